This is an optimization exercise on Yosys and OpenROAD, whose aim is small area, not a production implementation. At most, simulation tests tie the RTL to the original design; equivalence was not proved. The runs stand in the order in which they began. Some may have run side by side, so a run need not build on the results above it, and the first need not be the original design. Some runs may be left out. An edit can pass the tests and still lose a function that they never use. No functional check of the RTL was part of runs 1 and 2. Power and IR drop assume default switching activity.

==> design.v <==
`timescale 1ns/1ps
`timescale 1ns/1ps
module pe (
    input [31:0] x,
    input [31:0] weight,
    input in_valid,
    input flush,
    input out_en,
    input calc_bias,
    input calc_relu,
    output wire [31:0] result_out,
    output reg out_valid_r,
    output reg illegal_uop,
    input clk,
    input rst_n
);
wire signed [31:0] x_signed;
wire signed [31:0] weight_signed;
reg signed [31:0] result_nxt, result_r_signed;
reg out_valid;
assign x_signed = x;
assign weight_signed = weight;
assign result_out = result_r_signed;
always @* begin
    result_nxt = '0;
    out_valid = '0;
    illegal_uop = '0;
    casez ({flush, in_valid, calc_bias, calc_relu, out_en})
        5'b1????: begin
            result_nxt = '0;
            out_valid = '0; 
        end 
        5'b00000: begin
            result_nxt = result_r_signed;
            out_valid = out_valid_r;
        end 
        5'b00001: begin
            result_nxt = result_r_signed;
            out_valid = '1;
        end
        5'b00010: begin
            result_nxt = result_r_signed[32-1] ? '0 : result_r_signed;
            out_valid = '0;
        end
        5'b00011: begin
            result_nxt = result_r_signed[32-1] ? '0 : result_r_signed;
            out_valid = '1;
        end
        5'b001??, 5'b01?1?: begin
            illegal_uop = '1;
        end
        5'b01000: begin
            result_nxt = result_r_signed + x_signed * weight_signed;
        end
        5'b01001: begin
            result_nxt = result_r_signed + x_signed * weight_signed;
            out_valid = '1;
        end
        5'b01100: begin
            result_nxt = result_r_signed + weight_signed;
        end
        5'b01101: begin
            result_nxt = result_r_signed + weight_signed;
            out_valid = '1;
        end
    endcase
end
always @(posedge clk or negedge rst_n) begin
    if (!rst_n) begin
        result_r_signed <= '0;
    end
    else begin
        result_r_signed <= result_nxt;
    end
end
always @(posedge clk or negedge rst_n) begin
    if (!rst_n) begin
        out_valid_r <= '0;
    end
    else begin
        out_valid_r <= out_valid;
    end
end
endmodule
`timescale 1ns/1ps
module cu (
    input [8*32-1:0] kernel_data,
    input [31:0] feature_data,
    input [31:0] valid_pe_num,
    input [8-1:0] in_valid  ,
    input [8-1:0] out_en    ,
    input [8-1:0] calc_bias ,
    input [8-1:0] calc_relu ,
    input               flush     ,
    input [14:0] wb_baseaddr,
    input [31:0]      wb_ch_offset,
    output logic wb_busy,
    input last_uop,
    output logic [31:0] result_out,
    output logic [14:0] wb_addr,
    output logic result_out_valid,
    output logic illegal_uop,
    output logic compute_done,
    input wire clk,
    input wire rst_n
);
    localparam IDLE = 2'b00;
    localparam OUTPUT = 2'b01; 
    reg [31:0] counter;
    reg [1:0] state;
    reg [31:0] local_ch_offset_r;
    reg [31:0] local_valid_pe_num;
    reg local_tlast;
    reg [31:0] kernel_data_sync  [8-1:0];
    reg [31:0] feature_data_sync  ;
    reg [8-1:0] in_valid_sync  ;
    reg [8-1:0] out_en_sync    ;
    reg [8-1:0] calc_bias_sync ;
    reg [8-1:0] calc_relu_sync ;
    reg               flush_sync     ;
    reg               last_uop_sync  ;
    reg [14:0]  wb_baseaddr_sync;
    reg [31:0]       wb_ch_offset_sync;
    reg [31:0] result_r [8-1:0];
    reg [14:0]   wb_addr_r;
    wire [31:0] pe_result [8-1:0];
    wire [8-1:0]  pe_out_valid   ;
    wire [8-1:0]  pe_illegal_uop ;
    assign illegal_uop = |pe_illegal_uop;
    assign wb_busy = state != IDLE;
    assign wb_addr = wb_addr_r;
    always @(posedge clk or negedge rst_n) begin
        if (!rst_n) begin
            for (int i = 0; i < 8; i++) begin
                kernel_data_sync[i] <= '0;
            end
            feature_data_sync <= '0;
            in_valid_sync  <= '0;
            out_en_sync    <= '0;
            calc_bias_sync <= '0;
            calc_relu_sync <= '0;
            flush_sync     <= '0;
            last_uop_sync  <= '0;
            wb_baseaddr_sync <= '0;
            wb_ch_offset_sync <= '0;
        end
        else begin
            for (int i = 0; i < 8; i++) begin
                kernel_data_sync[i] <= kernel_data[i*32 +: 32];
            end
            feature_data_sync <= feature_data;
            in_valid_sync  <= in_valid;
            out_en_sync    <= out_en;
            calc_bias_sync <= calc_bias;
            calc_relu_sync <= calc_relu;
            flush_sync     <= flush;
            last_uop_sync  <= last_uop;
            wb_baseaddr_sync <= wb_baseaddr;
            wb_ch_offset_sync <= wb_ch_offset;
        end 
    end
    genvar i;
    generate
        for (i = 0; i < 8; i = i + 1) begin : pe_array
            pe u_pe (
                .x(feature_data_sync),
                .weight(kernel_data_sync[i]),
                .in_valid(in_valid_sync[i]),
                .flush(flush_sync),
                .out_en(out_en_sync[i]),
                .calc_bias(calc_bias_sync[i]),
                .calc_relu(calc_relu_sync[i]),
                .result_out(pe_result[i]),
                .out_valid_r(pe_out_valid[i]),
                .illegal_uop(pe_illegal_uop[i]),
                .clk(clk),
                .rst_n(rst_n)
            );
        end
    endgenerate
    always_ff @(posedge clk or negedge rst_n) begin
        if (~rst_n) begin
            for (int i = 0; i < 8; i++) begin
                result_r[i] <= '0;
            end
            counter <= 0;
            state <= IDLE;
            result_out <= '0;
            result_out_valid <= '0;
            wb_addr_r <= '0;
            local_ch_offset_r <= '0;
            local_valid_pe_num <= '0;
            local_tlast <= '0;
            compute_done <= '0;
        end
        else begin
            case (state)
                IDLE: begin
                    wb_addr_r <= wb_baseaddr_sync;
                    compute_done <= '0;
                    if (|pe_out_valid) begin
                        for (int i = 0; i < 8; i++) begin
                            result_r[i] <= pe_result[i];
                        end
                        counter <= 0;
                        state <= OUTPUT;
                        local_ch_offset_r <= wb_ch_offset_sync;
                        local_valid_pe_num <= valid_pe_num;
                        local_tlast <= last_uop_sync;
                    end
                end
                OUTPUT: begin
                    if (counter == 0) begin
                        result_out <= result_r[counter];
                        wb_addr_r  <= wb_addr_r;
                        result_out_valid <= 1;
                        counter <= counter + 1;
                        compute_done <= '0;
                    end
                    else if (counter < local_valid_pe_num) begin
                        result_out <= result_r[counter];
                        wb_addr_r  <= wb_addr_r + local_ch_offset_r;
                        result_out_valid <= 1;
                        counter <= counter + 1;
                        compute_done <= '0;
                    end
                    else begin
                        result_out <= '0;
                        result_out_valid <= 0;
                        state <= IDLE;
                        compute_done <= local_tlast;
                    end
                end
            endcase
        end
    end
endmodule
`timescale 1ns/1ps
module decoder (
    input [14:0] feature_baseaddr,
    input [15:0] kernel_baseaddr,
    input [31:0] feature_chin,
    input [31:0] feature_chout,
    input [31:0] feature_width,
    input [31:0] feature_height,
    input [7:0] kernel_sizeh,
    input [7:0] kernel_sizew,
    input has_bias,
    input has_relu,
    input [14:0] wb_baseaddr,
    input [31:0]      wb_ch_offset,
    input inst_valid,
    input tlast,
    output decoder_ready,
    output reg [31:0] valid_pe_num,
    output reg [8-1:0] in_valid  ,
    output reg [8-1:0] out_en    ,
    output reg [8-1:0] calc_bias ,
    output reg [8-1:0] calc_relu ,
    output reg               flush     ,
    output [14:0] cu_wb_baseaddr,
    output [31:0]      cu_wb_ch_offset,
    output reg last_uop,
    input wb_busy,
    output logic [14:0] fram_addr,
    output logic [9:0] kram_addr,
    output logic which_slot,     
    input wire clk,
    input wire rst_n
);
localparam IDLE     = 3'd0;
localparam DECODE   = 3'd1;
localparam MAC      = 3'd2;
localparam BIAS     = 3'd3;
localparam RELU     = 3'd4;
localparam OUTPUT   = 3'd5;
localparam FLUSH    = 3'd6;
reg [2:0] state;
reg [2:0] next_state;
reg [14:0]  feature_baseaddr_r;
reg [15:0]  kernel_baseaddr_r;
reg [31:0]       feature_chin_r;
reg [31:0]       feature_chout_r;
reg [31:0]       feature_width_r;
reg [31:0]       feature_height_r;
reg [7:0]       kernel_sizeh_r;
reg [7:0]       kernel_sizew_r;
reg                     has_bias_r;
reg                     has_relu_r;
reg [14:0]  wb_baseaddr_r;
reg [31:0]       wb_ch_offset_r;
reg [32-1:0] kernel_flat_offset;
reg [32-1:0] feature_flat_offset;
reg tlast_r;
reg [32-1:0] ch_cnt;
reg [32-1:0] col_cnt;
reg [32-1:0] row_cnt;
always @(posedge clk or negedge rst_n) begin
    if (!rst_n) begin
        feature_baseaddr_r  <= '0;
        kernel_baseaddr_r   <= '0;
        feature_chin_r      <= '0;
        feature_chout_r     <= '0;
        feature_width_r     <= '0;
        feature_height_r    <= '0;
        kernel_sizeh_r      <= '0;
        kernel_sizew_r      <= '0;
        has_bias_r          <= '0;
        has_relu_r          <= '0;
        wb_baseaddr_r       <= '0;
        wb_ch_offset_r      <= '0;
        kernel_flat_offset  <= '0;
        feature_flat_offset <= '0;
        tlast_r             <= '0;
    end
    else if (inst_valid & decoder_ready) begin
        feature_baseaddr_r  <= feature_baseaddr;
        kernel_baseaddr_r   <= kernel_baseaddr;
        feature_chin_r      <= feature_chin;
        feature_chout_r     <= feature_chout;
        feature_width_r     <= feature_width;
        feature_height_r    <= feature_height;
        kernel_sizeh_r      <= kernel_sizeh;
        kernel_sizew_r      <= kernel_sizew;
        has_bias_r          <= has_bias;
        has_relu_r          <= has_relu;
        wb_baseaddr_r       <= wb_baseaddr;
        wb_ch_offset_r      <= wb_ch_offset;
        kernel_flat_offset  <= kernel_sizew * kernel_sizeh;
        feature_flat_offset <= feature_width * feature_height;
        tlast_r             <= tlast;
    end
end
always @(posedge clk or negedge rst_n) begin
    if (!rst_n) begin
        ch_cnt    <= '0;
        col_cnt   <= '0;
        row_cnt   <= '0;
    end
    else if (state == FLUSH) begin
        ch_cnt    <= '0;
        col_cnt   <= '0;
        row_cnt   <= '0;
    end
    else if (state == MAC) begin
        if (col_cnt == kernel_sizew_r - 1) begin
            col_cnt <= '0;
            if (row_cnt == kernel_sizeh_r - 1) begin
                row_cnt <= '0;
                if (ch_cnt < feature_chin_r) begin
                    ch_cnt <= ch_cnt + 1;
                end
            end
            else begin
                row_cnt <= row_cnt + 1;
            end
        end
        else begin
            col_cnt <= col_cnt + 1;
        end
    end
end
always @(*) begin
    case(state)
        IDLE: begin
            if(inst_valid & decoder_ready) begin
                next_state = DECODE;
            end
            else begin
                next_state = IDLE;
            end
        end
        DECODE: begin
            next_state = MAC;
        end
        MAC: begin
            if ( ch_cnt == feature_chin_r - 1 
                && row_cnt == kernel_sizeh_r - 1 
                && col_cnt == kernel_sizew_r - 1 ) begin
                if(has_bias) begin
                    next_state = BIAS;
                end else if(has_relu) begin
                    next_state = RELU;
                end else begin
                    next_state = OUTPUT;
                end
            end
            else begin
                next_state = MAC;
            end
        end
        BIAS: begin
            if(has_relu) begin
                next_state = RELU;
            end else begin
                next_state = OUTPUT;
            end
        end
        RELU: begin
            next_state = OUTPUT;
        end
        OUTPUT: begin
            if (wb_busy) begin
                next_state = OUTPUT;
            end
            else begin
                next_state = FLUSH;
            end
        end
        FLUSH: begin
            next_state = IDLE;
        end
        default: begin
            next_state = IDLE;
        end
    endcase
end
always @(posedge clk or negedge rst_n) begin
    if(~rst_n) begin
        state <= IDLE;
    end else begin
        state <= next_state;
    end
end
always @(posedge clk or negedge rst_n) begin
    if (!rst_n) begin
        in_valid      <= '0;
        out_en        <= '0;
        calc_bias     <= '0;
        calc_relu     <= '0;
        flush         <= '0; 
        last_uop      <= '0;  
    end
    else begin
        case (state)
            IDLE: begin
                in_valid      <= '0;
                out_en        <= '0;
                calc_bias     <= '0;
                calc_relu     <= '0;
                flush         <= '0; 
                last_uop      <= '0;  
            end
            DECODE: begin
                in_valid      <= '0;
                out_en        <= '0;
                calc_bias     <= '0;
                calc_relu     <= '0;
                flush         <= '0;
                last_uop      <= '0; 
            end
            MAC: begin
                in_valid      <= '1;
                out_en        <= '0;
                calc_bias     <= '0;
                calc_relu     <= '0;
                flush         <= '0; 
                last_uop      <= '0;
            end
            BIAS: begin
                in_valid      <= '1;
                out_en        <= '0;
                calc_bias     <= '1;
                calc_relu     <= '0;
                flush         <= '0; 
                last_uop      <= '0;
            end
            RELU: begin
                in_valid      <= '0;
                out_en        <= '0;
                calc_bias     <= '0;
                calc_relu     <= '1;
                flush         <= '0; 
                last_uop      <= '0;
            end
            OUTPUT: begin
                if (!wb_busy) begin
                    in_valid      <= '0;
                    out_en        <= '1;
                    calc_bias     <= '0;
                    calc_relu     <= '0;
                    flush         <= '0;
                    last_uop      <= tlast_r; 
                end
                else begin
                    in_valid      <= '0;
                    out_en        <= '0;
                    calc_bias     <= '0;
                    calc_relu     <= '0;
                    flush         <= '0;
                    last_uop      <= tlast_r; 
                end
            end
            FLUSH: begin
                in_valid      <= '0;
                out_en        <= '0;
                calc_bias     <= '0;
                calc_relu     <= '0;
                flush         <= '1; 
                last_uop      <= tlast_r;
            end
        endcase
    end
end
always @(posedge clk or negedge rst_n) begin
    if (!rst_n) begin
        valid_pe_num <= '0;
    end
    else if (feature_chout_r < 8) begin
        valid_pe_num <= feature_chout_r;
    end
    else begin
        valid_pe_num <= 8;
    end
end
assign decoder_ready = (state == IDLE);
assign which_slot = kernel_baseaddr_r[16-1];
wire [31:0] k_offset = ch_cnt * kernel_flat_offset + row_cnt * kernel_sizew_r + col_cnt;
wire [31:0] f_offset = ch_cnt * feature_flat_offset + row_cnt * feature_width_r + col_cnt;
assign fram_addr = feature_baseaddr_r + f_offset;
assign kram_addr = kernel_baseaddr_r[9:0] + k_offset;
assign cu_wb_baseaddr = wb_baseaddr_r;
assign cu_wb_ch_offset = wb_ch_offset_r;
endmodule
`timescale 1ns/1ps
module instgen (
    input [31:0] feature_baseaddr,
    input [31:0] kernel_baseaddr,
    input [31:0] feature_width,
    input [31:0] feature_height,
    input [31:0] feature_chin,
    input [31:0] feature_chout,
    input [7:0] kernel_sizeh,
    input [7:0] kernel_sizew,
    input has_bias,
    input has_relu,
    input [7:0] stride,
    input [31:0] output_baseaddr,
    input [31:0] output_width,
    input [31:0] output_height,
    input csrcmd_valid,
    output instgen_ready,
    output reg [14:0]   stride_feature_baseaddr,
    output reg [15:0]   stride_kernel_baseaddr,
    output reg [31:0]        stride_feature_chin,
    output reg [31:0]        stride_feature_chout,
    output reg [31:0]        stride_feature_width,
    output reg [31:0]        stride_feature_height,
    output reg [7:0]                stride_kernel_sizeh,
    output reg [7:0]                stride_kernel_sizew,
    output reg                      stride_has_bias,
    output reg                      stride_has_relu,
    output reg [14:0]   stride_wb_baseaddr,
    output reg [31:0]        stride_wb_ch_offset,
    output inst_valid,
    output reg tlast,
    input  decoder_ready,
    input wire clk,
    input wire rst_n
);
localparam IDLE     = 3'd0;
localparam INIT     = 3'd1;
localparam EXEC     = 3'd2;
localparam DONE     = 3'd3;
reg [2:0] state;
reg [2:0] next_state;
reg [31:0]       feature_baseaddr_r;
reg [31:0]       kernel_baseaddr_r;
reg [31:0]       feature_chin_r;
reg [31:0]       feature_chout_r;
reg [31:0]       feature_width_r;
reg [31:0]       feature_height_r;
reg [7:0]               kernel_sizeh_r;
reg [7:0]               kernel_sizew_r;
reg                     has_bias_r;
reg                     has_relu_r;
reg [7:0]               stride_r;
reg [31:0]       wb_baseaddr_r;
reg [31:0]       output_width_r;
reg [31:0]       output_height_r;
reg [31:0]       position_x, position_x_nxt;
reg [31:0]       position_y, position_y_nxt;
reg [31:0]       feature_flat_offset;
reg [14:0]  wbaddr_offset;
reg conv_done;
assign instgen_ready = (state == IDLE);
assign inst_valid = (state == EXEC);
always @(posedge clk or negedge rst_n) begin
    if (!rst_n) begin
        feature_baseaddr_r  <= '0;
        kernel_baseaddr_r   <= '0;
        feature_chin_r      <= '0;
        feature_chout_r     <= '0;
        feature_width_r     <= '0;
        feature_height_r    <= '0;
        kernel_sizeh_r      <= '0;
        kernel_sizew_r      <= '0;
        has_bias_r          <= '0;
        has_relu_r          <= '0;
        stride_r            <= '0;
        wb_baseaddr_r       <= '0;
        output_width_r      <= '0;
        output_height_r     <= '0;
        feature_flat_offset <= '0;
    end
    else if (csrcmd_valid && instgen_ready) begin
        feature_baseaddr_r  <= feature_baseaddr;
        kernel_baseaddr_r   <= kernel_baseaddr;
        feature_chin_r      <= feature_chin;
        feature_chout_r     <= feature_chout;
        feature_width_r     <= feature_width;
        feature_height_r    <= feature_height;
        kernel_sizeh_r      <= kernel_sizeh;
        kernel_sizew_r      <= kernel_sizew;
        has_bias_r          <= has_bias;
        has_relu_r          <= has_relu;
        stride_r            <= stride;
        wb_baseaddr_r       <= output_baseaddr;
        output_width_r      <= output_width;
        output_height_r     <= output_height;
        feature_flat_offset <= feature_width * feature_height;
    end
end
always @(posedge clk or negedge rst_n) begin
    if (!rst_n) begin
        position_x <= '0;
        position_y <= '0;
    end
    else begin
        position_x <= position_x_nxt;
        position_y <= position_y_nxt;
    end
end
always @(posedge clk or negedge rst_n) begin
    if (!rst_n) begin
        wbaddr_offset <= '0;
    end
    else if (state != EXEC) begin
        wbaddr_offset <= '0;
    end
    else if(inst_valid && decoder_ready) begin
        wbaddr_offset <= wbaddr_offset + 1;
    end
end
always @* begin
    position_x_nxt = '0;
    position_y_nxt = '0;
    conv_done = '0;
    casez (state)
        IDLE: begin
            position_x_nxt = '0;
            position_y_nxt = '0;
        end
        INIT: begin
            position_x_nxt = kernel_sizew_r - 1;
            position_y_nxt = kernel_sizeh_r - 1;
        end
        EXEC: begin
            if(inst_valid && decoder_ready) begin
                position_x_nxt = position_x + stride_r;
                if (position_x_nxt >= feature_width_r) begin
                    position_x_nxt = kernel_sizew_r - 1;
                    position_y_nxt = position_y + stride_r;
                    if (position_y_nxt >= feature_height_r) begin
                        conv_done = 1;
                    end
                end
                else begin
                    position_y_nxt = position_y;
                end
            end
            else begin
                position_x_nxt = position_x;
                position_y_nxt = position_y;
            end
        end
        default: begin
            position_x_nxt = '0;
            position_y_nxt = '0;
        end
    endcase
end
always_ff @(posedge clk or negedge rst_n) begin
    if (~rst_n) begin
        state <= IDLE;
    end else begin
        state <= next_state;
    end
end
always @* begin
    tlast = '0;
    casez (state)
        IDLE: begin
            if (csrcmd_valid & instgen_ready) begin
                next_state = INIT;
            end else begin
                next_state = IDLE;
            end
        end
        INIT: begin
            next_state = EXEC;
        end
        EXEC: begin
            if (conv_done & decoder_ready) begin
                next_state = DONE;
                tlast = '1;
            end else begin
                next_state = EXEC;
            end
        end
        DONE: begin
            if (decoder_ready) begin
                next_state = IDLE;
            end
            else begin
                next_state = DONE;
            end
        end
        default: 
            next_state = IDLE;
    endcase
end
wire [31:0] f_offset = (position_y - kernel_sizeh_r + 1) * feature_width_r + position_x - kernel_sizew_r + 1; 
always @* begin
    stride_feature_baseaddr = feature_baseaddr_r[2+:15] + f_offset;
    stride_kernel_baseaddr = kernel_baseaddr_r[2+:16];
    stride_feature_chin = feature_chin_r;
    stride_feature_chout = feature_chout_r;
    stride_feature_width = feature_width_r;
    stride_feature_height = feature_height_r;
    stride_kernel_sizeh = kernel_sizeh_r;
    stride_kernel_sizew = kernel_sizew_r;
    stride_has_bias = has_bias_r;
    stride_has_relu = has_relu_r;
    stride_wb_baseaddr = wb_baseaddr_r[2+:15] + wbaddr_offset;
    stride_wb_ch_offset = output_width_r * output_height_r;
end
endmodule
`timescale 1ns/1ps
module npu_core (
    input  wire                  start,
    input  wire [31:0]    kernel_baseaddr,
    input  wire [31:0]    feature_baseaddr,
    input  wire [31:0]    output_baseaddr,
    input  wire [31:0]    feature_width,
    input  wire [31:0]    feature_height,
    input  wire [31:0]    feature_chin,
    input  wire [31:0]    feature_chout,
    input  wire [31:0]    output_width,
    input  wire [31:0]    output_height,
    input  wire [7:0]            kernel_size,
    input  wire [7:0]            stride,
    input  wire                  has_bias,
    input  wire                  has_relu,
    input  wire                  conv_mode,    
    output wire                  busy,
    output wire [14:0] fram_raddr,
    input  wire [31:0]      fram_rdata,
    output wire [14:0] fram_waddr,
    output wire [31:0]      fram_wdata,
    output wire                    fram_we,
    output wire [9:0]     kram_raddr,
    output wire                            kram_slot,
    input  wire [8*32-1:0]  kram_rdata,
    output wire                  compute_done,
    output wire                  exception,
    input  wire                  clk,
    input  wire                  rst_n
);
wire [7:0] kernel_sizeh = conv_mode ? kernel_size : 8'd1;
wire [7:0] kernel_sizew = kernel_size;
wire instgen_ready;
wire [14:0]   stride_feature_baseaddr;
wire [15:0]   stride_kernel_baseaddr;
wire [31:0]        stride_feature_chin;
wire [31:0]        stride_feature_chout;
wire [31:0]        stride_feature_width;
wire [31:0]        stride_feature_height;
wire [7:0]                stride_kernel_sizeh;
wire [7:0]                stride_kernel_sizew;
wire                      stride_has_bias;
wire                      stride_has_relu;
wire inst_valid;
wire tlast;
wire decoder_ready;
wire [14:0]   stride_wb_baseaddr;
wire [31:0]        stride_wb_ch_offset;
wire  [31:0] valid_pe_num;
wire  [8-1:0] in_valid  ;
wire  [8-1:0] out_en    ;
wire  [8-1:0] calc_bias ;
wire  [8-1:0] calc_relu ;
wire                flush     ;
wire  [14:0] cu_wb_baseaddr;
wire  [31:0]      cu_wb_ch_offset;
wire wb_busy;
wire last_uop;
wire [14:0] shared_fram_addr;
wire [9:0] shared_kram_addr;
wire which_slot;
wire [31:0] result_out;
wire [14:0] wb_addr;
wire result_out_valid;
wire illegal_uop;
wire bank_conflict;
instgen u_instgen(
    .feature_baseaddr       (feature_baseaddr),
    .kernel_baseaddr        (kernel_baseaddr),
    .feature_width          (feature_width),
    .feature_height         (feature_height),
    .feature_chin           (feature_chin),
    .feature_chout          (feature_chout),
    .kernel_sizeh           (kernel_sizeh),
    .kernel_sizew           (kernel_sizew),
    .has_bias               (has_bias),
    .has_relu               (has_relu),
    .stride                 (stride),
    .output_baseaddr        (output_baseaddr),
    .output_height          (output_height),
    .output_width           (output_width),
    .csrcmd_valid           (start),
    .instgen_ready          (instgen_ready),
    .stride_feature_baseaddr    (stride_feature_baseaddr),
    .stride_kernel_baseaddr     (stride_kernel_baseaddr),
    .stride_feature_chin        (stride_feature_chin),
    .stride_feature_chout       (stride_feature_chout),
    .stride_feature_width       (stride_feature_width),
    .stride_feature_height      (stride_feature_height),
    .stride_kernel_sizeh        (stride_kernel_sizeh),
    .stride_kernel_sizew        (stride_kernel_sizew),
    .stride_has_bias            (stride_has_bias),
    .stride_has_relu            (stride_has_relu),
    .stride_wb_baseaddr         (stride_wb_baseaddr),
    .stride_wb_ch_offset        (stride_wb_ch_offset),
    .inst_valid                 (inst_valid),
    .tlast                      (tlast),
    .decoder_ready              (decoder_ready),
    .clk                        (clk),
    .rst_n                      (rst_n)
);
decoder u_decoder(
    .feature_baseaddr   (stride_feature_baseaddr),
    .kernel_baseaddr    (stride_kernel_baseaddr),
    .feature_chin       (stride_feature_chin),
    .feature_chout      (stride_feature_chout),
    .feature_width      (stride_feature_width),
    .feature_height     (stride_feature_height),
    .kernel_sizeh       (stride_kernel_sizeh),
    .kernel_sizew       (stride_kernel_sizew),
    .has_bias           (stride_has_bias),
    .has_relu           (stride_has_relu),
    .wb_baseaddr        (stride_wb_baseaddr),
    .wb_ch_offset       (stride_wb_ch_offset),
    .inst_valid         (inst_valid),
    .tlast              (tlast),
    .decoder_ready      (decoder_ready),
    .valid_pe_num       (valid_pe_num),
    .in_valid           (in_valid),
    .out_en             (out_en),
    .calc_bias          (calc_bias),
    .calc_relu          (calc_relu),
    .flush              (flush),
    .cu_wb_baseaddr     (cu_wb_baseaddr),
    .cu_wb_ch_offset    (cu_wb_ch_offset),
    .wb_busy            (wb_busy),
    .last_uop           (last_uop),
    .fram_addr          (shared_fram_addr),
    .kram_addr          (shared_kram_addr),
    .which_slot         (which_slot),
    .clk                (clk),
    .rst_n              (rst_n)
);
cu u_cu(
    .kernel_data    (kram_rdata),
    .feature_data   (fram_rdata),
    .valid_pe_num   (valid_pe_num),
    .in_valid       (in_valid),
    .out_en         (out_en),
    .calc_bias      (calc_bias),
    .calc_relu      (calc_relu),
    .flush          (flush),
    .wb_baseaddr    (cu_wb_baseaddr),
    .wb_ch_offset   (cu_wb_ch_offset),
    .wb_busy        (wb_busy),
    .last_uop       (last_uop),
    .result_out     (result_out),
    .wb_addr        (wb_addr),
    .result_out_valid   (result_out_valid),
    .illegal_uop    (illegal_uop),
    .compute_done   (compute_done),
    .clk    (clk),
    .rst_n  (rst_n)
);
assign bank_conflict = (shared_fram_addr[15-1 -: 2] == wb_addr[15-1 -: 2]) && result_out_valid;
assign fram_raddr = shared_fram_addr;
assign fram_waddr = wb_addr;
assign fram_wdata = result_out;
assign fram_we    = result_out_valid;
assign kram_raddr = shared_kram_addr;
assign kram_slot  = which_slot;
assign exception  = illegal_uop | bank_conflict;
assign busy       = ~instgen_ready;
endmodule
==> run.sh <==
#!/bin/bash
# synth_recipe.tcl (not shown) runs the flow's synth.tcl, then flattens the netlist and writes it again
# the make line also repeats each setting of config.mk as NAME=value (left out here)
make -C /OpenROAD-flow-scripts/flow DESIGN_CONFIG=/design/flow/config.mk WORK_HOME=/design/flow/orfs CLKGATE_MAP_FILE= SYNTH_SCRIPT=/design/flow/synth_recipe.tcl finish
==> config.mk <==
export PLATFORM = sky130hd
export DESIGN_NAME = npu_core
export DESIGN_NICKNAME = npu_core
export VERILOG_FILES = /design/flow/design.v
export SDC_FILE = /design/flow/constraint.sdc
export NUM_CORES = 8
export LEC_CHECK = 0
export CAP_MARGIN = 20
export CORE_MARGIN = 2
export CORE_UTILIZATION = 40
export PLACE_DENSITY = 0.6
export SLEW_MARGIN = 20
==> constraint.sdc <==
create_clock -name core_clock -period 13.0 [get_ports {clk}]
set_input_delay 2.6000 -clock core_clock [delete_from_list [all_inputs] [get_ports {clk}]]
set_output_delay 2.6000 -clock core_clock [all_outputs]
set_load 0.01 [all_outputs]
==> run notes, run 1 <==
- DRT iter0 DRCs: 13200
- Critical path startpoint category: flip-flop
- Storage cell area: between 30000 and 40000 um2
- Syn Area/Cell: a little over 9 um2
- Sequential area share after synthesis: 0.166
- Fmax: 85.5 MHz
- DRC: 0
- Rows: 283
- Post-synth EDFFs: 0
- Share of cells above drive strength 1: 0.0405
- FF-to-FF End: u_decoder.feature_baseaddr_r[14]
- Clk latency of the worst-skew pair: between 1 and 1.5 ns
- Post-layout nets: ~32000
- Top Registers: u_cu.kernel_data_sync: 256 flops, u_cu.pe_array.u_pe.result_r_signed: 256 flops, u_cu.result_r: 256 flops
- Seq cells post-synth: 1587
- Overall routed net length: 762000 um
- Worst Max-Slew Pin Slew: 1.31 ns
- Synth async-reset ratio: 1.00
- CTS buffer count: 210
- Placer's final routability congestion estimate: 0.939
- Die ar.: slightly above 600000 um2
- Area added between synthesis and finish: 9.11%
- Routed Antenna Nets: 0
- Ports: ~680
- Post-CTS Resized: 0
- Final hold vios: 0
- Die width: 777 um
- Slew Limit Fails: 0
- TritonCTS clock tree: built
- CTS Buffer Depth: 4
- Wire length per cell: 22.5 um
- Vias in the first global route: 189000
- Worst Hold Class: reg2reg
- Post-DP HPWL: 576000 um
- Hold path start: u_decoder.wb_baseaddr_r[11]
- Final core occ: 0.438
- Distinct cells, synth: between 70 and 80
- Die H: between 700 and 800 um
- Antenna violations before repair: 76
- Via density: 5.26
- Routed vias: 178000
- Top-area cell type share of the netlist area: 0.338
- Starting density of the core: 0.402
- Clk_skew: 0.112 ns
- Post-CTS Hold Fix Bufs: 0
- Crit path max fanout: 15
- MaxCap Viol Count: 0
- Post-CTS Setup Inserts: 0
- CTS Root Cell: clkbuf_16
- Mapped Area: 239000 um2
- Pin count of the biggest net entering global routing: 229
- Synth area leaders: fa_1 34%, dfrtp_1 17%, ha_1 10%
- IO Port Bufs: 585
- TNS Setup: 0 ns
- GRT overflow: 0
- Fin crit share: 0.900
- Relative max-transition margin: 0.126
- Multi-input gate area: 176000 um2
- Sinks on Clock Net: between 1500 and 2000
- Crit Path Category: reg2out
- Gr usage total: 0.254
- RSZ-0062 raised after global routing: no
- Synth Flop Type: dfrtp_1
- Total core area: about 590000 um2
- Worst path required time: around 10 ns
- Start point of the critical path: u_decoder.ch_cnt[2]
- Clock transition at path regs: 0.06 ns
- CP endpoint kind: output pin
- Min Clock Period, post-route: between 10 and 15 ns
- Cells after Synth: around 26000
- Setup violators final: 0
- Setup crit end: exception
- Hold Crit Depth: 0
- Fill cells: 57900
- First drt pass iteration count: 8
- Synth area leader: fa_1
- Ys Warns: 8
- Reg2reg setup slack: around 3.5 ns
- Critical Path AT: 9.09 ns
- R2r startpoint: u_instgen.kernel_sizeh_r[0]
- R2r worst-path depth: 32
- First-pass GRT wire length: 1170000 um
- Status: no timing/DRC/antenna violations
- H-tree depth: 4
-- layout make-up --
type	count	area share
clock buffer	264	0.0219
timing repair buffer	880	0.0327
sequential	1587	0.153
antenna	62	0.000595
clock inverter	127	0.00702
inverter	5114	0.0736
tap	7837	0.0376
multi-input combinational	18000	0.674
-- cells by family after synthesis --
kind of cell    count (synthesis)  synth area share
mux                           290            0.0135
compound gates               2426            0.0656
simple gates                 7826             0.161
flops                        1587             0.166
fa+ha+maj                    6008             0.442
xor+xnor                     1413            0.0520
buf+inv                      6368             0.100
other cells                     1         0.0000157
-- cells in the final DEF, fill, tap and decap left out, drive strengths merged, types with 36 or more instances in the layout --
cell type / Yosys / layout
fa: 4038 / 4038
o211ai: 42 / 42
mux2i: 36 / 36
a31oi: 49 / 49
nand2b: 119 / 119
or2: 49 / 49
o21ai: 722 / 722
clkdlybuf4s50: 0 / 584
nand3: 170 / 170
o2bb2ai: 38 / 38
dfrtp: 1587 / 1587
inv: 5105 / 5125
nor2: 593 / 593
a211oi: 37 / 37
xnor2: 980 / 980
or3: 48 / 48
mux2: 254 / 254
a21oi: 534 / 534
nor2b: 77 / 77
and2: 2831 / 2831
o221ai: 66 / 66
o21a: 65 / 65
nor3: 152 / 152
a221o: 56 / 56
a221oi: 39 / 39
and3: 59 / 59
a21o: 239 / 239
ha: 1970 / 1970
buf: 59 / 296
o21bai: 93 / 93
clkbuf: 1195 / 264
diode: 0 / 62
a22oi: 164 / 164
xor2: 429 / 429
clkinv: 9 / 61
a21boi: 37 / 37
nor4: 53 / 53
nand2: 3499 / 3499
nand4: 96 / 96
-- synthesized netlist by cell type, types with 38 or more instances --
master and count:
nand2b_1 119, a21o_1 239, mux2_2 254, and3_1 59, inv_1 5105, nand4_1 96, xnor2_1 980, a221o_1 56
fa_1 4038, nor2b_1 77, nand3_1 170, nor4_1 53, and2_1 2831, ha_1 1970, o21a_1 65, o21bai_1 93
a31oi_1 49, xor2_1 429, o221ai_1 66, o2bb2ai_1 38, or2_2 49, o21ai_0 721, nand2_1 3499, a221oi_1 39
or3_1 47, dfrtp_1 1587, buf_1 57, a22oi_1 164, a21oi_1 534, clkbuf_1 1195, nor3_1 152, nor2_1 593
o211ai_1 42
-- worst max-delay path: stages (launching register included) --
cell	delay [ns]
dfrtp_1	0.72
buf_4	0.35
and2_1	0.19
fa_1	0.44
fa_1	0.41
fa_1	0.51
ha_1	0.30
ha_1	0.28
inv_1	0.05
fa_1	0.53
inv_1	0.04
ha_1	0.29
fa_1	0.47
ha_1	0.33
nor2b_1	0.15
o21ai_0	0.20
a21boi_0	0.16
o21ai_0	0.18
nand2b_1	0.11
a21o_1	0.19
a21oi_1	0.25
o21ai_0	0.19
o41ai_1	0.49
xnor3_1	0.24
nand3_1	0.08
o21ai_0	0.18
clkdlybuf4s50_1	0.75
-- worst min path at each step --
| stage | slack [ns] | endpoint |
|---|---|---|
| after floorplan | 0.35 | u_cu.last_uop_sync |
| after global placement | 0.36 | u_cu.wb_ch_offset_sync[9] |
| after detailed placement | 0.36 | u_cu.wb_baseaddr_sync[11] |
| after CTS | 0.37 | u_cu.wb_baseaddr_sync[11] |
| after global routing | 0.38 | u_cu.flush_sync |
| final | 0.37 | u_cu.wb_baseaddr_sync[11] |
-- through the flow --
stage | area (um2) | setup slack, ns | instances | hold slack, ns
global placement | 253000 | 2.37 | 33400 | 0.360
global route | 261000 | 0.906 | 33800 | 0.379
finish | 261000 | 1.31 | 33900 | 0.371
CTS | 260000 | 1.22 | 33800 | 0.372
detailed placement | 253000 | 2.42 | 33400 | 0.358
floorplan | 239000 | 3.52 | 25900 | 0.349
-- per-layer routing --
metal | global-route usage | vias to the layer above | wire [um]
met5 | 0 | - | 122
met4 | 0.0998 | 18 | 35000
met3 | 0.0491 | 1442 | 61400
met2 | 0.407 | 6315 | 346000
met1 | 0.341 | 91800 | 319000
li1 | - | 78400 | -
Power of run 1 is left out: the tool's default activity adds up to more than one toggle a clock period on the data nets, which glitch-free logic cannot reach.
## Run 2: large edit since run 1, in outline
design.v: 903 -> 2925 lines; modules unchanged: 0
  fa: new, 4 lines
  ha: new, 4 lines
  gxor: new, 3 lines
  gxnor: new, 3 lines
  gor: new, 3 lines
  gnand: new, 3 lines
  ga22o: new, 3 lines
  ga22oi: new, 3 lines
  ga21oi: new, 3 lines
  pe_tree: new, 1957 lines, shown in part
  mul_unit: new, 550 lines
  add_rc: new, 20 lines
  sub_rc: new, 23 lines
  inc_rc: new, 14 lines
  dec_rc: new, 15 lines
  npu_core: edited, 164 -> 315 lines
  removed: pe, cu, decoder, instgen
  code outside the modules changed too, not shown
==> module fa as of run 2 <==
module fa (input a, input b, input c, output s, output co);
  assign s = a ^ b ^ c;
  assign co = (a & b) | (a & c) | (b & c);
endmodule
==> module ha as of run 2 <==
module ha (input a, input b, output s, output co);
  assign s = a ^ b;
  assign co = a & b;
endmodule
==> module gxor as of run 2 <==
module gxor (input a, input b, output y);
  assign y = a ^ b;
endmodule
==> module gxnor as of run 2 <==
module gxnor (input a, input b, output y);
  assign y = ~(a ^ b);
endmodule
==> module gor as of run 2 <==
module gor (input a, input b, output y);
  assign y = a | b;
endmodule
==> module gnand as of run 2 <==
module gnand (input a, input b, output y);
  assign y = ~(a & b);
endmodule
==> module ga22o as of run 2 <==
module ga22o (input a1, input a2, input b1, input b2, output y);
  assign y = (a1 & a2) | (b1 & b2);
endmodule
==> module ga22oi as of run 2 <==
module ga22oi (input a1, input a2, input b1, input b2, output y);
  assign y = ~((a1 & a2) | (b1 & b2));
endmodule
==> module ga21oi as of run 2 <==
module ga21oi (input a1, input a2, input b1, output y);
  assign y = ~((a1 & a2) | b1);
endmodule
==> module pe_tree as of run 2, first 126 of 1957 lines <==
module pe_tree (input [31:0] x1, input [31:0] x3, input [31:0] w, input [31:0] accn,
                input [2:0] pcn, output [31:0] yn, output [2:0] pcon);
  wire [15:0] s1, s2, s3;
  genvar j;
  generate for (j = 0; j < 16; j = j + 1) begin : dig
    assign s1[j] = ~w[2*j+1] & w[2*j];
    assign s2[j] = w[2*j+1] & ~w[2*j];
    assign s3[j] = w[2*j+1] & w[2*j];
  end endgenerate
  wire p1;
  wire p2;
  wire q3;
  wire p4;
  wire q5;
  wire p6;
  wire q7;
  wire p8;
  wire q9;
  wire p10;
  wire q11;
  wire p12;
  wire q13;
  wire p14;
  wire q15;
  wire p16;
  wire q17;
  wire p18;
  wire q19;
  wire p20;
  wire q21;
  wire p22;
  wire q23;
  wire p24;
  wire q25;
  wire p26;
  wire q27;
  wire p28;
  wire q29;
  wire p30;
  wire q31;
  wire p32;
  wire q33;
  wire p34;
  wire q35;
  wire p36;
  wire q37;
  wire p38;
  wire q39;
  wire p40;
  wire q41;
  wire p42;
  wire q43;
  wire p44;
  wire q45;
  wire p46;
  wire q47;
  wire p48;
  wire q49;
  wire p50;
  wire q51;
  wire p52;
  wire q53;
  wire p54;
  wire q55;
  wire p56;
  wire q57;
  wire p58;
  wire q59;
  wire p60;
  wire q61;
  wire p62;
  wire q63;
  wire p64;
  wire p65;
  wire q66;
  wire p67;
  wire q68;
  wire p69;
  wire q70;
  wire p71;
  wire q72;
  wire p73;
  wire q74;
  wire p75;
  wire q76;
  wire p77;
  wire q78;
  wire p79;
  wire q80;
  wire p81;
  wire q82;
  wire p83;
  wire q84;
  wire p85;
  wire q86;
  wire p87;
  wire q88;
  wire p89;
  wire q90;
  wire p91;
  wire q92;
  wire p93;
  wire q94;
  wire p95;
  wire q96;
  wire p97;
  wire q98;
  wire p99;
  wire q100;
  wire p101;
  wire q102;
  wire p103;
  wire q104;
  wire p105;
  wire q106;
  wire p107;
  wire q108;
  wire p109;
  wire q110;
  wire p111;
  wire q112;
  wire p113;
  wire q114;
  wire p115;
  wire q116;
  wire p117;
==> module mul_unit as of run 2 <==
module mul_unit (input [10:0] a, input [10:0] b, input [14:0] r, output [14:0] y);
  wire [14:0] rn = ~r;
  wire p1;
  wire p2;
  wire p3;
  wire p4;
  wire p5;
  wire p6;
  wire p7;
  wire p8;
  wire p9;
  wire p10;
  wire p11;
  wire p12;
  wire p13;
  wire p14;
  wire p15;
  wire p16;
  wire p17;
  wire p18;
  wire p19;
  wire p20;
  wire p21;
  wire p22;
  wire p23;
  wire p24;
  wire p25;
  wire p26;
  wire p27;
  wire p28;
  wire p29;
  wire p30;
  wire p31;
  wire p32;
  wire p33;
  wire p34;
  wire p35;
  wire p36;
  wire p37;
  wire p38;
  wire p39;
  wire p40;
  wire p41;
  wire p42;
  wire p43;
  wire p44;
  wire p45;
  wire p46;
  wire p47;
  wire p48;
  wire p49;
  wire p50;
  wire p51;
  wire p52;
  wire p53;
  wire p54;
  wire p55;
  wire p56;
  wire p57;
  wire p58;
  wire p59;
  wire p60;
  wire p61;
  wire p62;
  wire p63;
  wire p64;
  wire p65;
  wire p66;
  wire p67;
  wire p68;
  wire p69;
  wire p70;
  wire p71;
  wire p72;
  wire p73;
  wire p74;
  wire p75;
  wire p76;
  wire p77;
  wire p78;
  wire p79;
  wire p80;
  wire p81;
  wire p82;
  wire p83;
  wire p84;
  wire p85;
  wire p86;
  wire p87;
  wire p88;
  wire p89;
  wire p90;
  wire p91;
  wire p92;
  wire p93;
  wire p94;
  wire p95;
  wire p96;
  wire p97;
  wire p98;
  wire p99;
  wire p100;
  wire s101;
  wire c102;
  wire s103;
  wire c104;
  wire s105;
  wire c106;
  wire s107;
  wire c108;
  wire s109;
  wire c110;
  wire s111;
  wire c112;
  wire s113;
  wire c114;
  wire s115;
  wire c116;
  wire s117;
  wire c118;
  wire s119;
  wire c120;
  wire s121;
  wire c122;
  wire s123;
  wire c124;
  wire s125;
  wire c126;
  wire s127;
  wire c128;
  wire s129;
  wire c130;
  wire s131;
  wire c132;
  wire s133;
  wire c134;
  wire s135;
  wire c136;
  wire s137;
  wire c138;
  wire s139;
  wire c140;
  wire s141;
  wire c142;
  wire s143;
  wire c144;
  wire s145;
  wire c146;
  wire s147;
  wire c148;
  wire s149;
  wire c150;
  wire s151;
  wire c152;
  wire s153;
  wire c154;
  wire s155;
  wire c156;
  wire s157;
  wire c158;
  wire s159;
  wire c160;
  wire s161;
  wire c162;
  wire s163;
  wire c164;
  wire s165;
  wire c166;
  wire s167;
  wire c168;
  wire s169;
  wire c170;
  wire s171;
  wire c172;
  wire t173;
  wire s174;
  wire t175;
  wire s176;
  wire t177;
  wire s178;
  wire s179;
  wire c180;
  wire s181;
  wire c182;
  wire s183;
  wire c184;
  wire s185;
  wire c186;
  wire s187;
  wire c188;
  wire s189;
  wire c190;
  wire s191;
  wire c192;
  wire s193;
  wire c194;
  wire s195;
  wire c196;
  wire s197;
  wire c198;
  wire s199;
  wire c200;
  wire s201;
  wire c202;
  wire s203;
  wire c204;
  wire s205;
  wire c206;
  wire s207;
  wire c208;
  wire s209;
  wire c210;
  wire s211;
  wire c212;
  wire s213;
  wire c214;
  wire s215;
  wire c216;
  wire s217;
  wire c218;
  wire s219;
  wire c220;
  wire t221;
  wire s222;
  wire t223;
  wire s224;
  wire s225;
  wire c226;
  wire s227;
  wire c228;
  wire s229;
  wire c230;
  wire s231;
  wire c232;
  wire s233;
  wire c234;
  wire s235;
  wire c236;
  wire s237;
  wire c238;
  wire s239;
  wire c240;
  wire s241;
  wire c242;
  wire s243;
  wire c244;
  wire s245;
  wire c246;
  wire s247;
  wire c248;
  wire t249;
  wire s250;
  wire s251;
  wire c252;
  wire s253;
  wire c254;
  wire s255;
  wire c256;
  wire s257;
  wire c258;
  wire s259;
  wire c260;
  wire s261;
  wire c262;
  wire s263;
  wire c264;
  wire s265;
  wire c266;
  wire s267;
  wire c268;
  wire s269;
  wire c270;
  wire s271;
  wire c272;
  wire s273;
  wire c274;
  wire s275;
  wire c276;
  wire t277;
  wire s278;
  wire s279;
  wire c280;
  wire s281;
  wire c282;
  wire s283;
  wire c284;
  wire s285;
  wire c286;
  wire s287;
  wire c288;
  wire s289;
  wire c290;
  wire s291;
  wire c292;
  wire s293;
  wire c294;
  wire s295;
  wire c296;
  wire s297;
  wire c298;
  wire s299;
  wire c300;
  wire s301;
  wire c302;
  wire s303;
  wire c304;
  wire s305;
  wire c306;
  wire t307;
  wire s308;
  gnand u1 (.a(a[0]), .b(b[0]), .y(p1));
  gnand u2 (.a(a[0]), .b(b[1]), .y(p2));
  gnand u3 (.a(a[0]), .b(b[2]), .y(p3));
  gnand u4 (.a(a[0]), .b(b[3]), .y(p4));
  gnand u5 (.a(a[0]), .b(b[4]), .y(p5));
  gnand u6 (.a(a[0]), .b(b[5]), .y(p6));
  gnand u7 (.a(a[0]), .b(b[6]), .y(p7));
  gnand u8 (.a(a[0]), .b(b[7]), .y(p8));
  gnand u9 (.a(a[0]), .b(b[8]), .y(p9));
  gnand u10 (.a(a[0]), .b(b[9]), .y(p10));
  gnand u11 (.a(a[0]), .b(b[10]), .y(p11));
  gnand u12 (.a(a[1]), .b(b[0]), .y(p12));
  gnand u13 (.a(a[1]), .b(b[1]), .y(p13));
  gnand u14 (.a(a[1]), .b(b[2]), .y(p14));
  gnand u15 (.a(a[1]), .b(b[3]), .y(p15));
  gnand u16 (.a(a[1]), .b(b[4]), .y(p16));
  gnand u17 (.a(a[1]), .b(b[5]), .y(p17));
  gnand u18 (.a(a[1]), .b(b[6]), .y(p18));
  gnand u19 (.a(a[1]), .b(b[7]), .y(p19));
  gnand u20 (.a(a[1]), .b(b[8]), .y(p20));
  gnand u21 (.a(a[1]), .b(b[9]), .y(p21));
  gnand u22 (.a(a[1]), .b(b[10]), .y(p22));
  gnand u23 (.a(a[2]), .b(b[0]), .y(p23));
  gnand u24 (.a(a[2]), .b(b[1]), .y(p24));
  gnand u25 (.a(a[2]), .b(b[2]), .y(p25));
  gnand u26 (.a(a[2]), .b(b[3]), .y(p26));
  gnand u27 (.a(a[2]), .b(b[4]), .y(p27));
  gnand u28 (.a(a[2]), .b(b[5]), .y(p28));
  gnand u29 (.a(a[2]), .b(b[6]), .y(p29));
  gnand u30 (.a(a[2]), .b(b[7]), .y(p30));
  gnand u31 (.a(a[2]), .b(b[8]), .y(p31));
  gnand u32 (.a(a[2]), .b(b[9]), .y(p32));
  gnand u33 (.a(a[2]), .b(b[10]), .y(p33));
  gnand u34 (.a(a[3]), .b(b[0]), .y(p34));
  gnand u35 (.a(a[3]), .b(b[1]), .y(p35));
  gnand u36 (.a(a[3]), .b(b[2]), .y(p36));
  gnand u37 (.a(a[3]), .b(b[3]), .y(p37));
  gnand u38 (.a(a[3]), .b(b[4]), .y(p38));
  gnand u39 (.a(a[3]), .b(b[5]), .y(p39));
  gnand u40 (.a(a[3]), .b(b[6]), .y(p40));
  gnand u41 (.a(a[3]), .b(b[7]), .y(p41));
  gnand u42 (.a(a[3]), .b(b[8]), .y(p42));
  gnand u43 (.a(a[3]), .b(b[9]), .y(p43));
  gnand u44 (.a(a[3]), .b(b[10]), .y(p44));
  gnand u45 (.a(a[4]), .b(b[0]), .y(p45));
  gnand u46 (.a(a[4]), .b(b[1]), .y(p46));
  gnand u47 (.a(a[4]), .b(b[2]), .y(p47));
  gnand u48 (.a(a[4]), .b(b[3]), .y(p48));
  gnand u49 (.a(a[4]), .b(b[4]), .y(p49));
  gnand u50 (.a(a[4]), .b(b[5]), .y(p50));
  gnand u51 (.a(a[4]), .b(b[6]), .y(p51));
  gnand u52 (.a(a[4]), .b(b[7]), .y(p52));
  gnand u53 (.a(a[4]), .b(b[8]), .y(p53));
  gnand u54 (.a(a[4]), .b(b[9]), .y(p54));
  gnand u55 (.a(a[4]), .b(b[10]), .y(p55));
  gnand u56 (.a(a[5]), .b(b[0]), .y(p56));
  gnand u57 (.a(a[5]), .b(b[1]), .y(p57));
  gnand u58 (.a(a[5]), .b(b[2]), .y(p58));
  gnand u59 (.a(a[5]), .b(b[3]), .y(p59));
  gnand u60 (.a(a[5]), .b(b[4]), .y(p60));
  gnand u61 (.a(a[5]), .b(b[5]), .y(p61));
  gnand u62 (.a(a[5]), .b(b[6]), .y(p62));
  gnand u63 (.a(a[5]), .b(b[7]), .y(p63));
  gnand u64 (.a(a[5]), .b(b[8]), .y(p64));
  gnand u65 (.a(a[5]), .b(b[9]), .y(p65));
  gnand u66 (.a(a[6]), .b(b[0]), .y(p66));
  gnand u67 (.a(a[6]), .b(b[1]), .y(p67));
  gnand u68 (.a(a[6]), .b(b[2]), .y(p68));
  gnand u69 (.a(a[6]), .b(b[3]), .y(p69));
  gnand u70 (.a(a[6]), .b(b[4]), .y(p70));
  gnand u71 (.a(a[6]), .b(b[5]), .y(p71));
  gnand u72 (.a(a[6]), .b(b[6]), .y(p72));
  gnand u73 (.a(a[6]), .b(b[7]), .y(p73));
  gnand u74 (.a(a[6]), .b(b[8]), .y(p74));
  gnand u75 (.a(a[7]), .b(b[0]), .y(p75));
  gnand u76 (.a(a[7]), .b(b[1]), .y(p76));
  gnand u77 (.a(a[7]), .b(b[2]), .y(p77));
  gnand u78 (.a(a[7]), .b(b[3]), .y(p78));
  gnand u79 (.a(a[7]), .b(b[4]), .y(p79));
  gnand u80 (.a(a[7]), .b(b[5]), .y(p80));
  gnand u81 (.a(a[7]), .b(b[6]), .y(p81));
  gnand u82 (.a(a[7]), .b(b[7]), .y(p82));
  gnand u83 (.a(a[8]), .b(b[0]), .y(p83));
  gnand u84 (.a(a[8]), .b(b[1]), .y(p84));
  gnand u85 (.a(a[8]), .b(b[2]), .y(p85));
  gnand u86 (.a(a[8]), .b(b[3]), .y(p86));
  gnand u87 (.a(a[8]), .b(b[4]), .y(p87));
  gnand u88 (.a(a[8]), .b(b[5]), .y(p88));
  gnand u89 (.a(a[8]), .b(b[6]), .y(p89));
  gnand u90 (.a(a[9]), .b(b[0]), .y(p90));
  gnand u91 (.a(a[9]), .b(b[1]), .y(p91));
  gnand u92 (.a(a[9]), .b(b[2]), .y(p92));
  gnand u93 (.a(a[9]), .b(b[3]), .y(p93));
  gnand u94 (.a(a[9]), .b(b[4]), .y(p94));
  gnand u95 (.a(a[9]), .b(b[5]), .y(p95));
  gnand u96 (.a(a[10]), .b(b[0]), .y(p96));
  gnand u97 (.a(a[10]), .b(b[1]), .y(p97));
  gnand u98 (.a(a[10]), .b(b[2]), .y(p98));
  gnand u99 (.a(a[10]), .b(b[3]), .y(p99));
  gnand u100 (.a(a[10]), .b(b[4]), .y(p100));
  gxnor u102x (.a(p9), .b(p19), .y(s101));
  gor u102o (.a(p9), .b(p19), .y(c102));
  fa u104 (.a(p10), .b(p20), .c(p30), .s(s103), .co(c104));
  gxnor u106x (.a(p40), .b(p50), .y(s105));
  gor u106o (.a(p40), .b(p50), .y(c106));
  fa u108 (.a(p11), .b(p21), .c(p31), .s(s107), .co(c108));
  fa u110 (.a(p41), .b(p51), .c(p61), .s(s109), .co(c110));
  gxnor u112x (.a(p70), .b(p78), .y(s111));
  gor u112o (.a(p70), .b(p78), .y(c112));
  fa u114 (.a(p22), .b(p32), .c(p42), .s(s113), .co(c114));
  fa u116 (.a(p52), .b(p62), .c(p71), .s(s115), .co(c116));
  gxnor u118x (.a(p79), .b(p86), .y(s117));
  gor u118o (.a(p79), .b(p86), .y(c118));
  fa u120 (.a(p33), .b(p43), .c(p53), .s(s119), .co(c120));
  fa u122 (.a(p63), .b(p72), .c(p80), .s(s121), .co(c122));
  fa u124 (.a(p44), .b(p54), .c(p64), .s(s123), .co(c124));
  gxnor u126x (.a(p6), .b(p16), .y(s125));
  gor u126o (.a(p6), .b(p16), .y(c126));
  fa u128 (.a(p7), .b(p17), .c(p27), .s(s127), .co(c128));
  gxnor u130x (.a(p37), .b(p47), .y(s129));
  gor u130o (.a(p37), .b(p47), .y(c130));
  fa u132 (.a(p8), .b(p18), .c(p28), .s(s131), .co(c132));
  fa u134 (.a(p38), .b(p48), .c(p58), .s(s133), .co(c134));
  gxnor u136x (.a(p67), .b(p75), .y(s135));
  gor u136o (.a(p67), .b(p75), .y(c136));
  fa u138 (.a(p29), .b(p39), .c(p49), .s(s137), .co(c138));
  fa u140 (.a(p59), .b(p68), .c(p76), .s(s139), .co(c140));
  fa u142 (.a(p83), .b(rn[8]), .c(s101), .s(s141), .co(c142));
  fa u144 (.a(p60), .b(p69), .c(p77), .s(s143), .co(c144));
  fa u146 (.a(p84), .b(p90), .c(rn[9]), .s(s145), .co(c146));
  fa u148 (.a(s103), .b(s105), .c(c102), .s(s147), .co(c148));
  fa u150 (.a(p85), .b(p91), .c(p96), .s(s149), .co(c150));
  fa u152 (.a(rn[10]), .b(s107), .c(s109), .s(s151), .co(c152));
  fa u154 (.a(s111), .b(c104), .c(c106), .s(s153), .co(c154));
  fa u156 (.a(p92), .b(p97), .c(rn[11]), .s(s155), .co(c156));
  fa u158 (.a(s113), .b(s115), .c(s117), .s(s157), .co(c158));
  fa u160 (.a(c108), .b(c110), .c(c112), .s(s159), .co(c160));
  fa u162 (.a(p87), .b(p93), .c(p98), .s(s161), .co(c162));
  fa u164 (.a(rn[12]), .b(s119), .c(s121), .s(s163), .co(c164));
  fa u166 (.a(c114), .b(c116), .c(c118), .s(s165), .co(c166));
  fa u168 (.a(p73), .b(p81), .c(p88), .s(s167), .co(c168));
  fa u170 (.a(p94), .b(p99), .c(rn[13]), .s(s169), .co(c170));
  fa u172 (.a(s123), .b(c120), .c(c122), .s(s171), .co(c172));
  gxor u174a (.a(p55), .b(p65), .y(t173));
  gxor u174b (.a(t173), .b(p74), .y(s174));
  gxor u176a (.a(p82), .b(p89), .y(t175));
  gxor u176b (.a(t175), .b(p95), .y(s176));
  gxor u178a (.a(p100), .b(rn[14]), .y(t177));
  gxor u178b (.a(t177), .b(c124), .y(s178));
  gxnor u180x (.a(p4), .b(p14), .y(s179));
  gor u180o (.a(p4), .b(p14), .y(c180));
  fa u182 (.a(p5), .b(p15), .c(p25), .s(s181), .co(c182));
  gxnor u184x (.a(p35), .b(p45), .y(s183));
  gor u184o (.a(p35), .b(p45), .y(c184));
  fa u186 (.a(p26), .b(p36), .c(p46), .s(s185), .co(c186));
  fa u188 (.a(p56), .b(rn[5]), .c(s125), .s(s187), .co(c188));
  fa u190 (.a(p57), .b(p66), .c(rn[6]), .s(s189), .co(c190));
  fa u192 (.a(s127), .b(s129), .c(c126), .s(s191), .co(c192));
  fa u194 (.a(rn[7]), .b(s131), .c(s133), .s(s193), .co(c194));
  fa u196 (.a(s135), .b(c128), .c(c130), .s(s195), .co(c196));
  fa u198 (.a(s137), .b(s139), .c(s141), .s(s197), .co(c198));
  fa u200 (.a(c132), .b(c134), .c(c136), .s(s199), .co(c200));
  fa u202 (.a(s143), .b(s145), .c(s147), .s(s201), .co(c202));
  fa u204 (.a(c138), .b(c140), .c(c142), .s(s203), .co(c204));
  fa u206 (.a(s149), .b(s151), .c(s153), .s(s205), .co(c206));
  fa u208 (.a(c144), .b(c146), .c(c148), .s(s207), .co(c208));
  fa u210 (.a(s155), .b(s157), .c(s159), .s(s209), .co(c210));
  fa u212 (.a(c150), .b(c152), .c(c154), .s(s211), .co(c212));
  fa u214 (.a(s161), .b(s163), .c(s165), .s(s213), .co(c214));
  fa u216 (.a(c156), .b(c158), .c(c160), .s(s215), .co(c216));
  fa u218 (.a(s167), .b(s169), .c(s171), .s(s217), .co(c218));
  fa u220 (.a(c162), .b(c164), .c(c166), .s(s219), .co(c220));
  gxor u222a (.a(s174), .b(s176), .y(t221));
  gxor u222b (.a(t221), .b(s178), .y(s222));
  gxor u224a (.a(c168), .b(c170), .y(t223));
  gxor u224b (.a(t223), .b(c172), .y(s224));
  gxnor u226x (.a(p3), .b(p13), .y(s225));
  gor u226o (.a(p3), .b(p13), .y(c226));
  fa u228 (.a(p24), .b(p34), .c(rn[3]), .s(s227), .co(c228));
  fa u230 (.a(rn[4]), .b(s181), .c(s183), .s(s229), .co(c230));
  fa u232 (.a(s185), .b(s187), .c(c182), .s(s231), .co(c232));
  fa u234 (.a(s189), .b(s191), .c(c186), .s(s233), .co(c234));
  fa u236 (.a(s193), .b(s195), .c(c190), .s(s235), .co(c236));
  fa u238 (.a(s197), .b(s199), .c(c194), .s(s237), .co(c238));
  fa u240 (.a(s201), .b(s203), .c(c198), .s(s239), .co(c240));
  fa u242 (.a(s205), .b(s207), .c(c202), .s(s241), .co(c242));
  fa u244 (.a(s209), .b(s211), .c(c206), .s(s243), .co(c244));
  fa u246 (.a(s213), .b(s215), .c(c210), .s(s245), .co(c246));
  fa u248 (.a(s217), .b(s219), .c(c214), .s(s247), .co(c248));
  gxor u250a (.a(s222), .b(s224), .y(t249));
  gxor u250b (.a(t249), .b(c218), .y(s250));
  gxnor u252x (.a(p2), .b(p12), .y(s251));
  gor u252o (.a(p2), .b(p12), .y(c252));
  fa u254 (.a(p23), .b(rn[2]), .c(s225), .s(s253), .co(c254));
  fa u256 (.a(s179), .b(s227), .c(c226), .s(s255), .co(c256));
  fa u258 (.a(c180), .b(s229), .c(c228), .s(s257), .co(c258));
  fa u260 (.a(c184), .b(s231), .c(c230), .s(s259), .co(c260));
  fa u262 (.a(c188), .b(s233), .c(c232), .s(s261), .co(c262));
  fa u264 (.a(c192), .b(s235), .c(c234), .s(s263), .co(c264));
  fa u266 (.a(c196), .b(s237), .c(c236), .s(s265), .co(c266));
  fa u268 (.a(c200), .b(s239), .c(c238), .s(s267), .co(c268));
  fa u270 (.a(c204), .b(s241), .c(c240), .s(s269), .co(c270));
  fa u272 (.a(c208), .b(s243), .c(c242), .s(s271), .co(c272));
  fa u274 (.a(c212), .b(s245), .c(c244), .s(s273), .co(c274));
  fa u276 (.a(c216), .b(s247), .c(c246), .s(s275), .co(c276));
  gxor u278a (.a(c220), .b(s250), .y(t277));
  gxor u278b (.a(t277), .b(c248), .y(s278));
  gxnor u280x (.a(p1), .b(rn[0]), .y(s279));
  gor u280o (.a(p1), .b(rn[0]), .y(c280));
  fa u282 (.a(rn[1]), .b(s251), .c(c280), .s(s281), .co(c282));
  fa u284 (.a(s253), .b(c252), .c(c282), .s(s283), .co(c284));
  fa u286 (.a(s255), .b(c254), .c(c284), .s(s285), .co(c286));
  fa u288 (.a(s257), .b(c256), .c(c286), .s(s287), .co(c288));
  fa u290 (.a(s259), .b(c258), .c(c288), .s(s289), .co(c290));
  fa u292 (.a(s261), .b(c260), .c(c290), .s(s291), .co(c292));
  fa u294 (.a(s263), .b(c262), .c(c292), .s(s293), .co(c294));
  fa u296 (.a(s265), .b(c264), .c(c294), .s(s295), .co(c296));
  fa u298 (.a(s267), .b(c266), .c(c296), .s(s297), .co(c298));
  fa u300 (.a(s269), .b(c268), .c(c298), .s(s299), .co(c300));
  fa u302 (.a(s271), .b(c270), .c(c300), .s(s301), .co(c302));
  fa u304 (.a(s273), .b(c272), .c(c302), .s(s303), .co(c304));
  fa u306 (.a(s275), .b(c274), .c(c304), .s(s305), .co(c306));
  gxor u308a (.a(s278), .b(c276), .y(t307));
  gxor u308b (.a(t307), .b(c306), .y(s308));
  assign y[0] = ~s279;
  assign y[1] = ~s281;
  assign y[2] = ~s283;
  assign y[3] = ~s285;
  assign y[4] = ~s287;
  assign y[5] = ~s289;
  assign y[6] = ~s291;
  assign y[7] = ~s293;
  assign y[8] = ~s295;
  assign y[9] = ~s297;
  assign y[10] = ~s299;
  assign y[11] = ~s301;
  assign y[12] = ~s303;
  assign y[13] = ~s305;
  assign y[14] = ~s308;
endmodule
==> module add_rc as of run 2 <==
module add_rc #(parameter W = 15, parameter N = 15) (
    input  [W-1:0] a,
    input  [N-1:0] b,
    input          ci,
    output [W-1:0] s
);
    wire [W:0] c;
    assign c[0] = ci;
    genvar i;
    generate
        for (i = 0; i < W; i = i + 1) begin : bits
            if (i < N) begin : f
                fa u (.a(a[i]), .b(b[i]), .c(c[i]), .s(s[i]), .co(c[i+1]));
            end
            else begin : h
                ha u (.a(a[i]), .b(c[i]), .s(s[i]), .co(c[i+1]));
            end
        end
    endgenerate
endmodule
==> module sub_rc as of run 2 <==
module sub_rc #(parameter W = 10, parameter N = 4) (
    input  [W-1:0] a,
    input  [N-1:0] b,
    output [W-1:0] s,
    output         nb
);
    wire [W:0] c;
    assign c[0] = 1'b1;
    genvar i;
    generate
        for (i = 0; i < W; i = i + 1) begin : bits
            if (i < N) begin : f
                wire bn = ~b[i];
                fa u (.a(a[i]), .b(bn), .c(c[i]), .s(s[i]), .co(c[i+1]));
            end
            else begin : d
                gxnor ux (.a(a[i]), .b(c[i]), .y(s[i]));
                gor   uo (.a(a[i]), .b(c[i]), .y(c[i+1]));
            end
        end
    endgenerate
    assign nb = ~c[W];
endmodule
==> module inc_rc as of run 2 <==
module inc_rc #(parameter W = 10) (
    input  [W-1:0] a,
    output [W-1:0] s
);
    wire [W:0] c;
    assign s[0] = ~a[0];
    assign c[1] = a[0];
    genvar i;
    generate
        for (i = 1; i < W; i = i + 1) begin : bits
            ha u (.a(a[i]), .b(c[i]), .s(s[i]), .co(c[i+1]));
        end
    endgenerate
endmodule
==> module dec_rc as of run 2 <==
module dec_rc #(parameter W = 10) (
    input  [W-1:0] a,
    output [W-1:0] s
);
    wire [W:0] c;    
    assign s[0] = ~a[0];
    assign c[1] = a[0];
    genvar i;
    generate
        for (i = 1; i < W; i = i + 1) begin : bits
            gxnor ux (.a(a[i]), .b(c[i]), .y(s[i]));
            gor   uo (.a(a[i]), .b(c[i]), .y(c[i+1]));
        end
    endgenerate
endmodule
==> module npu_core as of run 2 <==
module npu_core (
    input  wire                  start,
    input  wire [31:0]    kernel_baseaddr,
    input  wire [31:0]    feature_baseaddr,
    input  wire [31:0]    output_baseaddr,
    input  wire [31:0]    feature_width,
    input  wire [31:0]    feature_height,
    input  wire [31:0]    feature_chin,
    input  wire [31:0]    feature_chout,
    input  wire [31:0]    output_width,
    input  wire [31:0]    output_height,
    input  wire [7:0]            kernel_size,
    input  wire [7:0]            stride,
    input  wire                  has_bias,
    input  wire                  has_relu,
    input  wire                  conv_mode,
    output wire                  busy,
    output wire [14:0] fram_raddr,
    input  wire [31:0]      fram_rdata,
    output wire [14:0] fram_waddr,
    output wire [31:0]      fram_wdata,
    output wire                    fram_we,
    output wire [9:0]     kram_raddr,
    output wire                            kram_slot,
    input  wire [8*32-1:0]  kram_rdata,
    output wire                  compute_done,
    output wire                  exception,
    input  wire                  clk,
    input  wire                  rst_n
);
localparam IG_IDLE = 2'd0, IG_INIT = 2'd1, IG_EXEC = 2'd2, IG_DONE = 2'd3;
localparam D_IDLE = 3'd0, D_DECODE = 3'd1, D_MAC = 3'd2, D_BIAS = 3'd3,
           D_RELU = 3'd4, D_OUTPUT = 3'd5, D_FLUSH = 3'd6;
reg [1:0] ig_st;
reg [2:0] d_st;
wire start_acc = start & (ig_st == IG_IDLE);
wire ig_init   = (ig_st == IG_INIT);
wire d_idle    = (d_st == D_IDLE);
wire accept    = d_idle & (ig_st == IG_EXEC);
wire d_mac     = (d_st == D_MAC);
wire d_flush   = (d_st == D_FLUSH);
assign busy = (ig_st != IG_IDLE);
wire [3:0] kh_in = conv_mode ? kernel_size[3:0] : 4'd1;
wire [9:0] fwk_in, ey0_in;
wire       fwk_nb, ey0_nb;
sub_rc #(.W(10), .N(4)) u_fwk (.a(feature_width[9:0]),  .b(kernel_size[3:0]), .s(fwk_in), .nb(fwk_nb));
sub_rc #(.W(10), .N(4)) u_ey0 (.a(feature_height[9:0]), .b(kh_in),            .s(ey0_in), .nb(ey0_nb));
reg [3:0]  c_s, c_kw, c_kh;
reg [9:0]  c_fwk, c_kbase;
reg [10:0] c_chin;
reg        c_bias, c_relu, c_slot;
reg [3:0]  c_cl;                  
reg [14:0] c_choff;               
reg [14:0] c_dcm1;                
reg [14:0] c_sfw;                 
reg        m2, m3;                
wire [14:0] mu_y;
wire        mu_c1 = ig_init;
mul_unit u_mul (
    .a (mu_c1 ? c_choff[10:0] : c_sfw[10:0]),
    .b (mu_c1 ? c_dcm1[10:0] : m2 ? {1'b0, ey} : {7'd0, c_s}),
    .r (m2 ? {5'd0, c_fwk} : 15'd0),
    .y (mu_y)
);
always @(posedge clk) begin
    if (start_acc) begin
        c_s     <= stride[3:0];
        c_kw    <= kernel_size[3:0];
        c_kh    <= kh_in;
        c_fwk   <= fwk_in;
        c_chin  <= feature_chin[10:0];
        c_kbase <= kernel_baseaddr[11:2];
        c_slot  <= kernel_baseaddr[17];
        c_bias  <= has_bias;
        c_relu  <= has_relu;
        c_cl    <= (feature_chout[10:3] != 8'd0) ? 4'd11 : {1'b0, feature_chout[2:0]} + 4'd3;
    end
    if (start_acc)  c_choff <= {4'd0, output_width[10:0]};
    else if (mu_c1) c_choff <= mu_y;
    if (start_acc)  c_dcm1  <= {4'd0, output_height[10:0]};
    else if (m2)    c_dcm1  <= mu_y;
    if (start_acc)  c_sfw   <= {4'd0, feature_width[10:0]};
    else if (m3)    c_sfw   <= mu_y;
end
reg [9:0]  ex, ey;
reg [14:0] f_win, f_row;
wire [9:0]  exs, eys;
wire        wrapx, wrapy;
sub_rc #(.W(10), .N(4)) u_exs (.a(ex), .b(c_s), .s(exs), .nb(wrapx));
sub_rc #(.W(10), .N(4)) u_eys (.a(ey), .b(c_s), .s(eys), .nb(wrapy));
wire conv_done = wrapx & wrapy;
wire [14:0] fwin_s, frow_s;
add_rc #(.W(15), .N(4))  u_fwin (.a(f_win), .b(c_s),   .ci(1'b0), .s(fwin_s));
add_rc #(.W(15), .N(15)) u_frow (.a(f_row), .b(c_sfw), .ci(1'b0), .s(frow_s));
always @(posedge clk) begin
    if (start_acc) begin
        ex    <= fwk_in;
        ey    <= ey0_in;
        f_win <= feature_baseaddr[16:2];
        f_row <= feature_baseaddr[16:2];
    end
    else if (d_flush) begin
        if (wrapx) begin
            ex    <= c_fwk;
            ey    <= eys;
            f_win <= frow_s;
            f_row <= frow_s;
        end
        else begin
            ex    <= exs;
            f_win <= fwin_s;
        end
    end
end
always @(posedge clk or negedge rst_n) begin
    if (!rst_n) begin
        ig_st <= IG_IDLE;
        m2    <= 1'b0;
        m3    <= 1'b0;
    end
    else begin
        m2 <= ig_init;
        m3 <= m2;
        case (ig_st)
            IG_IDLE: if (start) ig_st <= IG_INIT;
            IG_INIT: ig_st <= IG_EXEC;
            IG_EXEC: if (d_idle & conv_done) ig_st <= IG_DONE;
            default: if (d_idle) ig_st <= IG_IDLE;
        endcase
    end
end
reg [3:0]  colr, rowr;
reg [10:0] chr;
reg [14:0] f;
reg [9:0]  kaddr;
reg        slot_d, tlast_d;
wire col_end  = (colr == 4'd1);
wire row_end  = (rowr == 4'd1);
wire last_mac = col_end & row_end & (chr == 11'd1);
reg [3:0] cnt;
wire wb_busy = (cnt != 4'd0);
always @(posedge clk or negedge rst_n) begin
    if (!rst_n) begin
        d_st <= D_IDLE;
    end
    else begin
        case (d_st)
            D_IDLE:   if (ig_st == IG_EXEC) d_st <= D_DECODE;
            D_DECODE: d_st <= D_MAC;
            D_MAC:    if (last_mac) d_st <= c_bias ? D_BIAS : c_relu ? D_RELU : D_OUTPUT;
            D_BIAS:   d_st <= c_relu ? D_RELU : D_OUTPUT;
            D_RELU:   d_st <= D_OUTPUT;
            D_OUTPUT: if (!wb_busy) d_st <= D_FLUSH;
            default:  d_st <= D_IDLE;
        endcase
    end
end
wire [10:0] chr_m1;
dec_rc #(.W(11)) u_chr (.a(chr), .s(chr_m1));
always @(posedge clk) begin
    if (accept) begin
        colr <= c_kw;
        rowr <= c_kh;
        chr  <= c_chin;
    end
    else if (d_mac) begin
        if (col_end) begin
            colr <= c_kw;
            if (row_end) begin
                rowr <= c_kh;
                chr  <= chr_m1;
            end
            else begin
                rowr <= rowr - 4'd1;
            end
        end
        else begin
            colr <= colr - 4'd1;
        end
    end
end
wire [14:0] f_step = !col_end ? 15'd0 : !row_end ? {5'd0, c_fwk} : c_dcm1;
wire [14:0] f_s;
wire [9:0]  kaddr_s;
add_rc #(.W(15), .N(15)) u_f (.a(f), .b(f_step), .ci(1'b1), .s(f_s));
inc_rc #(.W(10)) u_kaddr (.a(kaddr), .s(kaddr_s));
always @(posedge clk or negedge rst_n) begin
    if (!rst_n) begin
        f       <= '0;
        kaddr   <= '0;
        slot_d  <= 1'b0;
        tlast_d <= 1'b0;
    end
    else begin
        if (accept | d_flush) begin
            f     <= f_win;
            kaddr <= c_kbase;
        end
        else if (d_mac) begin
            f     <= f_s;
            kaddr <= kaddr_s;
        end
        if (accept) begin
            slot_d  <= c_slot;
            tlast_d <= conv_done;
        end
    end
end
assign fram_raddr = f;
assign kram_raddr = kaddr;
assign kram_slot  = slot_d;
reg mac_d, mac_dd, bias_d;
always @(posedge clk or negedge rst_n) begin
    if (!rst_n) begin
        mac_d  <= 1'b0;
        mac_dd <= 1'b0;
        bias_d <= 1'b0;
    end
    else begin
        mac_d  <= d_mac;
        mac_dd <= mac_d;
        bias_d <= (d_st == D_BIAS);
    end
end
wire first = mac_d & ~mac_dd;
wire [31:0] x1 = mac_d ? fram_rdata : {31'd0, bias_d};
wire [31:0] x3 = x1 + {x1[30:0], 1'b0};
reg [31:0] accn [0:8-1];    
reg [2:0]  pcn  [0:8-1];    
genvar gi;
generate
    for (gi = 0; gi < 8; gi = gi + 1) begin : pe_array
        wire [31:0] yn;
        wire [2:0]  pcon;
        pe_tree u_tree (
            .x1   (x1),
            .x3   (x3),
            .w    (kram_rdata[gi*32 +: 32]),
            .accn (accn[gi] | {32{first}}),
            .pcn  (pcn[gi] | {3{first}}),
            .yn   (yn),
            .pcon (pcon)
        );
        always @(posedge clk) begin
            accn[gi] <= yn;
            pcn[gi]  <= pcon;
        end
    end
endgenerate
reg [14:0] wbc, wa, choff_w;
reg [3:0]  cl_w;
reg        relu_w, tlast_w, done_r;
reg [31:0] dout_n;
reg [31:0] wbuf [0:5];
wire we = cnt[3] | cnt[2];
wire cnt_end = (cnt == cl_w);
wire [14:0] wbc_s, wa_s;
inc_rc #(.W(15)) u_wbc (.a(wbc), .s(wbc_s));
add_rc #(.W(15), .N(15)) u_wa (.a(wa), .b(choff_w), .ci(1'b0), .s(wa_s));
always @(posedge clk or negedge rst_n) begin
    if (!rst_n) begin
        cnt     <= 4'd0;
        done_r  <= 1'b0;
        cl_w    <= 4'd0;
        tlast_w <= 1'b0;
    end
    else begin
        if (d_flush)
            cnt <= 4'd1;
        else if (wb_busy)
            cnt <= cnt_end ? 4'd0 : cnt + 4'd1;
        done_r <= cnt_end & tlast_w & wb_busy;
        if (d_flush) begin
            cl_w    <= c_cl;
            tlast_w <= tlast_d;
        end
    end
end
always @(posedge clk) begin
    if (start_acc)
        wbc <= output_baseaddr[16:2];
    else if (d_flush)
        wbc <= wbc_s;
    if (d_flush) begin
        wa      <= wbc;
        choff_w <= c_choff;
        relu_w  <= c_relu;
    end
    else if (we) begin
        wa <= wa_s;
    end
    if (cnt == 4'd3)
        dout_n <= accn[0];
    else if (cnt == 4'd4)
        dout_n <= accn[1];
    else
        dout_n <= wbuf[0];
end
integer bi;
always @(posedge clk) begin
    for (bi = 0; bi < 5; bi = bi + 1) begin
        if (cnt == 4'd4)
            wbuf[bi] <= accn[bi + 2];
        else
            wbuf[bi] <= wbuf[bi + 1];
    end
    wbuf[5] <= accn[7];
end
wire relu_zero = relu_w & ~dout_n[31];
assign fram_wdata   = ~dout_n & {32{~relu_zero}};
assign fram_waddr   = wa;
assign fram_we      = we;
assign compute_done = done_r;
assign exception    = we & (f[14:13] == wa[14:13]);
endmodule
--- a/config.mk
+++ b/config.mk
@@ -11,2 +11,3 @@
 export PLACE_DENSITY = 0.6
 export SLEW_MARGIN = 20
+export SYNTH_HIERARCHICAL = 1
==> run notes, run 2 <==
- Cells after Synth: 10300 (-60%)
- Crit path max fanout: 38 (+23)
- Power Dens Cells: between 300 and 400 nW/um2
- Die H: 548 um (-29%)
- Rows: 199 (-30%)
- Leakage: 0.0454 uW
- Crit Path Category: in2reg
- Wire length per cell: 34.6 um (+54%)
- Placer's final routability congestion estimate: 0.974 (+3.7%)
- Routed vias: 98900 (-44%)
- DRC: 0 (unchanged)
- Fin crit share: 0.885 (-0.0144)
- Post-CTS Hold Fix Bufs: 0 (unchanged)
- Multi-input gate area: 99000 um2 (-44%)
- Top Registers: accn: 256 flops, wbuf: 192 flops, dout_n: 32 flops
- Min Clock Period, post-route: 11.51 ns (-0.188 ns)
- Gr usage total: 0.334 (+0.0794)
- Clk_skew: 0.0726 ns (-0.0396 ns)
- Die ar.: 301000 um2 (-50%)
- Via density: 6.68 (+27%)
- Fmax: 86.9 MHz (+1.6%)
- Fin area: 134000 um2 (-49%)
- Sinks on Clock Net: 761 (-52%)
- Post-CTS Resized: 0 (unchanged)
- Place WS: 0.724 ns (-1.69 ns)
- Antenna violations before repair: 70 (-7.9%)
- Worst Max-Slew Pin Slew: 1.12 ns (-0.192 ns)
- GRT overflow: 0 (unchanged)
- Syn Area/Cell: 11.5 um2 (+25%)
- Clock transition at path regs: 0.07 ns (about the same)
- Vias in the first global route: 105000 (-45%)
- Die width: 548 um (-29%)
- P_sw: 20300 uW
- RSZ-0062 raised after global routing: no
- Total core area: 294000 um2 (-50%)
- Clk latency of the worst-skew pair: 0.81 ns (-0.22 ns)
- Worst path required time: 13.64 ns (+3.24 ns)
- MaxCap Viol Count: 0 (unchanged)
- Post-layout nets: 13500 (-58%)
- VDD IR max: 422 uV
- Setup violators final: 0 (unchanged)
- Worst path slowest cell: fa_1
- First drt pass iteration count: 7 (-1)
- Routed Antenna Nets: 0 (unchanged)
- Starting density of the core: 0.403 (+0.000872)
- Relative max-transition margin: 0.249 (+0.123)
- Comb pwr share: 0.808
- Reg power frac: 0.119
- CTS buffer count: 97 (-54%)
- Setup ws final: 1.49 ns (+0.188 ns)
- Ports: 675 (unchanged)
- CP endpoint kind: flip-flop
- CTS Root Cell: clkbuf_16
- CTS Buffer Depth: 3 (-1)
- Overall routed net length: 512000 um (-33%)
- H-tree depth: 3 (-1)
- Number of flip-flops in the largest register: 256
- Fill cells: 27200 (-53%)
- Post-CTS Setup Inserts: 0 (unchanged)
- Final core occ: 0.455 (+0.0162)
- Commonest non-fill, non-tap cells in the layout: 2055 x a22o_1, 2048 x a21oi_2, 1910 x fa_1
- Critical path startpoint category: input pin
- Most common cell after layout, fill and taps aside: a22o_1
- Storage cell area: 17500 um2 (-56%)
- Worst Hold Class: reg2reg
- TritonCTS clock tree: built
- Pin count of the biggest net entering global routing: 108 (-53%)
- Cell internal pwr: 22600 uW
- Area post-placement: 130000 um2 (-49%)
- IO Port Bufs: 484 (-17%)
- Total Power: 42900 uW
- Status: no timing/DRC/antenna violations
- TNS Setup: 0 ns (unchanged)
- Area added between synthesis and finish: 12.9%
- Final hold vios: 0 (unchanged)
- Clk network pwr share: 0.073
- Critical Path AT: 12.15 ns (+3.06 ns)
- Post-DP HPWL: 357000 um (-38%)
- Share of cells above drive strength 1: 0.324 (+0.283)
- First-pass GRT wire length: 740000 um (-37%)
- Sw frac: 0.473
- DRT iter0 DRCs: 11600 (-12%)
- Slowest Stage Delay on Critical Path: 0.60 ns (-0.15 ns)
- Ys Warns: 10 (+2)
- CP most frequent cell: fa_1
- Top reg by flops: accn
- Slew Limit Fails: 0 (unchanged)
- Mapped Area: 119000 um2 (-50%)
==> run 2: power groups by stage <==
stage	clock, uW	sequential [uW]	combinational, uW
after floorplan	0	4630	38300
final	3130	5090	34700
after detailed placement	0	5090	34100
after CTS	3170	5050	34700
after global routing	3260	5120	38900
after global placement	0	5090	33300
==> run 2: layout make-up <==
cell class | instances | area share
clock inverters | 76 | 0.00807
multi-input cells | 9000 | 0.740
clock buffers | 108 | 0.0187
flip-flops and latches | 761 | 0.130
repair buffers | 830 | 0.0632
inverters | 88 | 0.00266
diodes | 21 | 0.000393
well taps | 3919 | 0.0366
==> run 2: worst paths after layout <==
path / start / endpoint / slack (ns) / depth (start not counted)
worst min register to register: accn[7][11] / wbuf[5][11] / 0.33 / 0
worst max register to register: mac_d / accn[0][31] / 3.22 / 25
max in group asynchronous: rst_n / mac_d / 10.47 / 2
worst min-delay path: accn[7][11] / wbuf[5][11] / 0.33 / 0
worst max-delay path: fram_rdata[0] / accn[0][31] / 1.49 / 26
min in group asynchronous: rst_n / mac_dd / 1.95 / 2
==> run 2: metrics by stage <==
step           cells  hold WS (ns)
6_report       14800         0.332
5_1_grt        14800         0.349
4_1_cts        14800         0.334
3_5_place_dp   14600         0.329
3_3_place_gp   14600         0.332
2_1_floorplan  10300         0.323
==> run 2: critical path, delay by kind of cell <==
family                     cells  cell delay (ns)
and+or+nand+nor                1             0.32
muxes                          1             0.42
AOI/OAI and AO/OA              6             1.66
buffers and inverters          2             0.95
adders and majority gates     14             5.76
xor gates and xnor gates       2             0.38
==> run 2: per-layer routing <==
metal  vias up  wire length, um  part of all wire  GRT usage
met5         -              546            0.0011          0
met4        86            32000             0.063      0.182
met2      7227           224000              0.44      0.501
met1     51100           193000              0.38      0.421
li1      39000                -                 -          -
met3      1588            62600              0.12      0.115
==> run 3: too many edits to list; what changed since run 2 <==
design.v: 2925 -> 2909 lines; modules unchanged: 11
  go22a: new, 3 lines
  go22ai: new, 3 lines
  go21ai: new, 3 lines
  pe_tree: edited, 1957 -> 1939 lines, shown in part
  npu_core: edited, 315 -> 317 lines
  removed: ga22o, ga22oi, ga21oi
==> module go22a as of run 3 <==
module go22a (input a1, input a2, input b1, input b2, output y);
  assign y = (a1 | a2) & (b1 | b2);
endmodule
==> module go22ai as of run 3 <==
module go22ai (input a1, input a2, input b1, input b2, output y);
  assign y = ~((a1 | a2) & (b1 | b2));
endmodule
==> module go21ai as of run 3 <==
module go21ai (input a1, input a2, input b1, output y);
  assign y = ~((a1 | a2) & b1);
endmodule
==> module pe_tree, changes in run 3, first 35 of 1388 lines <==
@@ -1,10 +1,10 @@
-module pe_tree (input [31:0] x1, input [31:0] x3, input [31:0] w, input [31:0] accn,
-                input [2:0] pcn, output [31:0] yn, output [2:0] pcon);
-  wire [15:0] s1, s2, s3;
+module pe_tree (input [31:0] x1n, input [31:0] x3n, input [31:0] w, input [31:0] acc,
+                input [2:0] pc, output [31:0] y, output [2:0] pco);
+  wire [15:0] s1n, s2n, s3n;
   genvar j;
   generate for (j = 0; j < 16; j = j + 1) begin : dig
-    assign s1[j] = ~w[2*j+1] & w[2*j];
-    assign s2[j] = w[2*j+1] & ~w[2*j];
-    assign s3[j] = w[2*j+1] & w[2*j];
+    assign s1n[j] = w[2*j+1] | ~w[2*j];
+    assign s2n[j] = ~w[2*j+1] | w[2*j];
+    assign s3n[j] = ~(w[2*j+1] & w[2*j]);
   end endgenerate
   wire p1;
@@ -1084,543 +1084,541 @@
   wire t1075;
   wire s1076;
-  ga22oi u1 (.a1(s1[0]), .a2(x1[0]), .b1(s3[0]), .b2(x3[0]), .y(p1));
-  ga22o u3a (.a1(s1[0]), .a2(x1[1]), .b1(s2[0]), .b2(x1[0]), .y(q3));
-  ga21oi u3b (.a1(s3[0]), .a2(x3[1]), .b1(q3), .y(p2));
-  ga22o u5a (.a1(s1[0]), .a2(x1[2]), .b1(s2[0]), .b2(x1[1]), .y(q5));
-  ga21oi u5b (.a1(s3[0]), .a2(x3[2]), .b1(q5), .y(p4));
-  ga22o u7a (.a1(s1[0]), .a2(x1[3]), .b1(s2[0]), .b2(x1[2]), .y(q7));
-  ga21oi u7b (.a1(s3[0]), .a2(x3[3]), .b1(q7), .y(p6));
-  ga22o u9a (.a1(s1[0]), .a2(x1[4]), .b1(s2[0]), .b2(x1[3]), .y(q9));
-  ga21oi u9b (.a1(s3[0]), .a2(x3[4]), .b1(q9), .y(p8));
-  ga22o u11a (.a1(s1[0]), .a2(x1[5]), .b1(s2[0]), .b2(x1[4]), .y(q11));
-  ga21oi u11b (.a1(s3[0]), .a2(x3[5]), .b1(q11), .y(p10));
-  ga22o u13a (.a1(s1[0]), .a2(x1[6]), .b1(s2[0]), .b2(x1[5]), .y(q13));
-  ga21oi u13b (.a1(s3[0]), .a2(x3[6]), .b1(q13), .y(p12));
-  ga22o u15a (.a1(s1[0]), .a2(x1[7]), .b1(s2[0]), .b2(x1[6]), .y(q15));
-  ga21oi u15b (.a1(s3[0]), .a2(x3[7]), .b1(q15), .y(p14));
==> module npu_core, changes in run 3 <==
@@ -226,23 +226,25 @@
 wire [31:0] x1 = mac_d ? fram_rdata : {31'd0, bias_d};
 wire [31:0] x3 = x1 + {x1[30:0], 1'b0};
-reg [31:0] accn [0:8-1];    
-reg [2:0]  pcn  [0:8-1];    
+wire [31:0] x1n = ~x1;
+wire [31:0] x3n = ~x3;
+reg [31:0] acc [0:8-1];    
+reg [2:0]  pc  [0:8-1];    
 genvar gi;
 generate
     for (gi = 0; gi < 8; gi = gi + 1) begin : pe_array
-        wire [31:0] yn;
-        wire [2:0]  pcon;
+        wire [31:0] y;
+        wire [2:0]  pco;
         pe_tree u_tree (
-            .x1   (x1),
-            .x3   (x3),
-            .w    (kram_rdata[gi*32 +: 32]),
-            .accn (accn[gi] | {32{first}}),
-            .pcn  (pcn[gi] | {3{first}}),
-            .yn   (yn),
-            .pcon (pcon)
+            .x1n (x1n),
+            .x3n (x3n),
+            .w   (kram_rdata[gi*32 +: 32]),
+            .acc (acc[gi] & {32{~first}}),
+            .pc  (pc[gi] & {3{~first}}),
+            .y   (y),
+            .pco (pco)
         );
         always @(posedge clk) begin
-            accn[gi] <= yn;
-            pcn[gi]  <= pcon;
+            acc[gi] <= y;
+            pc[gi]  <= pco;
         end
     end
@@ -251,5 +253,5 @@
 reg [3:0]  cl_w;
 reg        relu_w, tlast_w, done_r;
-reg [31:0] dout_n;
+reg [31:0] dout;
 reg [31:0] wbuf [0:5];
 wire we = cnt[3] | cnt[2];
@@ -291,9 +293,9 @@
     end
     if (cnt == 4'd3)
-        dout_n <= accn[0];
+        dout <= acc[0];
     else if (cnt == 4'd4)
-        dout_n <= accn[1];
+        dout <= acc[1];
     else
-        dout_n <= wbuf[0];
+        dout <= wbuf[0];
 end
 integer bi;
@@ -301,12 +303,12 @@
     for (bi = 0; bi < 5; bi = bi + 1) begin
         if (cnt == 4'd4)
-            wbuf[bi] <= accn[bi + 2];
+            wbuf[bi] <= acc[bi + 2];
         else
             wbuf[bi] <= wbuf[bi + 1];
     end
-    wbuf[5] <= accn[7];
+    wbuf[5] <= acc[7];
 end
-wire relu_zero = relu_w & ~dout_n[31];
-assign fram_wdata   = ~dout_n & {32{~relu_zero}};
+wire relu_zero = relu_w & dout[31];
+assign fram_wdata   = dout & {32{~relu_zero}};
 assign fram_waddr   = wa;
 assign fram_we      = we;
==> run notes, run 3 <==
- Status: no timing/DRC/antenna violations
- CTS Root Cell: clkbuf_16
- Area post-placement: 120000 um2 (-7.7%)
- Top Registers: acc: 256 flops, wbuf: 192 flops, dout: 32 flops
- DRC: 0 (unchanged)
- Fin area: 124000 um2 (-7.7%)
- Number of flip-flops in the largest register: 256 (unchanged)
- Slowest Stage Delay on Critical Path: 0.67 ns (+0.07 ns)
- Crit Path Category: in2reg
- Setup violators final: 0 (unchanged)
- Clk_skew: 0.0821 ns (+0.00953 ns)
- Rows: 191 (-4.0%)
- Sinks on Clock Net: 761 (unchanged)
- R2r worst-path depth: 26 (+4.0%)
- Post-CTS Hold Fix Bufs: 0 (unchanged)
- Mapped Area: 108000 um2 (-8.5%)
- First drt pass iteration count: 9 (+2)
- CTS Buffer Depth: 3 (unchanged)
- Post-layout nets: 13600 (+0.45%)
- Most common cell after layout, fill and taps aside: o21ai_1
- Post-CTS Resized: 0 (unchanged)
- Final core occ: 0.457 (+0.00230)
- Wire length per cell: 33.7 um (-2.5%)
- Relative max-transition margin: 0.229 (-0.0202)
- Fin crit share: 0.864 (-0.0213)
- WP depth: 27 (+3.8%)
- Reg2reg setup slack: 2.99 ns (-0.23 ns)
- TritonCTS clock tree: built
- Die ar.: 275000 um2 (-8.4%)
- Clock transition at path regs: 0.07 ns (about the same)
- Routed vias: 96900 (-2.0%)
- Worst path required time: 13.63 ns (about the same)
- Commonest non-fill, non-tap cells in the layout: 2052 x o21ai_1, 2048 x o22a_1, 1874 x fa_1
- CTS buffer count: 94 (-3.1%)
- Setup crit end: acc[6][31]
- Post-DP HPWL: 327000 um (-8.4%)
- Starting density of the core: 0.401 (-0.00131)
- DRT iter0 DRCs: 12600 (+8.4%)
- Critical path startpoint category: input pin
- Min Clock Period, post-route: 11.23 ns (-0.277 ns)
- Start point of the critical path: fram_rdata[1]
- Top reg by flops: acc
- Fmax: 89.1 MHz (+2.5%)
- Worst Hold Class: reg2reg
- RSZ-0062 raised after global routing: no
- H-tree depth: 3 (unchanged)
- Pin count of the biggest net entering global routing: 134 (+24%)
- Via density: 6.74 (+0.88%)
- Post-CTS Setup Inserts: 0 (unchanged)
- Total core area: 270000 um2 (-8.2%)
- GRT overflow: 0 (unchanged)
- Slew Limit Fails: 0 (unchanged)
- Overall routed net length: 484000 um (-5.4%)
- Gr usage total: 0.344 (+0.0106)
- Place WS: 1.07 ns (+0.341 ns)
- FF-to-FF End: acc[6][31]
- Setup ws final: 1.77 ns (+0.277 ns)
- Ys Warns: 10 (unchanged)
- Die H: 525 um (-4.3%)
- Crit path max fanout: 32 (-16%)
- Vias in the first global route: 102000 (-2.9%)
- Worst Max-Slew Pin Slew: 1.15 ns (+0.0321 ns)
- Share of cells above drive strength 1: 0.0959 (-0.228)
- Worst path slowest cell: clkdlybuf4s50_1
- MaxCap Viol Count: 0 (unchanged)
- Ports: 675 (unchanged)
- Cells after Synth: 10100 (-1.4%)
- CP endpoint kind: flip-flop
- Critical Path AT: 11.86 ns (-0.29 ns)
- Antenna violations before repair: 54 (-23%)
- Final hold vios: 0 (unchanged)
- CP Buf/Inv Count: 5 (+3)
- IO Port Bufs: 484 (unchanged)
- Syn Area/Cell: 10.7 um2 (-7.1%)
- CP top delay family: adder cells
- Routed Antenna Nets: 0 (unchanged)
- Placer's final routability congestion estimate: 0.953 (-2.2%)
- TNS Setup: 0 ns (unchanged)
- R2r startpoint: mac_d
- Clk latency of the worst-skew pair: 0.82 ns (about the same)
- First-pass GRT wire length: 706000 um (-4.6%)
- Die width: 525 um (-4.3%)
- Area added between synthesis and finish: 13.8%
[run 3: per-layer routing]
layer	routed length, um	part of all wire	global-route usage	vias up
met5	418	0.00086	0	-
met4	36200	0.075	0.220	60
met3	60300	0.12	0.118	1941
met2	213000	0.44	0.522	7785
met1	174000	0.36	0.418	48200
li1	-	-	-	39000
[run 3: area by class of cell]
class / instances / area (um2)
inverter: 85 / 330
multi-input combinational: 8860 / 89200
clock buffer: 119 / 2520
clock inverter: 58 / 763
fill: 25000 / 147000
timing repair buffer: 894 / 8740
antenna: 29 / 72.6
sequential: 761 / 17500
tap: 3570 / 4470
[run 3: per-stage QoR]
step / instances / hold slack [ns]
2_1_floorplan: 10100 / 0.323
3_3_place_gp: 14200 / 0.330
3_5_place_dp: 14200 / 0.330
4_1_cts: 14300 / 0.348
5_1_grt: 14400 / 0.355
6_report: 14400 / 0.346
[run 3: worst min-delay path by stage]
stage                from           to  slack, ns  cells past startpoint
3_3_place_gp    acc[7][8]   wbuf[5][8]       0.33                      0
6_report       acc[7][19]  wbuf[5][19]       0.35                      0
4_1_cts         acc[7][6]   wbuf[5][6]       0.35                      0
3_5_place_dp    acc[7][6]   wbuf[5][6]       0.33                      0
5_1_grt        acc[7][10]  wbuf[5][10]       0.36                      0
2_1_floorplan   acc[7][0]   wbuf[5][0]       0.32                      0
Power of run 3 is not shown: the default activity estimate is doubtful for this run.
==> inputs of run 4 (changes only) <==
--- a/config.mk
+++ b/config.mk
@@ -8,6 +8,7 @@
 export CAP_MARGIN = 20
 export CORE_MARGIN = 2
-export CORE_UTILIZATION = 40
-export PLACE_DENSITY = 0.6
+export CORE_UTILIZATION = 55
+export CTS_BUF_LIST = sky130_fd_sc_hd__clkbuf_4 sky130_fd_sc_hd__clkbuf_8
+export PLACE_DENSITY = 0.65
 export SLEW_MARGIN = 20
 export SYNTH_HIERARCHICAL = 1
==> run notes, run 4 <==
- Status: no timing/DRC/antenna violations
- Gr usage total: 0.461 (+0.116)
- Min Clock Period, post-route: 11.28 ns (+0.0554 ns)
- Slew Limit Fails: 0 (unchanged)
- Commonest non-fill, non-tap cells in the layout: 2052 x o21ai_1, 2048 x o22a_1, 1874 x fa_1
- Starting density of the core: 0.552 (+0.150)
- Via density: 7.25 (+7.5%)
- Cells after Synth: 10100 (unchanged)
- Critical Path AT: 12.13 ns (+0.27 ns)
- Fin crit share: 0.868 (+0.00426)
- Area added between synthesis and finish: 12.9%
- Most common cell after layout, fill and taps aside: o21ai_1
- Relative max-transition margin: 0.125 (-0.104)
- Overall routed net length: 465000 um (-3.9%)
- Worst path required time: 13.85 ns (+0.22 ns)
- GRT overflow: 0 (unchanged)
- Post-DP HPWL: 309000 um (-5.4%)
- Pin count of the biggest net entering global routing: 134 (unchanged)
- Post-CTS Resized: 0 (unchanged)
- Setup violators final: 0 (unchanged)
- Hold Crit Depth: 0 (unchanged)
- R2r worst-path depth: 25 (-3.8%)
- Slowest Stage Delay on Critical Path: 0.86 ns (+0.19 ns)
- First drt pass iteration count: 8 (-1)
- Mapped Area: 108000 um2 (unchanged)
- MaxCap Viol Count: 0 (unchanged)
- Top reg by flops: acc
- RSZ-0062 raised after global routing: no
- Crit path max fanout: 16 (-50%)
- Die ar.: 201000 um2 (-27%)
- Total core area: 197000 um2 (-27%)
- Clk latency of the worst-skew pair: 1.00 ns (+0.18 ns)
- First-pass GRT wire length: 681000 um (-3.4%)
- H-tree depth: 4 (+1)
- Placer's final routability congestion estimate: 0.976 (+2.4%)
- Die H: 448 um (-15%)
- CTS Buffer Depth: 3 (unchanged)
- Ports: 675 (unchanged)
- CP most frequent cell: fa_1
- Worst path slowest cell: clkdlybuf4s50_1
- Routed vias: 98200 (+1.3%)
- Crit Path Category: in2reg
- CTS buffer count: 153 (+63%)
- Rows: 163 (-15%)
- CP endpoint kind: flip-flop
- Ys Warns: 10 (unchanged)
- Final hold vios: 0 (unchanged)
- DRT iter0 DRCs: 13700 (+8.6%)
- Vias in the first global route: 103000 (+0.92%)
- Post-CTS Hold Fix Bufs: 0 (unchanged)
- IO Port Bufs: 484 (unchanged)
- DRC: 0 (unchanged)
- Share of cells above drive strength 1: 0.106 (+0.0105)
- Clock transition at path regs: 0.06 ns (about the same)
- Die width: 448 um (-15%)
- Post-layout nets: 13600 (+0.49%)
- Fmax: 88.6 MHz (-0.49%)
- Critical path startpoint category: input pin
- Clk_skew: 0.0719 ns (-0.0102 ns)
- Antenna violations before repair: 37 (-31%)
- Number of flip-flops in the largest register: 256 (unchanged)
- Top Registers: acc: 256 flops, wbuf: 192 flops, dout: 32 flops
- TritonCTS clock tree: built
- Wire length per cell: 34.4 um (+1.9%)
- Reg2reg setup slack: 3.13 ns (+0.14 ns)
- Routed Antenna Nets: 0 (unchanged)
- Worst Max-Slew Pin Slew: 1.31 ns (+0.159 ns)
- Post-CTS Setup Inserts: 0 (unchanged)
- Final core occ: 0.623 (+0.166)
- Syn Area/Cell: 10.7 um2 (unchanged)
- Worst Hold Class: reg2reg
- Sinks on Clock Net: 761 (unchanged)
- CTS Root Cell: clkbuf_8
- Fill cells: 16400 (-34%)
[run 4: final timing paths]
path	to	start
setup / recovery	acc[0][31]	fram_rdata[2]
hold / removal	wbuf[5][12]	acc[7][12]
setup reg to reg	acc[0][31]	mac_d
hold reg to reg	wbuf[5][12]	acc[7][12]
max in group asynchronous	mac_d	rst_n
min in group asynchronous	slot_d	rst_n
[run 4: metal layers]
| layer | global-route usage | routed length [um] | vias up |
|---|---|---|---|
| met5 | 0.00337 | 286 | - |
| met4 | 0.353 | 41700 | 34 |
| met3 | 0.163 | 61400 | 2238 |
| met2 | 0.675 | 201000 | 8337 |
| met1 | 0.557 | 161000 | 48500 |
| li1 | - | - | 39100 |
[run 4: stage by stage]
step	instance area (um2)	worst slack (ns)	setup TNS (ns)	cells	hold WS, ns
2_1_floorplan	109000	-1.17	-54.47	10100	0.323
4_1_cts	122000	1.87	0	13500	0.345
5_1_grt	123000	1.39	0	13500	0.353
3_5_place_dp	119000	0.861	0	13200	0.329
3_3_place_gp	119000	0.867	0	13200	0.329
6_report	123000	1.72	0	13500	0.343
[run 4: critical path: cells and delay by family]
| family | cells | cell delay, ns |
|---|---|---|
| buf+inv | 4 | 1.56 |
| fa+ha+maj | 13 | 5.59 |
| compound gates | 5 | 1.77 |
| xor+xnor | 3 | 0.52 |
| simple gates | 1 | 0.06 |
[run 4: final cells by class]
| class | count | area (um2) | share of cell area |
|---|---|---|---|
| repair buffers | 901 | 8690 | 0.0709 |
| clock inverters | 65 | 810 | 0.00661 |
| clock buffers | 210 | 2710 | 0.0221 |
| flip-flops and latches | 761 | 17500 | 0.142 |
| diodes | 27 | 67.6 | 0.000551 |
| well taps | 2640 | 3300 | 0.0270 |
| inverters | 85 | 329 | 0.00269 |
| multi-input cells | 8860 | 89200 | 0.728 |
Power of run 4 is not shown: the default activity estimate is doubtful for this run.
==> inputs of run 5 (changes only) <==
==> flow/run.sh (new file) <==
#!/bin/bash
# The standard layout (standard.sh: the standard flow's own ORFS run), with two changes:
# the port buffers are the smallest buffer cell, and after global routing the
# resizer gives back drive strength that timing does not need.
export BUFFER_PORTS_ARGS="-buffer_cell sky130_fd_sc_hd__buf_1"
export RECOVER_POWER=100
bash standard.sh > standard.log 2>&1
==> standard.sh (new file) <==
#!/bin/bash
# synth_recipe.tcl (not shown) runs the flow's synth.tcl, then flattens the netlist and writes it again
# the make line also repeats each setting of config.mk as NAME=value (left out here)
make -C /OpenROAD-flow-scripts/flow DESIGN_CONFIG=/design/flow/config.mk WORK_HOME=/design/flow/orfs CLKGATE_MAP_FILE= SYNTH_SCRIPT=/design/flow/synth_recipe.tcl "${@:-finish}"
--- a/config.mk
+++ b/config.mk
@@ -8,7 +8,8 @@
 export CAP_MARGIN = 20
 export CORE_MARGIN = 2
-export CORE_UTILIZATION = 55
-export CTS_BUF_LIST = sky130_fd_sc_hd__clkbuf_4 sky130_fd_sc_hd__clkbuf_8
-export PLACE_DENSITY = 0.65
+export CORE_UTILIZATION = 40
+export CTS_CLUSTER_DIAMETER = 60
+export CTS_CLUSTER_SIZE = 30
+export PLACE_DENSITY = 0.6
 export SLEW_MARGIN = 20
 export SYNTH_HIERARCHICAL = 1
removed: run.sh
==> run notes, run 5 <==
- R2r startpoint: mac_d
- Mapped Area: 108000 um2 (unchanged)
- CTS Root Cell: clkbuf_16
- Number of flip-flops in the largest register: 256 (unchanged)
- Top reg by flops: acc
- Post-CTS Setup Inserts: 0 (unchanged)
- Total core area: 270000 um2 (+37%)
- CP most frequent cell: fa_1
- Wire length per cell: 33.6 um (-2.1%)
- Clk_skew: 0.0700 ns (-0.00188 ns)
- Die width: 525 um (+17%)
- Worst path required time: 13.75 ns (-0.10 ns)
- Area added between synthesis and finish: 10.7%
- Worst Hold Class: reg2reg
- Crit path max fanout: 43 (+27)
- Top Registers: acc: 256 flops, wbuf: 192 flops, dout: 32 flops
- Ys Warns: 10 (unchanged)
- Post-DP HPWL: 324000 um (+4.7%)
- Gr usage total: 0.344 (-0.117)
- Clk latency of the worst-skew pair: 0.82 ns (-0.18 ns)
- Slew Limit Fails: 875 (+875)
- CTS Buffer Depth: 3 (unchanged)
- Post-CTS Hold Fix Bufs: 0 (unchanged)
- Start point of the critical path: mac_d
- Layout check fault list: capacitance limit, slew limit
- CP endpoint kind: flip-flop
- Share of cells above drive strength 1: 0.0767 (-0.0297)
- Slowest Stage Delay on Critical Path: 1.36 ns (+0.50 ns)
- Crit Path Category: reg2reg
- Syn Area/Cell: 10.7 um2 (unchanged)
- Routed Antenna Nets: 0 (unchanged)
- Fmax: 84.3 MHz (-4.8%)
- Multi-input gate area: 88900 um2 (-0.33%)
- Cells after Synth: 10100 (unchanged)
- Storage cell area: 17500 um2 (about the same)
- Sinks on Clock Net: 761 (unchanged)
- Post-CTS Resized: 0 (unchanged)
- Via density: 6.80 (-6.2%)
- Overall routed net length: 483000 um (+3.7%)
- Setup crit end: acc[3][23]
- Worst Max-Slew Pin Slew: 7.25 ns (+5.94 ns)
- H-tree depth: 3 (-1)
- CP top delay family: adder cells
- Busiest grt layer: met2
- Place WS: 1.36 ns (+0.496 ns)
- DRT iter0 DRCs: 13600 (-0.81%)
- DRC: 0 (unchanged)
- Vias in the first global route: 102000 (-0.82%)
- CTS buffer count: 89 (-42%)
- Relative max-transition margin: -3.83 (-3.96)
- First drt pass iteration count: 9 (+1)
- Post-layout nets: 13500 (-0.69%)
- Min Clock Period, post-route: 11.86 ns (+0.575 ns)
- Fin crit share: 0.912 (+0.0442)
- Status: complete, but fails checks
- Final hold vios: 0 (unchanged)
- Critical Path AT: 12.61 ns (+0.48 ns)
- Die H: 525 um (+17%)
- Clock transition at path regs: 0.09 ns (+0.03 ns)
- Critical path startpoint category: flip-flop
- Placer's final routability congestion estimate: 0.950 (-2.6%)
- CP Buf/Inv Count: 5 (+1)
- GRT overflow: 0 (unchanged)
- WP depth: 24 (-7.7%)
- Setup violators final: 0 (unchanged)
- Starting density of the core: 0.401 (-0.150)
- R2r worst-path depth: 24 (-4.0%)
- Routed vias: 97600 (-0.62%)
- Worst path slowest cell: dfrtp_1
- Met3 Use GR: 0.115 (-0.0482)
- Fill cells: 25400 (+55%)
- Commonest non-fill, non-tap cells in the layout: 2048 x o22a_1, 2023 x o21ai_1, 1975 x fa_1
- Die ar.: 275000 um2 (+37%)
- TritonCTS clock tree: built
- Met1 Resource Use GR: 0.422 (-0.135)
- Antenna violations before repair: 83 (+120%)
- MaxCap Viol Count: 20 (+20)
- RSZ-0062 raised after global routing: no
- Pin count of the biggest net entering global routing: 101 (-25%)
- Most common cell after layout, fill and taps aside: o22a_1
- IO Port Bufs: 484 (unchanged)
- Reg2reg setup slack: 1.14 ns (-1.99 ns)
- Cell breakdown of the critical path: buf_4 -> inv_1 -> nor2_1 -> ha_1 -> inv_1 -> a211oi_1 -> a211oi_1 -> or3_1 -> nand3_4 -> buf_12 -> clkbuf_1 -> o21ai_0 -> fa_1 -> fa_1 -> fa_1 -> fa_1 -> ha_1 -> fa_1 -> fa_1 -> fa_1 -> fa_1 -> fa_2 -> fa_2 -> fa_2
- Rows: 191 (+17%)
- Ports: 675 (unchanged)
- First-pass GRT wire length: 706000 um (+3.6%)
- FF-to-FF End: acc[3][23]
- Setup ws final: 1.14 ns (-0.575 ns)
- Routing usage on met2: 0.518 (-0.157)
==> run 5: metrics by stage <==
stage,std cells,hold slack (ns),instance area [um2],TNS [ns],util
after global routing,14300,0.357,120000,0,0.444
after floorplan,10100,0.323,109000,-54.47,-
final,14300,0.344,120000,0,0.444
after CTS,14300,0.346,120000,0,0.445
after detailed placement,14100,0.331,117000,0,0.432
after global placement,14100,0.329,117000,0,0.432
==> run 5: cell type report <==
class	count	area share
antenna	32	0.000667
clock buffer	93	0.0190
clock inverter	75	0.0101
inverter	85	0.00272
multi-input combinational	8860	0.740
sequential	761	0.145
tap	3570	0.0372
timing repair buffer	871	0.0447
==> run 5: worst reg2reg max path, stage by stage (launching register included) <==
cell and delay (ns):
dfrtp_1 1.36, buf_4 0.76, inv_1 0.35, nor2_1 0.19, ha_1 0.31, inv_1 0.08, a211oi_1 0.79, a211oi_1 0.37
or3_1 0.51, nand3_4 0.27, buf_12 0.42, clkbuf_1 0.98, o21ai_0 0.34, fa_1 0.52, fa_1 0.58, fa_1 0.45
fa_1 0.48, ha_1 0.23, fa_1 0.40, fa_1 0.43, fa_1 0.40, fa_1 0.42, fa_2 0.37, fa_2 0.35
fa_2 0.52
==> run 5: worst min-delay path by stage <==
stage / start / end / slack [ns] / depth (start not counted)
2_1_floorplan: acc[7][0] / wbuf[5][0] / 0.32 / 0
3_3_place_gp: acc[7][8] / wbuf[5][8] / 0.33 / 0
3_5_place_dp: acc[7][1] / wbuf[5][1] / 0.33 / 0
4_1_cts: acc[7][1] / wbuf[5][1] / 0.35 / 0
5_1_grt: acc[7][0] / wbuf[5][0] / 0.36 / 0
6_report: acc[7][1] / wbuf[5][1] / 0.34 / 0
==> run 5: metal layers <==
metal	wire, um	up-vias
li1	-	38900
met1	174000	48700
met2	211000	7926
met3	60800	1955
met4	36300	84
met5	555	-
Power of run 5 is not shown: the default activity estimate is doubtful for this run.
==> inputs of run 6 (changes only) <==
==> flow/run.sh (replaced) <==
#!/bin/bash
# The standard layout (standard.sh: the standard flow's own ORFS run), with two changes:
# the port buffers are the smallest buffer cell, and the floorplan step drops
# synthesis buffers instead of upsizing cells on unplaced timing.
export BUFFER_PORTS_ARGS="-buffer_cell sky130_fd_sc_hd__buf_1"
export REMOVE_ABC_BUFFERS=1
bash standard.sh > standard.log 2>&1
--- a/config.mk
+++ b/config.mk
@@ -9,6 +9,6 @@
 export CORE_MARGIN = 2
 export CORE_UTILIZATION = 40
-export CTS_CLUSTER_DIAMETER = 60
-export CTS_CLUSTER_SIZE = 30
+export CTS_CLUSTER_DIAMETER = 80
+export CTS_CLUSTER_SIZE = 35
 export PLACE_DENSITY = 0.6
 export SLEW_MARGIN = 20
==> run notes, run 6 <==
- First-pass GRT wire length: 717000 um (+1.6%)
- Commonest non-fill, non-tap cells in the layout: 2069 x fa_1, 2054 x o21ai_1, 2048 x o22a_1
- Starting density of the core: 0.401 (unchanged)
- Most common cell after layout, fill and taps aside: fa_1
- Top Registers: acc: 256 flops, wbuf: 192 flops, dout: 32 flops
- Status: no timing/DRC/antenna violations
- CTS Root Cell: clkbuf_16
- GRT overflow: 0 (unchanged)
- Setup ws final: 1.78 ns (+0.635 ns)
- Vias in the first global route: 103000 (+0.77%)
- CP most frequent cell: fa_1
- Placer's final routability congestion estimate: 0.966 (+1.7%)
- Slowest Stage Delay on Critical Path: 0.59 ns (-0.77 ns)
- Storage cell area: 17500 um2 (about the same)
- Clock transition at path regs: 0.09 ns (about the same)
- Post-CTS Hold Fix Bufs: 0 (unchanged)
- Setup violators final: 0 (unchanged)
- Multi-input gate area: 88600 um2 (-0.28%)
- Worst path slowest cell: o22ai_1
- Syn Area/Cell: 10.7 um2 (unchanged)
- First drt pass iteration count: 9 (unchanged)
- Routed Antenna Nets: 0 (unchanged)
- TritonCTS clock tree: built
- Die H: 525 um (unchanged)
- Cells after Synth: 10100 (unchanged)
- DRT iter0 DRCs: 13100 (-3.3%)
- CP top delay family: adder cells
- Place WS: 1.12 ns (-0.236 ns)
- CTS Buffer Depth: 3 (unchanged)
- Post-CTS Resized: 0 (unchanged)
- Post-route insts no fill: 14300 (-0.16%)
- Number of flip-flops in the largest register: 256 (unchanged)
- Total core area: 270000 um2 (unchanged)
- Fin crit share: 0.863 (-0.0489)
- Rows: 191 (unchanged)
- Area added between synthesis and finish: 10.0%
- Crit path max fanout: 40 (-7.0%)
- Hold path start: acc[7][17]
- DRC: 0 (unchanged)
- RSZ-0062 raised after global routing: no
- H-tree depth: 3 (unchanged)
- R2r startpoint: mac_d
- Fmax: 89.1 MHz (+5.7%)
- Worst Hold Class: reg2reg
- Mapped Area: 108000 um2 (unchanged)
- Ys Warns: 10 (unchanged)
- Relative max-transition margin: 0.151 (+3.98)
- Crit Path Category: in2reg
- Fill cells: 25400 (-0.33%)
- CTS buffer count: 70 (-21%)
- Overall routed net length: 495000 um (+2.6%)
- Tightest hold margin: 0.341 ns (-0.00339 ns)
- Routed vias: 98000 (+0.47%)
- Final hold vios: 0 (unchanged)
- MaxCap Viol Count: 0 (-100%)
- Via density: 6.84 (+0.63%)
- Top reg by flops: acc
- Die width: 525 um (unchanged)
- Pin count of the biggest net entering global routing: 128 (+27%)
- Gr usage total: 0.351 (+0.00776)
- Clk latency of the worst-skew pair: 0.76 ns (-0.06 ns)
- Clk_skew: 0.0467 ns (-0.0233 ns)
- Worst path required time: 13.62 ns (-0.13 ns)
- Post-CTS Setup Inserts: 0 (unchanged)
- Sinks on Clock Net: 761 (unchanged)
- Worst Max-Slew Pin Slew: 1.27 ns (-5.98 ns)
- Placed Cells: 14200 (+0.19%)
- Antenna violations before repair: 89 (+7.2%)
- Ports: 675 (unchanged)
- Share of cells above drive strength 1: 0.0750 (-0.00168)
- Slew Limit Fails: 0 (-100%)
- Post-layout nets: 13500 (+0.052%)
- Post-DP HPWL: 329000 um (+1.6%)
- CP endpoint kind: flip-flop
- Critical Path AT: 11.84 ns (-0.77 ns)
- IO Port Bufs: 484 (unchanged)
- Start point of the critical path: fram_rdata[2]
- CP Buf/Inv Count: 2 (-3)
- Min Clock Period, post-route: 11.22 ns (-0.635 ns)
- Wire length per cell: 34.6 um (+2.7%)
- Critical path startpoint category: input pin
- Die ar.: 275000 um2 (unchanged)
[run 6: stage by stage]
stage | TNS, ns | utilization | instance area, um2
after floorplan | -2793.10 | - | 106000
after global placement | 0 | 0.431 | 117000
after detailed placement | 0 | 0.431 | 117000
after CTS | 0 | 0.442 | 119000
after global routing | 0 | 0.442 | 119000
final | 0 | 0.442 | 119000
[run 6: cell type report]
cell class              instances  share of cell area
multi-input cells            8860               0.742
flip-flops and latches        761               0.146
repair buffers                897              0.0481
well taps                    3570              0.0374
clock buffers                  72              0.0148
clock inverters                57             0.00787
inverters                      85             0.00276
diodes                         22            0.000461
[run 6: final timing paths]
kind	slack [ns]	endpoint	cells past startpoint
max reg2reg	2.83	acc[5][31]	23
max	1.78	acc[5][31]	26
min reg2reg	0.34	wbuf[5][17]	0
min in group asynchronous	1.95	slot_d	2
max in group asynchronous	10.52	mac_d	2
min	0.34	wbuf[5][17]	0
[run 6: layer usage]
layer / vias up / track usage / part of all wire
li1: 38900 / - / -
met1: 49000 / 0.427 / 0.36
met2: 8079 / 0.521 / 0.43
met3: 1981 / 0.150 / 0.14
met4: 114 / 0.199 / 0.068
met5: - / 0.00225 / 0.0016
Power of run 6 is not shown: the default activity estimate is doubtful for this run.
==> inputs of run 7 (changes only) <==
==> flow/run.sh (replaced) <==
#!/bin/bash
# The standard layout (standard.sh: the standard flow's own ORFS run, standard synthesis
# included), with three changes made through ORFS's own variables:
# * the port buffers are the smallest buffer cell (every port still gets one);
# * the floorplan step drops synthesis buffers instead of upsizing cells on
#   unplaced timing;
# * after global routing the resizer gives back drive strength that timing
#   does not need.
# Each tool's output is in orfs/logs/; make's own output goes to standard.log.
export BUFFER_PORTS_ARGS="-buffer_cell sky130_fd_sc_hd__buf_1"
export REMOVE_ABC_BUFFERS=1
export RECOVER_POWER=100
bash standard.sh > standard.log 2>&1
==> run notes, run 7 <==
- Status: complete, but fails checks
- Layout check fault list: capacitance limit, slew limit
- CTS Root Cell: clkbuf_16
- Worst Max-Slew Pin Slew: 8.16 ns (+6.89 ns)
- Post-CTS Setup Inserts: 0 (unchanged)
- Critical path startpoint category: input pin
- Die width: 525 um (unchanged)
- Top reg by flops: acc
- Top Registers: acc: 256 flops, wbuf: 192 flops, dout: 32 flops
- Overall routed net length: 495000 um (about the same)
- Routed Antenna Nets: 0 (unchanged)
- Hold Crit Depth: 0 (unchanged)
- DRT iter0 DRCs: 13800 (+5.2%)
- Slew Limit Fails: 762 (+762)
- Syn Area/Cell: 10.7 um2 (unchanged)
- Clk latency of the worst-skew pair: 0.76 ns (about the same)
- Cells after Synth: 10100 (unchanged)
- Antenna violations before repair: 90 (+1.1%)
- Ys Warns: 10 (unchanged)
- R2r worst-path depth: 7 (-70%)
- Final hold vios: 0 (unchanged)
- Sinks on Clock Net: 761 (unchanged)
- Crit Path Category: in2reg
- Worst path required time: 13.59 ns (-0.03 ns)
- Ports: 675 (unchanged)
- Mapped Area: 108000 um2 (unchanged)
- Vias in the first global route: 103000 (unchanged)
- Fmax: 83.3 MHz (-6.5%)
- Die H: 525 um (unchanged)
- FF-to-FF End: dout[24]
- Gr usage total: 0.351 (unchanged)
- Via density: 6.85 (about the same)
- Worst hold endpoint: wbuf[5][17]
- Post-route insts no fill: 14300 (+0.021%)
- H-tree depth: 3 (unchanged)
- DRC: 0 (unchanged)
- Critical Path AT: 12.60 ns (+0.76 ns)
- Total core area: 270000 um2 (unchanged)
- Rows: 191 (unchanged)
- Post-DP HPWL: 329000 um (unchanged)
- Relative max-transition margin: -4.44 (-4.59)
- RSZ-0062 raised after global routing: no
- Hold path start: acc[7][17]
- Post-CTS Hold Fix Bufs: 0 (unchanged)
- Routed vias: 98100 (+0.093%)
- Most common cell after layout, fill and taps aside: fa_1
- TritonCTS clock tree: built
- Placer's final routability congestion estimate: 0.966 (unchanged)
- Min Clock Period, post-route: 12.00 ns (+0.778 ns)
- R2r startpoint: cnt[0]
- First drt pass iteration count: 7 (-2)
- Reg2reg setup slack: 1.39 ns (-1.44 ns)
- Starting density of the core: 0.401 (unchanged)
- Clk_skew: 0.0451 ns (-0.00168 ns)
- CTS buffer count: 70 (unchanged)
- Number of flip-flops in the largest register: 256 (unchanged)
- Wire length per cell: 34.6 um (about the same)
- MaxCap Viol Count: 18 (+18)
- Placed Cells: 14200 (unchanged)
- First-pass GRT wire length: 717000 um (unchanged)
- Setup violators final: 0 (unchanged)
- Die ar.: 275000 um2 (unchanged)
- Pin count of the biggest net entering global routing: 128 (unchanged)
- IO Port Bufs: 484 (unchanged)
- GRT overflow: 0 (unchanged)
- Post-layout nets: 13500 (unchanged)
- Clock transition at path regs: 0.09 ns (about the same)
- Crit path max fanout: 33 (-18%)
- Share of cells above drive strength 1: 0.0666 (-0.00839)
- Worst Hold Class: reg2reg
- Area added between synthesis and finish: 9.95% (about the same)
- Setup ws final: 0.997 ns (-0.778 ns)
- Fin crit share: 0.923 (+0.0599)
- CTS Buffer Depth: 3 (unchanged)
- Commonest non-fill, non-tap cells in the layout: 2069 x fa_1, 2048 x o22a_1, 2014 x o21ai_1
- CP endpoint kind: flip-flop
- Place WS: 1.12 ns (unchanged)
- Post-CTS Resized: 0 (unchanged)
[run 7: worst max-delay path by stage]
| stage | startpoint | endpoint | slack, ns | depth (start not counted) |
|---|---|---|---|---|
| final | fram_rdata[0] | pc[5][2] | 1.0 | 18 |
| after global routing | fram_rdata[0] | acc[4][23] | 0.79 | 18 |
| after CTS | fram_rdata[2] | acc[5][31] | 1.91 | 27 |
| after detailed placement | fram_rdata[2] | acc[3][31] | 1.12 | 26 |
| after global placement | fram_rdata[2] | acc[5][31] | 1.21 | 27 |
| after floorplan | fram_rdata[0] | acc[0][31] | -12.05 | 15 |
[run 7: routing by layer]
layer / GRT usage / wire (um) / vias up
met3: 0.150 / 70800 / 1950
li1: - / - / 38900
met4: 0.199 / 33800 / 114
met2: 0.521 / 212000 / 8124
met1: 0.427 / 178000 / 49000
met5: 0.00225 / 849 / -
[run 7: layout make-up]
type / count / area [um2]
Fill cell: 25400 / 151000
Multi-Input combinational cell: 8860 / 88600
Sequential cell: 761 / 17500
Timing Repair Buffer: 897 / 5680
Tap cell: 3570 / 4470
Clock buffer: 72 / 1770
Clock inverter: 57 / 940
Inverter: 85 / 325
Antenna cell: 25 / 62.6
[run 7: metrics by stage]
stage / hold slack, ns / util / setup TNS (ns) / instance area (um2)
2_1_floorplan: 0.323 / - / -2793.10 / 106000
5_1_grt: 0.342 / 0.441 / 0 / 119000
3_3_place_gp: 0.330 / 0.431 / 0 / 117000
3_5_place_dp: 0.330 / 0.431 / 0 / 117000
6_report: 0.339 / 0.441 / 0 / 119000
4_1_cts: 0.338 / 0.442 / 0 / 119000
[run 7: worst max-delay path: stages]
cell,delay (ns)
buf_1,0.13
mux2i_1,1.65
a21o_1,1.79
buf_12,0.35
clkbuf_1,0.54
o21ai_0,0.33
fa_1,0.61
fa_1,0.46
fa_1,0.55
fa_1,0.48
ha_1,0.22
fa_1,0.38
fa_1,0.41
fa_1,0.39
fa_1,0.41
fa_1,0.39
fa_1,0.39
fa_1,0.43
Power of run 7 is not shown: the default activity estimate is doubtful for this run.
==> inputs of run 8 (changes only) <==
--- a/design.v
+++ b/design.v
@@ -20,4 +20,7 @@
   assign y = ~(a & b);
 endmodule
+module ga22o (input a1, input a2, input b1, input b2, output y);
+  assign y = (a1 & a2) | (b1 & b2);
+endmodule
 module go22a (input a1, input a2, input b1, input b2, output y);
   assign y = (a1 | a2) & (b1 | b2);
@@ -30,5 +33,5 @@
 endmodule
 module pe_tree (input [31:0] x1n, input [31:0] x3n, input [31:0] w, input [31:0] acc,
-                input [2:0] pc, output [31:0] y, output [2:0] pco);
+                input [1:0] pc, output [31:0] y, output [1:0] pco);
   wire [15:0] s1n, s2n, s3n;
   genvar j;
@@ -598,12 +601,12 @@
   wire s559;
   wire c560;
-  wire t561;
-  wire s562;
-  wire t563;
-  wire s564;
-  wire t565;
-  wire s566;
-  wire t567;
-  wire s568;
+  wire s561;
+  wire c562;
+  wire s563;
+  wire c564;
+  wire s565;
+  wire c566;
+  wire s567;
+  wire c568;
   wire s569;
   wire c570;
@@ -702,12 +705,12 @@
   wire s663;
   wire c664;
-  wire t665;
-  wire s666;
-  wire t667;
-  wire s668;
-  wire t669;
-  wire s670;
-  wire t671;
-  wire s672;
+  wire s665;
+  wire c666;
+  wire s667;
+  wire c668;
+  wire s669;
+  wire c670;
+  wire s671;
+  wire c672;
   wire s673;
   wire c674;
@@ -828,10 +831,10 @@
   wire s789;
   wire c790;
-  wire t791;
-  wire s792;
-  wire t793;
-  wire s794;
-  wire t795;
-  wire s796;
+  wire s791;
+  wire c792;
+  wire s793;
+  wire c794;
+  wire s795;
+  wire c796;
   wire s797;
   wire c798;
@@ -930,8 +933,8 @@
   wire s891;
   wire c892;
-  wire t893;
-  wire s894;
-  wire t895;
-  wire s896;
+  wire s893;
+  wire c894;
+  wire s895;
+  wire c896;
   wire s897;
   wire c898;
@@ -988,6 +991,6 @@
   wire s949;
   wire c950;
-  wire t951;
-  wire s952;
+  wire s951;
+  wire c952;
   wire s953;
   wire c954;
@@ -1016,38 +1019,38 @@
   wire s977;
   wire c978;
-  wire s979;
-  wire c980;
-  wire s981;
-  wire c982;
-  wire s983;
-  wire c984;
-  wire s985;
-  wire c986;
-  wire s987;
-  wire c988;
-  wire s989;
-  wire c990;
-  wire s991;
-  wire c992;
-  wire s993;
-  wire c994;
-  wire s995;
-  wire c996;
-  wire s997;
-  wire c998;
-  wire s999;
-  wire c1000;
-  wire s1001;
-  wire c1002;
-  wire s1003;
-  wire c1004;
-  wire s1005;
-  wire c1006;
-  wire s1007;
-  wire c1008;
+  wire t979;
+  wire s980;
+  wire t981;
+  wire s982;
+  wire t983;
+  wire s984;
+  wire t985;
+  wire s986;
+  wire t987;
+  wire s988;
+  wire t989;
+  wire s990;
+  wire t991;
+  wire s992;
+  wire t993;
+  wire s994;
+  wire t995;
+  wire s996;
+  wire t997;
+  wire s998;
+  wire t999;
+  wire s1000;
+  wire t1001;
+  wire s1002;
+  wire t1003;
+  wire s1004;
+  wire t1005;
+  wire s1006;
+  wire t1007;
+  wire s1008;
   wire s1009;
   wire c1010;
-  wire t1011;
-  wire s1012;
+  wire s1011;
+  wire c1012;
   wire s1013;
   wire c1014;
@@ -1108,10 +1111,6 @@
   wire s1069;
   wire c1070;
-  wire s1071;
-  wire c1072;
-  wire s1073;
-  wire c1074;
-  wire t1075;
-  wire s1076;
+  wire t1071;
+  wire s1072;
   go22ai u1 (.a1(s3n[0]), .a2(x3n[0]), .b1(s1n[0]), .b2(x1n[0]), .y(p1));
   go22a u3a (.a1(s1n[0]), .a2(x1n[1]), .b1(s2n[0]), .b2(x1n[0]), .y(q3));
@@ -1642,329 +1641,326 @@
   go22a u528a (.a1(s1n[15]), .a2(x1n[1]), .b1(s2n[15]), .b2(x1n[0]), .y(q528));
   go21ai u528b (.a1(s3n[15]), .a2(x3n[1]), .b1(q528), .y(p527));
-  fa u530 (.a(p48), .b(p107), .c(p162), .s(s529), .co(c530));
-  fa u532 (.a(p50), .b(p109), .c(p164), .s(s531), .co(c532));
-  fa u534 (.a(p52), .b(p111), .c(p166), .s(s533), .co(c534));
-  ha u536 (.a(p217), .b(p264), .s(s535), .co(c536));
-  fa u538 (.a(p54), .b(p113), .c(p168), .s(s537), .co(c538));
-  fa u540 (.a(p219), .b(p266), .c(p309), .s(s539), .co(c540));
-  fa u542 (.a(p56), .b(p115), .c(p170), .s(s541), .co(c542));
-  fa u544 (.a(p221), .b(p268), .c(p311), .s(s543), .co(c544));
-  ha u546 (.a(p350), .b(p385), .s(s545), .co(c546));
-  fa u548 (.a(p58), .b(p117), .c(p172), .s(s547), .co(c548));
-  fa u550 (.a(p223), .b(p270), .c(p313), .s(s549), .co(c550));
-  fa u552 (.a(p352), .b(p387), .c(p418), .s(s551), .co(c552));
-  fa u554 (.a(p60), .b(p119), .c(p174), .s(s553), .co(c554));
-  fa u556 (.a(p225), .b(p272), .c(p315), .s(s555), .co(c556));
-  fa u558 (.a(p354), .b(p389), .c(p420), .s(s557), .co(c558));
-  ha u560 (.a(p447), .b(p470), .s(s559), .co(c560));
-  gxor u562a (.a(p62), .b(p121), .y(t561));
-  gxor u562b (.a(t561), .b(p176), .y(s562));
-  gxor u564a (.a(p227), .b(p274), .y(t563));
-  gxor u564b (.a(t563), .b(p317), .y(s564));
-  gxor u566a (.a(p356), .b(p391), .y(t565));
-  gxor u566b (.a(t565), .b(p422), .y(s566));
-  gxor u568a (.a(p449), .b(p472), .y(t567));
-  gxor u568b (.a(t567), .b(p491), .y(s568));
-  fa u570 (.a(p32), .b(p91), .c(p146), .s(s569), .co(c570));
-  fa u572 (.a(p34), .b(p93), .c(p148), .s(s571), .co(c572));
-  fa u574 (.a(p36), .b(p95), .c(p150), .s(s573), .co(c574));
-  ha u576 (.a(p201), .b(p248), .s(s575), .co(c576));
-  fa u578 (.a(p38), .b(p97), .c(p152), .s(s577), .co(c578));
-  fa u580 (.a(p203), .b(p250), .c(p293), .s(s579), .co(c580));
-  fa u582 (.a(p40), .b(p99), .c(p154), .s(s581), .co(c582));
-  fa u584 (.a(p205), .b(p252), .c(p295), .s(s583), .co(c584));
-  ha u586 (.a(p334), .b(p369), .s(s585), .co(c586));
-  fa u588 (.a(p42), .b(p101), .c(p156), .s(s587), .co(c588));
-  fa u590 (.a(p207), .b(p254), .c(p297), .s(s589), .co(c590));
-  fa u592 (.a(p336), .b(p371), .c(p402), .s(s591), .co(c592));
-  fa u594 (.a(p44), .b(p103), .c(p158), .s(s593), .co(c594));
-  fa u596 (.a(p209), .b(p256), .c(p299), .s(s595), .co(c596));
-  fa u598 (.a(p338), .b(p373), .c(p404), .s(s597), .co(c598));
-  ha u600 (.a(p431), .b(p454), .s(s599), .co(c600));
-  fa u602 (.a(p46), .b(p105), .c(p160), .s(s601), .co(c602));
-  fa u604 (.a(p211), .b(p258), .c(p301), .s(s603), .co(c604));
-  fa u606 (.a(p340), .b(p375), .c(p406), .s(s605), .co(c606));
-  fa u608 (.a(p433), .b(p456), .c(p475), .s(s607), .co(c608));
-  fa u610 (.a(p213), .b(p260), .c(p303), .s(s609), .co(c610));
-  fa u612 (.a(p342), .b(p377), .c(p408), .s(s611), .co(c612));
-  fa u614 (.a(p435), .b(p458), .c(p477), .s(s613), .co(c614));
-  fa u616 (.a(p493), .b(acc[24]), .c(pc[2]), .s(s615), .co(c616));
-  fa u618 (.a(p215), .b(p262), .c(p305), .s(s617), .co(c618));
-  fa u620 (.a(p344), .b(p379), .c(p410), .s(s619), .co(c620));
-  fa u622 (.a(p437), .b(p460), .c(p479), .s(s621), .co(c622));
-  fa u624 (.a(p494), .b(acc[25]), .c(s531), .s(s623), .co(c624));
-  fa u626 (.a(p307), .b(p346), .c(p381), .s(s625), .co(c626));
-  fa u628 (.a(p412), .b(p439), .c(p462), .s(s627), .co(c628));
-  fa u630 (.a(p481), .b(p496), .c(p508), .s(s629), .co(c630));
-  fa u632 (.a(acc[26]), .b(s533), .c(s535), .s(s631), .co(c632));
-  fa u634 (.a(p348), .b(p383), .c(p414), .s(s633), .co(c634));
-  fa u636 (.a(p441), .b(p464), .c(p483), .s(s635), .co(c636));
-  fa u638 (.a(p498), .b(p509), .c(acc[27]), .s(s637), .co(c638));
-  fa u640 (.a(s537), .b(s539), .c(c534), .s(s639), .co(c640));
-  fa u642 (.a(p416), .b(p443), .c(p466), .s(s641), .co(c642));
-  fa u644 (.a(p485), .b(p500), .c(p511), .s(s643), .co(c644));
-  fa u646 (.a(p519), .b(acc[28]), .c(s541), .s(s645), .co(c646));
-  fa u648 (.a(s543), .b(s545), .c(c538), .s(s647), .co(c648));
-  fa u650 (.a(p445), .b(p468), .c(p487), .s(s649), .co(c650));
-  fa u652 (.a(p502), .b(p513), .c(p520), .s(s651), .co(c652));
-  fa u654 (.a(acc[29]), .b(s547), .c(s549), .s(s653), .co(c654));
-  fa u656 (.a(s551), .b(c542), .c(c544), .s(s655), .co(c656));
-  fa u658 (.a(p489), .b(p504), .c(p515), .s(s657), .co(c658));
-  fa u660 (.a(p522), .b(p526), .c(acc[30]), .s(s659), .co(c660));
-  fa u662 (.a(s553), .b(s555), .c(s557), .s(s661), .co(c662));
-  fa u664 (.a(s559), .b(c548), .c(c550), .s(s663), .co(c664));
-  gxor u666a (.a(p506), .b(p517), .y(t665));
-  gxor u666b (.a(t665), .b(p524), .y(s666));
-  gxor u668a (.a(p527), .b(acc[31]), .y(t667));
-  gxor u668b (.a(t667), .b(s562), .y(s668));
-  gxor u670a (.a(s564), .b(s566), .y(t669));
-  gxor u670b (.a(t669), .b(s568), .y(s670));
-  gxor u672a (.a(c554), .b(c556), .y(t671));
-  gxor u672b (.a(t671), .b(c558), .y(s672));
-  ha u674 (.a(p16), .b(p75), .s(s673), .co(c674));
-  ha u676 (.a(p18), .b(p77), .s(s675), .co(c676));
-  fa u678 (.a(p20), .b(p79), .c(p134), .s(s677), .co(c678));
-  fa u680 (.a(p22), .b(p81), .c(p136), .s(s679), .co(c680));
-  fa u682 (.a(p24), .b(p83), .c(p138), .s(s681), .co(c682));
-  ha u684 (.a(p189), .b(p236), .s(s683), .co(c684));
-  fa u686 (.a(p26), .b(p85), .c(p140), .s(s685), .co(c686));
-  fa u688 (.a(p191), .b(p238), .c(p281), .s(s687), .co(c688));
-  fa u690 (.a(p28), .b(p87), .c(p142), .s(s689), .co(c690));
-  fa u692 (.a(p193), .b(p240), .c(p283), .s(s691), .co(c692));
-  ha u694 (.a(p322), .b(p358), .s(s693), .co(c694));
-  fa u696 (.a(p30), .b(p89), .c(p144), .s(s695), .co(c696));
-  fa u698 (.a(p195), .b(p242), .c(p285), .s(s697), .co(c698));
-  fa u700 (.a(p324), .b(p359), .c(acc[15]), .s(s699), .co(c700));
-  fa u702 (.a(p197), .b(p244), .c(p287), .s(s701), .co(c702));
-  fa u704 (.a(p326), .b(p361), .c(p393), .s(s703), .co(c704));
-  fa u706 (.a(acc[16]), .b(pc[1]), .c(s569), .s(s705), .co(c706));
-  fa u708 (.a(p199), .b(p246), .c(p289), .s(s707), .co(c708));
-  fa u710 (.a(p328), .b(p363), .c(p394), .s(s709), .co(c710));
-  fa u712 (.a(acc[17]), .b(s571), .c(c570), .s(s711), .co(c712));
-  fa u714 (.a(p291), .b(p330), .c(p365), .s(s713), .co(c714));
-  fa u716 (.a(p396), .b(p424), .c(acc[18]), .s(s715), .co(c716));
-  fa u718 (.a(s573), .b(s575), .c(c572), .s(s717), .co(c718));
-  fa u720 (.a(p332), .b(p367), .c(p398), .s(s719), .co(c720));
-  fa u722 (.a(p425), .b(acc[19]), .c(s577), .s(s721), .co(c722));
-  fa u724 (.a(s579), .b(c574), .c(c576), .s(s723), .co(c724));
-  fa u726 (.a(p400), .b(p427), .c(p451), .s(s725), .co(c726));
-  fa u728 (.a(acc[20]), .b(s581), .c(s583), .s(s727), .co(c728));
-  fa u730 (.a(s585), .b(c578), .c(c580), .s(s729), .co(c730));
-  fa u732 (.a(p429), .b(p452), .c(acc[21]), .s(s731), .co(c732));
-  fa u734 (.a(s587), .b(s589), .c(s591), .s(s733), .co(c734));
-  fa u736 (.a(c582), .b(c584), .c(c586), .s(s735), .co(c736));
-  fa u738 (.a(p474), .b(acc[22]), .c(s593), .s(s737), .co(c738));
-  fa u740 (.a(s595), .b(s597), .c(s599), .s(s739), .co(c740));
-  fa u742 (.a(c588), .b(c590), .c(c592), .s(s741), .co(c742));
-  fa u744 (.a(acc[23]), .b(s601), .c(s603), .s(s743), .co(c744));
-  fa u746 (.a(s605), .b(s607), .c(c594), .s(s745), .co(c746));
-  fa u748 (.a(c596), .b(c598), .c(c600), .s(s747), .co(c748));
-  fa u750 (.a(s529), .b(s609), .c(s611), .s(s749), .co(c750));
-  fa u752 (.a(s613), .b(s615), .c(c602), .s(s751), .co(c752));
-  fa u754 (.a(c604), .b(c606), .c(c608), .s(s753), .co(c754));
-  fa u756 (.a(c530), .b(s617), .c(s619), .s(s755), .co(c756));
-  fa u758 (.a(s621), .b(s623), .c(c610), .s(s757), .co(c758));
-  fa u760 (.a(c612), .b(c614), .c(c616), .s(s759), .co(c760));
-  fa u762 (.a(c532), .b(s625), .c(s627), .s(s761), .co(c762));
-  fa u764 (.a(s629), .b(s631), .c(c618), .s(s763), .co(c764));
-  fa u766 (.a(c620), .b(c622), .c(c624), .s(s765), .co(c766));
-  fa u768 (.a(c536), .b(s633), .c(s635), .s(s767), .co(c768));
-  fa u770 (.a(s637), .b(s639), .c(c626), .s(s769), .co(c770));
-  fa u772 (.a(c628), .b(c630), .c(c632), .s(s771), .co(c772));
-  fa u774 (.a(c540), .b(s641), .c(s643), .s(s773), .co(c774));
-  fa u776 (.a(s645), .b(s647), .c(c634), .s(s775), .co(c776));
-  fa u778 (.a(c636), .b(c638), .c(c640), .s(s777), .co(c778));
-  fa u780 (.a(c546), .b(s649), .c(s651), .s(s779), .co(c780));
-  fa u782 (.a(s653), .b(s655), .c(c642), .s(s781), .co(c782));
-  fa u784 (.a(c644), .b(c646), .c(c648), .s(s783), .co(c784));
-  fa u786 (.a(c552), .b(s657), .c(s659), .s(s785), .co(c786));
-  fa u788 (.a(s661), .b(s663), .c(c650), .s(s787), .co(c788));
-  fa u790 (.a(c652), .b(c654), .c(c656), .s(s789), .co(c790));
-  gxor u792a (.a(c560), .b(s666), .y(t791));
-  gxor u792b (.a(t791), .b(s668), .y(s792));
-  gxor u794a (.a(s670), .b(s672), .y(t793));
-  gxor u794b (.a(t793), .b(c658), .y(s794));
-  gxor u796a (.a(c660), .b(c662), .y(t795));
-  gxor u796b (.a(t795), .b(c664), .y(s796));
-  ha u798 (.a(p12), .b(p71), .s(s797), .co(c798));
-  fa u800 (.a(p14), .b(p73), .c(p128), .s(s799), .co(c800));
-  fa u802 (.a(p130), .b(p181), .c(p229), .s(s801), .co(c802));
-  ha u804 (.a(acc[8]), .b(pc[0]), .s(s803), .co(c804));
-  fa u806 (.a(p132), .b(p183), .c(p230), .s(s805), .co(c806));
-  fa u808 (.a(acc[9]), .b(s675), .c(c674), .s(s807), .co(c808));
-  fa u810 (.a(p185), .b(p232), .c(p276), .s(s809), .co(c810));
-  fa u812 (.a(acc[10]), .b(s677), .c(c676), .s(s811), .co(c812));
-  fa u814 (.a(p187), .b(p234), .c(p277), .s(s813), .co(c814));
-  fa u816 (.a(acc[11]), .b(s679), .c(c678), .s(s815), .co(c816));
-  fa u818 (.a(p279), .b(p319), .c(acc[12]), .s(s817), .co(c818));
-  fa u820 (.a(s681), .b(s683), .c(c680), .s(s819), .co(c820));
-  fa u822 (.a(p320), .b(acc[13]), .c(s685), .s(s821), .co(c822));
-  fa u824 (.a(s687), .b(c682), .c(c684), .s(s823), .co(c824));
-  fa u826 (.a(acc[14]), .b(s689), .c(s691), .s(s825), .co(c826));
-  fa u828 (.a(s693), .b(c686), .c(c688), .s(s827), .co(c828));
-  fa u830 (.a(s695), .b(s697), .c(s699), .s(s829), .co(c830));
-  fa u832 (.a(c690), .b(c692), .c(c694), .s(s831), .co(c832));
-  fa u834 (.a(s701), .b(s703), .c(s705), .s(s833), .co(c834));
-  fa u836 (.a(c696), .b(c698), .c(c700), .s(s835), .co(c836));
-  fa u838 (.a(s707), .b(s709), .c(s711), .s(s837), .co(c838));
-  fa u840 (.a(c702), .b(c704), .c(c706), .s(s839), .co(c840));
-  fa u842 (.a(s713), .b(s715), .c(s717), .s(s841), .co(c842));
-  fa u844 (.a(c708), .b(c710), .c(c712), .s(s843), .co(c844));
-  fa u846 (.a(s719), .b(s721), .c(s723), .s(s845), .co(c846));
-  fa u848 (.a(c714), .b(c716), .c(c718), .s(s847), .co(c848));
-  fa u850 (.a(s725), .b(s727), .c(s729), .s(s849), .co(c850));
-  fa u852 (.a(c720), .b(c722), .c(c724), .s(s851), .co(c852));
-  fa u854 (.a(s731), .b(s733), .c(s735), .s(s853), .co(c854));
-  fa u856 (.a(c726), .b(c728), .c(c730), .s(s855), .co(c856));
-  fa u858 (.a(s737), .b(s739), .c(s741), .s(s857), .co(c858));
-  fa u860 (.a(c732), .b(c734), .c(c736), .s(s859), .co(c860));
-  fa u862 (.a(s743), .b(s745), .c(s747), .s(s861), .co(c862));
-  fa u864 (.a(c738), .b(c740), .c(c742), .s(s863), .co(c864));
-  fa u866 (.a(s749), .b(s751), .c(s753), .s(s865), .co(c866));
-  fa u868 (.a(c744), .b(c746), .c(c748), .s(s867), .co(c868));
-  fa u870 (.a(s755), .b(s757), .c(s759), .s(s869), .co(c870));
-  fa u872 (.a(c750), .b(c752), .c(c754), .s(s871), .co(c872));
-  fa u874 (.a(s761), .b(s763), .c(s765), .s(s873), .co(c874));
-  fa u876 (.a(c756), .b(c758), .c(c760), .s(s875), .co(c876));
-  fa u878 (.a(s767), .b(s769), .c(s771), .s(s877), .co(c878));
-  fa u880 (.a(c762), .b(c764), .c(c766), .s(s879), .co(c880));
-  fa u882 (.a(s773), .b(s775), .c(s777), .s(s881), .co(c882));
-  fa u884 (.a(c768), .b(c770), .c(c772), .s(s883), .co(c884));
-  fa u886 (.a(s779), .b(s781), .c(s783), .s(s885), .co(c886));
-  fa u888 (.a(c774), .b(c776), .c(c778), .s(s887), .co(c888));
-  fa u890 (.a(s785), .b(s787), .c(s789), .s(s889), .co(c890));
-  fa u892 (.a(c780), .b(c782), .c(c784), .s(s891), .co(c892));
-  gxor u894a (.a(s792), .b(s794), .y(t893));
-  gxor u894b (.a(t893), .b(s796), .y(s894));
-  gxor u896a (.a(c786), .b(c788), .y(t895));
-  gxor u896b (.a(t895), .b(c790), .y(s896));
-  ha u898 (.a(p8), .b(p67), .s(s897), .co(c898));
-  fa u900 (.a(p10), .b(p69), .c(p124), .s(s899), .co(c900));
-  fa u902 (.a(p126), .b(p178), .c(acc[6]), .s(s901), .co(c902));
-  fa u904 (.a(p179), .b(acc[7]), .c(s799), .s(s903), .co(c904));
-  fa u906 (.a(s673), .b(s801), .c(s803), .s(s905), .co(c906));
-  fa u908 (.a(s805), .b(s807), .c(c802), .s(s907), .co(c908));
-  fa u910 (.a(s809), .b(s811), .c(c806), .s(s909), .co(c910));
-  fa u912 (.a(s813), .b(s815), .c(c810), .s(s911), .co(c912));
-  fa u914 (.a(s817), .b(s819), .c(c814), .s(s913), .co(c914));
-  fa u916 (.a(s821), .b(s823), .c(c818), .s(s915), .co(c916));
-  fa u918 (.a(s825), .b(s827), .c(c822), .s(s917), .co(c918));
-  fa u920 (.a(s829), .b(s831), .c(c826), .s(s919), .co(c920));
-  fa u922 (.a(s833), .b(s835), .c(c830), .s(s921), .co(c922));
-  fa u924 (.a(s837), .b(s839), .c(c834), .s(s923), .co(c924));
-  fa u926 (.a(s841), .b(s843), .c(c838), .s(s925), .co(c926));
-  fa u928 (.a(s845), .b(s847), .c(c842), .s(s927), .co(c928));
-  fa u930 (.a(s849), .b(s851), .c(c846), .s(s929), .co(c930));
-  fa u932 (.a(s853), .b(s855), .c(c850), .s(s931), .co(c932));
-  fa u934 (.a(s857), .b(s859), .c(c854), .s(s933), .co(c934));
-  fa u936 (.a(s861), .b(s863), .c(c858), .s(s935), .co(c936));
-  fa u938 (.a(s865), .b(s867), .c(c862), .s(s937), .co(c938));
-  fa u940 (.a(s869), .b(s871), .c(c866), .s(s939), .co(c940));
-  fa u942 (.a(s873), .b(s875), .c(c870), .s(s941), .co(c942));
-  fa u944 (.a(s877), .b(s879), .c(c874), .s(s943), .co(c944));
-  fa u946 (.a(s881), .b(s883), .c(c878), .s(s945), .co(c946));
-  fa u948 (.a(s885), .b(s887), .c(c882), .s(s947), .co(c948));
-  fa u950 (.a(s889), .b(s891), .c(c886), .s(s949), .co(c950));
-  gxor u952a (.a(s894), .b(s896), .y(t951));
-  gxor u952b (.a(t951), .b(c890), .y(s952));
-  ha u954 (.a(p4), .b(p64), .s(s953), .co(c954));
-  fa u956 (.a(p6), .b(p65), .c(acc[3]), .s(s955), .co(c956));
-  fa u958 (.a(p123), .b(acc[4]), .c(s897), .s(s957), .co(c958));
-  fa u960 (.a(acc[5]), .b(s899), .c(c898), .s(s959), .co(c960));
-  fa u962 (.a(s797), .b(s901), .c(c900), .s(s961), .co(c962));
-  fa u964 (.a(c798), .b(s903), .c(c902), .s(s963), .co(c964));
-  fa u966 (.a(c800), .b(s905), .c(c904), .s(s965), .co(c966));
-  fa u968 (.a(c804), .b(s907), .c(c906), .s(s967), .co(c968));
-  fa u970 (.a(c808), .b(s909), .c(c908), .s(s969), .co(c970));
-  fa u972 (.a(c812), .b(s911), .c(c910), .s(s971), .co(c972));
-  fa u974 (.a(c816), .b(s913), .c(c912), .s(s973), .co(c974));
-  fa u976 (.a(c820), .b(s915), .c(c914), .s(s975), .co(c976));
-  fa u978 (.a(c824), .b(s917), .c(c916), .s(s977), .co(c978));
-  fa u980 (.a(c828), .b(s919), .c(c918), .s(s979), .co(c980));
-  fa u982 (.a(c832), .b(s921), .c(c920), .s(s981), .co(c982));
-  fa u984 (.a(c836), .b(s923), .c(c922), .s(s983), .co(c984));
-  fa u986 (.a(c840), .b(s925), .c(c924), .s(s985), .co(c986));
-  fa u988 (.a(c844), .b(s927), .c(c926), .s(s987), .co(c988));
-  fa u990 (.a(c848), .b(s929), .c(c928), .s(s989), .co(c990));
-  fa u992 (.a(c852), .b(s931), .c(c930), .s(s991), .co(c992));
-  fa u994 (.a(c856), .b(s933), .c(c932), .s(s993), .co(c994));
-  fa u996 (.a(c860), .b(s935), .c(c934), .s(s995), .co(c996));
-  fa u998 (.a(c864), .b(s937), .c(c936), .s(s997), .co(c998));
-  fa u1000 (.a(c868), .b(s939), .c(c938), .s(s999), .co(c1000));
-  fa u1002 (.a(c872), .b(s941), .c(c940), .s(s1001), .co(c1002));
-  fa u1004 (.a(c876), .b(s943), .c(c942), .s(s1003), .co(c1004));
-  fa u1006 (.a(c880), .b(s945), .c(c944), .s(s1005), .co(c1006));
-  fa u1008 (.a(c884), .b(s947), .c(c946), .s(s1007), .co(c1008));
-  fa u1010 (.a(c888), .b(s949), .c(c948), .s(s1009), .co(c1010));
-  gxor u1012a (.a(c892), .b(s952), .y(t1011));
-  gxor u1012b (.a(t1011), .b(c950), .y(s1012));
-  ha u1014 (.a(p1), .b(acc[0]), .s(s1013), .co(c1014));
-  fa u1016 (.a(p2), .b(acc[1]), .c(c1014), .s(s1015), .co(c1016));
-  fa u1018 (.a(acc[2]), .b(s953), .c(c1016), .s(s1017), .co(c1018));
-  fa u1020 (.a(s955), .b(c954), .c(c1018), .s(s1019), .co(c1020));
-  fa u1022 (.a(s957), .b(c956), .c(c1020), .s(s1021), .co(c1022));
-  fa u1024 (.a(s959), .b(c958), .c(c1022), .s(s1023), .co(c1024));
-  fa u1026 (.a(s961), .b(c960), .c(c1024), .s(s1025), .co(c1026));
-  fa u1028 (.a(s963), .b(c962), .c(c1026), .s(s1027), .co(c1028));
-  ha u1030 (.a(s965), .b(c964), .s(s1029), .co(c1030));
-  fa u1032 (.a(s967), .b(c966), .c(c1030), .s(s1031), .co(c1032));
-  fa u1034 (.a(s969), .b(c968), .c(c1032), .s(s1033), .co(c1034));
-  fa u1036 (.a(s971), .b(c970), .c(c1034), .s(s1035), .co(c1036));
-  fa u1038 (.a(s973), .b(c972), .c(c1036), .s(s1037), .co(c1038));
-  fa u1040 (.a(s975), .b(c974), .c(c1038), .s(s1039), .co(c1040));
-  fa u1042 (.a(s977), .b(c976), .c(c1040), .s(s1041), .co(c1042));
-  fa u1044 (.a(s979), .b(c978), .c(c1042), .s(s1043), .co(c1044));
-  ha u1046 (.a(s981), .b(c980), .s(s1045), .co(c1046));
-  fa u1048 (.a(s983), .b(c982), .c(c1046), .s(s1047), .co(c1048));
-  fa u1050 (.a(s985), .b(c984), .c(c1048), .s(s1049), .co(c1050));
-  fa u1052 (.a(s987), .b(c986), .c(c1050), .s(s1051), .co(c1052));
-  fa u1054 (.a(s989), .b(c988), .c(c1052), .s(s1053), .co(c1054));
-  fa u1056 (.a(s991), .b(c990), .c(c1054), .s(s1055), .co(c1056));
-  fa u1058 (.a(s993), .b(c992), .c(c1056), .s(s1057), .co(c1058));
-  fa u1060 (.a(s995), .b(c994), .c(c1058), .s(s1059), .co(c1060));
-  ha u1062 (.a(s997), .b(c996), .s(s1061), .co(c1062));
-  fa u1064 (.a(s999), .b(c998), .c(c1062), .s(s1063), .co(c1064));
-  fa u1066 (.a(s1001), .b(c1000), .c(c1064), .s(s1065), .co(c1066));
-  fa u1068 (.a(s1003), .b(c1002), .c(c1066), .s(s1067), .co(c1068));
-  fa u1070 (.a(s1005), .b(c1004), .c(c1068), .s(s1069), .co(c1070));
-  fa u1072 (.a(s1007), .b(c1006), .c(c1070), .s(s1071), .co(c1072));
-  fa u1074 (.a(s1009), .b(c1008), .c(c1072), .s(s1073), .co(c1074));
-  gxor u1076a (.a(s1012), .b(c1010), .y(t1075));
-  gxor u1076b (.a(t1075), .b(c1074), .y(s1076));
-  assign y[0] = s1013;
-  assign y[1] = s1015;
-  assign y[2] = s1017;
-  assign y[3] = s1019;
-  assign y[4] = s1021;
-  assign y[5] = s1023;
-  assign y[6] = s1025;
-  assign y[7] = s1027;
-  assign y[8] = s1029;
-  assign y[9] = s1031;
-  assign y[10] = s1033;
-  assign y[11] = s1035;
-  assign y[12] = s1037;
-  assign y[13] = s1039;
-  assign y[14] = s1041;
-  assign y[15] = s1043;
-  assign y[16] = s1045;
-  assign y[17] = s1047;
-  assign y[18] = s1049;
-  assign y[19] = s1051;
-  assign y[20] = s1053;
-  assign y[21] = s1055;
-  assign y[22] = s1057;
-  assign y[23] = s1059;
-  assign y[24] = s1061;
-  assign y[25] = s1063;
-  assign y[26] = s1065;
-  assign y[27] = s1067;
-  assign y[28] = s1069;
-  assign y[29] = s1071;
-  assign y[30] = s1073;
-  assign y[31] = s1076;
-  assign pco[0] = c1028;
-  assign pco[1] = c1044;
-  assign pco[2] = c1060;
+  fa u530 (.a(acc[2]), .b(p4), .c(p64), .s(s529), .co(c530));
+  fa u532 (.a(acc[3]), .b(p6), .c(p65), .s(s531), .co(c532));
+  fa u534 (.a(acc[4]), .b(p8), .c(p67), .s(s533), .co(c534));
+  fa u536 (.a(p123), .b(c532), .c(s533), .s(s535), .co(c536));
+  fa u538 (.a(acc[5]), .b(p10), .c(p69), .s(s537), .co(c538));
+  fa u540 (.a(p124), .b(c534), .c(s537), .s(s539), .co(c540));
+  fa u542 (.a(acc[6]), .b(p12), .c(p71), .s(s541), .co(c542));
+  fa u544 (.a(p126), .b(p178), .c(c538), .s(s543), .co(c544));
+  fa u546 (.a(s541), .b(s543), .c(c540), .s(s545), .co(c546));
+  fa u548 (.a(acc[7]), .b(p14), .c(p73), .s(s547), .co(c548));
+  fa u550 (.a(p128), .b(p179), .c(c542), .s(s549), .co(c550));
+  fa u552 (.a(s547), .b(c544), .c(s549), .s(s551), .co(c552));
+  fa u554 (.a(acc[8]), .b(p16), .c(p75), .s(s553), .co(c554));
+  fa u556 (.a(p130), .b(p181), .c(p229), .s(s555), .co(c556));
+  fa u558 (.a(c548), .b(s553), .c(s555), .s(s557), .co(c558));
+  fa u560 (.a(c550), .b(s557), .c(c552), .s(s559), .co(c560));
+  fa u562 (.a(acc[9]), .b(p18), .c(p77), .s(s561), .co(c562));
+  fa u564 (.a(p132), .b(p183), .c(p230), .s(s563), .co(c564));
+  fa u566 (.a(c554), .b(c556), .c(s561), .s(s565), .co(c566));
+  fa u568 (.a(s563), .b(c558), .c(s565), .s(s567), .co(c568));
+  fa u570 (.a(acc[10]), .b(p20), .c(p79), .s(s569), .co(c570));
+  fa u572 (.a(p134), .b(p185), .c(p232), .s(s571), .co(c572));
+  fa u574 (.a(p276), .b(c562), .c(c564), .s(s573), .co(c574));
+  fa u576 (.a(s569), .b(s571), .c(s573), .s(s575), .co(c576));
+  fa u578 (.a(c566), .b(c568), .c(s575), .s(s577), .co(c578));
+  fa u580 (.a(acc[11]), .b(p22), .c(p81), .s(s579), .co(c580));
+  fa u582 (.a(p136), .b(p187), .c(p234), .s(s581), .co(c582));
+  fa u584 (.a(p277), .b(c570), .c(c572), .s(s583), .co(c584));
+  fa u586 (.a(s579), .b(s581), .c(c574), .s(s585), .co(c586));
+  fa u588 (.a(s583), .b(c576), .c(s585), .s(s587), .co(c588));
+  fa u590 (.a(acc[12]), .b(p24), .c(p83), .s(s589), .co(c590));
+  fa u592 (.a(p138), .b(p189), .c(p236), .s(s591), .co(c592));
+  fa u594 (.a(p279), .b(p319), .c(c580), .s(s593), .co(c594));
+  fa u596 (.a(c582), .b(s589), .c(s591), .s(s595), .co(c596));
+  fa u598 (.a(c584), .b(s593), .c(s595), .s(s597), .co(c598));
+  fa u600 (.a(c586), .b(s597), .c(c588), .s(s599), .co(c600));
+  fa u602 (.a(acc[13]), .b(p26), .c(p85), .s(s601), .co(c602));
+  fa u604 (.a(p140), .b(p191), .c(p238), .s(s603), .co(c604));
+  fa u606 (.a(p281), .b(p320), .c(c590), .s(s605), .co(c606));
+  fa u608 (.a(c592), .b(s601), .c(s603), .s(s607), .co(c608));
+  fa u610 (.a(c594), .b(s605), .c(c596), .s(s609), .co(c610));
+  fa u612 (.a(s607), .b(c598), .c(s609), .s(s611), .co(c612));
+  fa u614 (.a(acc[14]), .b(pc[0]), .c(p28), .s(s613), .co(c614));
+  fa u616 (.a(p87), .b(p142), .c(p193), .s(s615), .co(c616));
+  fa u618 (.a(p240), .b(p283), .c(p322), .s(s617), .co(c618));
+  fa u620 (.a(p358), .b(c602), .c(c604), .s(s619), .co(c620));
+  fa u622 (.a(s613), .b(s615), .c(s617), .s(s621), .co(c622));
+  fa u624 (.a(c606), .b(s619), .c(c608), .s(s623), .co(c624));
+  fa u626 (.a(s621), .b(c610), .c(s623), .s(s625), .co(c626));
+  fa u628 (.a(acc[15]), .b(p30), .c(p89), .s(s627), .co(c628));
+  fa u630 (.a(p144), .b(p195), .c(p242), .s(s629), .co(c630));
+  fa u632 (.a(p285), .b(p324), .c(p359), .s(s631), .co(c632));
+  fa u634 (.a(c614), .b(c616), .c(c618), .s(s633), .co(c634));
+  fa u636 (.a(s627), .b(s629), .c(s631), .s(s635), .co(c636));
+  fa u638 (.a(c620), .b(s633), .c(c622), .s(s637), .co(c638));
+  fa u640 (.a(s635), .b(c624), .c(s637), .s(s639), .co(c640));
+  fa u642 (.a(acc[16]), .b(p32), .c(p91), .s(s641), .co(c642));
+  fa u644 (.a(p146), .b(p197), .c(p244), .s(s643), .co(c644));
+  fa u646 (.a(p287), .b(p326), .c(p361), .s(s645), .co(c646));
+  fa u648 (.a(p393), .b(c628), .c(c630), .s(s647), .co(c648));
+  fa u650 (.a(c632), .b(s641), .c(s643), .s(s649), .co(c650));
+  fa u652 (.a(s645), .b(c634), .c(s647), .s(s651), .co(c652));
+  fa u654 (.a(c636), .b(s649), .c(c638), .s(s653), .co(c654));
+  fa u656 (.a(s651), .b(c640), .c(s653), .s(s655), .co(c656));
+  fa u658 (.a(acc[17]), .b(p34), .c(p93), .s(s657), .co(c658));
+  fa u660 (.a(p148), .b(p199), .c(p246), .s(s659), .co(c660));
+  fa u662 (.a(p289), .b(p328), .c(p363), .s(s661), .co(c662));
+  fa u664 (.a(p394), .b(c642), .c(c644), .s(s663), .co(c664));
+  fa u666 (.a(c646), .b(s657), .c(s659), .s(s665), .co(c666));
+  fa u668 (.a(s661), .b(c648), .c(s663), .s(s667), .co(c668));
+  fa u670 (.a(c650), .b(s665), .c(c652), .s(s669), .co(c670));
+  fa u672 (.a(s667), .b(c654), .c(s669), .s(s671), .co(c672));
+  fa u674 (.a(acc[18]), .b(p36), .c(p95), .s(s673), .co(c674));
+  fa u676 (.a(p150), .b(p201), .c(p248), .s(s675), .co(c676));
+  fa u678 (.a(p291), .b(p330), .c(p365), .s(s677), .co(c678));
+  fa u680 (.a(p396), .b(p424), .c(c658), .s(s679), .co(c680));
+  fa u682 (.a(c660), .b(c662), .c(s673), .s(s681), .co(c682));
+  fa u684 (.a(s675), .b(s677), .c(c664), .s(s683), .co(c684));
+  fa u686 (.a(s679), .b(c666), .c(s681), .s(s685), .co(c686));
+  fa u688 (.a(c668), .b(s683), .c(s685), .s(s687), .co(c688));
+  fa u690 (.a(c670), .b(s687), .c(c672), .s(s689), .co(c690));
+  fa u692 (.a(acc[19]), .b(p38), .c(p97), .s(s691), .co(c692));
+  fa u694 (.a(p152), .b(p203), .c(p250), .s(s693), .co(c694));
+  fa u696 (.a(p293), .b(p332), .c(p367), .s(s695), .co(c696));
+  fa u698 (.a(p398), .b(p425), .c(c674), .s(s697), .co(c698));
+  fa u700 (.a(c676), .b(c678), .c(s691), .s(s699), .co(c700));
+  fa u702 (.a(s693), .b(s695), .c(c680), .s(s701), .co(c702));
+  fa u704 (.a(s697), .b(c682), .c(s699), .s(s703), .co(c704));
+  fa u706 (.a(c684), .b(s701), .c(c686), .s(s705), .co(c706));
+  fa u708 (.a(s703), .b(c688), .c(s705), .s(s707), .co(c708));
+  fa u710 (.a(acc[20]), .b(p40), .c(p99), .s(s709), .co(c710));
+  fa u712 (.a(p154), .b(p205), .c(p252), .s(s711), .co(c712));
+  fa u714 (.a(p295), .b(p334), .c(p369), .s(s713), .co(c714));
+  fa u716 (.a(p400), .b(p427), .c(p451), .s(s715), .co(c716));
+  fa u718 (.a(c692), .b(c694), .c(c696), .s(s717), .co(c718));
+  fa u720 (.a(s709), .b(s711), .c(s713), .s(s719), .co(c720));
+  fa u722 (.a(s715), .b(c698), .c(s717), .s(s721), .co(c722));
+  fa u724 (.a(c700), .b(s719), .c(c702), .s(s723), .co(c724));
+  fa u726 (.a(c704), .b(s721), .c(s723), .s(s725), .co(c726));
+  fa u728 (.a(c706), .b(s725), .c(c708), .s(s727), .co(c728));
+  fa u730 (.a(acc[21]), .b(p42), .c(p101), .s(s729), .co(c730));
+  fa u732 (.a(p156), .b(p207), .c(p254), .s(s731), .co(c732));
+  fa u734 (.a(p297), .b(p336), .c(p371), .s(s733), .co(c734));
+  fa u736 (.a(p402), .b(p429), .c(p452), .s(s735), .co(c736));
+  fa u738 (.a(c710), .b(c712), .c(c714), .s(s737), .co(c738));
+  fa u740 (.a(c716), .b(s729), .c(s731), .s(s739), .co(c740));
+  fa u742 (.a(s733), .b(s735), .c(c718), .s(s741), .co(c742));
+  fa u744 (.a(s737), .b(c720), .c(s739), .s(s743), .co(c744));
+  fa u746 (.a(c722), .b(s741), .c(s743), .s(s745), .co(c746));
+  fa u748 (.a(c724), .b(s745), .c(c726), .s(s747), .co(c748));
+  fa u750 (.a(acc[22]), .b(p44), .c(p103), .s(s749), .co(c750));
+  fa u752 (.a(p158), .b(p209), .c(p256), .s(s751), .co(c752));
+  fa u754 (.a(p299), .b(p338), .c(p373), .s(s753), .co(c754));
+  fa u756 (.a(p404), .b(p431), .c(p454), .s(s755), .co(c756));
+  fa u758 (.a(p474), .b(c730), .c(c732), .s(s757), .co(c758));
+  fa u760 (.a(c734), .b(c736), .c(s749), .s(s759), .co(c760));
+  fa u762 (.a(s751), .b(s753), .c(s755), .s(s761), .co(c762));
+  fa u764 (.a(c738), .b(s757), .c(c740), .s(s763), .co(c764));
+  fa u766 (.a(s759), .b(s761), .c(c742), .s(s765), .co(c766));
+  fa u768 (.a(c744), .b(s763), .c(s765), .s(s767), .co(c768));
+  fa u770 (.a(c746), .b(s767), .c(c748), .s(s769), .co(c770));
+  fa u772 (.a(acc[23]), .b(p46), .c(p105), .s(s771), .co(c772));
+  fa u774 (.a(p160), .b(p211), .c(p258), .s(s773), .co(c774));
+  fa u776 (.a(p301), .b(p340), .c(p375), .s(s775), .co(c776));
+  fa u778 (.a(p406), .b(p433), .c(p456), .s(s777), .co(c778));
+  fa u780 (.a(p475), .b(c750), .c(c752), .s(s779), .co(c780));
+  fa u782 (.a(c754), .b(c756), .c(s771), .s(s781), .co(c782));
+  fa u784 (.a(s773), .b(s775), .c(s777), .s(s783), .co(c784));
+  fa u786 (.a(c758), .b(s779), .c(c760), .s(s785), .co(c786));
+  fa u788 (.a(c762), .b(s781), .c(s783), .s(s787), .co(c788));
+  fa u790 (.a(c764), .b(s785), .c(s787), .s(s789), .co(c790));
+  fa u792 (.a(c766), .b(s789), .c(c768), .s(s791), .co(c792));
+  fa u794 (.a(acc[24]), .b(pc[1]), .c(p48), .s(s793), .co(c794));
+  fa u796 (.a(p107), .b(p162), .c(p213), .s(s795), .co(c796));
+  fa u798 (.a(p260), .b(p303), .c(p342), .s(s797), .co(c798));
+  fa u800 (.a(p377), .b(p408), .c(p435), .s(s799), .co(c800));
+  fa u802 (.a(p458), .b(p477), .c(p493), .s(s801), .co(c802));
+  fa u804 (.a(c772), .b(c774), .c(c776), .s(s803), .co(c804));
+  fa u806 (.a(c778), .b(s793), .c(s795), .s(s805), .co(c806));
+  fa u808 (.a(s797), .b(s799), .c(s801), .s(s807), .co(c808));
+  fa u810 (.a(c780), .b(s803), .c(c782), .s(s809), .co(c810));
+  fa u812 (.a(c784), .b(s805), .c(s807), .s(s811), .co(c812));
+  fa u814 (.a(c786), .b(c788), .c(s809), .s(s813), .co(c814));
+  fa u816 (.a(s811), .b(c790), .c(s813), .s(s815), .co(c816));
+  fa u818 (.a(acc[25]), .b(p50), .c(p109), .s(s817), .co(c818));
+  fa u820 (.a(p164), .b(p215), .c(p262), .s(s819), .co(c820));
+  fa u822 (.a(p305), .b(p344), .c(p379), .s(s821), .co(c822));
+  fa u824 (.a(p410), .b(p437), .c(p460), .s(s823), .co(c824));
+  fa u826 (.a(p479), .b(p494), .c(c794), .s(s825), .co(c826));
+  fa u828 (.a(c796), .b(c798), .c(c800), .s(s827), .co(c828));
+  fa u830 (.a(c802), .b(s817), .c(s819), .s(s829), .co(c830));
+  fa u832 (.a(s821), .b(s823), .c(c804), .s(s831), .co(c832));
+  fa u834 (.a(s825), .b(s827), .c(c806), .s(s833), .co(c834));
+  fa u836 (.a(c808), .b(s829), .c(c810), .s(s835), .co(c836));
+  fa u838 (.a(s831), .b(c812), .c(s833), .s(s837), .co(c838));
+  fa u840 (.a(c814), .b(s835), .c(s837), .s(s839), .co(c840));
+  fa u842 (.a(acc[26]), .b(p52), .c(p111), .s(s841), .co(c842));
+  fa u844 (.a(p166), .b(p217), .c(p264), .s(s843), .co(c844));
+  fa u846 (.a(p307), .b(p346), .c(p381), .s(s845), .co(c846));
+  fa u848 (.a(p412), .b(p439), .c(p462), .s(s847), .co(c848));
+  fa u850 (.a(p481), .b(p496), .c(p508), .s(s849), .co(c850));
+  fa u852 (.a(c818), .b(c820), .c(c822), .s(s851), .co(c852));
+  fa u854 (.a(c824), .b(s841), .c(s843), .s(s853), .co(c854));
+  fa u856 (.a(s845), .b(s847), .c(s849), .s(s855), .co(c856));
+  fa u858 (.a(c826), .b(c828), .c(s851), .s(s857), .co(c858));
+  fa u860 (.a(c830), .b(s853), .c(s855), .s(s859), .co(c860));
+  fa u862 (.a(c832), .b(c834), .c(s857), .s(s861), .co(c862));
+  fa u864 (.a(s859), .b(c836), .c(c838), .s(s863), .co(c864));
+  fa u866 (.a(s861), .b(c840), .c(s863), .s(s865), .co(c866));
+  fa u868 (.a(acc[27]), .b(p54), .c(p113), .s(s867), .co(c868));
+  fa u870 (.a(p168), .b(p219), .c(p266), .s(s869), .co(c870));
+  fa u872 (.a(p309), .b(p348), .c(p383), .s(s871), .co(c872));
+  fa u874 (.a(p414), .b(p441), .c(p464), .s(s873), .co(c874));
+  fa u876 (.a(p483), .b(p498), .c(p509), .s(s875), .co(c876));
+  fa u878 (.a(c842), .b(c844), .c(c846), .s(s877), .co(c878));
+  fa u880 (.a(c848), .b(c850), .c(s867), .s(s879), .co(c880));
+  fa u882 (.a(s869), .b(s871), .c(s873), .s(s881), .co(c882));
+  fa u884 (.a(s875), .b(c852), .c(s877), .s(s883), .co(c884));
+  fa u886 (.a(c854), .b(c856), .c(s879), .s(s885), .co(c886));
+  fa u888 (.a(s881), .b(c858), .c(c860), .s(s887), .co(c888));
+  fa u890 (.a(s883), .b(s885), .c(c862), .s(s889), .co(c890));
+  fa u892 (.a(s887), .b(c864), .c(s889), .s(s891), .co(c892));
+  fa u894 (.a(acc[28]), .b(p56), .c(p115), .s(s893), .co(c894));
+  fa u896 (.a(p170), .b(p221), .c(p268), .s(s895), .co(c896));
+  fa u898 (.a(p311), .b(p350), .c(p385), .s(s897), .co(c898));
+  fa u900 (.a(p416), .b(p443), .c(p466), .s(s899), .co(c900));
+  fa u902 (.a(p485), .b(p500), .c(p511), .s(s901), .co(c902));
+  fa u904 (.a(p519), .b(c868), .c(c870), .s(s903), .co(c904));
+  fa u906 (.a(c872), .b(c874), .c(c876), .s(s905), .co(c906));
+  fa u908 (.a(s893), .b(s895), .c(s897), .s(s907), .co(c908));
+  fa u910 (.a(s899), .b(s901), .c(c878), .s(s909), .co(c910));
+  fa u912 (.a(s903), .b(s905), .c(c880), .s(s911), .co(c912));
+  fa u914 (.a(c882), .b(s907), .c(c884), .s(s913), .co(c914));
+  fa u916 (.a(s909), .b(c886), .c(s911), .s(s915), .co(c916));
+  fa u918 (.a(c888), .b(s913), .c(s915), .s(s917), .co(c918));
+  fa u920 (.a(c890), .b(s917), .c(c892), .s(s919), .co(c920));
+  fa u922 (.a(acc[29]), .b(p58), .c(p117), .s(s921), .co(c922));
+  fa u924 (.a(p172), .b(p223), .c(p270), .s(s923), .co(c924));
+  fa u926 (.a(p313), .b(p352), .c(p387), .s(s925), .co(c926));
+  fa u928 (.a(p418), .b(p445), .c(p468), .s(s927), .co(c928));
+  fa u930 (.a(p487), .b(p502), .c(p513), .s(s929), .co(c930));
+  fa u932 (.a(p520), .b(c894), .c(c896), .s(s931), .co(c932));
+  fa u934 (.a(c898), .b(c900), .c(c902), .s(s933), .co(c934));
+  fa u936 (.a(s921), .b(s923), .c(s925), .s(s935), .co(c936));
+  fa u938 (.a(s927), .b(s929), .c(c904), .s(s937), .co(c938));
+  fa u940 (.a(c906), .b(s931), .c(s933), .s(s939), .co(c940));
+  fa u942 (.a(c908), .b(s935), .c(c910), .s(s941), .co(c942));
+  fa u944 (.a(c912), .b(s937), .c(s939), .s(s943), .co(c944));
+  fa u946 (.a(c914), .b(s941), .c(c916), .s(s945), .co(c946));
+  fa u948 (.a(s943), .b(c918), .c(s945), .s(s947), .co(c948));
+  fa u950 (.a(acc[30]), .b(p60), .c(p119), .s(s949), .co(c950));
+  fa u952 (.a(p174), .b(p225), .c(p272), .s(s951), .co(c952));
+  fa u954 (.a(p315), .b(p354), .c(p389), .s(s953), .co(c954));
+  fa u956 (.a(p420), .b(p447), .c(p470), .s(s955), .co(c956));
+  fa u958 (.a(p489), .b(p504), .c(p515), .s(s957), .co(c958));
+  fa u960 (.a(p522), .b(p526), .c(c922), .s(s959), .co(c960));
+  fa u962 (.a(c924), .b(c926), .c(c928), .s(s961), .co(c962));
+  fa u964 (.a(c930), .b(s949), .c(s951), .s(s963), .co(c964));
+  fa u966 (.a(s953), .b(s955), .c(s957), .s(s965), .co(c966));
+  fa u968 (.a(c932), .b(c934), .c(s959), .s(s967), .co(c968));
+  fa u970 (.a(s961), .b(c936), .c(s963), .s(s969), .co(c970));
+  fa u972 (.a(s965), .b(c938), .c(c940), .s(s971), .co(c972));
+  fa u974 (.a(s967), .b(s969), .c(c942), .s(s973), .co(c974));
+  fa u976 (.a(c944), .b(s971), .c(s973), .s(s975), .co(c976));
+  fa u978 (.a(c946), .b(s975), .c(c948), .s(s977), .co(c978));
+  gxor u980a (.a(acc[31]), .b(p62), .y(t979));
+  gxor u980b (.a(t979), .b(p121), .y(s980));
+  gxor u982a (.a(p176), .b(p227), .y(t981));
+  gxor u982b (.a(t981), .b(p274), .y(s982));
+  gxor u984a (.a(p317), .b(p356), .y(t983));
+  gxor u984b (.a(t983), .b(p391), .y(s984));
+  gxor u986a (.a(p422), .b(p449), .y(t985));
+  gxor u986b (.a(t985), .b(p472), .y(s986));
+  gxor u988a (.a(p491), .b(p506), .y(t987));
+  gxor u988b (.a(t987), .b(p517), .y(s988));
+  gxor u990a (.a(p524), .b(p527), .y(t989));
+  gxor u990b (.a(t989), .b(c950), .y(s990));
+  gxor u992a (.a(c952), .b(c954), .y(t991));
+  gxor u992b (.a(t991), .b(c956), .y(s992));
+  gxor u994a (.a(c958), .b(s980), .y(t993));
+  gxor u994b (.a(t993), .b(s982), .y(s994));
+  gxor u996a (.a(s984), .b(s986), .y(t995));
+  gxor u996b (.a(t995), .b(s988), .y(s996));
+  gxor u998a (.a(c960), .b(c962), .y(t997));
+  gxor u998b (.a(t997), .b(c964), .y(s998));
+  gxor u1000a (.a(c966), .b(s990), .y(t999));
+  gxor u1000b (.a(t999), .b(s992), .y(s1000));
+  gxor u1002a (.a(s994), .b(s996), .y(t1001));
+  gxor u1002b (.a(t1001), .b(c968), .y(s1002));
+  gxor u1004a (.a(c970), .b(s998), .y(t1003));
+  gxor u1004b (.a(t1003), .b(s1000), .y(s1004));
+  gxor u1006a (.a(c972), .b(s1002), .y(t1005));
+  gxor u1006b (.a(t1005), .b(c974), .y(s1006));
+  gxor u1008a (.a(s1004), .b(c976), .y(t1007));
+  gxor u1008b (.a(t1007), .b(s1006), .y(s1008));
+  ha u1010 (.a(acc[0]), .b(p1), .s(s1009), .co(c1010));
+  fa u1012 (.a(acc[1]), .b(p2), .c(c1010), .s(s1011), .co(c1012));
+  ha u1014 (.a(s529), .b(c1012), .s(s1013), .co(c1014));
+  fa u1016 (.a(c530), .b(s531), .c(c1014), .s(s1015), .co(c1016));
+  ha u1018 (.a(s535), .b(c1016), .s(s1017), .co(c1018));
+  fa u1020 (.a(c536), .b(s539), .c(c1018), .s(s1019), .co(c1020));
+  ha u1022 (.a(s545), .b(c1020), .s(s1021), .co(c1022));
+  fa u1024 (.a(c546), .b(s551), .c(c1022), .s(s1023), .co(c1024));
+  ha u1026 (.a(s559), .b(c1024), .s(s1025), .co(c1026));
+  fa u1028 (.a(s567), .b(c560), .c(c1026), .s(s1027), .co(c1028));
+  ha u1030 (.a(s577), .b(c1028), .s(s1029), .co(c1030));
+  fa u1032 (.a(c578), .b(s587), .c(c1030), .s(s1031), .co(c1032));
+  ha u1034 (.a(s599), .b(c1032), .s(s1033), .co(c1034));
+  fa u1036 (.a(s611), .b(c600), .c(c1034), .s(s1035), .co(c1036));
+  ha u1038 (.a(c612), .b(s625), .s(s1037), .co(c1038));
+  fa u1040 (.a(c626), .b(s639), .c(c1038), .s(s1039), .co(c1040));
+  ha u1042 (.a(s655), .b(c1040), .s(s1041), .co(c1042));
+  fa u1044 (.a(c656), .b(s671), .c(c1042), .s(s1043), .co(c1044));
+  ha u1046 (.a(s689), .b(c1044), .s(s1045), .co(c1046));
+  fa u1048 (.a(s707), .b(c690), .c(c1046), .s(s1047), .co(c1048));
+  ha u1050 (.a(s727), .b(c1048), .s(s1049), .co(c1050));
+  fa u1052 (.a(s747), .b(c728), .c(c1050), .s(s1051), .co(c1052));
+  ha u1054 (.a(s769), .b(c1052), .s(s1053), .co(c1054));
+  fa u1056 (.a(s791), .b(c770), .c(c1054), .s(s1055), .co(c1056));
+  ha u1058 (.a(s815), .b(c792), .s(s1057), .co(c1058));
+  fa u1060 (.a(c816), .b(s839), .c(c1058), .s(s1059), .co(c1060));
+  ha u1062 (.a(s865), .b(c1060), .s(s1061), .co(c1062));
+  fa u1064 (.a(c866), .b(s891), .c(c1062), .s(s1063), .co(c1064));
+  ha u1066 (.a(s919), .b(c1064), .s(s1065), .co(c1066));
+  fa u1068 (.a(s947), .b(c920), .c(c1066), .s(s1067), .co(c1068));
+  ha u1070 (.a(s977), .b(c1068), .s(s1069), .co(c1070));
+  gxor u1072a (.a(c978), .b(s1008), .y(t1071));
+  gxor u1072b (.a(t1071), .b(c1070), .y(s1072));
+  assign y[0] = s1009;
+  assign y[1] = s1011;
+  assign y[2] = s1013;
+  assign y[3] = s1015;
+  assign y[4] = s1017;
+  assign y[5] = s1019;
+  assign y[6] = s1021;
+  assign y[7] = s1023;
+  assign y[8] = s1025;
+  assign y[9] = s1027;
+  assign y[10] = s1029;
+  assign y[11] = s1031;
+  assign y[12] = s1033;
+  assign y[13] = s1035;
+  assign y[14] = s1037;
+  assign y[15] = s1039;
+  assign y[16] = s1041;
+  assign y[17] = s1043;
+  assign y[18] = s1045;
+  assign y[19] = s1047;
+  assign y[20] = s1049;
+  assign y[21] = s1051;
+  assign y[22] = s1053;
+  assign y[23] = s1055;
+  assign y[24] = s1057;
+  assign y[25] = s1059;
+  assign y[26] = s1061;
+  assign y[27] = s1063;
+  assign y[28] = s1065;
+  assign y[29] = s1067;
+  assign y[30] = s1069;
+  assign y[31] = s1072;
+  assign pco[0] = c1036;
+  assign pco[1] = c1056;
 endmodule
 module mul_unit (input [10:0] a, input [10:0] b, input [14:0] r, output [14:0] y);
@@ -2821,10 +2817,10 @@
 wire [31:0] x3n = ~x3;
 reg [31:0] acc [0:8-1];    
-reg [2:0]  pc  [0:8-1];    
+reg [1:0]  pc  [0:8-1];    
 genvar gi;
 generate
     for (gi = 0; gi < 8; gi = gi + 1) begin : pe_array
         wire [31:0] y;
-        wire [2:0]  pco;
+        wire [1:0]  pco;
         pe_tree u_tree (
             .x1n (x1n),
@@ -2832,5 +2828,5 @@
             .w   (kram_rdata[gi*32 +: 32]),
             .acc (acc[gi] & {32{~first}}),
-            .pc  (pc[gi] & {3{~first}}),
+            .pc  (pc[gi] & {2{~first}}),
             .y   (y),
             .pco (pco)
@@ -2891,14 +2887,17 @@
         dout <= wbuf[0];
 end
-integer bi;
-always @(posedge clk) begin
-    for (bi = 0; bi < 5; bi = bi + 1) begin
-        if (cnt == 4'd4)
-            wbuf[bi] <= acc[bi + 2];
-        else
-            wbuf[bi] <= wbuf[bi + 1];
+wire wb_ld  = (cnt == 4'd4);
+wire wb_ldn = ~wb_ld;
+genvar bj, bk;
+generate
+    for (bj = 0; bj < 5; bj = bj + 1) begin : wbs
+        for (bk = 0; bk < 32; bk = bk + 1) begin : b
+            wire d;
+            ga22o u_mux (.a1(wb_ld), .a2(acc[bj + 2][bk]), .b1(wb_ldn), .b2(wbuf[bj + 1][bk]), .y(d));
+            always @(posedge clk) wbuf[bj][bk] <= d;
+        end
     end
-    wbuf[5] <= acc[7];
-end
+endgenerate
+always @(posedge clk) wbuf[5] <= acc[7];
 wire relu_zero = relu_w & dout[31];
 assign fram_wdata   = dout & {32{~relu_zero}};
==> flow/run.sh (replaced) <==
#!/bin/bash
# The standard layout (standard.sh: the standard flow's own ORFS run, standard synthesis
# included), with two changes made through ORFS's own variables:
# * the port buffers are the smallest buffer cell (every port still gets one);
# * the floorplan step drops synthesis buffers instead of upsizing cells on
#   unplaced timing.
# Each tool's output is in orfs/logs/; make's own output goes to standard.log.
export BUFFER_PORTS_ARGS="-buffer_cell sky130_fd_sc_hd__buf_1"
export REMOVE_ABC_BUFFERS=1
bash standard.sh > standard.log 2>&1
==> run notes, run 8 <==
- Relative max-transition margin: 0.164 (+4.60)
- Total core area: 268000 um2 (-0.96%)
- Fin area: 118000 um2 (-1.4%)
- FF-to-FF End: acc[2][23]
- Ports: 675 (unchanged)
- DRC: 0 (unchanged)
- Fill cells: 25500 (+0.30%)
- Top Registers: acc: 256 flops, wbuf: 192 flops, dout: 32 flops
- CTS buffer count: 58 (-17%)
- Cell breakdown of the critical path: buf_1 -> nand2b_1 -> or4b_2 -> a21oi_1 -> nor2b_1 -> a21oi_1 -> xnor2_1 -> nand2_4 -> buf_4 -> o21ai_1 -> fa_1 -> fa_1 -> fa_1 -> fa_1 -> ha_1 -> fa_1 -> ha_1 -> fa_1 -> ha_1 -> fa_1 -> ha_1 -> fa_1 -> ha_1 -> fa_1
- Fmax: 95.2 MHz (+14%)
- Worst Hold Class: reg2reg
- Sinks on Clock Net: 753 (-1.1%)
- Crit path max fanout: 31 (-6.1%)
- Slowest Stage Delay on Critical Path: 0.64 ns (-1.15 ns)
- CP most frequent cell: fa_1
- Area post-placement: 115000 um2 (-1.4%)
- Setup crit end: acc[2][23]
- Critical Path AT: 11.20 ns (-1.40 ns)
- Min Clock Period, post-route: 10.50 ns (-1.50 ns)
- Post-CTS Resized: 0 (unchanged)
- Die ar.: 273000 um2 (-0.81%)
- Slew Limit Fails: 0 (-100%)
- Post-DP HPWL: 315000 um (-4.3%)
- Worst path required time: 13.70 ns (+0.11 ns)
- Routed vias: 98000 (-0.10%)
- First drt pass iteration count: 9 (+2)
- H-tree depth: 2 (-1)
- Vias in the first global route: 102000 (-0.56%)
- Worst Max-Slew Pin Slew: 1.25 ns (-6.91 ns)
- First-pass GRT wire length: 710000 um (-1.1%)
- CTS Buffer Depth: 3 (unchanged)
- Wire length per cell: 34.5 um (-0.22%)
- Critical path startpoint category: input pin
- Die H: 523 um (-0.40%)
- R2r worst-path depth: 25 (+18)
- Post-CTS Setup Inserts: 0 (unchanged)
- Mapped Area: 108000 um2 (-0.82%)
- MaxCap Viol Count: 0 (-18)
- GRT overflow: 0 (unchanged)
- Gr usage total: 0.352 (+0.000464)
- Post-route insts no fill: 14200 (-0.83%)
- Clk latency of the worst-skew pair: 0.82 ns (+0.06 ns)
- Worst path slowest cell: or4b_2
- Tightest hold margin: 0.298 ns (-0.0413 ns)
- R2r startpoint: mac_d
- Clk_skew: 0.0838 ns (+0.0388 ns)
- Fin crit share: 0.808 (-0.115)
- Start point of the critical path: fram_rdata[5]
- IO Port Bufs: 484 (unchanged)
- Antenna violations before repair: 81 (-10%)
- CP endpoint kind: flip-flop
- Cells after Synth: 10100 (-0.45%)
- Placer's final routability congestion estimate: 0.950 (-1.7%)
- Share of cells above drive strength 1: 0.0525 (-0.0141)
- TritonCTS clock tree: built
- Post-CTS Hold Fix Bufs: 0 (unchanged)
- Rows: 190 (-0.52%)
- Final hold vios: 0 (unchanged)
- Area added between synthesis and finish: 9.35%
- Status: no timing/DRC/antenna violations
- Starting density of the core: 0.402 (+0.000600)
- DRT iter0 DRCs: 13700 (-0.49%)
- Crit Path Category: in2reg
- Placed Cells: 14100 (-0.80%)
- Post-layout nets: 13400 (-0.90%)
- Number of flip-flops in the largest register: 256 (unchanged)
- Routed Antenna Nets: 0 (unchanged)
- CTS Root Cell: clkbuf_16
- Clock transition at path regs: 0.10 ns (about the same)
- Pin count of the biggest net entering global routing: 153 (+20%)
- Setup violators final: 0 (unchanged)
- RSZ-0062 raised after global routing: no
- Overall routed net length: 490000 um (-1.0%)
- Top reg by flops: acc
- Reg2reg setup slack: 3.43 ns (+2.04 ns)
- Syn Area/Cell: 10.7 um2 (-0.36%)
- Ys Warns: 13 (+3)
- Commonest non-fill, non-tap cells in the layout: 2069 x fa_1, 2055 x o21ai_1, 2053 x o22a_1
- Most common cell after layout, fill and taps aside: fa_1
- Die width: 523 um (-0.40%)
- Via density: 6.90 (+0.73%)
run 8: cell types whose count changed in the layout (fill, tap and decap cells not counted), sizes merged, moves of 12 or more:
cell,previous run,this run
ha,197,181
nor2b,18,6
nand2,676,689
mux2,184,25
clkbuf,94,61
diode,25,37
a22o,9,168
buf,875,823
run 8: metal layers:
layer	vias to the layer above	track usage	wire [um]
met3	2163	0.125	66400
met1	48700	0.427	173000
li1	38800	-	-
met2	8360	0.525	212000
met4	62	0.235	38100
met5	-	0.00491	524
run 8: layout make-up:
| type | instances | area, um2 | share of cell area |
|---|---|---|---|
| multi-input cells | 8842 | 88000 | 0.748 |
| flip-flops and latches | 753 | 17300 | 0.147 |
| repair buffers | 824 | 5000 | 0.0425 |
| well taps | 3552 | 4440 | 0.0378 |
| clock buffers | 60 | 1470 | 0.0125 |
| clock inverters | 50 | 1030 | 0.00876 |
| inverters | 90 | 352 | 0.00299 |
| diodes | 37 | 92.6 | 0.000787 |
run 8: how the worst min path moves through the flow:
| stage | from | end | slack [ns] | depth (start not counted) |
|---|---|---|---|---|
| 6_report | acc[7][0] | wbuf[5][0] | 0.30 | 0 |
| 5_1_grt | acc[7][0] | wbuf[5][0] | 0.31 | 0 |
| 4_1_cts | acc[7][0] | wbuf[5][0] | 0.33 | 0 |
| 3_5_place_dp | acc[7][18] | wbuf[5][18] | 0.33 | 0 |
| 3_3_place_gp | acc[7][4] | wbuf[5][4] | 0.33 | 0 |
| 2_1_floorplan | acc[7][0] | wbuf[5][0] | 0.32 | 0 |
run 8: stage by stage:
stage          setup TNS (ns)   util  setup slack [ns]
3_3_place_gp                0  0.430              1.83
5_1_grt                     0  0.439              2.28
2_1_floorplan        -2630.82      -            -11.23
4_1_cts                     0  0.439              2.63
3_5_place_dp                0  0.430              1.75
6_report                    0  0.440              2.50
run 8: worst max-delay path, delay by kind of cell:
family	cells	cell delay, ns
fa+ha+maj	14	4.81
simple gates	4	1.61
buf+inv	2	1.00
compound gates	3	0.86
xor+xnor	1	0.20
Power of run 8 is not shown: the default activity estimate is doubtful for this run.
==> inputs of run 9 (changes only) <==
==> run.sh (new file) <==
#!/bin/bash
# synth_recipe.tcl (not shown) runs the flow's synth.tcl, then flattens the netlist and writes it again
# the make line also repeats each setting of config.mk as NAME=value (left out here)
make -C /OpenROAD-flow-scripts/flow DESIGN_CONFIG=/design/flow/config.mk WORK_HOME=/design/flow/orfs CLKGATE_MAP_FILE= SYNTH_SCRIPT=/design/flow/synth_recipe.tcl finish
--- a/config.mk
+++ b/config.mk
@@ -9,6 +9,4 @@
 export CORE_MARGIN = 2
 export CORE_UTILIZATION = 40
-export CTS_CLUSTER_DIAMETER = 80
-export CTS_CLUSTER_SIZE = 35
 export PLACE_DENSITY = 0.6
 export SLEW_MARGIN = 20
removed: flow/run.sh
removed: standard.sh
==> run notes, run 9 <==
- Clk_skew: 0.0874 ns (+0.00353 ns)
- Via density: 6.95 (+0.73%)
- Status: no timing/DRC/antenna violations
- Die ar.: 273000 um2 (unchanged)
- Ys Warns: 13 (unchanged)
- Die width: 523 um (unchanged)
- Pin count of the biggest net entering global routing: 137 (-10%)
- Ports: 675 (unchanged)
- Clock transition at path regs: 0.06 ns (-0.04 ns)
- Worst Max-Slew Pin Slew: 1.26 ns (+0.00871 ns)
- Slew Limit Fails: 0 (unchanged)
- Post-CTS Resized: 0 (unchanged)
- R2r startpoint: mac_d
- Final hold vios: 0 (unchanged)
- Placer's final routability congestion estimate: 0.953 (+0.27%)
- Starting density of the core: 0.402 (unchanged)
- Gr usage total: 0.358 (+0.00610)
- Overall routed net length: 497000 um (+1.5%)
- CTS Root Cell: clkbuf_16
- Area post-placement: 119000 um2 (+3.7%)
- Routed vias: 99200 (+1.2%)
- Critical Path AT: 11.36 ns (+0.16 ns)
- Fin crit share: 0.820 (+0.0118)
- First-pass GRT wire length: 722000 um (+1.8%)
- IO Port Bufs: 484 (unchanged)
- DRC: 0 (unchanged)
- Start point of the critical path: fram_rdata[5]
- Worst Hold Class: reg2reg
- Fmax: 93.8 MHz (-1.4%)
- Total core area: 268000 um2 (unchanged)
- Post-layout nets: 13500 (+0.34%)
- Relative max-transition margin: 0.158 (-0.00581)
- Fin area: 123000 um2 (+4.2%)
- Wire length per cell: 34.9 um (+1.0%)
- Routed Antenna Nets: 0 (unchanged)
- Antenna violations before repair: 62 (-23%)
- Die H: 523 um (unchanged)
- TritonCTS clock tree: built
- Mapped Area: 108000 um2 (unchanged)
- First drt pass iteration count: 8 (-1)
- Crit Path Category: in2reg
- Syn Area/Cell: 10.7 um2 (unchanged)
- Setup violators final: 0 (unchanged)
- RSZ-0062 raised after global routing: no
- CTS Buffer Depth: 3 (unchanged)
- Post-CTS Hold Fix Bufs: 0 (unchanged)
- Rows: 190 (unchanged)
- Critical path startpoint category: input pin
- Number of flip-flops in the largest register: 256 (unchanged)
- MaxCap Viol Count: 0 (unchanged)
- Worst path required time: 13.70 ns (about the same)
- H-tree depth: 3 (+1)
- R2r worst-path depth: 23 (-8.0%)
- Hold path start: acc[7][16]
- Min Clock Period, post-route: 10.66 ns (+0.153 ns)
- Most common cell after layout, fill and taps aside: o21ai_1
- Clk latency of the worst-skew pair: 0.82 ns (about the same)
- Share of cells above drive strength 1: 0.0859 (+0.0334)
- GRT overflow: 0 (unchanged)
- CTS buffer count: 95 (+64%)
- Sinks on Clock Net: 753 (unchanged)
- Vias in the first global route: 103000 (+1.2%)
- DRT iter0 DRCs: 14200 (+3.3%)
- Post-CTS Setup Inserts: 0 (unchanged)
- Commonest non-fill, non-tap cells in the layout: 2055 x o21ai_1, 2053 x o22a_1, 1891 x fa_1
- Post-DP HPWL: 325000 um (+3.4%)
- Area added between synthesis and finish: 14.0%
- Top Registers: acc: 256 flops, wbuf: 192 flops, dout: 32 flops
- Crit path max fanout: 25 (-19%)
- Top reg by flops: acc
- Hold Crit Depth: 0 (unchanged)
- Cells after Synth: 10100 (unchanged)
- TNS Setup: 0 ns (unchanged)
- CP endpoint kind: flip-flop
-- run 9: final cells by class --
cell class / instances / area (um2)
diodes: 27 / 67.6
clock buffers: 122 / 2600
clock inverters: 54 / 688
fillers: 25000 / 145000
inverters: 90 / 350
multi-input cells: 8842 / 89000
flip-flops and latches: 753 / 17300
well taps: 3552 / 4440
repair buffers: 833 / 8210
-- run 9: path summary, 6_finish.rpt --
check	to	slack (ns)
worst min register to register	wbuf[5][16]	0.34
worst min-delay path	wbuf[5][16]	0.34
worst max register to register	acc[0][31]	3.48
max in group asynchronous	mac_d	10.56
worst max-delay path	acc[2][23]	2.34
min in group asynchronous	slot_d	1.91
-- run 9: metrics by stage --
stage	utilization	worst slack (ns)	hold WS, ns	instances
after floorplan	-	-0.395	0.323	10100
final	0.458	2.34	0.345	14300
after CTS	0.458	2.51	0.346	14200
after detailed placement	0.446	1.69	0.329	14100
after global routing	0.458	2.12	0.351	14300
after global placement	0.446	1.76	0.330	14100
-- run 9: worst max-delay path, stage by stage --
cell	delay, ns
clkdlybuf4s50_1	0.95
nand2b_1	0.22
or4b_2	0.64
a21oi_1	0.39
nor2b_1	0.15
a21oi_1	0.21
xnor2_1	0.19
nand2_4	0.56
buf_4	0.45
o21ai_1	0.19
fa_1	0.47
fa_1	0.44
fa_1	0.57
fa_1	0.44
ha_2	0.20
fa_2	0.33
ha_2	0.20
fa_2	0.34
ha_2	0.20
fa_2	0.33
ha_2	0.20
fa_2	0.36
ha_4	0.17
fa_2	0.50
-- run 9: metal layers --
metal  routed length, um  track usage  vias up
met5                 478      0.00123        -
met4               31900        0.196       76
met3               69300        0.147     2089
met2              212000        0.522     8416
met1              184000        0.449    49700
li1                    -            -    38900
Power of run 9 is not shown: the default activity estimate is doubtful for this run.
==> inputs of run 10 (changes only) <==
--- a/design.v
+++ b/design.v
@@ -20,4 +20,10 @@
   assign y = ~(a & b);
 endmodule
+module ga21o (input a1, input a2, input b1, output y);
+  assign y = (a1 & a2) | b1;
+endmodule
+module gand (input a, input b, output y);
+  assign y = a & b;
+endmodule
 module ga22o (input a1, input a2, input b1, input b2, output y);
   assign y = (a1 & a2) | (b1 & b2);
@@ -1964,4 +1970,221 @@
   assign pco[1] = c1056;
 endmodule
+module add3x (input [31:0] x, output [31:0] y);
+  wire [31:1] p, g;
+  genvar i;
+  generate for (i = 1; i < 32; i = i + 1) begin : pg
+    ha u (.a(x[i]), .b(x[i-1]), .s(p[i]), .co(g[i]));
+  end endgenerate
+  wire gg1;
+  ga21o u1g (.a1(p[2]), .a2(g[1]), .b1(g[2]), .y(gg1));
+  wire pp1;
+  gand u1p (.a(p[2]), .b(p[1]), .y(pp1));
+  wire gg2;
+  ga21o u2g (.a1(p[4]), .a2(g[3]), .b1(g[4]), .y(gg2));
+  wire pp2;
+  gand u2p (.a(p[4]), .b(p[3]), .y(pp2));
+  wire gg3;
+  ga21o u3g (.a1(p[6]), .a2(g[5]), .b1(g[6]), .y(gg3));
+  wire pp3;
+  gand u3p (.a(p[6]), .b(p[5]), .y(pp3));
+  wire gg4;
+  ga21o u4g (.a1(p[8]), .a2(g[7]), .b1(g[8]), .y(gg4));
+  wire pp4;
+  gand u4p (.a(p[8]), .b(p[7]), .y(pp4));
+  wire gg5;
+  ga21o u5g (.a1(p[10]), .a2(g[9]), .b1(g[10]), .y(gg5));
+  wire pp5;
+  gand u5p (.a(p[10]), .b(p[9]), .y(pp5));
+  wire gg6;
+  ga21o u6g (.a1(p[12]), .a2(g[11]), .b1(g[12]), .y(gg6));
+  wire pp6;
+  gand u6p (.a(p[12]), .b(p[11]), .y(pp6));
+  wire gg7;
+  ga21o u7g (.a1(p[14]), .a2(g[13]), .b1(g[14]), .y(gg7));
+  wire pp7;
+  gand u7p (.a(p[14]), .b(p[13]), .y(pp7));
+  wire gg8;
+  ga21o u8g (.a1(p[16]), .a2(g[15]), .b1(g[16]), .y(gg8));
+  wire pp8;
+  gand u8p (.a(p[16]), .b(p[15]), .y(pp8));
+  wire gg9;
+  ga21o u9g (.a1(p[18]), .a2(g[17]), .b1(g[18]), .y(gg9));
+  wire pp9;
+  gand u9p (.a(p[18]), .b(p[17]), .y(pp9));
+  wire gg10;
+  ga21o u10g (.a1(p[20]), .a2(g[19]), .b1(g[20]), .y(gg10));
+  wire pp10;
+  gand u10p (.a(p[20]), .b(p[19]), .y(pp10));
+  wire gg11;
+  ga21o u11g (.a1(p[22]), .a2(g[21]), .b1(g[22]), .y(gg11));
+  wire pp11;
+  gand u11p (.a(p[22]), .b(p[21]), .y(pp11));
+  wire gg12;
+  ga21o u12g (.a1(p[24]), .a2(g[23]), .b1(g[24]), .y(gg12));
+  wire pp12;
+  gand u12p (.a(p[24]), .b(p[23]), .y(pp12));
+  wire gg13;
+  ga21o u13g (.a1(p[26]), .a2(g[25]), .b1(g[26]), .y(gg13));
+  wire pp13;
+  gand u13p (.a(p[26]), .b(p[25]), .y(pp13));
+  wire gg14;
+  ga21o u14g (.a1(p[28]), .a2(g[27]), .b1(g[28]), .y(gg14));
+  wire pp14;
+  gand u14p (.a(p[28]), .b(p[27]), .y(pp14));
+  wire gg15;
+  ga21o u15g (.a1(p[30]), .a2(g[29]), .b1(g[30]), .y(gg15));
+  wire pp15;
+  gand u15p (.a(p[30]), .b(p[29]), .y(pp15));
+  wire gg16;
+  ga21o u16g (.a1(pp2), .a2(gg1), .b1(gg2), .y(gg16));
+  wire pp16;
+  gand u16p (.a(pp2), .b(pp1), .y(pp16));
+  wire gg17;
+  ga21o u17g (.a1(pp4), .a2(gg3), .b1(gg4), .y(gg17));
+  wire pp17;
+  gand u17p (.a(pp4), .b(pp3), .y(pp17));
+  wire gg18;
+  ga21o u18g (.a1(pp6), .a2(gg5), .b1(gg6), .y(gg18));
+  wire pp18;
+  gand u18p (.a(pp6), .b(pp5), .y(pp18));
+  wire gg19;
+  ga21o u19g (.a1(pp8), .a2(gg7), .b1(gg8), .y(gg19));
+  wire pp19;
+  gand u19p (.a(pp8), .b(pp7), .y(pp19));
+  wire gg20;
+  ga21o u20g (.a1(pp10), .a2(gg9), .b1(gg10), .y(gg20));
+  wire pp20;
+  gand u20p (.a(pp10), .b(pp9), .y(pp20));
+  wire gg21;
+  ga21o u21g (.a1(pp12), .a2(gg11), .b1(gg12), .y(gg21));
+  wire pp21;
+  gand u21p (.a(pp12), .b(pp11), .y(pp21));
+  wire gg22;
+  ga21o u22g (.a1(pp14), .a2(gg13), .b1(gg14), .y(gg22));
+  wire pp22;
+  gand u22p (.a(pp14), .b(pp13), .y(pp22));
+  wire gg23;
+  ga21o u23g (.a1(pp17), .a2(gg16), .b1(gg17), .y(gg23));
+  wire pp23;
+  gand u23p (.a(pp17), .b(pp16), .y(pp23));
+  wire gg24;
+  ga21o u24g (.a1(pp19), .a2(gg18), .b1(gg19), .y(gg24));
+  wire pp24;
+  gand u24p (.a(pp19), .b(pp18), .y(pp24));
+  wire gg25;
+  ga21o u25g (.a1(pp21), .a2(gg20), .b1(gg21), .y(gg25));
+  wire pp25;
+  gand u25p (.a(pp21), .b(pp20), .y(pp25));
+  wire gg26;
+  ga21o u26g (.a1(pp24), .a2(gg23), .b1(gg24), .y(gg26));
+  wire pp26;
+  gand u26p (.a(pp24), .b(pp23), .y(pp26));
+  wire gg27;
+  ga21o u27g (.a1(pp25), .a2(gg26), .b1(gg25), .y(gg27));
+  wire pp27;
+  gand u27p (.a(pp25), .b(pp26), .y(pp27));
+  wire gg28;
+  ga21o u28g (.a1(pp18), .a2(gg23), .b1(gg18), .y(gg28));
+  wire pp28;
+  gand u28p (.a(pp18), .b(pp23), .y(pp28));
+  wire gg29;
+  ga21o u29g (.a1(pp20), .a2(gg26), .b1(gg20), .y(gg29));
+  wire pp29;
+  gand u29p (.a(pp20), .b(pp26), .y(pp29));
+  wire gg30;
+  ga21o u30g (.a1(pp22), .a2(gg27), .b1(gg22), .y(gg30));
+  wire pp30;
+  gand u30p (.a(pp22), .b(pp27), .y(pp30));
+  wire gg31;
+  ga21o u31g (.a1(pp3), .a2(gg16), .b1(gg3), .y(gg31));
+  wire pp31;
+  gand u31p (.a(pp3), .b(pp16), .y(pp31));
+  wire gg32;
+  ga21o u32g (.a1(pp5), .a2(gg23), .b1(gg5), .y(gg32));
+  wire pp32;
+  gand u32p (.a(pp5), .b(pp23), .y(pp32));
+  wire gg33;
+  ga21o u33g (.a1(pp7), .a2(gg28), .b1(gg7), .y(gg33));
+  wire pp33;
+  gand u33p (.a(pp7), .b(pp28), .y(pp33));
+  wire gg34;
+  ga21o u34g (.a1(pp9), .a2(gg26), .b1(gg9), .y(gg34));
+  wire pp34;
+  gand u34p (.a(pp9), .b(pp26), .y(pp34));
+  wire gg35;
+  ga21o u35g (.a1(pp11), .a2(gg29), .b1(gg11), .y(gg35));
+  wire pp35;
+  gand u35p (.a(pp11), .b(pp29), .y(pp35));
+  wire gg36;
+  ga21o u36g (.a1(pp13), .a2(gg27), .b1(gg13), .y(gg36));
+  wire pp36;
+  gand u36p (.a(pp13), .b(pp27), .y(pp36));
+  wire gg37;
+  ga21o u37g (.a1(pp15), .a2(gg30), .b1(gg15), .y(gg37));
+  wire pp37;
+  gand u37p (.a(pp15), .b(pp30), .y(pp37));
+  wire gg38;
+  ga21o u38g (.a1(p[3]), .a2(gg1), .b1(g[3]), .y(gg38));
+  wire gg39;
+  ga21o u39g (.a1(p[5]), .a2(gg16), .b1(g[5]), .y(gg39));
+  wire gg40;
+  ga21o u40g (.a1(p[7]), .a2(gg31), .b1(g[7]), .y(gg40));
+  wire gg41;
+  ga21o u41g (.a1(p[9]), .a2(gg23), .b1(g[9]), .y(gg41));
+  wire gg42;
+  ga21o u42g (.a1(p[11]), .a2(gg32), .b1(g[11]), .y(gg42));
+  wire gg43;
+  ga21o u43g (.a1(p[13]), .a2(gg28), .b1(g[13]), .y(gg43));
+  wire gg44;
+  ga21o u44g (.a1(p[15]), .a2(gg33), .b1(g[15]), .y(gg44));
+  wire gg45;
+  ga21o u45g (.a1(p[17]), .a2(gg26), .b1(g[17]), .y(gg45));
+  wire gg46;
+  ga21o u46g (.a1(p[19]), .a2(gg34), .b1(g[19]), .y(gg46));
+  wire gg47;
+  ga21o u47g (.a1(p[21]), .a2(gg29), .b1(g[21]), .y(gg47));
+  wire gg48;
+  ga21o u48g (.a1(p[23]), .a2(gg35), .b1(g[23]), .y(gg48));
+  wire gg49;
+  ga21o u49g (.a1(p[25]), .a2(gg27), .b1(g[25]), .y(gg49));
+  wire gg50;
+  ga21o u50g (.a1(p[27]), .a2(gg36), .b1(g[27]), .y(gg50));
+  wire gg51;
+  ga21o u51g (.a1(p[29]), .a2(gg30), .b1(g[29]), .y(gg51));
+  wire gg52;
+  ga21o u52g (.a1(p[31]), .a2(gg37), .b1(g[31]), .y(gg52));
+  assign y[0] = x[0];
+  assign y[1] = p[1];
+  gxor us2 (.a(p[2]), .b(g[1]), .y(y[2]));
+  gxor us3 (.a(p[3]), .b(gg1), .y(y[3]));
+  gxor us4 (.a(p[4]), .b(gg38), .y(y[4]));
+  gxor us5 (.a(p[5]), .b(gg16), .y(y[5]));
+  gxor us6 (.a(p[6]), .b(gg39), .y(y[6]));
+  gxor us7 (.a(p[7]), .b(gg31), .y(y[7]));
+  gxor us8 (.a(p[8]), .b(gg40), .y(y[8]));
+  gxor us9 (.a(p[9]), .b(gg23), .y(y[9]));
+  gxor us10 (.a(p[10]), .b(gg41), .y(y[10]));
+  gxor us11 (.a(p[11]), .b(gg32), .y(y[11]));
+  gxor us12 (.a(p[12]), .b(gg42), .y(y[12]));
+  gxor us13 (.a(p[13]), .b(gg28), .y(y[13]));
+  gxor us14 (.a(p[14]), .b(gg43), .y(y[14]));
+  gxor us15 (.a(p[15]), .b(gg33), .y(y[15]));
+  gxor us16 (.a(p[16]), .b(gg44), .y(y[16]));
+  gxor us17 (.a(p[17]), .b(gg26), .y(y[17]));
+  gxor us18 (.a(p[18]), .b(gg45), .y(y[18]));
+  gxor us19 (.a(p[19]), .b(gg34), .y(y[19]));
+  gxor us20 (.a(p[20]), .b(gg46), .y(y[20]));
+  gxor us21 (.a(p[21]), .b(gg29), .y(y[21]));
+  gxor us22 (.a(p[22]), .b(gg47), .y(y[22]));
+  gxor us23 (.a(p[23]), .b(gg35), .y(y[23]));
+  gxor us24 (.a(p[24]), .b(gg48), .y(y[24]));
+  gxor us25 (.a(p[25]), .b(gg27), .y(y[25]));
+  gxor us26 (.a(p[26]), .b(gg49), .y(y[26]));
+  gxor us27 (.a(p[27]), .b(gg36), .y(y[27]));
+  gxor us28 (.a(p[28]), .b(gg50), .y(y[28]));
+  gxor us29 (.a(p[29]), .b(gg30), .y(y[29]));
+  gxor us30 (.a(p[30]), .b(gg51), .y(y[30]));
+  gxor us31 (.a(p[31]), .b(gg37), .y(y[31]));
+endmodule
 module mul_unit (input [10:0] a, input [10:0] b, input [14:0] r, output [14:0] y);
   wire [14:0] rn = ~r;
@@ -2813,5 +3036,6 @@
 wire first = mac_d & ~mac_dd;
 wire [31:0] x1 = mac_d ? fram_rdata : {31'd0, bias_d};
-wire [31:0] x3 = x1 + {x1[30:0], 1'b0};
+wire [31:0] x3;
+add3x u_x3 (.x(x1), .y(x3));
 wire [31:0] x1n = ~x1;
 wire [31:0] x3n = ~x3;
==> flow/run.sh (new file) <==
#!/bin/bash
# The standard layout (standard.sh: the standard flow's own ORFS run, standard synthesis
# included), with two changes made through ORFS's own variables:
# * the port buffers are the smallest buffer cell (every port still gets one);
# * the floorplan step drops synthesis buffers instead of upsizing cells on
#   unplaced timing.
# Each tool's output is in orfs/logs/; make's own output goes to standard.log.
export BUFFER_PORTS_ARGS="-buffer_cell sky130_fd_sc_hd__buf_1"
export REMOVE_ABC_BUFFERS=1
bash standard.sh > standard.log 2>&1
==> standard.sh (new file) <==
#!/bin/bash
# synth_recipe.tcl (not shown) runs the flow's synth.tcl, then flattens the netlist and writes it again
# the make line also repeats each setting of config.mk as NAME=value (left out here)
make -C /OpenROAD-flow-scripts/flow DESIGN_CONFIG=/design/flow/config.mk WORK_HOME=/design/flow/orfs CLKGATE_MAP_FILE= SYNTH_SCRIPT=/design/flow/synth_recipe.tcl "${@:-finish}"
--- a/config.mk
+++ b/config.mk
@@ -9,4 +9,6 @@
 export CORE_MARGIN = 2
 export CORE_UTILIZATION = 40
+export CTS_CLUSTER_DIAMETER = 60
+export CTS_CLUSTER_SIZE = 30
 export PLACE_DENSITY = 0.6
 export SLEW_MARGIN = 20
removed: run.sh
==> run notes, run 10 <==
- Clk latency of the worst-skew pair: 0.79 ns (-0.03 ns)
- CP top delay family: adder cells
- Clk_skew: 0.0463 ns (-0.0411 ns)
- Worst Hold Class: reg2reg
- Mapped Area: 107000 um2 (-0.70%)
- Gr usage total: 0.352 (-0.00546)
- IO Port Bufs: 484 (unchanged)
- Antenna violations before repair: 75 (+21%)
- CTS Buffer Depth: 3 (unchanged)
- Placer's final routability congestion estimate: 0.967 (+1.5%)
- Most common cell after layout, fill and taps aside: fa_1
- Fmax: 94.2 MHz (+0.42%)
- Wire length per cell: 34.5 um (-0.90%)
- Critical Path AT: 11.24 ns (-0.12 ns)
- Share of cells above drive strength 1: 0.0604 (-0.0255)
- Crit path max fanout: 47 (+88%)
- Via density: 6.87 (-1.1%)
- CTS Root Cell: clkbuf_16
- Min Clock Period, post-route: 10.61 ns (-0.0447 ns)
- RSZ-0062 raised after global routing: no
- Post-layout nets: 13400 (-0.73%)
- DRC: 0 (unchanged)
- Vias in the first global route: 101000 (-2.3%)
- GRT overflow: 0 (unchanged)
- Sinks on Clock Net: 753 (unchanged)
- Die width: 521 um (-0.35%)
- Commonest non-fill, non-tap cells in the layout: 2069 x fa_1, 2051 x o21ai_1, 2048 x o22a_1
- Final hold vios: 0 (unchanged)
- Post-CTS Hold Fix Bufs: 0 (unchanged)
- Cells after Synth: 9909 (-1.7%)
- Ys Warns: 13 (unchanged)
- Post-CTS Setup Inserts: 0 (unchanged)
- Die H: 521 um (-0.35%)
- CTS buffer count: 95 (unchanged)
- Clock transition at path regs: 0.09 ns (+0.03 ns)
- Place WS: 1.83 ns (+0.143 ns)
- Top Registers: acc: 256 flops, wbuf: 192 flops, dout: 32 flops
- CP Buf/Inv Count: 4 (+2)
- Worst Max-Slew Pin Slew: 1.22 ns (-0.0388 ns)
- Post-CTS Resized: 0 (unchanged)
- Rows: 189 (-0.53%)
- Starting density of the core: 0.403 (+0.000729)
- Number of flip-flops in the largest register: 256 (unchanged)
- Routed vias: 97200 (-2.0%)
- Pin count of the biggest net entering global routing: 126 (-8.0%)
- Status: no timing/DRC/antenna violations
- Syn Area/Cell: 10.8 um2 (+1.0%)
- Total core area: 265000 um2 (-0.88%)
- Routed Antenna Nets: 0 (unchanged)
- H-tree depth: 3 (unchanged)
- CP most frequent cell: fa_1
- TritonCTS clock tree: built
- MaxCap Viol Count: 0 (unchanged)
- First drt pass iteration count: 7 (-1)
- Setup violators final: 0 (unchanged)
- Top reg by flops: acc
- Setup ws final: 2.39 ns (+0.0447 ns)
- Area added between synthesis and finish: 10.3%
- Relative max-transition margin: 0.184 (+0.0258)
- Slowest Stage Delay on Critical Path: 0.60 ns (-0.35 ns)
- Crit Path Category: in2reg
- Post-DP HPWL: 323000 um (-0.62%)
- Worst path slowest cell: clkinv_2
- First-pass GRT wire length: 708000 um (-2.0%)
- DRT iter0 DRCs: 14300 (+1.0%)
- Ports: 675 (unchanged)
- CP endpoint kind: flip-flop
- Critical path startpoint category: input pin
- Slew Limit Fails: 0 (unchanged)
- Worst path required time: 13.63 ns (-0.07 ns)
- Fin crit share: 0.816 (-0.00344)
- Overall routed net length: 489000 um (-1.7%)
- Die ar.: 271000 um2 (-0.70%)
-- run 10: worst paths after layout --
path | startpoint | to | slack, ns | depth (start not counted)
max in group asynchronous | rst_n | mac_d | 10.43 | 2
hold reg to reg | acc[7][8] | wbuf[5][8] | 0.31 | 0
min in group asynchronous | rst_n | f[14] | 1.95 | 2
hold / removal | acc[7][8] | wbuf[5][8] | 0.31 | 0
setup reg to reg | mac_d | acc[2][23] | 3.14 | 25
setup / recovery | fram_rdata[2] | acc[2][23] | 2.39 | 26
-- run 10: cell type report --
cell class | instances | area [um2]
inverter | 132 | 563
timing repair buffer | 847 | 4920
clock buffer | 96 | 2380
sequential | 753 | 17300
clock inverter | 82 | 1270
multi-input combinational | 8665 | 86900
tap | 3533 | 4420
fill | 25100 | 147000
antenna | 42 | 105
-- run 10: layer usage --
metal,share of wire,track usage
met5,0.00082,0
met4,0.063,0.189
met3,0.15,0.142
met2,0.42,0.510
met1,0.37,0.450
-- run 10: metrics by stage --
| stage | instance area (um2) | TNS, ns | instances | hold WS, ns | utilization |
|---|---|---|---|---|---|
| 4_1_cts | 118000 | 0 | 14100 | 0.310 | 0.444 |
| 3_5_place_dp | 114000 | 0 | 13900 | 0.330 | 0.430 |
| 6_report | 118000 | 0 | 14200 | 0.313 | 0.444 |
| 5_1_grt | 118000 | 0 | 14100 | 0.310 | 0.444 |
| 3_3_place_gp | 114000 | 0 | 13900 | 0.332 | 0.430 |
| 2_1_floorplan | 104000 | -1587.59 | 9550 | 0.323 | - |
Power of run 10 is not shown: the default activity estimate is doubtful for this run.
==> inputs of run 11 (changes only) <==
--- a/config.mk
+++ b/config.mk
@@ -10,5 +10,5 @@
 export CORE_UTILIZATION = 40
 export CTS_CLUSTER_DIAMETER = 60
-export CTS_CLUSTER_SIZE = 30
+export CTS_CLUSTER_SIZE = 40
 export PLACE_DENSITY = 0.6
 export SLEW_MARGIN = 20
==> run notes, run 11 <==
- Status: no timing/DRC/antenna violations
- Overall routed net length: 489000 um (unchanged)
- Routed Antenna Nets: 0 (unchanged)
- Ys Warns: 13 (unchanged)
- Starting density of the core: 0.403 (unchanged)
- Top reg by flops: acc
- Ports: 675 (unchanged)
- Critical path startpoint category: input pin
- CP endpoint kind: flip-flop
- DRT iter0 DRCs: 14300 (unchanged)
- Hold path start: acc[7][8]
- R2r startpoint: mac_d
- CP most frequent cell: fa_1
- CTS Buffer Depth: 3 (unchanged)
- Post-CTS Hold Fix Bufs: 0 (unchanged)
- H-tree depth: 3 (unchanged)
- Die width: 521 um (unchanged)
- Gr usage total: 0.352 (unchanged)
- TritonCTS clock tree: built
- Most common cell after layout, fill and taps aside: fa_1
- Post-DP HPWL: 323000 um (unchanged)
- Post-layout nets: 13400 (unchanged)
- Final core occ: 0.444 (unchanged)
- Mapped Area: 107000 um2 (unchanged)
- Fmax: 94.2 MHz (unchanged)
- Via density: 6.87 (unchanged)
- Area added between synthesis and finish: 10.3% (unchanged)
- First-pass GRT wire length: 708000 um (unchanged)
- Die H: 521 um (unchanged)
- Crit Path Category: in2reg
- Placer's final routability congestion estimate: 0.967 (unchanged)
- Sinks on Clock Net: 753 (unchanged)
- Start point of the critical path: fram_rdata[2]
- Slowest Stage Delay on Critical Path: 0.60 ns (about the same)
- CTS buffer count: 95 (unchanged)
- Final hold vios: 0 (unchanged)
- Worst Hold Class: reg2reg
- Slew Limit Fails: 0 (unchanged)
- Share of cells above drive strength 1: 0.0604 (unchanged)
- Syn Area/Cell: 10.8 um2 (unchanged)
- Clk_skew: 0.0463 ns (unchanged)
- IO Port Bufs: 484 (unchanged)
- CTS Root Cell: clkbuf_16
- Setup violators final: 0 (unchanged)
- Tightest hold margin: 0.313 ns (unchanged)
- RSZ-0062 raised after global routing: no
- Min Clock Period, post-route: 10.61 ns (unchanged)
- Vias in the first global route: 101000 (unchanged)
- Critical Path AT: 11.24 ns (about the same)
- Commonest non-fill, non-tap cells in the layout: 2069 x fa_1, 2051 x o21ai_1, 2048 x o22a_1
- Number of flip-flops in the largest register: 256 (unchanged)
- Reg2reg setup slack: 3.14 ns (about the same)
- Wire length per cell: 34.5 um (unchanged)
- GRT overflow: 0 (unchanged)
- Total core area: 265000 um2 (unchanged)
- Antenna violations before repair: 75 (unchanged)
- First drt pass iteration count: 7 (unchanged)
- Cells after Synth: 9909 (unchanged)
- Worst path required time: 13.63 ns (about the same)
- Post-CTS Setup Inserts: 0 (unchanged)
- Rows: 189 (unchanged)
- MaxCap Viol Count: 0 (unchanged)
- CP Buf/Inv Count: 4 (unchanged)
- Clk latency of the worst-skew pair: 0.79 ns (about the same)
- TNS Setup: 0 ns (unchanged)
- Top Registers: acc: 256 flops, wbuf: 192 flops, dout: 32 flops
- Crit path max fanout: 47 (unchanged)
- Die ar.: 271000 um2 (unchanged)
- Post-CTS Resized: 0 (unchanged)
- Pin count of the biggest net entering global routing: 126 (unchanged)
- DRC: 0 (unchanged)
- Worst Max-Slew Pin Slew: 1.22 ns (unchanged)
- Clock transition at path regs: 0.09 ns (about the same)
- Worst path slowest cell: clkinv_2
- Relative max-transition margin: 0.184 (unchanged)
- CP top delay family: adder cells
- Routed vias: 97200 (unchanged)
- Fin crit share: 0.816 (unchanged)
[run 11: cell type report]
| type | instances | area (um2) |
|---|---|---|
| Fill cell | 25100 | 147000 |
| Multi-Input combinational cell | 8665 | 86900 |
| Sequential cell | 753 | 17300 |
| Timing Repair Buffer | 847 | 4920 |
| Tap cell | 3533 | 4420 |
| Clock buffer | 96 | 2380 |
| Clock inverter | 82 | 1270 |
| Inverter | 132 | 563 |
| Antenna cell | 42 | 105 |
[run 11: routing by layer]
layer,track usage,up-vias,share of wire
li1,-,38300,-
met3,0.142,1903,0.15
met1,0.450,48600,0.37
met4,0.189,48,0.063
met2,0.510,8355,0.42
met5,0,-,0.00082
[run 11: final timing paths]
path,end,cells after the start
worst max-delay path,acc[2][23],26
worst max register to register,acc[2][23],25
max in group asynchronous,mac_d,2
worst min register to register,wbuf[5][8],0
worst min-delay path,wbuf[5][8],0
min in group asynchronous,f[14],2
[run 11: stage by stage]
step / instances / cell area [um2] / setup WS (ns)
2_1_floorplan: 9550 / 104000 / -7.56
3_3_place_gp: 13900 / 114000 / 1.90
3_5_place_dp: 13900 / 114000 / 1.83
4_1_cts: 14100 / 118000 / 2.65
5_1_grt: 14100 / 118000 / 2.23
6_report: 14200 / 118000 / 2.39
Power of run 11 is not shown: the default activity estimate is doubtful for this run.
==> inputs of run 12 (changes only) <==
--- a/config.mk
+++ b/config.mk
@@ -9,6 +9,6 @@
 export CORE_MARGIN = 2
 export CORE_UTILIZATION = 40
-export CTS_CLUSTER_DIAMETER = 60
-export CTS_CLUSTER_SIZE = 40
+export CTS_CLUSTER_DIAMETER = 50
+export CTS_CLUSTER_SIZE = 50
 export PLACE_DENSITY = 0.6
 export SLEW_MARGIN = 20
==> run notes, run 12 <==
- DRC: 0 (unchanged)
- Reg2reg setup slack: 3.12 ns (-0.02 ns)
- Rows: 189 (unchanged)
- IO Port Bufs: 484 (unchanged)
- First drt pass iteration count: 7 (unchanged)
- Die ar.: 271000 um2 (unchanged)
- Final hold vios: 0 (unchanged)
- Min Clock Period, post-route: 10.65 ns (+0.0434 ns)
- Clock transition at path regs: 0.06 ns (-0.03 ns)
- Most common cell after layout, fill and taps aside: fa_1
- Status: no timing/DRC/antenna violations
- CP top delay family: adder cells
- Clk latency of the worst-skew pair: 0.83 ns (+0.04 ns)
- CTS Root Cell: clkbuf_16
- H-tree depth: 3 (unchanged)
- Area added between synthesis and finish: 10.7%
- Antenna violations before repair: 78 (+4.0%)
- Mapped Area: 107000 um2 (unchanged)
- Top Registers: acc: 256 flops, wbuf: 192 flops, dout: 32 flops
- Crit path max fanout: 37 (-21%)
- CP Buf/Inv Count: 4 (unchanged)
- Via density: 6.90 (+0.46%)
- Total core area: 265000 um2 (unchanged)
- Gr usage total: 0.352 (about the same)
- Crit Path Category: in2reg
- Wire length per cell: 34.5 um (about the same)
- Post-layout nets: 13400 (+0.11%)
- Top reg by flops: acc
- Post-CTS Hold Fix Bufs: 0 (unchanged)
- WP depth: 26 (unchanged)
- Syn Area/Cell: 10.8 um2 (unchanged)
- Commonest non-fill, non-tap cells in the layout: 2069 x fa_1, 2050 x o21ai_1, 2048 x o22a_1
- Slowest Stage Delay on Critical Path: 0.71 ns (+0.11 ns)
- Worst path slowest cell: clkinv_2
- Critical path startpoint category: input pin
- Hold Crit Depth: 0 (unchanged)
- Worst Max-Slew Pin Slew: 1.21 ns (-0.0172 ns)
- Cells after Synth: 9909 (unchanged)
- Fmax: 93.9 MHz (-0.41%)
- Overall routed net length: 489000 um (+0.12%)
- Pin count of the biggest net entering global routing: 126 (unchanged)
- Post-CTS Setup Inserts: 0 (unchanged)
- GRT overflow: 0 (unchanged)
- Clk_skew: 0.114 ns (+0.0676 ns)
- Sinks on Clock Net: 753 (unchanged)
- Routed vias: 97900 (+0.67%)
- TritonCTS clock tree: built
- Die H: 521 um (unchanged)
- Share of cells above drive strength 1: 0.0632 (+0.00275)
- Slew Limit Fails: 0 (unchanged)
- Die width: 521 um (unchanged)
- Ys Warns: 13 (unchanged)
- Vias in the first global route: 101000 (+0.10%)
- Fin crit share: 0.820 (+0.00334)
- Routed Antenna Nets: 0 (unchanged)
- RSZ-0062 raised after global routing: no
- Post-DP HPWL: 323000 um (unchanged)
- First-pass GRT wire length: 708000 um (about the same)
- Post-CTS Resized: 0 (unchanged)
- CTS Buffer Depth: 3 (unchanged)
- Worst Hold Class: reg2reg
- CP endpoint kind: flip-flop
- R2r worst-path depth: 25 (unchanged)
- CP most frequent cell: fa_1
- Tightest hold margin: 0.340 ns (+0.0270 ns)
- Relative max-transition margin: 0.193 (+0.00951)
- Worst path required time: 13.63 ns (about the same)
- CTS buffer count: 110 (+16%)
- Ports: 675 (unchanged)
- Starting density of the core: 0.403 (unchanged)
- MaxCap Viol Count: 0 (unchanged)
- Number of flip-flops in the largest register: 256 (unchanged)
- DRT iter0 DRCs: 13900 (-3.3%)
- Setup violators final: 0 (unchanged)
- Placer's final routability congestion estimate: 0.967 (unchanged)
- Critical Path AT: 11.29 ns (+0.05 ns)
[run 12: cell count changes in the layout (fill, tap and decap cells not counted), sizes merged]
cell and change:
bufinv +3, diode -1, clkinv +8, clkbuf +20, inv -4, clkinvlp +3
[run 12: worst reg2reg max path: stages, from the launching register on]
cell and delay, ns:
dfrtp_4 1.01, nand2_4 0.60, inv_1 0.23, ha_1 0.28, a21o_1 0.23, a21o_1 0.22
a21o_1 0.24, a21o_1 0.22, a21o_1 0.19, xor2_1 0.44, clkinv_2 0.72, buf_12 0.46
o21ai_1 0.29, fa_1 0.47, fa_1 0.60, fa_1 0.48, fa_1 0.50, fa_1 0.43
ha_1 0.21, fa_1 0.41, ha_1 0.21, fa_1 0.39, ha_1 0.21, fa_1 0.39
ha_1 0.21, xor2_1 0.17
[run 12: final timing paths]
| check | startpoint | to |
|---|---|---|
| worst max-delay path | fram_rdata[2] | acc[2][31] |
| worst min-delay path | acc[7][8] | wbuf[5][8] |
| worst max register to register | mac_d | acc[2][31] |
| worst min register to register | acc[7][8] | wbuf[5][8] |
| max in group asynchronous | rst_n | mac_d |
| min in group asynchronous | rst_n | f[12] |
[run 12: metal layers]
| layer | vias to the layer above | GRT usage | routed length (um) |
|---|---|---|---|
| met5 | - | 0 | 276 |
| met4 | 44 | 0.191 | 30900 |
| met3 | 1908 | 0.143 | 69800 |
| met2 | 8608 | 0.510 | 207000 |
| met1 | 49000 | 0.448 | 181000 |
| li1 | 38300 | - | - |
[run 12: metrics by stage]
step	std cells	setup WS [ns]	setup TNS, ns	cell area [um2]	util
after floorplan	9550	-7.56	-1587.59	104000	-
after global placement	13900	1.90	0	114000	0.430
after detailed placement	13900	1.83	0	114000	0.430
after CTS	14100	2.67	0	118000	0.445
after global routing	14200	2.23	0	118000	0.446
final	14200	2.35	0	118000	0.446
[run 12: cell type report]
class / count / area [um2]
Fill cell: 25100 / 147000
Multi-Input combinational cell: 8665 / 86900
Sequential cell: 753 / 17300
Timing Repair Buffer: 847 / 4920
Tap cell: 3533 / 4420
Clock buffer: 116 / 2830
Clock inverter: 92 / 1300
Inverter: 132 / 563
Antenna cell: 41 / 103
Power of run 12 is not shown: the default activity estimate is doubtful for this run.
==> inputs of run 13 (changes only) <==
--- a/config.mk
+++ b/config.mk
@@ -9,6 +9,6 @@
 export CORE_MARGIN = 2
 export CORE_UTILIZATION = 40
-export CTS_CLUSTER_DIAMETER = 50
-export CTS_CLUSTER_SIZE = 50
+export CTS_CLUSTER_DIAMETER = 80
+export CTS_CLUSTER_SIZE = 35
 export PLACE_DENSITY = 0.6
 export SLEW_MARGIN = 20
==> run notes, run 13 <==
- Crit path max fanout: 36 (-2.7%)
- Most common cell after layout, fill and taps aside: fa_1
- CTS Root Cell: clkbuf_16
- Post-CTS Setup Inserts: 0 (unchanged)
- Post-DP HPWL: 323000 um (unchanged)
- R2r worst-path depth: 25 (unchanged)
- Critical path startpoint category: input pin
- DRC: 0 (unchanged)
- Fill cells: 25200 (+0.55%)
- Setup violators final: 0 (unchanged)
- Commonest non-fill, non-tap cells in the layout: 2069 x fa_1, 2051 x o21ai_1, 2048 x o22a_1
- Post-CTS Resized: 0 (unchanged)
- Die H: 521 um (unchanged)
- Slew Limit Fails: 0 (unchanged)
- Multi-input gate area: 86900 um2 (about the same)
- Worst Hold Class: reg2reg
- Storage cell area: 17300 um2 (unchanged)
- Ports: 675 (unchanged)
- Mapped Area: 107000 um2 (unchanged)
- Top reg by flops: acc
- H-tree depth: 3 (unchanged)
- Clock transition at path regs: 0.10 ns (+0.04 ns)
- WP depth: 26 (unchanged)
- Critical Path AT: 11.21 ns (-0.08 ns)
- Crit Path Category: in2reg
- CP Buf/Inv Count: 4 (unchanged)
- R2r startpoint: mac_d
- First-pass GRT wire length: 706000 um (-0.18%)
- FF-to-FF End: acc[1][31]
- Status: no timing/DRC/antenna violations
- Clk_skew: 0.0585 ns (-0.0553 ns)
- CP top delay family: adder cells
- Slowest Stage Delay on Critical Path: 0.70 ns (about the same)
- Post-CTS Hold Fix Bufs: 0 (unchanged)
- TritonCTS clock tree: built
- Worst path slowest cell: clkinv_2
- Syn Area/Cell: 10.8 um2 (unchanged)
- Die width: 521 um (unchanged)
- Share of cells above drive strength 1: 0.0566 (-0.00657)
- Final core occ: 0.441 (-0.00474)
- CTS buffer count: 71 (-35%)
- Fmax: 94.1 MHz (+0.24%)
- Worst Max-Slew Pin Slew: 1.23 ns (+0.0248 ns)
- Final hold vios: 0 (unchanged)
- CP endpoint kind: flip-flop
- IO Port Bufs: 484 (unchanged)
- CP most frequent cell: fa_1
- Placed Cells: 13900 (unchanged)
- Relative max-transition margin: 0.177 (-0.0166)
- Die ar.: 271000 um2 (unchanged)
- Ys Warns: 13 (unchanged)
- GRT overflow: 0 (unchanged)
- Fin crit share: 0.818 (-0.00196)
- Area added between synthesis and finish: 9.55%
- Post-route insts no fill: 14100 (-0.51%)
- Vias in the first global route: 100000 (-0.44%)
- CTS Buffer Depth: 3 (unchanged)
- Pin count of the biggest net entering global routing: 126 (unchanged)
- Overall routed net length: 488000 um (-0.31%)
- Min Clock Period, post-route: 10.63 ns (-0.0255 ns)
- Reg2reg setup slack: 3.14 ns (+0.02 ns)
- Placer's final routability congestion estimate: 0.967 (unchanged)
- Post-layout nets: 13300 (-0.29%)
- Antenna violations before repair: 70 (-10%)
- Top Registers: acc: 256 flops, wbuf: 192 flops, dout: 32 flops
- Gr usage total: 0.352 (-0.000700)
- Rows: 189 (unchanged)
- MaxCap Viol Count: 0 (unchanged)
- Wire length per cell: 34.6 um (+0.20%)
- Number of flip-flops in the largest register: 256 (unchanged)
- First drt pass iteration count: 8 (+1)
- Start point of the critical path: fram_rdata[2]
- Starting density of the core: 0.403 (unchanged)
- Routed vias: 97500 (-0.44%)
- Setup crit end: acc[1][31]
- Routed Antenna Nets: 0 (unchanged)
- RSZ-0062 raised after global routing: no
- Cells after Synth: 9909 (unchanged)
- DRT iter0 DRCs: 14100 (+1.4%)
- Hold Crit Depth: 0 (unchanged)
- Worst path required time: 13.58 ns (-0.05 ns)
- Via density: 6.91 (about the same)
- Sinks on Clock Net: 753 (unchanged)
- Clk latency of the worst-skew pair: 0.77 ns (-0.06 ns)
- Total core area: 265000 um2 (unchanged)
run 13: changes by cell type in the layout (fill, tap and decap cells not counted), moves of 3 or more:
cell,change
clkbuf_16,-39
inv_8,-20
inv_16,+12
clkinv_8,-9
clkinv_4,-7
clkinv_2,-5
diode_2,+4
bufinv_16,-3
clkinvlp_4,-3
run 13: area by class of cell:
type / instances / share of cell area
Multi-Input combinational cell: 8665 / 0.742
Sequential cell: 753 / 0.148
Timing Repair Buffer: 847 / 0.0420
Tap cell: 3533 / 0.0378
Clock buffer: 73 / 0.0155
Clock inverter: 59 / 0.00891
Inverter: 132 / 0.00481
Antenna cell: 45 / 0.000962
run 13: through the flow:
stage          cell area [um2]  worst slack (ns)  hold WS [ns]  TNS (ns)
3_3_place_gp            114000              1.90         0.332         0
3_5_place_dp            114000              1.83         0.330         0
4_1_cts                 117000              2.61         0.351         0
6_report                117000              2.37         0.350         0
2_1_floorplan           104000             -7.56         0.323  -1587.59
5_1_grt                 117000              2.22         0.361         0
run 13: how the worst min path moves through the flow:
stage | slack [ns] | endpoint | startpoint
6_report | 0.35 | wbuf[5][8] | acc[7][8]
5_1_grt | 0.36 | wbuf[5][8] | acc[7][8]
4_1_cts | 0.35 | wbuf[5][8] | acc[7][8]
3_5_place_dp | 0.33 | wbuf[5][8] | acc[7][8]
3_3_place_gp | 0.33 | wbuf[5][0] | acc[7][0]
2_1_floorplan | 0.32 | wbuf[5][0] | acc[7][0]
run 13: metal layers:
metal,track usage,part of all wire
met4,0.188,0.063
met3,0.139,0.14
met2,0.510,0.42
met1,0.449,0.37
met5,0,0.00076
Power of run 13 is not shown: the default activity estimate is doubtful for this run.
==> inputs of run 14 (changes only) <==
--- a/config.mk
+++ b/config.mk
@@ -6,5 +6,5 @@
 export NUM_CORES = 8
 export LEC_CHECK = 0
-export CAP_MARGIN = 20
+export CAP_MARGIN = 10
 export CORE_MARGIN = 2
 export CORE_UTILIZATION = 40
@@ -12,4 +12,4 @@
 export CTS_CLUSTER_SIZE = 35
 export PLACE_DENSITY = 0.6
-export SLEW_MARGIN = 20
+export SLEW_MARGIN = 10
 export SYNTH_HIERARCHICAL = 1
==> run notes, run 14 <==
- Wire length per cell: 34.7 um (+0.36%)
- Worst path slowest cell: clkinv_2
- Antenna violations before repair: 68 (-2.9%)
- CP most frequent cell: fa_1
- Ports: 675 (unchanged)
- Number of flip-flops in the largest register: 256 (unchanged)
- Critical path startpoint category: input pin
- CP top delay family: adder cells
- Share of cells above drive strength 1: 0.0564 (-0.000195)
- Slowest Stage Delay on Critical Path: 0.63 ns (-0.07 ns)
- Start point of the critical path: fram_rdata[2]
- TNS Setup: 0 ns (unchanged)
- Area added between synthesis and finish: 9.53% (about the same)
- Crit path max fanout: 46 (+28%)
- Worst Hold Class: reg2reg
- Top Registers: acc: 256 flops, wbuf: 192 flops, dout: 32 flops
- Fin area: 117000 um2 (about the same)
- Pin count of the biggest net entering global routing: 126 (unchanged)
- Mapped Area: 107000 um2 (unchanged)
- Routed Antenna Nets: 0 (unchanged)
- Place WS: 1.80 ns (-0.0281 ns)
- RSZ-0062 raised after global routing: no
- Gr usage total: 0.353 (+0.000790)
- Total core area: 265000 um2 (unchanged)
- Slew Limit Fails: 0 (unchanged)
- Post-DP HPWL: 323000 um (-0.13%)
- Critical Path AT: 11.33 ns (+0.12 ns)
- MaxCap Viol Count: 0 (unchanged)
- Final hold vios: 0 (unchanged)
- Post-layout nets: 13300 (unchanged)
- Sinks on Clock Net: 753 (unchanged)
- Worst Max-Slew Pin Slew: 1.32 ns (+0.0897 ns)
- Placer's final routability congestion estimate: 0.967 (unchanged)
- Top reg by flops: acc
- Setup ws final: 2.28 ns (-0.0940 ns)
- Cells after Synth: 9909 (unchanged)
- Worst path required time: 13.61 ns (+0.03 ns)
- Starting density of the core: 0.403 (unchanged)
- Rows: 189 (unchanged)
- CP endpoint kind: flip-flop
- R2r startpoint: mac_d
- Clk latency of the worst-skew pair: 0.79 ns (+0.02 ns)
- Status: no timing/DRC/antenna violations
- Syn Area/Cell: 10.8 um2 (unchanged)
- First drt pass iteration count: 7 (-1)
- TritonCTS clock tree: built
- CTS buffer count: 72 (+1.4%)
- CTS Buffer Depth: 3 (unchanged)
- Die H: 521 um (unchanged)
- Ys Warns: 13 (unchanged)
- Fmax: 93.3 MHz (-0.88%)
- CTS Root Cell: clkbuf_16
- Die width: 521 um (unchanged)
- DRC: 0 (unchanged)
- Area post-placement: 114000 um2 (about the same)
- Die ar.: 271000 um2 (unchanged)
- Hold path start: acc[7][1]
- Overall routed net length: 489000 um (+0.30%)
- Fin crit share: 0.825 (+0.00723)
- H-tree depth: 3 (unchanged)
- Clk_skew: 0.0608 ns (+0.00225 ns)
- Via density: 6.93 (+0.33%)
- Relative max-transition margin: 0.119 (-0.0578)
- Post-CTS Setup Inserts: 0 (unchanged)
- Vias in the first global route: 100000 (+0.074%)
- Post-CTS Resized: 0 (unchanged)
- Commonest non-fill, non-tap cells in the layout: 2069 x fa_1, 2052 x o21ai_1, 2048 x o22a_1
- Crit Path Category: in2reg
- Clock transition at path regs: 0.09 ns (about the same)
- Post-CTS Hold Fix Bufs: 0 (unchanged)
- Most common cell after layout, fill and taps aside: fa_1
- Min Clock Period, post-route: 10.72 ns (+0.0940 ns)
- Setup violators final: 0 (unchanged)
- DRT iter0 DRCs: 14300 (+1.9%)
- IO Port Bufs: 484 (unchanged)
- CP Buf/Inv Count: 4 (unchanged)
- First-pass GRT wire length: 708000 um (+0.16%)
- GRT overflow: 0 (unchanged)
- Routed vias: 97700 (+0.27%)
## run 14: routing by layer
metal / share of wire / track usage
met1: 0.37 / 0.448
met2: 0.42 / 0.511
met3: 0.14 / 0.143
met4: 0.064 / 0.189
met5: 0.00095 / 0.00105
## run 14: worst paths after layout
kind | to | slack (ns) | depth (start not counted)
max | acc[2][23] | 2.28 | 26
min | wbuf[5][1] | 0.35 | 0
max reg2reg | acc[2][23] | 3.01 | 25
min reg2reg | wbuf[5][1] | 0.35 | 0
max in group asynchronous | mac_d | 10.44 | 2
min in group asynchronous | f[9] | 1.94 | 2
## run 14: final cells by class
| class | count | area (um2) |
|---|---|---|
| fill | 25100 | 148000 |
| multi-input combinational | 8665 | 86900 |
| sequential | 753 | 17300 |
| timing repair buffer | 846 | 4900 |
| tap | 3533 | 4420 |
| clock buffer | 73 | 1820 |
| clock inverter | 61 | 1080 |
| inverter | 132 | 563 |
| antenna | 36 | 90.1 |
## run 14: per-stage QoR
step / instances / hold WS, ns / util
global placement: 13900 / 0.332 / 0.430
floorplan: 9550 / 0.323 / -
global route: 14100 / 0.359 / 0.441
CTS: 14100 / 0.354 / 0.441
detailed placement: 13900 / 0.336 / 0.430
finish: 14100 / 0.354 / 0.441
Power of run 14 is not shown: the default activity estimate is doubtful for this run.
==> inputs of run 15 (changes only) <==
--- a/config.mk
+++ b/config.mk
@@ -6,5 +6,5 @@
 export NUM_CORES = 8
 export LEC_CHECK = 0
-export CAP_MARGIN = 10
+export CAP_MARGIN = 0
 export CORE_MARGIN = 2
 export CORE_UTILIZATION = 40
@@ -12,4 +12,4 @@
 export CTS_CLUSTER_SIZE = 35
 export PLACE_DENSITY = 0.6
-export SLEW_MARGIN = 10
+export SLEW_MARGIN = 0
 export SYNTH_HIERARCHICAL = 1
==> run notes, run 15 <==
- Starting density of the core: 0.403 (unchanged)
- DRT iter0 DRCs: 14300 (unchanged)
- Routed vias: 97700 (unchanged)
- CTS Root Cell: clkbuf_16
- Placer's final routability congestion estimate: 0.967 (unchanged)
- Final hold vios: 0 (unchanged)
- Min Clock Period, post-route: 10.72 ns (unchanged)
- Most common cell after layout, fill and taps aside: fa_1
- DRC: 0 (unchanged)
- Post-layout nets: 13300 (unchanged)
- Post-CTS Hold Fix Bufs: 0 (unchanged)
- Post-CTS Resized: 0 (unchanged)
- Vias in the first global route: 100000 (unchanged)
- Tightest hold margin: 0.354 ns (unchanged)
- Routed Antenna Nets: 0 (unchanged)
- Syn Area/Cell: 10.8 um2 (unchanged)
- Ys Warns: 13 (unchanged)
- Ports: 675 (unchanged)
- Placed Cells: 13900 (unchanged)
- Final core occ: 0.441 (unchanged)
- Mapped Area: 107000 um2 (unchanged)
- Gr usage total: 0.353 (unchanged)
- Die H: 521 um (unchanged)
- Rows: 189 (unchanged)
- Slew Limit Fails: 0 (unchanged)
- Sinks on Clock Net: 753 (unchanged)
- Via density: 6.93 (unchanged)
- Post-route insts no fill: 14100 (unchanged)
- MaxCap Viol Count: 0 (unchanged)
- Top reg by flops: acc
- H-tree depth: 3 (unchanged)
- Fmax: 93.3 MHz (unchanged)
- TritonCTS clock tree: built
- Number of flip-flops in the largest register: 256 (unchanged)
- CTS buffer count: 72 (unchanged)
- Fill cells: 25100 (unchanged)
- RSZ-0062 raised after global routing: no
- Fin crit share: 0.825 (unchanged)
- Clk_skew: 0.0608 ns (unchanged)
- Crit Path Category: in2reg
- Total core area: 265000 um2 (unchanged)
- Worst path required time: 13.61 ns (about the same)
- Top Registers: acc: 256 flops, wbuf: 192 flops, dout: 32 flops
- Die width: 521 um (unchanged)
- Antenna violations before repair: 68 (unchanged)
- Post-CTS Setup Inserts: 0 (unchanged)
- Commonest non-fill, non-tap cells in the layout: 2069 x fa_1, 2052 x o21ai_1, 2048 x o22a_1
- Status: no timing/DRC/antenna violations
- Overall routed net length: 489000 um (unchanged)
- Clock transition at path regs: 0.09 ns (about the same)
- Crit path max fanout: 46 (unchanged)
- IO Port Bufs: 484 (unchanged)
- First drt pass iteration count: 7 (unchanged)
- Setup ws final: 2.28 ns (unchanged)
- Place WS: 1.80 ns (unchanged)
- Wire length per cell: 34.7 um (unchanged)
- Clk latency of the worst-skew pair: 0.79 ns (about the same)
- Post-DP HPWL: 323000 um (unchanged)
- Relative max-transition margin: 0.119 (unchanged)
- Setup violators final: 0 (unchanged)
- Area added between synthesis and finish: 9.53% (unchanged)
- Worst Max-Slew Pin Slew: 1.32 ns (unchanged)
- CTS Buffer Depth: 3 (unchanged)
- Die ar.: 271000 um2 (unchanged)
- First-pass GRT wire length: 708000 um (unchanged)
- Share of cells above drive strength 1: 0.0564 (unchanged)
- Critical path startpoint category: input pin
- Cells after Synth: 9909 (unchanged)
- Worst Hold Class: reg2reg
- CP endpoint kind: flip-flop
- Critical Path AT: 11.33 ns (about the same)
- Pin count of the biggest net entering global routing: 126 (unchanged)
- GRT overflow: 0 (unchanged)
run 15: critical path, cell delays in order:
cell	delay, ns
buf_1	0.10
nand2_4	0.41
inv_1	0.16
ha_1	0.36
a21o_1	0.23
a21o_1	0.21
a21o_1	0.24
a21o_1	0.22
a21o_1	0.17
xor2_1	0.50
clkinv_2	0.63
buf_12	0.45
o21ai_1	0.22
fa_1	0.46
fa_1	0.45
fa_1	0.51
fa_1	0.45
fa_1	0.46
ha_1	0.22
fa_1	0.36
ha_1	0.22
fa_1	0.41
ha_1	0.21
fa_1	0.37
ha_1	0.21
fa_1	0.42
run 15: worst paths after layout:
kind	endpoint	cells after the start	startpoint	slack [ns]
worst min register to register	wbuf[5][1]	0	acc[7][1]	0.35
worst min-delay path	wbuf[5][1]	0	acc[7][1]	0.35
worst max register to register	acc[2][23]	25	mac_d	3.01
max in group asynchronous	mac_d	2	rst_n	10.44
worst max-delay path	acc[2][23]	26	fram_rdata[2]	2.28
min in group asynchronous	f[9]	2	rst_n	1.94
run 15: cell type report:
cell class,instances,area (um2),share of cell area
tap,3533,4420,0.0378
sequential,753,17300,0.148
clock buffer,73,1820,0.0155
inverter,132,563,0.00481
timing repair buffer,846,4900,0.0419
clock inverter,61,1080,0.00923
multi-input combinational,8665,86900,0.742
antenna,36,90.1,0.000770
run 15: metrics by stage:
step,instance area (um2),TNS [ns]
3_5_place_dp,114000,0
6_report,117000,0
5_1_grt,117000,0
2_1_floorplan,104000,-1587.59
3_3_place_gp,114000,0
4_1_cts,117000,0
run 15: routing by layer:
layer,part of all wire,vias to the layer above,track usage
met5,0.00095,-,0.00105
met4,0.064,68,0.189
met3,0.14,1922,0.143
met2,0.42,8596,0.511
met1,0.37,48900,0.448
li1,-,38200,-
Power of run 15 is not shown: the default activity estimate is doubtful for this run.
==> inputs of run 16 (changes only) <==
--- a/design.v
+++ b/design.v
@@ -2809,4 +2809,26 @@
     endgenerate
 endmodule
+module add3p1_rc #(parameter W = 15, parameter N = 10) (
+    input  [W-1:0] a,
+    input  [N-1:0] b,
+    input  [W-1:0] c,
+    output [W-1:0] s
+);
+    wire [W-1:0] u;
+    wire [W:0]   v;
+    genvar i;
+    generate
+        for (i = 0; i < W; i = i + 1) begin : csa
+            if (i < N) begin : f
+                fa u_fa (.a(a[i]), .b(b[i]), .c(c[i]), .s(u[i]), .co(v[i+1]));
+            end
+            else begin : h
+                ha u_ha (.a(a[i]), .b(c[i]), .s(u[i]), .co(v[i+1]));
+            end
+        end
+    endgenerate
+    assign v[0] = 1'b1;
+    add_rc #(.W(W), .N(W)) u_add (.a(u), .b(v[W-1:0]), .ci(1'b0), .s(s));
+endmodule
 `timescale 1ns/1ps
 module npu_core (
@@ -2871,5 +2893,5 @@
     .a (mu_c1 ? c_choff[10:0] : c_sfw[10:0]),
     .b (mu_c1 ? c_dcm1[10:0] : m2 ? {1'b0, ey} : {7'd0, c_s}),
-    .r (m2 ? {5'd0, c_fwk} : 15'd0),
+    .r (m2 ? {5'd0, c_fwk} : m3 ? ~{5'd0, c_fwk} : 15'd0),
     .y (mu_y)
 );
@@ -2895,5 +2917,5 @@
 end
 reg [9:0]  ex, ey;
-reg [14:0] f_win, f_row;
+reg [14:0] f_win;
 wire [9:0]  exs, eys;
 wire        wrapx, wrapy;
@@ -2902,6 +2924,6 @@
 wire conv_done = wrapx & wrapy;
 wire [14:0] fwin_s, frow_s;
-add_rc #(.W(15), .N(4))  u_fwin (.a(f_win), .b(c_s),   .ci(1'b0), .s(fwin_s));
-add_rc #(.W(15), .N(15)) u_frow (.a(f_row), .b(c_sfw), .ci(1'b0), .s(frow_s));
+add_rc #(.W(15), .N(4)) u_fwin (.a(f_win), .b(c_s), .ci(1'b0), .s(fwin_s));
+add3p1_rc #(.W(15), .N(10)) u_frow (.a(f_win), .b(ex), .c(c_sfw), .s(frow_s));
 always @(posedge clk) begin
     if (start_acc) begin
@@ -2909,5 +2931,4 @@
         ey    <= ey0_in;
         f_win <= feature_baseaddr[16:2];
-        f_row <= feature_baseaddr[16:2];
     end
     else if (d_flush) begin
@@ -2916,5 +2937,4 @@
             ey    <= eys;
             f_win <= frow_s;
-            f_row <= frow_s;
         end
         else begin
@@ -3104,11 +3124,17 @@
         wa <= wa_s;
     end
-    if (cnt == 4'd3)
-        dout <= acc[0];
-    else if (cnt == 4'd4)
-        dout <= acc[1];
-    else
-        dout <= wbuf[0];
 end
+wire dsel0 = (cnt == 4'd3);
+wire dsel1 = (cnt == 4'd4);
+wire dselb = ~(dsel0 | dsel1);
+genvar dk;
+generate
+    for (dk = 0; dk < 32; dk = dk + 1) begin : dmux
+        wire t, d;
+        ga22o u_a (.a1(dsel0), .a2(acc[0][dk]), .b1(dsel1), .b2(acc[1][dk]), .y(t));
+        ga21o u_b (.a1(dselb), .a2(wbuf[0][dk]), .b1(t), .y(d));
+        always @(posedge clk) dout[dk] <= d;
+    end
+endgenerate
 wire wb_ld  = (cnt == 4'd4);
 wire wb_ldn = ~wb_ld;
--- a/config.mk
+++ b/config.mk
@@ -6,5 +6,5 @@
 export NUM_CORES = 8
 export LEC_CHECK = 0
-export CAP_MARGIN = 0
+export CAP_MARGIN = 20
 export CORE_MARGIN = 2
 export CORE_UTILIZATION = 40
@@ -12,4 +12,4 @@
 export CTS_CLUSTER_SIZE = 35
 export PLACE_DENSITY = 0.6
-export SLEW_MARGIN = 0
+export SLEW_MARGIN = 20
 export SYNTH_HIERARCHICAL = 1
==> run notes, run 16 <==
- Status: no timing/DRC/antenna violations
- Post-CTS Hold Fix Bufs: 0 (unchanged)
- Die width: 520 um (-0.18%)
- Ports: 675 (unchanged)
- Number of flip-flops in the largest register: 256 (unchanged)
- Worst Max-Slew Pin Slew: 1.28 ns (-0.0416 ns)
- Post-layout nets: 13300 (-0.21%)
- Wire length per cell: 35.1 um (+1.2%)
- Tightest hold margin: 0.322 ns (-0.0315 ns)
- Top reg by flops: acc
- Antenna violations before repair: 94 (+38%)
- Overall routed net length: 495000 um (+1.1%)
- DRC: 0 (unchanged)
- Clk_skew: 0.107 ns (+0.0461 ns)
- RSZ-0062 raised after global routing: no
- Share of cells above drive strength 1: 0.0563 (-0.000134)
- TritonCTS clock tree: built
- Worst Hold Class: reg2reg
- First drt pass iteration count: 7 (unchanged)
- Commonest non-fill, non-tap cells in the layout: 2079 x fa_1, 2051 x o21ai_1, 2048 x o22a_1
- Sinks on Clock Net: 738 (-2.0%)
- Starting density of the core: 0.402 (-0.000774)
- Total core area: 265000 um2 (-0.18%)
- Clock transition at path regs: 0.11 ns (+0.02 ns)
- Post-DP HPWL: 325000 um (+0.61%)
- CTS Buffer Depth: 3 (unchanged)
- Cells after Synth: 9858 (-0.51%)
- Crit Path Category: in2reg
- DRT iter0 DRCs: 14300 (-0.30%)
- Top Registers: acc: 256 flops, wbuf: 192 flops, dout: 32 flops
- Relative max-transition margin: 0.147 (+0.0277)
- First-pass GRT wire length: 714000 um (+0.89%)
- Pin count of the biggest net entering global routing: 161 (+28%)
- Fmax: 95.3 MHz (+2.2%)
- Syn Area/Cell: 10.8 um2 (+0.15%)
- Gr usage total: 0.357 (+0.00439)
- Critical path startpoint category: input pin
- Fin area: 117000 um2 (-0.32%)
- TNS Setup: 0 ns (unchanged)
- Area post-placement: 114000 um2 (-0.27%)
- MaxCap Viol Count: 0 (unchanged)
- Placer's final routability congestion estimate: 0.965 (-0.19%)
- Place WS: 1.94 ns (+0.135 ns)
- Die H: 520 um (-0.18%)
- GRT overflow: 0 (unchanged)
- Fill cells: 25200 (+0.35%)
- Critical Path AT: 11.12 ns (-0.21 ns)
- CTS buffer count: 70 (-2.8%)
- Routed vias: 98300 (+0.56%)
- Via density: 6.98 (+0.64%)
- Min Clock Period, post-route: 10.49 ns (-0.230 ns)
- H-tree depth: 3 (unchanged)
- IO Port Bufs: 484 (unchanged)
- Post-CTS Resized: 0 (unchanged)
- Most common cell after layout, fill and taps aside: fa_1
- Setup violators final: 0 (unchanged)
- Slew Limit Fails: 0 (unchanged)
- CTS Root Cell: clkbuf_16
- Post-CTS Setup Inserts: 0 (unchanged)
- Area added between synthesis and finish: 9.59% (about the same)
- Fin crit share: 0.807 (-0.0177)
- Die ar.: 270000 um2 (-0.37%)
- Worst path required time: 13.63 ns (+0.02 ns)
- Mapped Area: 106000 um2 (-0.37%)
- Clk latency of the worst-skew pair: 0.79 ns (about the same)
- Routed Antenna Nets: 0 (unchanged)
- Rows: 189 (unchanged)
- CP endpoint kind: flip-flop
- Crit path max fanout: 35 (-24%)
- Final hold vios: 0 (unchanged)
- Setup ws final: 2.51 ns (+0.230 ns)
- Vias in the first global route: 101000 (+0.79%)
- Ys Warns: 13 (unchanged)
[run 16: cell type report]
cell class	count	area [um2]	share of cell area
Clock inverter	55	928	0.00796
Sequential cell	738	16800	0.144
Antenna cell	70	175	0.00150
Inverter	139	592	0.00507
Tap cell	3533	4420	0.0379
Timing Repair Buffer	853	4980	0.0427
Multi-Input combinational cell	8625	86900	0.745
Clock buffer	74	1800	0.0154
[run 16: worst max-delay path, cell delays in order]
cell and delay (ns):
buf_1 0.10, nand2_4 0.48, inv_1 0.18, ha_1 0.35
a21o_1 0.23, a21o_1 0.21, a21o_1 0.24, a21o_1 0.22
a21o_1 0.20, a21o_1 0.17, xor2_1 0.26, clkinv_2 0.51
buf_4 0.42, o21ai_1 0.22, fa_1 0.49, fa_1 0.61
fa_1 0.49, fa_1 0.44, fa_1 0.39, ha_1 0.20
fa_1 0.37, ha_1 0.21, fa_1 0.40, ha_1 0.22
fa_1 0.37, ha_1 0.20, xor2_1 0.30
[run 16: stage by stage]
step / instances / utilization
floorplan: 9502 / -
global placement: 13900 / 0.429
detailed placement: 13900 / 0.429
CTS: 14000 / 0.440
global route: 14100 / 0.440
finish: 14100 / 0.441
[run 16: worst paths after layout]
path,to,slack (ns),start,depth (start not counted)
worst min-delay path,wbuf[5][2],0.32,acc[7][2],0
worst min register to register,wbuf[5][2],0.32,acc[7][2],0
min in group asynchronous,f[0],1.97,rst_n,2
max in group asynchronous,mac_d,10.41,rst_n,2
worst max-delay path,acc[2][31],2.51,fram_rdata[1],27
worst max register to register,acc[2][31],3.25,mac_d,26
[run 16: metal layers]
layer | vias up | track usage | wire, um
met4 | 34 | 0.226 | 36100
met1 | 49300 | 0.447 | 181000
met3 | 2138 | 0.125 | 64400
met5 | - | 0.00176 | 303
li1 | 38200 | - | -
met2 | 8590 | 0.524 | 213000
Power of run 16 is not shown: the default activity estimate is doubtful for this run.
==> inputs of run 17 (changes only) <==
--- a/config.mk
+++ b/config.mk
@@ -8,8 +8,8 @@
 export CAP_MARGIN = 20
 export CORE_MARGIN = 2
-export CORE_UTILIZATION = 40
+export CORE_UTILIZATION = 50
 export CTS_CLUSTER_DIAMETER = 80
 export CTS_CLUSTER_SIZE = 35
-export PLACE_DENSITY = 0.6
+export PLACE_DENSITY = 0.65
 export SLEW_MARGIN = 20
 export SYNTH_HIERARCHICAL = 1
==> run notes, run 17 <==
- Status: no timing/DRC/antenna violations
- Share of cells above drive strength 1: 0.0551 (-0.00116)
- Clk_skew: 0.0537 ns (-0.0532 ns)
- Setup violators final: 0 (unchanged)
- Post-DP HPWL: 309000 um (-4.7%)
- CTS buffer count: 61 (-13%)
- Hold Crit Depth: 0 (unchanged)
- Wire length per cell: 36.0 um (+2.7%)
- Mapped Area: 106000 um2 (unchanged)
- Worst Max-Slew Pin Slew: 1.24 ns (-0.0444 ns)
- R2r startpoint: mac_d
- Relative max-transition margin: 0.176 (+0.0296)
- CP endpoint kind: flip-flop
- Worst path required time: 13.68 ns (+0.05 ns)
- Ports: 675 (unchanged)
- Cells after Synth: 9858 (unchanged)
- Multi-input gate area: 86900 um2 (about the same)
- Storage cell area: 16800 um2 (about the same)
- Fin area: 116000 um2 (-0.80%)
- DRC: 0 (unchanged)
- Via density: 7.45 (+6.8%)
- Post-CTS Resized: 0 (unchanged)
- Most common cell after layout, fill and taps aside: fa_1
- Number of flip-flops in the largest register: 256 (unchanged)
- RSZ-0062 raised after global routing: no
- Sinks on Clock Net: 738 (unchanged)
- Crit path max fanout: 38 (+8.6%)
- CTS Root Cell: clkbuf_16
- Final core occ: 0.546 (+0.106)
- Top Registers: acc: 256 flops, wbuf: 192 flops, dout: 32 flops
- First drt pass iteration count: 14 (+7)
- Clk latency of the worst-skew pair: 0.80 ns (about the same)
- R2r worst-path depth: 25 (-3.8%)
- CTS Buffer Depth: 3 (unchanged)
- Rows: 169 (-11%)
- MaxCap Viol Count: 0 (unchanged)
- First-pass GRT wire length: 696000 um (-2.5%)
- Worst hold endpoint: wbuf[5][27]
- Overall routed net length: 481000 um (-2.7%)
- H-tree depth: 2 (-1)
- Critical Path AT: 11.63 ns (+0.51 ns)
- Slew Limit Fails: 0 (unchanged)
- Top reg by flops: acc
- Gr usage total: 0.434 (+0.0767)
- Routed vias: 99500 (+1.2%)
- Area added between synthesis and finish: 8.71%
- Starting density of the core: 0.502 (+0.101)
- TritonCTS clock tree: built
- Hold path start: acc[7][27]
- Worst Hold Class: reg2reg
- Final hold vios: 0 (unchanged)
- Clock transition at path regs: 0.10 ns (about the same)
- Die ar.: 217000 um2 (-20%)
- Fill cells: 18700 (-26%)
- Commonest non-fill, non-tap cells in the layout: 2079 x fa_1, 2050 x o21ai_1, 2048 x o22a_1
- IO Port Bufs: 484 (unchanged)
- Critical path startpoint category: input pin
- Syn Area/Cell: 10.8 um2 (unchanged)
- Vias in the first global route: 103000 (+1.9%)
- Die width: 465 um (-10%)
- Area post-placement: 113000 um2 (-0.85%)
- Fmax: 91.4 MHz (-4.1%)
- Post-CTS Setup Inserts: 0 (unchanged)
- GRT overflow: 0 (unchanged)
- Crit Path Category: in2reg
- Post-CTS Hold Fix Bufs: 0 (unchanged)
- Min Clock Period, post-route: 10.94 ns (+0.451 ns)
- Ys Warns: 13 (unchanged)
- Pin count of the biggest net entering global routing: 161 (unchanged)
- FF-to-FF End: acc[6][23]
- Die H: 465 um (-10%)
- Placer's final routability congestion estimate: 0.971 (+0.61%)
- Total core area: 212000 um2 (-20%)
- DRT iter0 DRCs: 16300 (+14%)
- Reg2reg setup slack: 3.02 ns (-0.23 ns)
- Antenna violations before repair: 59 (-37%)
- Post-layout nets: 13300 (-0.090%)
- Routed Antenna Nets: 0 (unchanged)
- Fin crit share: 0.842 (+0.0347)
## run 17: cell types whose count changed in the layout (fill, tap and decap cells not counted), moves of 3 or more
cell	previous run	this run
inv_12	6	10
buf_12	31	27
clkbuf_16	71	62
inv_8	10	3
inv_16	7	10
clkinv_2	7	4
diode_2	70	58
inv_6	13	8
clkinvlp_2	3	0
clkinv_16	11	24
## run 17: worst max path at each step
| stage | startpoint | to |
|---|---|---|
| floorplan | fram_rdata[0] | acc[0][23] |
| global placement | fram_rdata[4] | acc[7][23] |
| detailed placement | fram_rdata[4] | acc[5][23] |
| CTS | fram_rdata[4] | acc[5][23] |
| global route | fram_rdata[4] | acc[7][23] |
| finish | fram_rdata[4] | acc[6][23] |
## run 17: metrics by stage
stage	setup TNS, ns	instances	setup WS, ns	hold WS, ns
floorplan	-1587.59	9502	-7.56	0.323
global placement	0	13200	1.54	0.331
detailed placement	0	13200	1.77	0.334
CTS	0	13300	2.57	0.355
global route	0	13300	1.99	0.359
finish	0	13300	2.06	0.354
## run 17: final cells by class
type,instances,area share
Antenna cell,58,0.00125
Tap cell,2821,0.0305
Clock inverter,54,0.0105
Inverter,139,0.00509
Multi-Input combinational cell,8625,0.751
Sequential cell,738,0.146
Timing Repair Buffer,850,0.0425
Clock buffer,62,0.0134
## run 17: metal layers
metal | GRT usage | up-vias | share of wire | wire length (um)
li1 | - | 38100 | - | -
met1 | 0.546 | 49300 | 0.35 | 169000
met2 | 0.616 | 9610 | 0.42 | 202000
met3 | 0.160 | 2502 | 0.15 | 70400
met4 | 0.303 | 10 | 0.083 | 39800
met5 | 0.00417 | - | 0.00032 | 156
## run 17: critical path: stages
cell	delay, ns
buf_1	0.35
nand2_4	0.49
inv_1	0.25
ha_1	0.30
and2_1	0.17
a21o_1	0.22
a21o_1	0.23
a21o_1	0.22
a21o_1	0.17
xor2_1	0.20
clkinv_2	0.85
buf_4	0.56
o21ai_1	0.24
fa_1	0.49
fa_1	0.47
fa_1	0.52
fa_1	0.44
fa_1	0.42
ha_1	0.23
fa_1	0.37
ha_1	0.21
fa_1	0.37
ha_1	0.21
fa_1	0.38
ha_1	0.21
fa_1	0.42
Power of run 17 is not shown: the default activity estimate is doubtful for this run.
==> inputs of run 18 (changes only) <==
--- a/config.mk
+++ b/config.mk
@@ -8,8 +8,8 @@
 export CAP_MARGIN = 20
 export CORE_MARGIN = 2
-export CORE_UTILIZATION = 50
+export CORE_UTILIZATION = 40
 export CTS_CLUSTER_DIAMETER = 80
 export CTS_CLUSTER_SIZE = 35
-export PLACE_DENSITY = 0.65
+export PLACE_DENSITY = 0.7
 export SLEW_MARGIN = 20
 export SYNTH_HIERARCHICAL = 1
==> run notes, run 18 <==
- Status: no timing/DRC/antenna violations
- Crit path max fanout: 44 (+16%)
- Commonest non-fill, non-tap cells in the layout: 2079 x fa_1, 2050 x o21ai_1, 2048 x o22a_1
- Placed Cells: 13900 (+5.2%)
- CP endpoint kind: flip-flop
- Critical path startpoint category: input pin
- Wire length per cell: 34.3 um (-4.8%)
- Post-DP HPWL: 316000 um (+2.1%)
- Ys Warns: 13 (unchanged)
- Fill cells: 24700 (+32%)
- Uppermost layer routed: met5
- Place WS: 1.59 ns (-0.178 ns)
- Area post-placement: 113000 um2 (+0.53%)
- Syn Area/Cell: 10.8 um2 (unchanged)
- Die ar.: 270000 um2 (+25%)
- Setup violators final: 0 (unchanged)
- Fin area: 116000 um2 (+0.32%)
- Pin count of the biggest net entering global routing: 166 (+3.1%)
- Overall routed net length: 482000 um (about the same)
- Top Registers: acc: 256 flops, wbuf: 192 flops, dout: 32 flops
- Wire length on met2: 200000 um (-1.2%)
- Worst path slowest cell: clkinv_1
- Crit Path Category: in2reg
- H-tree depth: 3 (+1)
- Met3 WL: 76100 um (+8.2%)
- GRT overflow: 0 (unchanged)
- Post-route insts no fill: 14000 (+5.1%)
- Post-CTS Setup Inserts: 0 (unchanged)
- Rows: 189 (+12%)
- Worst Max-Slew Pin Slew: 1.27 ns (+0.0314 ns)
- Area added between synthesis and finish: 9.06%
- Number of flip-flops in the largest register: 256 (unchanged)
- DRC: 0 (unchanged)
- Routed vias: 100000 (+0.65%)
- Final hold vios: 0 (unchanged)
- RSZ-0062 raised after global routing: no
- Slowest Stage Delay on Critical Path: 0.85 ns (about the same)
- Die width: 520 um (+12%)
- Clock transition at path regs: 0.10 ns (about the same)
- Sinks on Clock Net: 738 (unchanged)
- Most common cell after layout, fill and taps aside: fa_1
- Slew Limit Fails: 0 (unchanged)
- CP top delay family: adder cells
- Placer's final routability congestion estimate: 0.969 (-0.22%)
- Clk latency of the worst-skew pair: 0.78 ns (-0.02 ns)
- Ports: 675 (unchanged)
- Tightest hold margin: 0.342 ns (-0.0118 ns)
- Starting density of the core: 0.402 (-0.101)
- Clk_skew: 0.0777 ns (+0.0240 ns)
- Fin crit share: 0.845 (+0.00288)
- Min Clock Period, post-route: 10.98 ns (+0.0374 ns)
- Via density: 7.13 (-4.3%)
- First-pass GRT wire length: 700000 um (+0.58%)
- Total core area: 265000 um2 (+25%)
- Post-CTS Resized: 0 (unchanged)
- Post-layout nets: 13300 (-0.14%)
- Top reg by flops: acc
- Cells after Synth: 9858 (unchanged)
- Routed Antenna Nets: 0 (unchanged)
- Die H: 520 um (+12%)
- CTS buffer count: 70 (+15%)
- DRT iter0 DRCs: 17200 (+5.5%)
- Critical Path AT: 11.63 ns (about the same)
- IO Port Bufs: 484 (unchanged)
- Antenna violations before repair: 94 (+59%)
- Met1 WL: 165000 um (-2.4%)
- Setup ws final: 2.02 ns (-0.0374 ns)
- CP Buf/Inv Count: 4 (unchanged)
- Share of cells above drive strength 1: 0.0538 (-0.00127)
- Post-CTS Hold Fix Bufs: 0 (unchanged)
- Mapped Area: 106000 um2 (unchanged)
- Relative max-transition margin: 0.155 (-0.0210)
- Gr usage total: 0.346 (-0.0872)
- Worst Hold Class: reg2reg
- First drt pass iteration count: 11 (-3)
- Worst path required time: 13.65 ns (-0.03 ns)
- CTS Root Cell: clkbuf_16
- TritonCTS clock tree: built
- CTS Buffer Depth: 3 (unchanged)
- Vias in the first global route: 104000 (+0.59%)
- MaxCap Viol Count: 0 (unchanged)
- Fmax: 91.1 MHz (-0.34%)
- CP most frequent cell: fa_1
==> run 18: cell types whose count changed in the layout (fill, tap and decap cells not counted), moves of 2 or more <==
cell / before / now
inv_6: 8 / 18
inv_16: 10 / 5
clkinv_16: 24 / 2
buf_12: 27 / 19
clkbuf_8: 0 / 2
clkbuf_1: 0 / 2
clkinv_8: 6 / 11
clkinvlp_4: 0 / 3
clkinv_2: 4 / 9
clkinv_4: 1 / 3
diode_2: 58 / 44
buf_4: 338 / 320
clkbuf_16: 62 / 73
==> run 18: through the flow <==
| step | utilization | TNS [ns] |
|---|---|---|
| floorplan | - | -1587.59 |
| global placement | 0.428 | 0 |
| detailed placement | 0.428 | 0 |
| CTS | 0.438 | 0 |
| global route | 0.438 | 0 |
| finish | 0.438 | 0 |
==> run 18: cell type report <==
cell class / count / area [um2] / area share
flip-flops and latches: 738 / 16800 / 0.145
repair buffers: 823 / 4600 / 0.0396
multi-input cells: 8625 / 86900 / 0.749
well taps: 3533 / 4420 / 0.0381
clock buffers: 77 / 1860 / 0.0160
clock inverters: 53 / 744 / 0.00641
diodes: 44 / 110 / 0.000948
inverters: 139 / 584 / 0.00503
==> run 18: layer usage <==
layer	vias to the layer above	global-route usage
li1	38100	-
met1	49000	0.420
met2	10200	0.495
met3	2772	0.153
met4	54	0.231
met5	-	0.00825
==> run 18: path summary, 6_finish.rpt <==
path	startpoint	end	slack [ns]	cells past startpoint
worst max-delay path	fram_rdata[7]	acc[5][31]	2.02	27
worst min-delay path	acc[7][10]	wbuf[5][10]	0.34	0
worst max register to register	mac_d	acc[5][31]	2.73	26
worst min register to register	acc[7][10]	wbuf[5][10]	0.34	0
max in group asynchronous	rst_n	mac_d	10.50	2
min in group asynchronous	rst_n	kaddr[3]	1.96	2
Power of run 18 is not shown: the default activity estimate is doubtful for this run.

[what the ideal ports hide]
The results above use ideal ports. As a check the final layouts listed here were re-extracted and re-timed, cells and wires unchanged.
Step 1 sets driving cells, clkbuf_16 on the clock port and buf_2 on the other inputs (assumed; they add their load-dependent delay and slew).
Step 2 also shifts input and output timing later by t, the mid clock arrival at the registers, as if the neighbouring blocks saw the same clock.
Slacks: ideal ports / drivers / drivers and shift; pairs: ideal ports / drivers.
run	shift t [ns]	setup WS [ns]	worst slew at a driven data input, ns
run 1	1.089	1.306 / 1.171 / 2.261	0.14
run 2	0.879	1.494 / 1.575 / 0.695	0.28
run 3	0.872	1.771 / 1.818 / 0.946	0.23
run 4	1.073	1.715 / 1.777 / 0.704	0.31
run 5	0.878	1.140 / 1.140 / 0.436	0.26
run 6	0.841	1.776 / 1.834 / 0.993	0.22
run 7	0.841	0.997 / 1.075 / 0.234	0.22
run 8	0.875	2.498 / 2.549 / 1.674	0.25
run 9	0.894	2.345 / 2.428 / 1.533	0.17
run 10	0.845	2.389 / 2.450 / 1.605	0.20
run 11	0.845	2.389 / 2.450 / 1.605	0.20
run 12	0.861	2.346 / 2.406 / 1.545	0.20
run 13	0.827	2.371 / 2.433 / 1.607	0.20
run 14	0.836	2.277 / 2.330 / 1.494	0.20
run 15	0.836	2.277 / 2.330 / 1.494	0.20
run 16	0.832	2.508 / 2.516 / 1.684	0.23
run 17	0.869	2.057 / 2.124 / 1.255	0.21
run 18	0.839	2.020 / 2.051 / 1.212	0.23
For run 4, which loses most, drivers alone change the setup slack by +0.062 ns; drivers and shift together by -1.011 ns.
